This design comes from an exercise in tuning for small area and a short achievable clock period on the open sky130 flow, not from production work. At most, simulation tests tie the RTL to the original design; equivalence was not proved. Runs are listed by start time; runs that overlapped did not see each other's results, and the first one shown may already differ from the original design. Not every run is shown, and edits may drop behaviour that the tests do not exercise. Function not checked in runs 3, 4, 8, 14 to 16 and 18 to 20: the RTL went through the layout flow alone. Power is estimated from default activity; no workload was simulated. No driver is modelled on the clock port, so clocking that relies on it looks cheaper here than on a real chip.

==> design.v <==
module RAM_FINAL #( parameter MEM_DEPTH = 256 , ADDR_SIZE = 8)
(
    input clk , rst , rx_valid ,
    input [0:9] din , 
    output reg tx_valid , 
    output reg [0:7] dout
);
reg [0 : ADDR_SIZE -1 ] mem [0 : MEM_DEPTH -1];
reg [0:7] internal_address_write;
reg [0:7] internal_address_read;
integer k;
integer i;  
integer j;  
always @ (posedge clk or negedge rst)
begin
    if (!rst)
    begin
        for (j=0 ; j<MEM_DEPTH ; j = j+1)
        begin mem [j] <= 1'd0;
        end
        internal_address_read <= 1'd0;
        internal_address_write <= 1'd0;
        tx_valid <= 1'd0;
        dout <= 1'd0;
        k <= 0;
        i <= 0;
    end
    else if (rx_valid)
    begin
        case (din[0:1])
            2'b00: begin
                internal_address_write <= din[2:9];
                tx_valid <= 1'b0;
                k <= 0;
            end
            2'b01: begin
                mem [internal_address_write] <= din[2:9];
                tx_valid <= 1'b0;
                k <= 0;
            end
            2'b10: begin
                internal_address_read <= din[2:9];
                k <= 0;
            end
            2'b11: begin
                dout <= mem [internal_address_read];
                tx_valid <= 1'b1;
                i <= 1;
            end
        endcase
    end
    else if ( k<8 && i == 1)
    begin
    tx_valid <= 1'b1;
    k <= k+1;
    end
    else tx_valid <= 1'b0;
end
endmodule
module SPI_SLAVE_FINAL(
    input MOSI , clk , rst ,
    tx_valid , ss_n ,
    input [0:7] tx_data ,
    output reg MISO , rx_valid ,
    output reg [0:9] rx_data );
integer i;
reg [1:0] cs;
localparam IDLE = 2'b00, 
CHK_CMD = 2'b01, 
WRITE = 2'b10;
always @ (posedge clk or negedge rst)
begin
if (!rst)
    begin
        MISO <= 1'b0;
        rx_valid <= 1'b0;
        rx_data <= 10'b0;
        cs <= IDLE;
        i <= 0;
    end
else
    begin
        case(cs)
            IDLE:
            begin
                if (ss_n) begin
                cs <= IDLE;
                rx_valid <= 1'b0;
                rx_data <= 10'b0;
                i <= 0;
                MISO <= 1'b0;
                end
                else if (!ss_n)
                begin 
                cs <= CHK_CMD;
                rx_valid <= 1'b0;
                rx_data <= 10'b0;
                i <= 0;
                MISO <= 1'b0;
                end
            end
            CHK_CMD:
            begin
                if (ss_n) cs <= IDLE;
                else if (tx_valid)
                begin
                    MISO <= (i < 8) ? tx_data[i] : 1'b0;
                    if (i<8)
                    begin
                        i <= i+1;
                        cs <= CHK_CMD;
                    end
                    else cs <= IDLE;
                end
                else cs <= WRITE;
            end       
            WRITE:
            begin
                if (ss_n) 
                begin
                    if (i == 9)
                    begin
                    rx_data[i] <= MOSI;
                    rx_valid <= 1'b1;
                    cs <= IDLE;
                    end
                    else cs <= IDLE;
                end
                else
                begin
                    rx_data[i] <= MOSI;
                    if (i<9)
                    begin
                        i <= i+1;
                        cs <= WRITE;
                    end
                    else 
                    begin
                        rx_valid <= 1'b1;
                        i <= 0;
                        cs <= IDLE;
                    end
                end
            end
        endcase
    end
end
endmodule
module SPI_Wrapper_FINAL (
    input MOSI , clk , rst , ss_n ,
    output MISO );
wire [0:9] w1_rx_data;
wire [0:7] w2_tx_data;
wire tx_valid_w3;
wire rx_valid_w4;
SPI_SLAVE_FINAL SPI ( .MOSI(MOSI) , 
.clk(clk) , 
.rst(rst) , 
.tx_valid(tx_valid_w3) ,
.ss_n(ss_n) ,
.tx_data(w2_tx_data) , 
.MISO(MISO) , 
.rx_valid(rx_valid_w4) , 
.rx_data(w1_rx_data) );
RAM_FINAL u_Ram ( .clk(clk) ,
.rst(rst) , 
.rx_valid(rx_valid_w4) , 
.din(w1_rx_data) , 
.dout(w2_tx_data) , 
.tx_valid(tx_valid_w3) );
endmodule
==> run.sh <==
#!/bin/bash
# synth_recipe.tcl (not shown) runs the flow's synth.tcl, then flattens the netlist and writes it again
# the make line also repeats each setting of config.mk as NAME=value (left out here)
make -C /OpenROAD-flow-scripts/flow DESIGN_CONFIG=/design/flow/config.mk WORK_HOME=/design/flow/orfs CLKGATE_MAP_FILE= SYNTH_SCRIPT=/design/flow/synth_recipe.tcl finish
==> config.mk <==
export PLATFORM = sky130hd
export DESIGN_NAME = SPI_Wrapper_FINAL
export DESIGN_NICKNAME = SPI_Wrapper_FINAL
export VERILOG_FILES = /design/flow/design.v
export SDC_FILE = /design/flow/constraint.sdc
export NUM_CORES = 4
export LEC_CHECK = 0
export CAP_MARGIN = 20
export CELL_PAD_IN_SITES_DETAIL_PLACEMENT = 1
export CORE_MARGIN = 2
export CORE_UTILIZATION = 25
export PLACE_DENSITY = 0.35
export SLEW_MARGIN = 40
==> constraint.sdc <==
create_clock -name core_clock -period 7.5 [get_ports {clk}]
set_input_delay 1.5000 -clock core_clock [delete_from_list [all_inputs] [get_ports {clk}]]
set_output_delay 1.5000 -clock core_clock [all_outputs]
set_load 0.01 [all_outputs]
==> reports/metrics.cfg, run 1 <==
[synth]
seq_area_frac_synth_pct=55.0
synth_edf_count=0
syn_area_per_cell_um2=12.7
ys_ff_latch=2152
synth_cell_types=88
syn-num-nets=7736
synthArstFlopShare_pct=100
synth_area_um2=98000
synthFlopType=dfrtp_1
synth_cells=7722
synth_warnings=3

[floorplan]
io_pins=5
coreArea_um2=390000
die_w_um=630
die_area_um2=397000
start_util_pct=25.1
rows=229
fp.dieH_um=630

[cts]
cts_root_buf=clkbuf_16
cts_max_level=5
numCtsBuffers=286
cts_tree=yes
clock_latency_ns=0.99
cts_buffer_depth=4
cts.clk_slew.worst_paths_ns=0.06
cts_hold_buf=0
cts_sinks=2152
cts_setup_buffers=0
cts_resized=0

[global_route]
grt_max_degree=127
first_global_vias=81300
antenna_found_initial=146
grtUsageTotal_pct=39.6
grt_first_pass_wirelength_mm=1000
grt-ovfl-total=0

[timing]
grt_setup_unrepaired=false
tns_ns=0
finalCritPeriodShare_pct=73.8
timing.final.ws_setup_ns=1.96
holdWs_ns=0.437
fin_worst_skew_ns=0.0534
slew_viol_final=0
fmax_mhz=181
min_period_ns=5.54
final-hold-violation-count=0
worst_pin_slew_ns=1.07
maxSlewHeadroom_pct=28.5
setup_viol=0

[layout]
drive_gt1_share_pct=42.9
fin_area_um2=120000
syn_to_final_growth_pct=22.6
num-fill-cells=41300
nNetsFinal=8047
stdcell_count=13500
fin_util_pct=30.8

[critical_path]
slowest_delay_ns=0.77
path_buf_inv=5
start_kind=flip-flop
crit_path_frequent_cell=buf_4
end_kind=flip-flop
cp_num_cells=13
r2r_slack_ns=1.96
cp-endpoint=u_Ram.dout[3]
cp_top_family=simple AND/OR/NAND/NOR gates
reg2reg_depth=13
crit_chain=buf_4, and4b_4, buf_12, a22oi_1, o22ai_1, nor4_1, buf_4, nand3_1, nor3_1, buf_4, nand4_1, buf_4, o32a_1
slowest_stage=nor4_1
critPathRequiredTime_ns=8.36
startpoint=u_Ram.internal_address_read[4]
r2r_start=u_Ram.internal_address_read[4]
reg2reg_to=u_Ram.dout[3]
critPathArrivalTime_ns=6.40
critPathMaxFanout=44
critPathKind=reg -> reg

[route]
drcViolationCount=0
via_per_inst=6.25
drt_wl_total_mm=805
wire_per_inst_um=59.6
dr.pass1.iters=8
antenna_left=0
drtIter0Drc=12900
vias=84400

[placed_design]
place_inst=12900
placed_area_um2=110000
gp_congestion=1.08
hpwl_mm=578
post-place-ws_ns=2.08
portBuffers=4

[power]
finalPower_mw=27.3
power.leakage_nw=54.3
ir_worst_vdd_v=0.000166
power_density_nw_per_um2=227

[hold_path]
min_path_type=in -> async

[status]
outcome=complete, no violations

[job]
maxCapViolations=0

-- worst reg2reg max path: stages, from the launching register on --
cell and delay [ns]:
dfrtp_4 0.70, buf_4 0.37, and4b_4 0.41, buf_12 0.24, a22oi_1 0.57, o22ai_1 0.28, nor4_1 0.77, buf_4 0.29
nand3_1 0.38, nor3_1 0.49, buf_4 0.19, nand4_1 0.20, buf_4 0.24, o32a_1 0.32
-- registers in the layout, indices dropped and copies added (netlist names) --
| register | flops |
|---|---|
| SPI.cs | 2 |
| u_Ram.internal_address_write | 8 |
| SPI.rx_data | 10 |
| u_Ram.k | 32 |
| SPI.MISO | 1 |
| u_Ram.i | 1 |
| u_Ram.tx_valid | 1 |
| u_Ram.dout | 8 |
| SPI.rx_valid | 1 |
| u_Ram.internal_address_read | 8 |
| u_Ram.mem | 2048 |
| SPI.i | 32 |
-- placed cells by master, fill, tap and decap left out, types with 33 or more instances in the layout --
master and instances:
a32oi_1 213, clkbuf_16 288, nor2_2 74, o22ai_1 156, nand2_2 36, nand3_1 186, nor2_1 276, a222oi_1 55
nor2_4 52, buf_4 523, clkbuf_1 72, clkbuf_8 79, nor4_1 64, a21oi_1 79, nor3_1 55, diode_2 54
clkinv_2 33, buf_12 59, o21ai_0 85, nand2_1 219, nand4_1 109, a221oi_1 42, a22oi_1 497, mux2_2 2067
a22o_1 63, dfrtp_1 2136
-- cell type report --
class / count / area [um2] / share of cell area (%)
Sequential cell: 2152 / 53900 / 44.9
Multi-Input combinational cell: 4915 / 43500 / 36.2
Clock buffer: 439 / 8560 / 7.13
Tap cell: 5197 / 6500 / 5.41
Timing Repair Buffer: 658 / 6320 / 5.26
Clock inverter: 75 / 1110 / 0.921
Antenna cell: 54 / 135 / 0.112
Inverter: 20 / 75.1 / 0.0625
-- layer usage --
layer  vias up  routed length [um]  GRT usage (%)
met4        40               73200           30.2
met5         -                 268              0
met3      1666               75500           11.3
met1     46800              328000           51.0
li1      30100                   -              -
met2      5851              328000           55.8
-- worst min-delay path by stage --
stage / startpoint / endpoint / slack, ns / cells after the start
floorplan: u_Ram.i[0] / u_Ram.i[0] / 0.43 / 1
global placement: u_Ram.i[0] / u_Ram.i[0] / 0.47 / 1
detailed placement: u_Ram.i[0] / u_Ram.i[0] / 0.47 / 1
CTS: rst / u_Ram.mem[109][2] / 0.42 / 1
global route: rst / u_Ram.mem[246][5] / 0.47 / 1
finish: rst / u_Ram.mem[230][3] / 0.44 / 1
-- cells in the mapped netlist (51+ instances only) --
| library cell | instances | area [um2] |
|---|---|---|
| o21ai_0 | 89 | 445 |
| nand4_1 | 109 | 682 |
| a222oi_1 | 55 | 551 |
| a22oi_1 | 510 | 3830 |
| nor4_1 | 86 | 538 |
| nor2_1 | 401 | 1510 |
| mux2_2 | 2067 | 23300 |
| o22ai_1 | 169 | 1060 |
| a22o_1 | 63 | 552 |
| nor3_1 | 68 | 340 |
| dfrtp_1 | 2152 | 53900 |
| nand2_1 | 279 | 1050 |
| buf_1 | 54 | 203 |
| nand3_1 | 190 | 951 |
| a21oi_1 | 83 | 415 |
| a221oi_1 | 51 | 447 |
| a32oi_1 | 223 | 1950 |
| clkbuf_1 | 540 | 2030 |
-- power by group --
group          leakage (nW)  internal, mW  switching [mW]
registers              30.0          11.6          0.0652
clock network          4.75          8.42            6.11
logic                  19.5         0.183           0.832
-- cells by family (layout without fill, tap and decap cells) --
kind of cell             count (synthesis)  in the layout  share of synthesized area, %
flip-flops                            2152           2152                          55.0
multiplexers                          2097           2097                          24.1
AO/OA/AOI/OAI                         1404           1404                          10.9
AND/OR/NAND/NOR                       1370           1370                          7.08
buffers and inverters                  655           1192                          2.58
XOR/XNOR                                34             34                         0.304
adder cells (fa/ha/maj)                 10             10                         0.128
other                                    0             54                             0
==> inputs of run 2 (changes only) <==
==> design.v (replaced) <==
module RAM_FINAL (
    input clk , rst , rx_valid ,
    input [0:9] din ,
    output reg tx_valid ,
    output reg [0:7] dout
);
reg [7:0] waddr, raddr;
reg [0:7] wdata;
reg [0:7] pf;
reg [2:0] q;
reg clearing;
reg wr_active;
reg [2:0] wcnt;
reg [3:0] k;
reg rd_seen;
wire [255:0] q7;
wire wbit = wdata[q] & ~clearing;
wire tap = q7[raddr];
genvar w;
generate
    for (w = 0; w < 256; w = w + 1) begin : g_word
        reg [7:0] r;
        wire sel = clearing | (wr_active & (waddr == w));
        always @ (posedge clk)
            r <= {r[6:0], sel ? wbit : r[7]};
        assign q7[w] = r[7];
    end
endgenerate
always @ (posedge clk or negedge rst)
begin
    if (!rst)
    begin
        q <= 3'd7;
        clearing <= 1'b1;
        pf <= 8'd0;
    end
    else
    begin
        q <= q - 3'd1;
        if (q == 3'd0) clearing <= 1'b0;
        pf[q] <= (clearing | (wr_active & (waddr == raddr))) ? wbit : tap;
    end
end
always @ (posedge clk)
    if (rx_valid && din[0:1] == 2'b01) wdata <= din[2:9];
always @ (posedge clk or negedge rst)
begin
    if (!rst)
    begin
        waddr <= 8'd0;
        raddr <= 8'd0;
        dout <= 8'd0;
        tx_valid <= 1'b0;
        k <= 4'd0;
        rd_seen <= 1'b0;
        wr_active <= 1'b0;
        wcnt <= 3'd0;
    end
    else
    begin
        if (wr_active)
        begin
            wcnt <= wcnt + 3'd1;
            if (wcnt == 3'd7) wr_active <= 1'b0;
        end
        if (rx_valid)
        begin
            case (din[0:1])
                2'b00: begin
                    waddr <= din[2:9];
                    tx_valid <= 1'b0;
                    k <= 4'd0;
                end
                2'b01: begin
                    wr_active <= 1'b1;
                    wcnt <= 3'd0;
                    tx_valid <= 1'b0;
                    k <= 4'd0;
                end
                2'b10: begin
                    raddr <= din[2:9];
                    k <= 4'd0;
                end
                2'b11: begin
                    dout <= pf;
                    tx_valid <= 1'b1;
                    rd_seen <= 1'b1;
                end
            endcase
        end
        else if (!k[3] && rd_seen)
        begin
            tx_valid <= 1'b1;
            k <= k + 4'd1;
        end
        else tx_valid <= 1'b0;
    end
end
endmodule
module SPI_SLAVE_FINAL(
    input MOSI , clk , rst ,
    tx_valid , ss_n ,
    input [0:7] tx_data ,
    output reg MISO , rx_valid ,
    output reg [0:9] rx_data );
reg [3:0] i;
reg [1:0] cs;
localparam IDLE = 2'b00,
CHK_CMD = 2'b01,
WRITE = 2'b10;
always @ (posedge clk or negedge rst)
begin
if (!rst)
    begin
        MISO <= 1'b0;
        rx_valid <= 1'b0;
        rx_data <= 10'b0;
        cs <= IDLE;
        i <= 4'd0;
    end
else
    begin
        case(cs)
            CHK_CMD:
            begin
                if (ss_n) cs <= IDLE;
                else if (tx_valid)
                begin
                    MISO <= (i < 4'd8) ? tx_data[i[2:0]] : 1'b0;
                    if (i < 4'd8)
                    begin
                        i <= i + 4'd1;
                        cs <= CHK_CMD;
                    end
                    else cs <= IDLE;
                end
                else cs <= WRITE;
            end
            WRITE:
            begin
                if (ss_n)
                begin
                    if (i == 4'd9)
                    begin
                        rx_data[9] <= MOSI;
                        rx_valid <= 1'b1;
                    end
                    cs <= IDLE;
                end
                else
                begin
                    rx_data[i] <= MOSI;
                    if (i < 4'd9)
                        i <= i + 4'd1;
                    else
                    begin
                        rx_valid <= 1'b1;
                        i <= 4'd0;
                        cs <= IDLE;
                    end
                end
            end
            default:
            begin
                cs <= ss_n ? IDLE : CHK_CMD;
                rx_valid <= 1'b0;
                rx_data <= 10'b0;
                i <= 4'd0;
                MISO <= 1'b0;
            end
        endcase
    end
end
endmodule
module SPI_Wrapper_FINAL (
    input MOSI , clk , rst , ss_n ,
    output MISO );
wire [0:9] w1_rx_data;
wire [0:7] w2_tx_data;
wire tx_valid_w3;
wire rx_valid_w4;
SPI_SLAVE_FINAL SPI ( .MOSI(MOSI) , 
.clk(clk) , 
.rst(rst) , 
.tx_valid(tx_valid_w3) ,
.ss_n(ss_n) ,
.tx_data(w2_tx_data) , 
.MISO(MISO) , 
.rx_valid(rx_valid_w4) , 
.rx_data(w1_rx_data) );
RAM_FINAL u_Ram ( .clk(clk) ,
.rst(rst) , 
.rx_valid(rx_valid_w4) , 
.din(w1_rx_data) , 
.dout(w2_tx_data) , 
.tx_valid(tx_valid_w3) );
endmodule
==> run 2 against run 1 <==
Worst setup slack improved by 1.4 ns. Largest cell class unchanged. Critical endpoint is now SPI.rx_data[0]. Still clean. Critical path depth increased by 1. Sequential share of layout area increased by 24 points. First-iteration DRC count decreased by 91%. Clock power decreased by 28%. Sequential cell count decreased by 32. Highest routed layer is now met4. Routed wire length decreased by 86%.
==> reports/metrics.cfg, run 2 <==
[layout]
syn_to_final_growth_pct=19.7
stdcell_count=6316  ; -53%
regMostFlops=u_Ram.g_word.r
largest_reg_flops=2048  ; unchanged
final_cell_mix=dfxtp_1 (2048), clkbuf_16 (209), o211ai_1 (194), o31ai_1 (192), nand2_1 (113)
fin_util_pct=30.2  ; -0.67 points
fin_area_um2=61900  ; -48%
top_regs=u_Ram.g_word.r: 2048 flops, SPI.rx_data: 10 flops
final_common_cell=dfxtp_1
drive_gt1_share_pct=13.9  ; -29 points
num-fill-cells=21300  ; -48%
nNetsFinal=3475  ; -57%

[critical_path]
slowest_stage=or4b_1
start_kind=flip-flop
crit_chain=inv_1, ha_1, ha_1, or3b_2, nand2b_1, ha_1, or4b_1, nor4_1, o21bai_1, nor3_2, and2_1, nand3_1, mux2_1, a22o_1
r2r_start=SPI.i[1]
crit_path_frequent_cell=ha_1
reg2reg_to=SPI.rx_data[0]
critPathRequiredTime_ns=8.22  ; -0.14 ns
slowest_delay_ns=0.50  ; -0.27 ns
path_buf_inv=1  ; -4
r2r_slack_ns=3.35  ; +1.38 ns
end_kind=flip-flop
cp_top_family=simple AND/OR/NAND/NOR gates
reg2reg_depth=14  ; +1
critPathMaxFanout=7  ; -84%
critPathArrivalTime_ns=4.87  ; -1.53 ns
critPathKind=reg -> reg

[route]
antenna_left=0  ; unchanged
drcViolationCount=0  ; unchanged
dr.pass1.iters=4  ; -4
drtIter0Drc=1191  ; -91%
drt_wl_total_mm=110  ; -86%
wire_per_inst_um=17.4  ; -71%
via_per_inst=3.89  ; -38%
vias=24600  ; -71%

[timing]
holdWs_ns=0.290  ; -0.147 ns
maxSlewHeadroom_pct=43.4  ; +15 points
grt_setup_unrepaired=false
min_period_ns=4.15  ; -1.38 ns
final-hold-violation-count=0  ; unchanged
finalCritPeriodShare_pct=55.4  ; -18 points
timing.final.ws_setup_ns=3.35  ; +1.38 ns
worst_pin_slew_ns=0.849  ; -0.222 ns
slew_viol_final=0  ; unchanged
fmax_mhz=241  ; +33%
setup_viol=0  ; unchanged
tns_ns=0  ; unchanged
fin_worst_skew_ns=0.0504  ; -0.00294 ns

[placed_design]
post-place-ws_ns=3.26  ; +1.18 ns
placed_area_um2=54800  ; -50%
place_inst=5926  ; -54%
portBuffers=4  ; unchanged
gp_congestion=0.705  ; -35%
hpwl_mm=64.2  ; -89%

[synth]
synth_cells=3365  ; -56%
yosysTopAreaCell=dfxtp_1
synth_common_cells=dfxtp_1 (2048), o211ai_1 (194), o31ai_1 (192)
synthFlopType=dfxtp_1
synthArstFlopShare_pct=3.02  ; -97 points
synth_warnings=2  ; -1
synth_cell_types=67  ; -24%
syn-num-nets=3392  ; -56%
synth_area_um2=51700  ; -47%
ys_ff_latch=2120  ; -1.5%
synth_area_leaders=dfxtp_1 (79%), dfrtp_1 (2.9%), o211ai_1 (2.8%)
seq_area_frac_synth_pct=82.8  ; +28 points
synth_edf_count=8  ; +8
syn_area_per_cell_um2=15.4  ; +21%
synth_most_common_cell=dfxtp_1
synth_top_cell_area_share_pct=79.3  ; +24 points

[global_route]
grtUsageTotal_pct=10.6  ; -29 points
grt_first_pass_wirelength_mm=168  ; -83%
grt_max_degree=142  ; +12%
first_global_vias=25600  ; -68%
antenna_found_initial=2  ; -99%
grt-ovfl-total=0  ; unchanged

[floorplan]
coreArea_um2=205000  ; -47%
die_w_um=459  ; -27%
die_area_um2=211000  ; -47%
io_pins=5  ; unchanged
rows=166  ; -28%
fp.dieH_um=459  ; -27%
start_util_pct=25.2  ; +0.056 points

[power]
p_clk_share_pct=47.9  ; -5.4 points
power_density_nw_per_um2=353  ; +56%
power.leakage_nw=23.4  ; -57%
p_comb_share_pct=0.5  ; -3.2 points
swShare_pct=20.1  ; -5.7 points
finalPower_mw=21.8  ; -20%
p_seq_share_pct=51.7  ; +8.8 points
p_int_mw=17.5  ; -14%
p_sw_mw=4.39  ; -37%
ir_worst_vdd_v=0.000253  ; +53%

[cts]
cts_resized=0  ; unchanged
numCtsBuffers=208  ; -27%
cts_tree=yes
cts_max_level=4  ; -1
clock_latency_ns=0.83  ; -0.16 ns
cts_setup_buffers=0  ; unchanged
cts_sinks=2120  ; -1.5%
cts_root_buf=clkbuf_16
cts_hold_buf=0  ; unchanged
cts.clk_slew.worst_paths_ns=0.06  ; about the same
cts_buffer_depth=3  ; -1

[hold_path]
min_path_type=reg -> reg
hold_path_end=u_Ram.g_word[165].r[1]
hold_depth=0
hp-start=u_Ram.g_word[165].r[0]

[status]
outcome=complete, no violations

[job]
maxCapViolations=0  ; unchanged

[run 2: final cells by class]
class                      count  area (um2)  share of cell area [%]
clock buffer                 312        6100                    9.85
timing repair buffer          46         374                   0.604
clock inverter                75         955                    1.54
tap                         2688        3360                    5.43
multi-input combinational   1047        8150                    13.2
inverter                      25         101                   0.164
antenna                        3        7.51                  0.0121
sequential                  2120       42900                    69.2
[run 2: logic make-up after synthesis]
family          after synthesis  synth area share, %
xor+xnor                     15                0.254
mux                         120                 4.07
buf+inv                     198                 1.58
simple gates                354                 3.32
fa+ha+maj                    23                0.556
compound gates              535                 7.37
flops                      2120                 82.8
[run 2: layer usage]
metal	up-vias	GRT usage [%]	part of all wire (%)
met2	350	16.3	44
met3	209	2.23	4.2
li1	11800	-	-
met4	0	3.97	2.7
met5	-	0	0
met1	12200	14.7	49
[run 2: worst max-delay path by stage]
| stage | slack [ns] | end | from | cells past startpoint |
|---|---|---|---|---|
| after detailed placement | 3.26 | SPI.rx_data[0] | SPI.i[1] | 13 |
| after CTS | 3.25 | SPI.rx_data[0] | SPI.i[1] | 13 |
| final | 3.35 | SPI.rx_data[0] | SPI.i[1] | 14 |
| after floorplan | 3.67 | SPI.rx_data[0] | SPI.i[1] | 14 |
| after global routing | 2.98 | SPI.rx_data[0] | SPI.i[1] | 14 |
| after global placement | 3.31 | SPI.rx_data[0] | SPI.i[1] | 14 |
[run 2: power by group through the flow]
stage	logic [mW]	registers, mW	clock network (mW)
2_1_floorplan	0.0730	11.5	0
3_3_place_gp	0.104	11.5	0
3_5_place_dp	0.105	11.5	0
4_1_cts	0.106	11.3	10.9
5_1_grt	0.116	11.3	11.4
6_report	0.101	11.3	10.5
==> inputs of run 3 (changes only) <==
--- a/design.v
+++ b/design.v
@@ -13,6 +13,9 @@
 reg [2:0] wcnt;
 reg [3:0] k;
 reg rd_seen;
+wire [2:0] q_next = {q[2] ^ ~(q[1] | q[0]), q[1] ^ ~q[0], ~q[0]};
+wire [2:0] wcnt_next = {wcnt[2] ^ (wcnt[1] & wcnt[0]), wcnt[1] ^ wcnt[0], ~wcnt[0]};
+wire [3:0] k_next = {k[2] & k[1] & k[0], k[2] ^ (k[1] & k[0]), k[1] ^ k[0], ~k[0]};
 wire [255:0] q7;
 wire wbit = wdata[q] & ~clearing;
 wire tap = q7[raddr];
@@ -36,7 +39,7 @@
     end
     else
     begin
-        q <= q - 3'd1;
+        q <= q_next;
         if (q == 3'd0) clearing <= 1'b0;
         pf[q] <= (clearing | (wr_active & (waddr == raddr))) ? wbit : tap;
     end
@@ -60,7 +63,7 @@
     begin
         if (wr_active)
         begin
-            wcnt <= wcnt + 3'd1;
+            wcnt <= wcnt_next;
             if (wcnt == 3'd7) wr_active <= 1'b0;
         end
         if (rx_valid)
@@ -91,7 +94,7 @@
         else if (!k[3] && rd_seen)
         begin
             tx_valid <= 1'b1;
-            k <= k + 4'd1;
+            k <= k_next;
         end
         else tx_valid <= 1'b0;
     end
@@ -108,6 +111,24 @@
 localparam IDLE = 2'b00,
 CHK_CMD = 2'b01,
 WRITE = 2'b10;
+function [3:0] inc;
+    input [3:0] v;
+    case (v)
+        4'd0: inc = 4'd1;
+        4'd1: inc = 4'd2;
+        4'd2: inc = 4'd3;
+        4'd3: inc = 4'd4;
+        4'd4: inc = 4'd5;
+        4'd5: inc = 4'd6;
+        4'd6: inc = 4'd7;
+        4'd7: inc = 4'd8;
+        4'd8: inc = 4'd9;
+        default: inc = 4'd0;
+    endcase
+endfunction
+wire send = (cs == CHK_CMD) & ~ss_n & tx_valid;
+wire recv = (cs == WRITE) & (~ss_n | (i == 4'd9));
+integer j;
 always @ (posedge clk or negedge rst)
 begin
 if (!rst)
@@ -120,54 +141,18 @@
     end
 else
     begin
-        case(cs)
-            CHK_CMD:
-            begin
-                if (ss_n) cs <= IDLE;
-                else if (tx_valid)
-                begin
-                    MISO <= (i < 4'd8) ? tx_data[i[2:0]] : 1'b0;
-                    if (i < 4'd8)
-                    begin
-                        i <= i + 4'd1;
-                        cs <= CHK_CMD;
-                    end
-                    else cs <= IDLE;
-                end
-                else cs <= WRITE;
-            end
-            WRITE:
-            begin
-                if (ss_n)
-                begin
-                    if (i == 4'd9)
-                    begin
-                        rx_data[9] <= MOSI;
-                        rx_valid <= 1'b1;
-                    end
-                    cs <= IDLE;
-                end
-                else
-                begin
-                    rx_data[i] <= MOSI;
-                    if (i < 4'd9)
-                        i <= i + 4'd1;
-                    else
-                    begin
-                        rx_valid <= 1'b1;
-                        i <= 4'd0;
-                        cs <= IDLE;
-                    end
-                end
-            end
-            default:
-            begin
-                cs <= ss_n ? IDLE : CHK_CMD;
-                rx_valid <= 1'b0;
-                rx_data <= 10'b0;
-                i <= 4'd0;
-                MISO <= 1'b0;
-            end
+        if (cs == IDLE) i <= 4'd0;
+        else if (send | (recv & ~ss_n)) i <= inc(i);
+        for (j = 0; j < 10; j = j + 1)
+            if (cs == IDLE) rx_data[j] <= 1'b0;
+            else if (recv && i == j) rx_data[j] <= MOSI;
+        rx_valid <= recv & (i == 4'd9);
+        if (cs == IDLE) MISO <= 1'b0;
+        else if (send) MISO <= ~i[3] & tx_data[i[2:0]];
+        case (cs)
+            CHK_CMD: cs <= ss_n ? IDLE : (tx_valid ? (i[3] ? IDLE : CHK_CMD) : WRITE);
+            WRITE:   cs <= (ss_n | (i == 4'd9)) ? IDLE : WRITE;
+            default: cs <= ss_n ? IDLE : CHK_CMD;
         endcase
     end
 end
==> run 3 against run 2 <==
Utilization hardly changed. Highest routed layer unchanged. Clock skew fell by 0.0028 ns. Worst setup slack better by 0.34 ns. Register-to-register slack improved by 0.34 ns. Still clean on timing, DRC and antenna. First-iteration DRC count fell by 15%. Sequential share of layout area up 0.33 points. Count of clock-buffer cells in the layout increased by 3. Synthesized cell count shrank 1.5%. Non-clock buffer count grew 3. Worst hold slack got worse by 0.0061 ns.
==> reports/metrics.cfg, run 3 <==
[hold_path]
min_path_type=reg -> reg

[synth]
synth_area_leaders=dfxtp_1 (80%), dfrtp_1 (2.9%), o211ai_1 (2.9%)
syn-num-nets=3335  ; -1.7%
synth_cell_types=59  ; -12%
seq_area_frac_synth_pct=83.6  ; +0.79 points
synth_warnings=2  ; unchanged
yosysTopAreaCell=dfxtp_1
synth_top_cell_area_share_pct=80.0  ; +0.75 points
synthFlopType=dfxtp_1
synth_most_common_cell=dfxtp_1
synthArstFlopShare_pct=3.02  ; unchanged
synth_common_cells=dfxtp_1 (2048), o211ai_1 (196), o31ai_1 (196)
syn_area_per_cell_um2=15.5  ; +0.58%
synth_area_um2=51200  ; -0.94%
ys_ff_latch=2120  ; unchanged
synth_cells=3314  ; -1.5%
synth_edf_count=8  ; unchanged

[floorplan]
coreArea_um2=204000  ; -0.51%
rows=166  ; unchanged
fp.dieH_um=457  ; -0.47%
die_w_um=457  ; -0.47%
io_pins=5  ; unchanged
die_area_um2=209000  ; -0.93%
start_util_pct=25.1  ; -0.11 points

[global_route]
grt_max_degree=140  ; -1.4%
first_global_vias=24900  ; -3.0%
grtUsageTotal_pct=10.5  ; -0.16 points
grt_first_pass_wirelength_mm=163  ; -2.8%
grt-ovfl-total=0  ; unchanged
antenna_found_initial=3  ; +1

[cts]
cts_hold_buf=0  ; unchanged
cts_tree=yes
cts_resized=0  ; unchanged
cts_root_buf=clkbuf_16
cts_setup_buffers=0  ; unchanged
cts.clk_slew.worst_paths_ns=0.06  ; about the same
numCtsBuffers=213  ; +2.4%
cts_max_level=4  ; unchanged
clock_latency_ns=0.82  ; about the same
cts_buffer_depth=3  ; unchanged
cts_sinks=2120  ; unchanged

[route]
via_per_inst=3.85  ; -1.2%
dr.pass1.iters=4  ; unchanged
vias=24100  ; -1.9%
drcViolationCount=0  ; unchanged
antenna_left=0  ; unchanged
drtIter0Drc=1015  ; -15%
drt_wl_total_mm=109  ; -1.1%
wire_per_inst_um=17.4  ; -0.45%

[critical_path]
end_kind=flip-flop
critPathMaxFanout=40  ; +33
critPathKind=reg -> reg
critPathArrivalTime_ns=4.51  ; -0.36 ns
critPathRequiredTime_ns=8.20  ; -0.02 ns
start_kind=flip-flop

[timing]
worst_pin_slew_ns=0.867  ; +0.0176 ns
min_period_ns=3.82  ; -0.338 ns
maxSlewHeadroom_pct=42.0  ; -1.4 points
tns_ns=0  ; unchanged
final-hold-violation-count=0  ; unchanged
slew_viol_final=0  ; unchanged
grt_setup_unrepaired=false
fin_worst_skew_ns=0.0476  ; -0.00278 ns
setup_viol=0  ; unchanged
fmax_mhz=262  ; +8.9%
finalCritPeriodShare_pct=50.9  ; -4.5 points

[layout]
final_cell_mix=dfxtp_1 (2048), clkbuf_16 (215), o31ai_1 (196), o211ai_1 (196), nand2_1 (126)
largest_reg_flops=2048  ; unchanged
top_regs=u_Ram.g_word.r: 2048 flops, SPI.rx_data: 10 flops
regMostFlops=u_Ram.g_word.r
drive_gt1_share_pct=14.2  ; +0.28 points
syn_to_final_growth_pct=20.2
nNetsFinal=3419  ; -1.6%
final_common_cell=dfxtp_1

[placed_design]
portBuffers=4  ; unchanged
gp_congestion=0.688  ; -2.4%
hpwl_mm=63.2  ; -1.6%

[job]
maxCapViolations=0  ; unchanged

[status]
outcome=complete, no violations

[run 3: final timing paths]
| check | startpoint | cells after the start | slack [ns] | end |
|---|---|---|---|---|
| max in group asynchronous | rst | 2 | 6.21 | u_Ram.raddr[2] |
| hold / removal | u_Ram.g_word[38].r[2] | 0 | 0.28 | u_Ram.g_word[38].r[3] |
| hold reg to reg | u_Ram.g_word[38].r[2] | 0 | 0.28 | u_Ram.g_word[38].r[3] |
| min in group asynchronous | rst | 2 | 0.79 | u_Ram.k[1] |
| setup / recovery | u_Ram.raddr[2] | 9 | 3.68 | u_Ram.pf[1] |
| setup reg to reg | u_Ram.raddr[2] | 9 | 3.68 | u_Ram.pf[1] |
[run 3: area by class of cell]
class                      count  area, um2
fill                       21200     143000
inverter                      18       80.1
clock inverter                83       1000
multi-input combinational    996       7640
antenna                        3       7.51
tap                         2688       3360
timing repair buffer          49        422
sequential                  2120      42900
clock buffer                 315       6240
[run 3: metal layers]
layer / GRT usage (%) / vias to the layer above / wire, um
met1: 14.6 / 12000 / 54800
met3: 2.32 / 212 / 3880
met4: 4.10 / 0 / 3150
met5: 0 / - / 0
met2: 15.7 / 323 / 47000
li1: - / 11600 / -
[run 3: logic make-up (layout without fill, tap and decap cells)]
logic type / after synthesis / in the layout / synth area share (%)
multiplexers: 104 / 104 / 3.64
buffers and inverters: 198 / 465 / 1.63
other: 0 / 3 / 0
AND/OR/NAND/NOR: 320 / 320 / 2.96
XOR/XNOR: 10 / 10 / 0.171
AO/OA/AOI/OAI: 545 / 545 / 7.56
adder cells (fa/ha/maj): 17 / 17 / 0.415
flip-flops: 2120 / 2120 / 83.6
[run 3: through the flow]
stage | area [um2] | std cells | hold slack [ns] | setup slack (ns) | utilization [%]
global placement | 54300 | 5870 | 0.310 | 3.59 | 26.6
finish | 61600 | 6272 | 0.284 | 3.68 | 30.2
CTS | 61600 | 6268 | 0.268 | 3.45 | 30.1
global route | 61600 | 6270 | 0.272 | 3.41 | 30.2
detailed placement | 54300 | 5870 | 0.313 | 3.49 | 26.6
floorplan | 51200 | 3314 | 0.310 | 4.68 | -
[run 3: critical path: stages (launching register included)]
cell	delay [ns]
dfrtp_4	0.90
buf_4	0.48
mux4_2	0.27
mux2i_1	0.09
mux2i_1	0.55
a31oi_1	0.19
a32oi_1	0.35
and3_4	0.26
a41oi_4	0.07
o41ai_1	0.47
Power of run 3 is not shown: the default activity estimate is doubtful for this run.
==> inputs of run 4 (changes only) <==
--- a/config.mk
+++ b/config.mk
@@ -8,6 +8,7 @@
 export CAP_MARGIN = 20
 export CELL_PAD_IN_SITES_DETAIL_PLACEMENT = 1
 export CORE_MARGIN = 2
-export CORE_UTILIZATION = 25
-export PLACE_DENSITY = 0.35
+export CORE_UTILIZATION = 50
+export CTS_CLUSTER_SIZE = 30
+export PLACE_DENSITY = 0.6
 export SLEW_MARGIN = 40
==> run 4 against run 3 <==
Non-clock buffer count fell by 16. Via count rose by 3.3%. Synthesized cell count unchanged. Routed wire length fell by 1.8%. Highest routed layer unchanged. Final area is 4.1% lower. Critical path depth did not move. Still clean. First-iteration DRC count up 52%. Maximum frequency is 1.7% lower. Sequential cell count did not move. Final cell count down 22%. Sequential share of layout area rose by 3.0 points.
==> reports/metrics.cfg, run 4 <==
[synth]
synth_top_cell_area_share_pct=80.0  ; unchanged
synth_area_leaders=dfxtp_1 (80%), dfrtp_1 (2.9%), o211ai_1 (2.9%)
seq_area_frac_synth_pct=83.6  ; unchanged
synth_area_um2=51200  ; unchanged
synth_most_common_cell=dfxtp_1
ys_ff_latch=2120  ; unchanged
synth_cells=3314  ; unchanged
synthMuxAreaShare_pct=3.64  ; unchanged
synth_top_family_by_area=compound AO/OA/AOI/OAI gates
synthFlopType=dfxtp_1
synth_warnings=2  ; unchanged
syn_area_per_cell_um2=15.5  ; unchanged
synth_fa_ha_area_share_pct=0.415  ; unchanged
yosysTopAreaCell=dfxtp_1
synth-simple-area-share_pct=2.96  ; unchanged
synth_common_cells=dfxtp_1 (2048), o211ai_1 (196), o31ai_1 (196)
synth_compound_area_share_pct=7.56  ; unchanged
synthArstFlopShare_pct=3.02  ; unchanged
synth_cell_types=59  ; unchanged
synth_xor_area_share_pct=0.171  ; unchanged
syn-num-nets=3335  ; unchanged
synth_edf_count=8  ; unchanged

[floorplan]
die_w_um=324  ; -29%
die_area_um2=105000  ; -50%
io_pins=5  ; unchanged
coreArea_um2=102000  ; -50%
rows=117  ; -30%
fp.dieH_um=324  ; -29%
start_util_pct=50.4  ; +25 points

[timing]
setup_viol=0  ; unchanged
slew_viol_final=0  ; unchanged
finalCritPeriodShare_pct=51.8  ; +0.88 points
worst_pin_slew_ns=0.827  ; -0.0396 ns
tns_ns=0  ; unchanged
fin_worst_skew_ns=0.0188  ; -0.0288 ns
maxSlewHeadroom_pct=44.6  ; +2.6 points
fmax_mhz=258  ; -1.7%
min_period_ns=3.88  ; +0.0657 ns
final-hold-violation-count=0  ; unchanged
grt_setup_unrepaired=false

[route]
drt_wl_total_mm=107  ; -1.8%
wire_per_inst_um=21.9  ; +26%
drtIter0Drc=1547  ; +52%
drcViolationCount=0  ; unchanged
antenna_left=0  ; unchanged
dr.pass1.iters=5  ; +1
via_per_inst=5.11  ; +33%
vias=24900  ; +3.3%

[cts]
cts_tree=yes
cts_resized=0  ; unchanged
cts_hold_buf=0  ; unchanged
cts.clk_slew.worst_paths_ns=0.07  ; about the same
cts_max_level=4  ; unchanged
cts_setup_buffers=0  ; unchanged
clock_latency_ns=0.78  ; -0.04 ns
cts_buffer_depth=3  ; unchanged
numCtsBuffers=189  ; -11%
cts_root_buf=clkbuf_16
cts_sinks=2120  ; unchanged

[global_route]
gr-usage-met3_pct=3.89  ; +1.6 points
antenna_found_initial=0  ; -3
grt_max_degree=123  ; -12%
grtUsageMet1_pct=27.6  ; +13 points
first_global_vias=27400  ; +10%
busiest_layer=met2
grt-ovfl-total=0  ; unchanged
use_met2_pct=34.2  ; +19 points
grt_first_pass_wirelength_mm=165  ; +1.3%
grtUsageTotal_pct=20.8  ; +10 points

[critical_path]
reg2reg_depth=9  ; unchanged
slowest_stage=dfrtp_4
crit_chain=buf_4, mux4_2, mux2i_1, mux2i_1, a31oi_1, a32oi_1, and3_4, a41oi_4, o41ai_1
slowest_delay_ns=0.78  ; -0.12 ns
critPathRequiredTime_ns=8.13  ; -0.07 ns
start_kind=flip-flop
r2r_slack_ns=3.62  ; -0.07 ns
r2r_start=u_Ram.raddr[2]
startpoint=u_Ram.raddr[2]
crit_path_frequent_cell=mux2i_1
reg2reg_to=u_Ram.pf[3]
critPathMaxFanout=32  ; -20%
critPathArrivalTime_ns=4.52  ; about the same
end_kind=flip-flop
critPathKind=reg -> reg

[job]
maxCapViolations=0  ; unchanged

[layout]
regMostFlops=u_Ram.g_word.r
largest_reg_flops=2048  ; unchanged
num-fill-cells=9128  ; -57%
syn_to_final_growth_pct=15.3
multi_input_area_um2=7650  ; +0.13%
regArea_um2=42900  ; about the same
final_common_cell=dfxtp_1
fin_util_pct=58.0  ; +28 points
drive_gt1_share_pct=13.2  ; -0.98 points
top_regs=u_Ram.g_word.r: 2048 flops, SPI.rx_data: 10 flops
nNetsFinal=3379  ; -1.2%
diodes=0  ; -3
final_cell_mix=dfxtp_1 (2048), o31ai_1 (196), o211ai_1 (196), clkbuf_16 (194), nand2_1 (120)

[hold_path]
min_path_type=reg -> reg
hold_depth=0  ; unchanged
hp-start=u_Ram.g_word[253].r[6]
hold_path_end=u_Ram.g_word[253].r[7]

[placed_design]
hpwl_mm=57.8  ; -8.6%
gp_congestion=0.790  ; +15%
portBuffers=4  ; unchanged

[status]
outcome=complete, no violations

run 4: cell counts after synthesis:
No cell type changed its count.
run 4: layout make-up:
| type | count | share of cell area (%) |
|---|---|---|
| clock inverter | 65 | 1.36 |
| timing repair buffer | 33 | 0.481 |
| tap | 1368 | 2.90 |
| clock buffer | 274 | 9.61 |
| sequential | 2120 | 72.6 |
| inverter | 18 | 0.127 |
| multi-input combinational | 996 | 13.0 |
run 4: cells by family after synthesis:
group                    count (synthesis)
adder cells (fa/ha/maj)                 17
AND/OR/NAND/NOR                        320
buffers and inverters                  198
XOR/XNOR                                10
flip-flops                            2120
multiplexers                           104
AO/OA/AOI/OAI                          545
run 4: worst max path at each step:
stage	to	slack (ns)
after floorplan	SPI.rx_data[4]	4.68
after global placement	u_Ram.pf[2]	3.90
after detailed placement	u_Ram.pf[3]	3.77
after CTS	u_Ram.pf[3]	3.68
after global routing	u_Ram.pf[5]	3.53
final	u_Ram.pf[3]	3.62
run 4: critical path, delay by kind of cell (launching register included):
kind / cells / cell delay, ns
AO/OA/AOI/OAI: 4 / 1.16
multiplexers: 3 / 0.85
flip-flops: 1 / 0.78
buffers and inverters: 1 / 0.60
AND/OR/NAND/NOR: 1 / 0.27
run 4: metal layers:
metal / up-vias / routed length (um)
li1: 11500 / -
met1: 12800 / 49100
met2: 468 / 50800
met3: 197 / 4160
met4: 0 / 2830
met5: - / 0
run 4: metrics by stage:
stage	worst slack (ns)	hold slack, ns	instance area (um2)	std cells
after floorplan	4.68	0.310	51200	3314
after global placement	3.90	0.310	52500	4534
after detailed placement	3.77	0.313	52500	4534
after CTS	3.68	0.304	59000	4873
after global routing	3.53	0.314	59100	4874
final	3.62	0.307	59100	4874
Power of run 4 is not shown: the default activity estimate is doubtful for this run.
==> inputs of run 5 (changes only) <==
--- a/design.v
+++ b/design.v
@@ -18,7 +18,10 @@
 wire [3:0] k_next = {k[2] & k[1] & k[0], k[2] ^ (k[1] & k[0]), k[1] ^ k[0], ~k[0]};
 wire [255:0] q7;
 wire wbit = wdata[q] & ~clearing;
-wire tap = q7[raddr];
+reg [3:0] t4;
+reg [2:0] qd;
+reg fd;
+wire fwd = clearing | (wr_active & (waddr == raddr));
 genvar w;
 generate
     for (w = 0; w < 256; w = w + 1) begin : g_word
@@ -35,24 +38,38 @@
     begin
         q <= 3'd7;
         clearing <= 1'b1;
-        pf <= 8'd0;
+        fd <= 1'b1;
     end
     else
     begin
         q <= q_next;
         if (q == 3'd0) clearing <= 1'b0;
-        pf[q] <= (clearing | (wr_active & (waddr == raddr))) ? wbit : tap;
+        fd <= fwd;
     end
 end
+integer b;
 always @ (posedge clk)
+begin
+    t4[0] <= q7[{2'd0, raddr[5:0]}];
+    t4[1] <= q7[{2'd1, raddr[5:0]}];
+    t4[2] <= q7[{2'd2, raddr[5:0]}];
+    t4[3] <= q7[{2'd3, raddr[5:0]}];
+    qd <= q;
+    for (b = 0; b < 8; b = b + 1)
+        if (fwd && q == b) pf[b] <= wbit;
+        else if (!fd && qd == b) pf[b] <= t4[raddr[7:6]];
+end
+always @ (posedge clk)
+begin
     if (rx_valid && din[0:1] == 2'b01) wdata <= din[2:9];
+    if (rx_valid && din[0:1] == 2'b11) dout <= pf;
+end
 always @ (posedge clk or negedge rst)
 begin
     if (!rst)
     begin
         waddr <= 8'd0;
         raddr <= 8'd0;
-        dout <= 8'd0;
         tx_valid <= 1'b0;
         k <= 4'd0;
         rd_seen <= 1'b0;
@@ -85,7 +102,6 @@
                     k <= 4'd0;
                 end
                 2'b11: begin
-                    dout <= pf;
                     tx_valid <= 1'b1;
                     rd_seen <= 1'b1;
                 end
@@ -129,23 +145,24 @@
 wire send = (cs == CHK_CMD) & ~ss_n & tx_valid;
 wire recv = (cs == WRITE) & (~ss_n | (i == 4'd9));
 integer j;
+always @ (posedge clk)
+begin
+    if (cs == IDLE) i <= 4'd0;
+    else if (send | (recv & ~ss_n)) i <= inc(i);
+    for (j = 0; j < 10; j = j + 1)
+        if (cs == IDLE) rx_data[j] <= 1'b0;
+        else if (recv && i == j) rx_data[j] <= MOSI;
+end
 always @ (posedge clk or negedge rst)
 begin
 if (!rst)
     begin
         MISO <= 1'b0;
         rx_valid <= 1'b0;
-        rx_data <= 10'b0;
         cs <= IDLE;
-        i <= 4'd0;
     end
 else
     begin
-        if (cs == IDLE) i <= 4'd0;
-        else if (send | (recv & ~ss_n)) i <= inc(i);
-        for (j = 0; j < 10; j = j + 1)
-            if (cs == IDLE) rx_data[j] <= 1'b0;
-            else if (recv && i == j) rx_data[j] <= MOSI;
         rx_valid <= recv & (i == 4'd9);
         if (cs == IDLE) MISO <= 1'b0;
         else if (send) MISO <= ~i[3] & tx_data[i[2:0]];
--- a/config.mk
+++ b/config.mk
@@ -11,4 +11,5 @@
 export CORE_UTILIZATION = 50
 export CTS_CLUSTER_SIZE = 30
 export PLACE_DENSITY = 0.6
+export SETUP_SLACK_MARGIN = 4.6
 export SLEW_MARGIN = 40
==> run 5 against run 4 <==
Routed wire length rose by 1.6%. Utilization rose by 0.49 points. Sequential cell count up 8. Worst setup slack better by 1.1 ns. Critical path depth decreased by 3. First-iteration DRC count decreased by 6.8%. Synthesized cell count shrank 0.24%. Sequential share of layout area fell by 0.41 points. Still clean on timing, DRC and antenna.
==> reports/metrics.cfg, run 5 <==
[status]
outcome=complete, no violations

[critical_path]
end_kind=flip-flop
crit_chain=buf_4, mux4_2, a31oi_1, o211ai_1, nand4_1, o21ai_0
critPathRequiredTime_ns=8.15  ; +0.02 ns
slowest_stage=dfrtp_2
critPathArrivalTime_ns=3.46  ; -1.06 ns
start_kind=flip-flop
path_buf_inv=1  ; unchanged
critPathMaxFanout=27  ; -16%
slowest_delay_ns=0.85  ; +0.07 ns
critPathKind=reg -> reg
cp_top_family=flip-flops

[timing]
finalCritPeriodShare_pct=37.4  ; -14 points
fmax_mhz=356  ; +38%
worst_pin_slew_ns=0.860  ; +0.0327 ns
maxSlewHeadroom_pct=42.7  ; -1.9 points
setup_viol=0  ; unchanged
min_period_ns=2.81  ; -1.07 ns
grt_setup_unrepaired=false
timing.final.ws_setup_ns=4.69  ; +1.07 ns
slew_viol_final=0  ; unchanged
tns_ns=0  ; unchanged
final-hold-violation-count=0  ; unchanged
fin_worst_skew_ns=0.0247  ; +0.00587 ns
holdWs_ns=0.307  ; -0.000517 ns

[cts]
cts.clk_slew.worst_paths_ns=0.06  ; about the same
clock_latency_ns=0.78  ; about the same
numCtsBuffers=189  ; unchanged
cts_buffer_depth=3  ; unchanged
cts_sinks=2128  ; +0.38%
cts_root_buf=clkbuf_16
cts_hold_buf=0  ; unchanged
cts_max_level=4  ; unchanged
cts_tree=yes

[synth]
ys_ff_latch=2128  ; +0.38%
seq_area_frac_synth_pct=83.6  ; about the same
synth_warnings=2  ; unchanged
synth_cell_types=60  ; +1.7%
synthFlopType=dfxtp_1
synth_area_um2=51500  ; +0.50%
synth_common_cells=dfxtp_1 (2069), o211ai_1 (200), o31ai_1 (197)
synth_edf_count=24  ; +16
synthArstFlopShare_pct=1.64  ; -1.4 points
synth_area_leaders=dfxtp_1 (80%), mux4_2 (3.0%), o211ai_1 (2.9%)
syn_area_per_cell_um2=15.6  ; +0.74%
synth_cells=3306  ; -0.24%
yosysTopAreaCell=dfxtp_1
synth_most_common_cell=dfxtp_1
syn-num-nets=3327  ; -0.24%
synth_top_cell_area_share_pct=80.4  ; +0.42 points

[layout]
drive_gt1_share_pct=13.9  ; +0.71 points
fin_area_um2=59600  ; +0.99%
top_regs=u_Ram.g_word.r: 2048 flops, SPI.rx_data: 10 flops
final_common_cell=dfxtp_1
diodes=0  ; unchanged
syn_to_final_growth_pct=15.8
regMostFlops=u_Ram.g_word.r
nNetsFinal=3395  ; +0.47%
largest_reg_flops=2048  ; unchanged
final_cell_mix=dfxtp_1 (2069), o211ai_1 (200), o31ai_1 (197), clkbuf_16 (194), nand2_1 (145)
num-fill-cells=9217  ; +0.98%

[floorplan]
rows=117  ; unchanged
io_pins=5  ; unchanged
coreArea_um2=102000  ; +0.14%
die_area_um2=106000  ; +0.49%
start_util_pct=50.5  ; +0.18 points
fp.dieH_um=325  ; +0.25%
die_w_um=325  ; +0.25%

[route]
drcViolationCount=0  ; unchanged
antenna_left=0  ; unchanged
wire_per_inst_um=22.1  ; +0.94%
drtIter0Drc=1442  ; -6.8%
via_per_inst=5.08  ; -0.54%
drt_wl_total_mm=109  ; +1.6%
dr.pass1.iters=5  ; unchanged
vias=24900  ; +0.076%

[placed_design]
portBuffers=4  ; unchanged
gp_congestion=0.786  ; -0.44%
hpwl_mm=57.5  ; -0.39%
post-place-ws_ns=4.28  ; +0.505 ns
placed_area_um2=52800  ; +0.55%

[global_route]
grt_first_pass_wirelength_mm=169  ; +2.1%
antenna_found_initial=0  ; unchanged
grtUsageTotal_pct=20.8  ; about the same
first_global_vias=27900  ; +2.1%
grt-ovfl-total=0  ; unchanged
grt_max_degree=114  ; -7.3%

[hold_path]
min_path_type=reg -> reg

[job]
maxCapViolations=0  ; unchanged

-- run 5: area by class of cell --
cell class / count / area, um2 / share of cell area (%)
flip-flops and latches: 2128 / 43000 / 72.2
multi-input cells: 983 / 7680 / 12.9
clock buffers: 268 / 5540 / 9.29
well taps: 1368 / 1710 / 2.87
clock inverters: 85 / 1120 / 1.88
repair buffers: 54 / 472 / 0.791
inverters: 18 / 75.1 / 0.126
-- run 5: kinds of logic (layout without fill, tap and decap cells) --
kind of cell / count (synthesis) / after routing / share of synthesized area [%]
xor+xnor: 10 / 10 / 0.170
buf+inv: 195 / 425 / 1.71
flops: 2128 / 2128 / 83.6
mux: 122 / 122 / 4.09
simple gates: 324 / 324 / 2.98
compound gates: 510 / 510 / 7.09
fa+ha+maj: 17 / 17 / 0.413
-- run 5: worst reg2reg max path: stages (launching register included) --
cell      delay, ns
dfrtp_2        0.85
buf_4          0.63
mux4_2         0.42
a31oi_1        0.25
o211ai_1       0.25
nand4_1        0.17
o21ai_0        0.11
-- run 5: repair_timing --
| item | CTS | global route |
|---|---|---|
| endpoints found under the setup margin | 94 | 84 |
| setup buffers | 0 | 13 |
| resized for setup | 11 | 7 |
-- run 5: path summary, 6_finish.rpt --
kind,from,end,slack [ns],cells after the start
min,u_Ram.g_word[60].r[3],u_Ram.g_word[60].r[4],0.31,0
min reg2reg,u_Ram.g_word[60].r[3],u_Ram.g_word[60].r[4],0.31,0
min in group asynchronous,rst,SPI.rx_valid,1.15,2
max in group asynchronous,rst,u_Ram.raddr[0],5.95,2
max reg2reg,u_Ram.raddr[2],u_Ram.t4[0],4.69,6
max,u_Ram.raddr[2],u_Ram.t4[0],4.69,6
-- run 5: per-stage QoR --
step                      util, %  instances
after floorplan                 -       3306
after global placement       51.7       4532
after detailed placement     51.8       4538
after CTS                    58.4       4891
after global routing         58.5       4904
final                        58.5       4904
-- run 5: per-layer routing --
metal	wire length (um)	vias up	share of wire (%)	GRT usage, %
met3	3730	249	3.4	3.52
met1	48300	12700	45	26.8
li1	-	11500	-	-
met5	0	-	0	0
met2	52200	483	48	34.9
met4	4240	0	3.9	8.57
Power of run 5 is not shown: the default activity estimate is doubtful for this run.
==> inputs of run 6 (changes only) <==
--- a/config.mk
+++ b/config.mk
@@ -9,6 +9,7 @@
 export CELL_PAD_IN_SITES_DETAIL_PLACEMENT = 1
 export CORE_MARGIN = 2
 export CORE_UTILIZATION = 50
+export CTS_BUF_LIST = sky130_fd_sc_hd__clkbuf_8 sky130_fd_sc_hd__clkbuf_4
 export CTS_CLUSTER_SIZE = 30
 export PLACE_DENSITY = 0.6
 export SETUP_SLACK_MARGIN = 4.6
==> run 6 against run 5 <==
Count of clock-buffer cells in the layout is 228 higher. Final cell count is 4.0% higher. Clock skew is 0.046 ns higher. First-iteration DRC count is 20% lower. Synthesized cell count stayed put. Critical path depth is 5 lower. Worst hold slack worse by 0.041 ns. Critical endpoint is now MISO. Sequential cell count stayed put. Register-to-register slack better by 0.03 ns. Largest cell class unchanged. Maximum frequency is 3.8% lower.
==> reports/metrics.cfg, run 6 <==
[floorplan]
io_pins=5  ; unchanged
die_area_um2=106000  ; unchanged
fp.dieH_um=325  ; unchanged
die_w_um=325  ; unchanged
coreArea_um2=102000  ; unchanged
rows=117  ; unchanged
start_util_pct=50.5  ; unchanged

[critical_path]
r2r_slack_ns=4.72  ; +0.03 ns
slowest_delay_ns=0.38  ; -0.47 ns
reg2reg_to=u_Ram.pf[2]
critPathKind=reg -> out
reg2reg_depth=7  ; +1
cp_top_family=flip-flops
critPathArrivalTime_ns=1.42  ; -2.04 ns
end_kind=output pin
critPathMaxFanout=2  ; -93%
r2r_start=u_Ram.raddr[4]
crit_chain=buf_2
slowest_stage=dfrtp_1
path_buf_inv=1  ; unchanged
critPathRequiredTime_ns=6.00  ; -2.15 ns
start_kind=flip-flop

[layout]
drive_gt1_share_pct=19.2  ; +5.3 points
final_cell_mix=dfxtp_1 (2069), clkbuf_8 (402), o211ai_1 (200), o31ai_1 (197), nand2_1 (145)
final_common_cell=dfxtp_1
fin_area_um2=59600  ; about the same
multi_input_area_um2=7670  ; -0.16%
top_regs=u_Ram.g_word.r: 2048 flops, SPI.rx_data: 10 flops
regMostFlops=u_Ram.g_word.r
num-fill-cells=9379  ; +1.8%
nNetsFinal=3532  ; +4.0%
largest_reg_flops=2048  ; unchanged
regArea_um2=43000  ; unchanged
syn_to_final_growth_pct=15.8  ; about the same

[synth]
synth_area_um2=51500  ; unchanged
syn_area_per_cell_um2=15.6  ; unchanged
yosysTopAreaCell=dfxtp_1
synth_common_cells=dfxtp_1 (2069), o211ai_1 (200), o31ai_1 (197)
ys_ff_latch=2128  ; unchanged
seq_area_frac_synth_pct=83.6  ; unchanged
synth_cell_types=60  ; unchanged
synth_most_common_cell=dfxtp_1
synthArstFlopShare_pct=1.64  ; unchanged
syn-num-nets=3327  ; unchanged
synth_warnings=2  ; unchanged
synth_edf_count=24  ; unchanged
synth_cells=3306  ; unchanged
synth_area_leaders=dfxtp_1 (80%), mux4_2 (3.0%), o211ai_1 (2.9%)
synth_top_cell_area_share_pct=80.4  ; unchanged
synthFlopType=dfxtp_1

[placed_design]
placed_area_um2=52800  ; unchanged
gp_congestion=0.786  ; unchanged
post-place-ws_ns=4.28  ; unchanged
hpwl_mm=57.5  ; unchanged
portBuffers=4  ; unchanged

[global_route]
antenna_found_initial=2  ; +2
grtUsageTotal_pct=19.9  ; -0.92 points
grt_first_pass_wirelength_mm=162  ; -4.1%
grt-ovfl-total=0  ; unchanged
grt_max_degree=114  ; unchanged
first_global_vias=28100  ; +0.54%

[hold_path]
hold_path_end=u_Ram.g_word[37].r[2]
hp-start=u_Ram.g_word[37].r[1]
min_path_type=reg -> reg
hold_depth=0  ; unchanged

[timing]
setup_viol=0  ; unchanged
fmax_mhz=343  ; -3.8%
final-hold-violation-count=0  ; unchanged
slew_viol_final=0  ; unchanged
worst_pin_slew_ns=0.893  ; +0.0330 ns
finalCritPeriodShare_pct=38.9  ; +1.5 points
maxSlewHeadroom_pct=40.3  ; -2.3 points
grt_setup_unrepaired=true
fin_worst_skew_ns=0.0709  ; +0.0462 ns
min_period_ns=2.92  ; +0.110 ns
timing.final.ws_setup_ns=4.58  ; -0.110 ns
tns_ns=0  ; unchanged

[route]
wire_per_inst_um=20.4  ; -7.8%
via_per_inst=4.97  ; -2.3%
antenna_left=0  ; unchanged
dr.pass1.iters=4  ; -1
drt_wl_total_mm=104  ; -4.1%
drcViolationCount=0  ; unchanged
vias=25300  ; +1.6%
drtIter0Drc=1155  ; -20%

[status]
outcome=complete, no violations

[job]
maxCapViolations=0  ; unchanged

[cts]
cts.clk_slew.worst_paths_ns=0.06  ; about the same
numCtsBuffers=325  ; +72%
cts_tree=yes
cts_max_level=5  ; +1
cts_sinks=2128  ; unchanged
cts_buffer_depth=4  ; +1
cts_hold_buf=0  ; unchanged
clock_latency_ns=0.96  ; +0.18 ns
cts_root_buf=clkbuf_8

## run 6: cell counts after synthesis
No cell type changed its count.
## run 6: metrics by stage
stage,util (%),hold WS (ns),instances
finish,58.5,0.266,5101
floorplan,-,0.310,3306
global route,58.5,0.279,5100
detailed placement,51.8,0.313,4538
global placement,51.7,0.309,4532
CTS,58.4,0.274,5085
## run 6: logic make-up after synthesis
family,count (synthesis),synth area share (%)
flip-flops,2128,83.6
AO/OA/AOI/OAI,510,7.09
AND/OR/NAND/NOR,324,2.98
buffers and inverters,195,1.71
XOR/XNOR,10,0.170
adder cells (fa/ha/maj),17,0.413
multiplexers,122,4.09
## run 6: what timing repair did
action,4_1_cts,5_1_grt
setup buffers,0,14
gates resized for setup,10,2
endpoints found under the setup margin,33,16
## run 6: worst max path at each step
| stage | from | to | cells after the start |
|---|---|---|---|
| floorplan | ss_n | SPI.rx_data[0] | 5 |
| global placement | ss_n | SPI.rx_data[5] | 5 |
| detailed placement | ss_n | SPI.rx_data[2] | 5 |
| CTS | SPI.MISO | MISO | 1 |
| global route | SPI.MISO | MISO | 1 |
| finish | SPI.MISO | MISO | 1 |
## run 6: layout make-up
class | count | share of cell area, %
inverters | 18 | 0.126
well taps | 1368 | 2.87
multi-input cells | 983 | 12.9
repair buffers | 55 | 0.789
diodes | 2 | 0.00839
clock buffers | 496 | 10.5
flip-flops and latches | 2128 | 72.2
clock inverters | 51 | 0.743
## run 6: layer usage
metal / wire length, um / up-vias / part of all wire, % / GRT usage (%)
met1: 46800 / 12800 / 45 / 25.5
met5: 0 / - / 0 / 0
li1: - / 11800 / - / -
met4: 3110 / 0 / 3.0 / 8.57
met3: 4650 / 230 / 4.5 / 4.51
met2: 49600 / 526 / 48 / 32.4
Power of run 6 is not shown: the default activity estimate is doubtful for this run.
==> inputs of run 7 (changes only) <==
--- a/config.mk
+++ b/config.mk
@@ -9,8 +9,8 @@
 export CELL_PAD_IN_SITES_DETAIL_PLACEMENT = 1
 export CORE_MARGIN = 2
 export CORE_UTILIZATION = 50
-export CTS_BUF_LIST = sky130_fd_sc_hd__clkbuf_8 sky130_fd_sc_hd__clkbuf_4
+export CTS_CLUSTER_DIAMETER = 60
 export CTS_CLUSTER_SIZE = 30
 export PLACE_DENSITY = 0.6
-export SETUP_SLACK_MARGIN = 4.6
+export SETUP_SLACK_MARGIN = 4.85
 export SLEW_MARGIN = 40
==> run 7 against run 6 <==
Largest cell class unchanged. Maximum frequency grew 5.9%. Routed wire length is 3.2% lower. First-iteration DRC count increased by 17%. Worst setup slack better by 0.16 ns. Sequential share of layout area rose by 3.1 points. Utilization is 2.4 points lower. Global-route usage shrank 0.77 points. Register-to-register slack better by 0.27 ns.
==> reports/metrics.cfg, run 7 <==
[layout]
regMostFlops=u_Ram.g_word.r
top_regs=u_Ram.g_word.r: 2048 flops, SPI.rx_data: 10 flops
largest_reg_flops=2048  ; unchanged
final_cell_mix=dfxtp_1 (2069), o211ai_1 (200), o31ai_1 (197), nand2_1 (145), clkbuf_16 (115)
diodes=0  ; -2
regArea_um2=43000  ; about the same
final_common_cell=dfxtp_1
syn_to_final_growth_pct=11.0
fin_util_pct=56.1  ; -2.4 points
nNetsFinal=3310  ; -6.3%
drive_gt1_share_pct=10.9  ; -8.3 points
multi_input_area_um2=7690  ; +0.28%
num-fill-cells=9332  ; -0.50%

[route]
dr.pass1.iters=5  ; +1
antenna_left=0  ; unchanged
wire_per_inst_um=21.2  ; +3.9%
drtIter0Drc=1351  ; +17%
drcViolationCount=0  ; unchanged
vias=23900  ; -5.7%
drt_wl_total_mm=101  ; -3.2%
via_per_inst=5.03  ; +1.2%

[floorplan]
io_pins=5  ; unchanged
coreArea_um2=102000  ; unchanged
fp.dieH_um=325  ; unchanged
start_util_pct=50.5  ; unchanged
rows=117  ; unchanged
die_w_um=325  ; unchanged
die_area_um2=106000  ; unchanged

[critical_path]
crit_chain=buf_2
critPathArrivalTime_ns=1.26  ; -0.16 ns
critPathKind=reg -> out
path_buf_inv=1  ; unchanged
start_kind=flip-flop
cp_top_family=flip-flops
critPathRequiredTime_ns=6.00  ; about the same
critPathMaxFanout=2  ; unchanged
end_kind=output pin
slowest_delay_ns=0.39  ; about the same
slowest_stage=dfrtp_1

[synth]
synth_common_cells=dfxtp_1 (2069), o211ai_1 (200), o31ai_1 (197)
syn_area_per_cell_um2=15.6  ; unchanged
synth_edf_count=24  ; unchanged
syn-num-nets=3327  ; unchanged
synth_most_common_cell=dfxtp_1
yosysTopAreaCell=dfxtp_1
synth_area_um2=51500  ; unchanged
synth_warnings=2  ; unchanged
seq_area_frac_synth_pct=83.6  ; unchanged
synth_cell_types=60  ; unchanged
synth_top_cell_area_share_pct=80.4  ; unchanged
synth_area_leaders=dfxtp_1 (80%), mux4_2 (3.0%), o211ai_1 (2.9%)
synthArstFlopShare_pct=1.64  ; unchanged
ys_ff_latch=2128  ; unchanged
synthFlopType=dfxtp_1
synth_cells=3306  ; unchanged

[timing]
final-hold-violation-count=0  ; unchanged
maxSlewHeadroom_pct=43.4  ; +3.0 points
worst_pin_slew_ns=0.843  ; -0.0501 ns
slew_viol_final=0  ; unchanged
fin_worst_skew_ns=0.0343  ; -0.0366 ns
min_period_ns=2.76  ; -0.164 ns
grt_setup_unrepaired=true
tns_ns=0  ; unchanged
setup_viol=0  ; unchanged
finalCritPeriodShare_pct=36.7  ; -2.2 points
timing.final.ws_setup_ns=4.74  ; +0.164 ns
fmax_mhz=363  ; +5.9%

[cts]
cts_hold_buf=0  ; unchanged
cts_max_level=3  ; -2
cts_tree=yes
cts_buffer_depth=3  ; -1
numCtsBuffers=111  ; -66%
cts_root_buf=clkbuf_16
cts.clk_slew.worst_paths_ns=0.11  ; +0.05 ns
cts_sinks=2128  ; unchanged
clock_latency_ns=0.72  ; -0.24 ns

[global_route]
grt-ovfl-total=0  ; unchanged
grt_max_degree=114  ; unchanged
antenna_found_initial=0  ; -2
grt_first_pass_wirelength_mm=157  ; -3.3%
first_global_vias=26100  ; -7.1%
grtUsageTotal_pct=19.1  ; -0.77 points

[status]
outcome=complete, no violations

[placed_design]
post-place-ws_ns=4.28  ; unchanged
gp_congestion=0.786  ; unchanged
portBuffers=4  ; unchanged
hpwl_mm=57.5  ; unchanged

[hold_path]
min_path_type=reg -> reg

[job]
maxCapViolations=0  ; unchanged

[run 7: cell counts after synthesis]
No cell type changed its count.
[run 7: final cells by class]
class	instances	share of cell area (%)
repair buffers	47	0.873
clock inverters	83	2.11
multi-input cells	983	13.5
clock buffers	123	5.14
inverters	18	0.140
well taps	1368	2.99
flip-flops and latches	2128	75.3
[run 7: timing repair]
action,4_1_cts,5_1_grt
resized for setup,20,11
endpoints found under the setup margin,251,116
cloned,0,1
setup buffers,3,2
[run 7: routing by layer]
metal,share of wire (%),wire (um),vias to the layer above,global-route usage (%)
met5,0,0,-,0
met4,2.5,2500,0,5.89
met3,3.2,3210,150,2.65
met2,48,48100,306,32.2
met1,47,47000,12200,25.6
li1,-,-,11300,-
[run 7: kinds of logic (layout without fill, tap and decap cells)]
kind of cell	count (synthesis)	after routing	share of synthesized area (%)
mux	122	122	4.09
buf+inv	195	271	1.71
fa+ha+maj	17	17	0.413
simple gates	324	324	2.98
xor+xnor	10	10	0.170
flops	2128	2128	83.6
compound gates	510	510	7.09
[run 7: worst paths after layout]
kind	start	to	slack, ns	depth (start not counted)
max	SPI.MISO	MISO	4.74	1
min	u_Ram.g_word[42].r[5]	u_Ram.g_word[42].r[6]	0.30	0
max reg2reg	u_Ram.raddr[5]	u_Ram.pf[2]	4.99	6
min reg2reg	u_Ram.g_word[42].r[5]	u_Ram.g_word[42].r[6]	0.30	0
max in group asynchronous	rst	u_Ram.raddr[1]	5.90	2
min in group asynchronous	rst	SPI.rx_valid	1.20	2
[run 7: per-stage QoR]
step / instances / hold WS [ns] / instance area, um2
after floorplan: 3306 / 0.310 / 51500
after global placement: 4532 / 0.309 / 52700
after detailed placement: 4538 / 0.313 / 52800
after CTS: 4747 / 0.307 / 57100
after global routing: 4750 / 0.309 / 57200
final: 4750 / 0.303 / 57200
Power of run 7 is not shown: the default activity estimate is doubtful for this run.
==> inputs of run 8 (changes only) <==
--- a/design.v
+++ b/design.v
@@ -8,6 +8,7 @@
 reg [0:7] wdata;
 reg [0:7] pf;
 reg [2:0] q;
+reg r;
 reg clearing;
 reg wr_active;
 reg [2:0] wcnt;
@@ -16,33 +17,60 @@
 wire [2:0] q_next = {q[2] ^ ~(q[1] | q[0]), q[1] ^ ~q[0], ~q[0]};
 wire [2:0] wcnt_next = {wcnt[2] ^ (wcnt[1] & wcnt[0]), wcnt[1] ^ wcnt[0], ~wcnt[0]};
 wire [3:0] k_next = {k[2] & k[1] & k[0], k[2] ^ (k[1] & k[0]), k[1] ^ k[0], ~k[0]};
+wire wbit = wdata[q] & ~clearing;
+wire wx = wbit ^ r;
+wire [15:0] whi, wlo;
+genvar a;
+generate
+    for (a = 0; a < 16; a = a + 1) begin : g_wdec
+        assign whi[a] = clearing | (wr_active & (waddr[7:4] == a));
+        assign wlo[a] = clearing | (waddr[3:0] == a);
+    end
+endgenerate
 wire [255:0] q7;
-wire wbit = wdata[q] & ~clearing;
+genvar w;
+generate
+    for (w = 0; w < 256; w = w + 1) begin : g_word
+        reg [7:0] s;
+        wire sel = whi[w / 16] & wlo[w % 16];
+        always @ (posedge clk)
+            s <= {s[6:0], ~(sel ? wx : s[7])};
+        assign q7[w] = s[7];
+    end
+endgenerate
+wire [15:0] rlo;
+wire [3:0] rmid;
+generate
+    for (a = 0; a < 16; a = a + 1) begin : g_rlo
+        assign rlo[a] = (raddr[3:0] == a);
+    end
+    for (a = 0; a < 4; a = a + 1) begin : g_rmid
+        assign rmid[a] = (raddr[5:4] == a);
+    end
+endgenerate
+wire [15:0] grp;
+generate
+    for (a = 0; a < 16; a = a + 1) begin : g_grp
+        assign grp[a] = |(q7[16 * a +: 16] & rlo);
+    end
+endgenerate
 reg [3:0] t4;
 reg [2:0] qd;
-reg fd;
+reg rd, fd;
 wire fwd = clearing | (wr_active & (waddr == raddr));
-genvar w;
-generate
-    for (w = 0; w < 256; w = w + 1) begin : g_word
-        reg [7:0] r;
-        wire sel = clearing | (wr_active & (waddr == w));
-        always @ (posedge clk)
-            r <= {r[6:0], sel ? wbit : r[7]};
-        assign q7[w] = r[7];
-    end
-endgenerate
 always @ (posedge clk or negedge rst)
 begin
     if (!rst)
     begin
         q <= 3'd7;
+        r <= 1'b0;
         clearing <= 1'b1;
         fd <= 1'b1;
     end
     else
     begin
         q <= q_next;
+        if (q == 3'd0) r <= ~r;
         if (q == 3'd0) clearing <= 1'b0;
         fd <= fwd;
     end
@@ -50,14 +78,15 @@
 integer b;
 always @ (posedge clk)
 begin
-    t4[0] <= q7[{2'd0, raddr[5:0]}];
-    t4[1] <= q7[{2'd1, raddr[5:0]}];
-    t4[2] <= q7[{2'd2, raddr[5:0]}];
-    t4[3] <= q7[{2'd3, raddr[5:0]}];
+    t4[0] <= |(grp[3:0] & rmid);
+    t4[1] <= |(grp[7:4] & rmid);
+    t4[2] <= |(grp[11:8] & rmid);
+    t4[3] <= |(grp[15:12] & rmid);
     qd <= q;
+    rd <= r;
     for (b = 0; b < 8; b = b + 1)
         if (fwd && q == b) pf[b] <= wbit;
-        else if (!fd && qd == b) pf[b] <= t4[raddr[7:6]];
+        else if (!fd && qd == b) pf[b] <= t4[raddr[7:6]] ^ rd;
 end
 always @ (posedge clk)
 begin
--- a/config.mk
+++ b/config.mk
@@ -9,8 +9,8 @@
 export CELL_PAD_IN_SITES_DETAIL_PLACEMENT = 1
 export CORE_MARGIN = 2
 export CORE_UTILIZATION = 50
-export CTS_CLUSTER_DIAMETER = 60
-export CTS_CLUSTER_SIZE = 30
+export CTS_CLUSTER_DIAMETER = 80
+export CTS_CLUSTER_SIZE = 26
 export PLACE_DENSITY = 0.6
 export SETUP_SLACK_MARGIN = 4.85
 export SLEW_MARGIN = 40
==> run 8 against run 7 <==
Area after synthesis down 0.47%. Highest routed layer unchanged. Global-route usage up 2.2 points. Die area down 0.47%. Worst hold slack better by 0.0023 ns. Largest cell class unchanged. Register-to-register slack worse by 0.07 ns. Still clean on timing, DRC and antenna. Synthesized cell count up 0.64%. Maximum frequency up 1.6%. Count of clock-buffer cells in the layout down 22. Worst setup slack better by 0.042 ns. Clock skew down 0.0066 ns. Critical path depth unchanged. Final area down 2.1%.
==> reports/metrics.cfg, run 8 <==
[floorplan]
coreArea_um2=102000  ; -0.14%
io_pins=5  ; unchanged
die_w_um=324  ; -0.23%
die_area_um2=105000  ; -0.47%
start_util_pct=50.4  ; -0.17 points
fp.dieH_um=324  ; -0.23%
rows=117  ; unchanged

[layout]
top_regs=u_Ram.g_word.s: 2048 flops, SPI.rx_data: 10 flops
final_common_cell=dfxtp_1
largest_reg_flops=2048  ; unchanged
diodes=0  ; unchanged
regArea_um2=43100  ; +0.10%
num-fill-cells=9358  ; +0.28%
nNetsFinal=3371  ; +1.8%
multi_input_area_um2=7870  ; +2.3%
drive_gt1_share_pct=7.90  ; -3.0 points
stdcell_count=4736  ; -0.29%
final_cell_mix=dfxtp_1 (2070), nand2_1 (312), mux2i_1 (301), clkbuf_16 (98), mux2_2 (39)
regMostFlops=u_Ram.g_word.s
syn_to_final_growth_pct=9.19
fin_util_pct=55.0  ; -1.1 points

[synth]
syn_area_per_cell_um2=15.4  ; -1.1%
synth_xor_area_share_pct=0.205  ; +0.035 points
syn-num-nets=3348  ; +0.63%
seq_area_frac_synth_pct=84.0  ; +0.48 points
synth_edf_count=24  ; unchanged
synth_fa_ha_area_share_pct=0.415  ; +0.0020 points
synth_area_leaders=dfxtp_1 (81%), mux2i_1 (5.9%), nand2_1 (2.3%)
ys_ff_latch=2130  ; +0.094%
synth_warnings=2  ; unchanged
synth_common_cells=dfxtp_1 (2070), nand2_1 (320), mux2i_1 (301)
synth_top_cell_area_share_pct=80.9  ; +0.42 points
synthFlopType=dfxtp_1
synth_area_um2=51200  ; -0.47%
synth_most_common_cell=dfxtp_1
synth_cells=3327  ; +0.64%
synth_top_family_by_area=multiplexers
synth_cell_types=74  ; +23%
synthArstFlopShare_pct=1.69  ; +0.045 points
synth-simple-area-share_pct=4.00  ; +1.0 points
yosysTopAreaCell=dfxtp_1
synthMuxAreaShare_pct=7.18  ; +3.1 points
synth_compound_area_share_pct=2.95  ; -4.1 points

[critical_path]
reg2reg_to=u_Ram.g_word[79].s[0]
crit_chain=buf_2
slowest_stage=dfrtp_1
start_kind=flip-flop
startpoint=SPI.MISO
r2r_slack_ns=4.92  ; -0.07 ns
critPathMaxFanout=2  ; unchanged
reg2reg_depth=8  ; +2
cp_num_cells=1  ; unchanged
critPathArrivalTime_ns=1.21  ; -0.05 ns
critPathKind=reg -> out
slowest_delay_ns=0.38  ; about the same
cp-endpoint=MISO
path_buf_inv=1  ; unchanged
end_kind=output pin
r2r_start=u_Ram.q[0]
critPathRequiredTime_ns=6.00  ; about the same
cp_top_family=flip-flops

[global_route]
antenna_found_initial=3  ; +3
busiest_layer=met2
grt-ovfl-total=0  ; unchanged
use_met2_pct=34.1  ; +1.9 points
grt_first_pass_wirelength_mm=163  ; +4.2%
grtUsageMet1_pct=29.2  ; +3.6 points
grt_max_degree=69  ; -39%
grtUsageTotal_pct=21.3  ; +2.2 points
gr-usage-met3_pct=3.55  ; +0.90 points
first_global_vias=25000  ; -4.1%

[route]
drcViolationCount=0  ; unchanged
vias=23600  ; -1.4%
drtIter0Drc=1712  ; +27%
dr.pass1.iters=5  ; unchanged
via_per_inst=4.97  ; -1.1%
antenna_left=0  ; unchanged
drt_wl_total_mm=111  ; +10%
wire_per_inst_um=23.5  ; +11%

[cts]
cts_root_buf=clkbuf_16
clock_latency_ns=0.71  ; about the same
cts_hold_buf=0  ; unchanged
numCtsBuffers=93  ; -16%
cts_buffer_depth=3  ; unchanged
cts_sinks=2130  ; +0.094%
cts_tree=yes
cts_max_level=3  ; unchanged
cts.clk_slew.worst_paths_ns=0.09  ; -0.02 ns

[timing]
grt_setup_unrepaired=true
worst_pin_slew_ns=0.944  ; +0.101 ns
setup_viol=0  ; unchanged
fin_worst_skew_ns=0.0277  ; -0.00656 ns
slew_viol_final=0  ; unchanged
timing.final.ws_setup_ns=4.79  ; +0.0422 ns
maxSlewHeadroom_pct=36.9  ; -6.5 points
fmax_mhz=369  ; +1.6%
tns_ns=0  ; unchanged
finalCritPeriodShare_pct=36.2  ; -0.56 points
min_period_ns=2.71  ; -0.0422 ns
final-hold-violation-count=0  ; unchanged

[job]
maxCapViolations=0  ; unchanged

[status]
outcome=complete, no violations

[placed_design]
portBuffers=4  ; unchanged
place_inst=4598  ; +1.3%
gp_congestion=0.849  ; +8.0%
hpwl_mm=64.2  ; +12%
post-place-ws_ns=4.14  ; -0.136 ns

[hold_path]
min_path_type=reg -> reg

## run 8: cell count changes after synthesis, sizes merged, moves of 10 or more
cell | previous run | this run
a21oi | 16 | 28
o21ai | 60 | 39
a31o | 2 | 14
a22oi | 0 | 14
o211ai | 200 | 5
clkbuf | 120 | 70
mux2 | 16 | 39
mux4 | 69 | 10
nand3 | 63 | 31
a22o | 1 | 11
o31ai | 197 | 6
nand2 | 155 | 321
a32oi | 0 | 13
mux2i | 37 | 301
## run 8: how the worst min path moves through the flow
stage	to	from	slack (ns)	cells after the start
2_1_floorplan	u_Ram.g_word[0].s[1]	u_Ram.g_word[0].s[0]	0.31	0
3_3_place_gp	u_Ram.g_word[225].s[5]	u_Ram.g_word[225].s[4]	0.31	0
3_5_place_dp	u_Ram.g_word[1].s[2]	u_Ram.g_word[1].s[1]	0.31	0
4_1_cts	u_Ram.g_word[32].s[4]	u_Ram.g_word[32].s[3]	0.31	0
5_1_grt	u_Ram.g_word[32].s[4]	u_Ram.g_word[32].s[3]	0.32	0
6_report	u_Ram.g_word[32].s[4]	u_Ram.g_word[32].s[3]	0.31	0
## run 8: timing repair
item | CTS | global route
setup buffers | 14 | 2
setup endpoints to repair | 263 | 102
pin swaps | 2 | 0
hold endpoints to repair | 0 | 0
resized for setup | 24 | 10
gates cloned | 5 | 3
## run 8: routing by layer
| layer | vias up | wire length, um |
|---|---|---|
| met3 | 180 | 5180 |
| met2 | 509 | 51500 |
| met4 | 0 | 3420 |
| met5 | - | 0 |
| met1 | 12000 | 51100 |
| li1 | 10900 | - |
## run 8: layout make-up
class	instances	area share [%]
inverters	25	0.174
well taps	1368	3.06
clock buffers	101	4.29
repair buffers	50	1.18
multi-input cells	1050	14.1
clock inverters	12	0.253
flip-flops and latches	2130	77.0
## run 8: metrics by stage
step | hold slack, ns | cell area, um2
finish | 0.305 | 56000
global route | 0.320 | 56000
CTS | 0.309 | 55800
detailed placement | 0.313 | 52900
global placement | 0.310 | 52700
floorplan | 0.310 | 51300
## run 8: cell families after synthesis
group                    count (synthesis)
buffers and inverters                  147
adder cells (fa/ha/maj)                 17
multiplexers                           350
AND/OR/NAND/NOR                        463
AO/OA/AOI/OAI                          208
XOR/XNOR                                12
flip-flops                            2130
Power of run 8 is not shown: the default activity estimate is doubtful for this run.
==> inputs of run 9 (changes only) <==
==> design.v: back to that of run 5 <==
--- a/config.mk
+++ b/config.mk
@@ -9,8 +9,8 @@
 export CELL_PAD_IN_SITES_DETAIL_PLACEMENT = 1
 export CORE_MARGIN = 2
 export CORE_UTILIZATION = 50
-export CTS_CLUSTER_DIAMETER = 80
-export CTS_CLUSTER_SIZE = 26
+export CTS_CLUSTER_DIAMETER = 120
+export CTS_CLUSTER_SIZE = 24
 export PLACE_DENSITY = 0.6
-export SETUP_SLACK_MARGIN = 4.85
+export SETUP_SLACK_MARGIN = 4.9
 export SLEW_MARGIN = 40
==> run 9 against run 8 <==
Worst setup slack better by 0.0040 ns. Clock skew is 0.0058 ns lower. Sequential share of layout area is 0.39 points higher. Final cell count is 1.7% lower. Still clean on timing, DRC and antenna. First-iteration DRC count is 20% lower. Worst hold slack better by 0.013 ns.
==> reports/metrics.cfg, run 9 <==
[timing]
tns_ns=0  ; unchanged
maxSlewHeadroom_pct=43.0  ; +6.2 points
grt_setup_unrepaired=true
setup_viol=0  ; unchanged
finalCritPeriodShare_pct=36.1  ; -0.053 points
min_period_ns=2.71  ; -0.00397 ns
worst_pin_slew_ns=0.848  ; -0.0954 ns
slew_viol_final=0  ; unchanged
fmax_mhz=369  ; +0.15%
final-hold-violation-count=0  ; unchanged
fin_worst_skew_ns=0.0219  ; -0.00583 ns

[cts]
cts.clk_slew.worst_paths_ns=0.09  ; about the same
cts_hold_buf=0  ; unchanged
cts_root_buf=clkbuf_16
clock_latency_ns=0.69  ; -0.02 ns
cts_buffer_depth=3  ; unchanged
cts_sinks=2128  ; -0.094%
cts_tree=yes
numCtsBuffers=98  ; +5.4%
cts_max_level=3  ; unchanged

[route]
vias=23600  ; +0.047%
drtIter0Drc=1362  ; -20%
drt_wl_total_mm=99.9  ; -10%
wire_per_inst_um=21.4  ; -8.6%
via_per_inst=5.06  ; +1.7%
dr.pass1.iters=4  ; -1
antenna_left=0  ; unchanged
drcViolationCount=0  ; unchanged

[layout]
final_common_cell=dfxtp_1
top_regs=u_Ram.g_word.r: 2048 flops, SPI.rx_data: 10 flops
syn_to_final_growth_pct=8.01
final_cell_mix=dfxtp_1 (2069), o211ai_1 (200), o31ai_1 (197), nand2_1 (145), clkbuf_16 (102)
diodes=0  ; unchanged
drive_gt1_share_pct=8.21  ; +0.31 points
largest_reg_flops=2048  ; unchanged
nNetsFinal=3297  ; -2.2%
regMostFlops=u_Ram.g_word.r

[global_route]
first_global_vias=25800  ; +3.2%
grt_max_degree=114  ; +65%
grtUsageTotal_pct=19.0  ; -2.3 points
grt-ovfl-total=0  ; unchanged
grt_first_pass_wirelength_mm=155  ; -5.0%
antenna_found_initial=0  ; -3

[placed_design]
portBuffers=4  ; unchanged
gp_congestion=0.786  ; -7.4%
hpwl_mm=57.5  ; -10%

[synth]
synth_compound_area_share_pct=7.09  ; +4.1 points
synth_cells=3306  ; -0.63%
synth_most_common_cell=dfxtp_1
synth_warnings=2  ; unchanged
synth_cell_types=60  ; -19%
synth_top_cell_area_share_pct=80.4  ; -0.42 points
synth_top_family_by_area=compound AO/OA/AOI/OAI gates
synth_area_um2=51500  ; +0.47%
synth_area_leaders=dfxtp_1 (80%), mux4_2 (3.0%), o211ai_1 (2.9%)
synthArstFlopShare_pct=1.64  ; -0.045 points
synthMuxAreaShare_pct=4.09  ; -3.1 points
synth_edf_count=24  ; unchanged
synth-simple-area-share_pct=2.98  ; -1.0 points
syn-num-nets=3327  ; -0.63%
synth_fa_ha_area_share_pct=0.413  ; -0.0020 points
synthFlopType=dfxtp_1
seq_area_frac_synth_pct=83.6  ; -0.48 points
yosysTopAreaCell=dfxtp_1
syn_area_per_cell_um2=15.6  ; +1.1%
synth_common_cells=dfxtp_1 (2069), o211ai_1 (200), o31ai_1 (197)
ys_ff_latch=2128  ; -0.094%
synth_xor_area_share_pct=0.170  ; -0.035 points

[critical_path]
reg2reg_depth=6  ; -2
r2r_start=u_Ram.raddr[0]
path_buf_inv=1  ; unchanged
critPathMaxFanout=2  ; unchanged
cp_top_family=flip-flops
slowest_stage=dfrtp_1
reg2reg_to=u_Ram.t4[2]
critPathKind=reg -> out
critPathArrivalTime_ns=1.21  ; about the same
end_kind=output pin
crit_chain=buf_2
critPathRequiredTime_ns=6.00  ; about the same
r2r_slack_ns=4.96  ; +0.04 ns
start_kind=flip-flop
slowest_delay_ns=0.38  ; about the same

[floorplan]
rows=117  ; unchanged
die_w_um=325  ; +0.23%
fp.dieH_um=325  ; +0.23%
io_pins=5  ; unchanged
start_util_pct=50.5  ; +0.17 points
coreArea_um2=102000  ; +0.14%
die_area_um2=106000  ; +0.47%

[hold_path]
hold_depth=0  ; unchanged
min_path_type=reg -> reg
hp-start=u_Ram.g_word[128].r[4]
hold_path_end=u_Ram.g_word[128].r[5]

[job]
maxCapViolations=0  ; unchanged

[status]
outcome=complete, no violations

==> run 9: kinds of logic (layout without fill, tap and decap cells) <==
kind of cell | after synthesis | after routing
DFF | 2128 | 2128
buffers and inverters | 195 | 178
adders and majority gates | 17 | 17
muxes | 122 | 122
AOI/OAI and AO/OA | 510 | 510
and+or+nand+nor | 324 | 324
xor gates and xnor gates | 10 | 10
==> run 9: through the flow <==
stage / cell area [um2] / std cells / setup WS [ns] / hold slack (ns) / util, %
6_report: 55600 / 4657 / 4.79 / 0.319 / 54.6
5_1_grt: 55600 / 4657 / 4.73 / 0.329 / 54.6
4_1_cts: 55500 / 4654 / 4.73 / 0.320 / 54.5
3_5_place_dp: 52800 / 4538 / 4.28 / 0.313 / 51.8
3_3_place_gp: 52700 / 4532 / 4.14 / 0.309 / 51.7
2_1_floorplan: 51500 / 3306 / 5.03 / 0.310 / -
==> run 9: area by class of cell <==
cell class	count	area [um2]
fill	9412	46300
tap	1368	1710
sequential	2128	43000
clock inverter	3	26.3
multi-input combinational	983	7700
clock buffer	110	2560
timing repair buffer	47	499
inverter	18	80.1
==> run 9: repair_timing <==
action,4_1_cts,5_1_grt
hold endpoints to repair,0,0
setup buffers,3,2
gates resized for setup,22,11
setup endpoints to repair,251,82
pin swaps,0,0
gates cloned,0,1
==> run 9: worst max path at each step <==
| stage | from | to | cells past startpoint |
|---|---|---|---|
| global route | SPI.MISO | MISO | 1 |
| finish | SPI.MISO | MISO | 1 |
| detailed placement | ss_n | SPI.rx_data[2] | 5 |
| CTS | SPI.MISO | MISO | 1 |
| global placement | ss_n | SPI.rx_data[5] | 5 |
| floorplan | ss_n | SPI.rx_data[0] | 5 |
==> run 9: layer usage <==
metal / part of all wire (%) / track usage [%]
met2: 47 / 31.8
met1: 47 / 25.5
met4: 2.7 / 6.17
met3: 3.1 / 2.67
met5: 0 / 0
Power of run 9 is not shown: the default activity estimate is doubtful for this run.
==> inputs of run 10 (changes only) <==
--- a/config.mk
+++ b/config.mk
@@ -9,8 +9,8 @@
 export CELL_PAD_IN_SITES_DETAIL_PLACEMENT = 1
 export CORE_MARGIN = 2
 export CORE_UTILIZATION = 50
-export CTS_CLUSTER_DIAMETER = 120
-export CTS_CLUSTER_SIZE = 24
+export CTS_CLUSTER_DIAMETER = 80
+export CTS_CLUSTER_SIZE = 26
 export PLACE_DENSITY = 0.6
-export SETUP_SLACK_MARGIN = 4.9
+export SETUP_SLACK_MARGIN = 4.85
 export SLEW_MARGIN = 40
==> run 10 against run 9 <==
Area after synthesis unchanged. Global-route usage is essentially flat. Synthesized cell count stayed put. Die area stayed put. Final area decreased by 0.25%. Via count is 0.11% lower. Clock skew is 0.0077 ns higher. Critical path depth is the same. Count of clock-buffer cells in the layout is 5 lower. Critical endpoint unchanged. Highest routed layer unchanged.
==> reports/metrics.cfg, run 10 <==
[cts]
clock_latency_ns=0.69  ; about the same
cts_max_level=3  ; unchanged
numCtsBuffers=92  ; -6.1%
cts_sinks=2128  ; unchanged
cts_buffer_depth=3  ; unchanged
cts_root_buf=clkbuf_16
cts.clk_slew.worst_paths_ns=0.09  ; about the same
cts_tree=yes

[layout]
diodes=0  ; unchanged
fin_util_pct=54.4  ; -0.14 points
drive_gt1_share_pct=8.04  ; -0.17 points
syn_to_final_growth_pct=7.74
nNetsFinal=3289  ; -0.24%
top_regs=u_Ram.g_word.r: 2048 flops, SPI.rx_data: 10 flops
final_cell_mix=dfxtp_1 (2069), o211ai_1 (200), o31ai_1 (197), nand2_1 (145), clkbuf_16 (97)
regMostFlops=u_Ram.g_word.r
num-fill-cells=9398  ; -0.15%
final_common_cell=dfxtp_1
largest_reg_flops=2048  ; unchanged

[critical_path]
critPathKind=reg -> out
slowest_delay_ns=0.39  ; about the same
end_kind=output pin
critPathArrivalTime_ns=1.21  ; about the same
path_buf_inv=1  ; unchanged
crit_chain=buf_2
critPathMaxFanout=2  ; unchanged
start_kind=flip-flop
critPathRequiredTime_ns=6.00  ; about the same
slowest_stage=dfrtp_1
cp_top_family=flip-flops

[placed_design]
hpwl_mm=57.5  ; unchanged
portBuffers=4  ; unchanged
gp_congestion=0.786  ; unchanged

[timing]
grt_setup_unrepaired=true
fin_worst_skew_ns=0.0296  ; +0.00769 ns
slew_viol_final=0  ; unchanged
min_period_ns=2.71  ; -0.000590 ns
setup_viol=0  ; unchanged
tns_ns=0  ; unchanged
final-hold-violation-count=0  ; unchanged
finalCritPeriodShare_pct=36.1  ; about the same
worst_pin_slew_ns=0.803  ; -0.0455 ns
fmax_mhz=369  ; about the same
maxSlewHeadroom_pct=46.2  ; +3.2 points

[synth]
seq_area_frac_synth_pct=83.6  ; unchanged
synthFlopType=dfxtp_1
synth_top_cell_area_share_pct=80.4  ; unchanged
synth_warnings=2  ; unchanged
synth_edf_count=24  ; unchanged
ys_ff_latch=2128  ; unchanged
synth_cell_types=60  ; unchanged
syn_area_per_cell_um2=15.6  ; unchanged
synthArstFlopShare_pct=1.64  ; unchanged
synth_most_common_cell=dfxtp_1
synth_cells=3306  ; unchanged
syn-num-nets=3327  ; unchanged
yosysTopAreaCell=dfxtp_1
synth_area_leaders=dfxtp_1 (80%), mux4_2 (3.0%), o211ai_1 (2.9%)
synth_area_um2=51500  ; unchanged
synth_common_cells=dfxtp_1 (2069), o211ai_1 (200), o31ai_1 (197)

[hold_path]
min_path_type=reg -> reg

[route]
via_per_inst=5.06  ; about the same
vias=23500  ; -0.11%
dr.pass1.iters=5  ; +1
drt_wl_total_mm=99.6  ; -0.26%
antenna_left=0  ; unchanged
drtIter0Drc=1347  ; -1.1%
wire_per_inst_um=21.4  ; -0.11%
drcViolationCount=0  ; unchanged

[floorplan]
coreArea_um2=102000  ; unchanged
die_w_um=325  ; unchanged
fp.dieH_um=325  ; unchanged
rows=117  ; unchanged
die_area_um2=106000  ; unchanged
start_util_pct=50.5  ; unchanged
io_pins=5  ; unchanged

[global_route]
first_global_vias=25600  ; -0.79%
grt_max_degree=114  ; unchanged
antenna_found_initial=0  ; unchanged
grt_first_pass_wirelength_mm=155  ; about the same
grtUsageTotal_pct=18.9  ; -0.028 points
grt-ovfl-total=0  ; unchanged

[job]
maxCapViolations=0  ; unchanged

[status]
outcome=complete, no violations

-- run 10: layout make-up --
| type | instances | area, um2 | area share [%] |
|---|---|---|---|
| flip-flops and latches | 2128 | 43000 | 77.6 |
| multi-input cells | 983 | 7700 | 13.9 |
| clock buffers | 105 | 2460 | 4.43 |
| well taps | 1368 | 1710 | 3.09 |
| repair buffers | 45 | 454 | 0.819 |
| inverters | 18 | 80.1 | 0.144 |
| clock inverters | 3 | 36.3 | 0.0654 |
-- run 10: cells by family (layout without fill, tap and decap cells) --
family	count (synthesis)	count (layout)	synth area share, %
AOI/OAI and AO/OA	510	510	7.09
xor gates and xnor gates	10	10	0.170
muxes	122	122	4.09
buffers and inverters	195	171	1.71
adders and majority gates	17	17	0.413
and+or+nand+nor	324	324	2.98
DFF	2128	2128	83.6
-- run 10: final timing paths --
path                       slack (ns)              startpoint  cells past startpoint                      to
min in group asynchronous        1.25                     rst                      2                SPI.MISO
max                              4.79                SPI.MISO                      1                    MISO
min reg2reg                      0.32  u_Ram.g_word[185].r[5]                      0  u_Ram.g_word[185].r[6]
max in group asynchronous        5.84                     rst                      2          u_Ram.raddr[0]
min                              0.32  u_Ram.g_word[185].r[5]                      0  u_Ram.g_word[185].r[6]
max reg2reg                      4.95          u_Ram.raddr[1]                      7             u_Ram.pf[3]
-- run 10: timing repair --
item / in CTS / in global routing
buffers inserted: 3 / 1
hold buffers: 0 / 0
endpoints found under the setup margin: 251 / 138
cloned: 0 / 0
gates resized for setup: 18 / 13
-- run 10: metrics by stage --
step	worst slack [ns]	hold slack, ns	area (um2)	instances
floorplan	5.03	0.310	51500	3306
global placement	4.14	0.309	52700	4532
detailed placement	4.28	0.313	52800	4538
CTS	4.74	0.323	55400	4649
global route	4.73	0.332	55500	4650
finish	4.79	0.318	55500	4650
-- run 10: per-layer routing --
| metal | global-route usage (%) | share of wire, % | wire length, um | vias up |
|---|---|---|---|---|
| li1 | - | - | - | 11100 |
| met1 | 25.5 | 47 | 46800 | 12000 |
| met2 | 32.0 | 48 | 47600 | 264 |
| met3 | 2.54 | 2.8 | 2780 | 139 |
| met5 | 0 | 0 | 0 | - |
| met4 | 5.74 | 2.5 | 2500 | 0 |
Power of run 10 is not shown: the default activity estimate is doubtful for this run.
==> inputs of run 11 (changes only) <==
--- a/config.mk
+++ b/config.mk
@@ -8,9 +8,9 @@
 export CAP_MARGIN = 20
 export CELL_PAD_IN_SITES_DETAIL_PLACEMENT = 1
 export CORE_MARGIN = 2
-export CORE_UTILIZATION = 50
+export CORE_UTILIZATION = 65
 export CTS_CLUSTER_DIAMETER = 80
 export CTS_CLUSTER_SIZE = 26
-export PLACE_DENSITY = 0.6
+export PLACE_DENSITY = 0.75
 export SETUP_SLACK_MARGIN = 4.85
 export SLEW_MARGIN = 40
==> run 11 against run 10 <==
Still clean. Worst setup slack got worse by 0.0095 ns. Via count increased by 11%. Die area decreased by 23%. Global-route usage increased by 14 points. Clock skew decreased by 0.0063 ns. Critical path depth increased by 5. Maximum frequency decreased by 0.35%. Sequential cell count unchanged. Final cell count decreased by 6.9%. Sequential share of layout area increased by 0.52 points. Critical endpoint is now u_Ram.t4[0]. Largest cell class unchanged.
==> reports/metrics.cfg, run 11 <==
[cts]
numCtsBuffers=91  ; -1.1%
cts_max_level=3  ; unchanged
cts_root_buf=clkbuf_16
cts_hold_buf=0  ; unchanged
cts.clk_slew.worst_paths_ns=0.11  ; +0.02 ns
cts_tree=yes
cts_sinks=2128  ; unchanged
cts_buffer_depth=3  ; unchanged
clock_latency_ns=0.69  ; about the same

[global_route]
antenna_found_initial=4  ; +4
busiest_layer=met2
grt-ovfl-total=0  ; unchanged
gr-usage-met3_pct=5.08  ; +2.5 points
grtUsageMet1_pct=41.1  ; +16 points
first_global_vias=28800  ; +12%
grt_first_pass_wirelength_mm=198  ; +28%
grt_max_degree=94  ; -18%
use_met2_pct=56.2  ; +24 points
grtUsageTotal_pct=32.9  ; +14 points

[route]
drt_wl_total_mm=135  ; +35%
vias=26100  ; +11%
drtIter0Drc=2379  ; +77%
antenna_left=0  ; unchanged
drcViolationCount=0  ; unchanged
via_per_inst=6.03  ; +19%
dr.pass1.iters=5  ; unchanged
wire_per_inst_um=31.1  ; +45%

[floorplan]
fp.dieH_um=285  ; -12%
coreArea_um2=78700  ; -23%
io_pins=5  ; unchanged
start_util_pct=65.4  ; +15 points
rows=103  ; -12%
die_w_um=285  ; -12%
die_area_um2=81500  ; -23%

[synth]
syn-num-nets=3327  ; unchanged
ys_ff_latch=2128  ; unchanged
synthArstFlopShare_pct=1.64  ; unchanged
synth_warnings=2  ; unchanged
synth_cell_types=60  ; unchanged
syn_area_per_cell_um2=15.6  ; unchanged
synth_top_cell_area_share_pct=80.4  ; unchanged
synthFlopType=dfxtp_1
synth_area_um2=51500  ; unchanged
synth_cells=3306  ; unchanged
synth_most_common_cell=dfxtp_1
synth_edf_count=24  ; unchanged
seq_area_frac_synth_pct=83.6  ; unchanged
yosysTopAreaCell=dfxtp_1
synth_area_leaders=dfxtp_1 (80%), mux4_2 (3.0%), o211ai_1 (2.9%)
synth_common_cells=dfxtp_1 (2069), o211ai_1 (200), o31ai_1 (197)

[layout]
multi_input_area_um2=7770  ; +0.91%
nNetsFinal=3291  ; +0.061%
syn_to_final_growth_pct=7.03
regMostFlops=u_Ram.g_word.r
largest_reg_flops=2048  ; unchanged
final_cell_mix=dfxtp_1 (2069), o211ai_1 (200), o31ai_1 (197), nand2_1 (141), clkbuf_16 (95)
regArea_um2=43000  ; unchanged
drive_gt1_share_pct=8.50  ; +0.46 points
diodes=0  ; unchanged
num-fill-cells=6496  ; -31%
top_regs=u_Ram.g_word.r: 2048 flops, SPI.rx_data: 10 flops
final_common_cell=dfxtp_1

[timing]
final-hold-violation-count=0  ; unchanged
maxSlewHeadroom_pct=34.7  ; -12 points
grt_setup_unrepaired=true
fin_worst_skew_ns=0.0233  ; -0.00627 ns
tns_ns=0  ; unchanged
timing.final.ws_setup_ns=4.78  ; -0.00951 ns
setup_viol=0  ; unchanged
finalCritPeriodShare_pct=36.2  ; +0.13 points
worst_pin_slew_ns=0.972  ; +0.170 ns
min_period_ns=2.72  ; +0.00951 ns
fmax_mhz=368  ; -0.35%
slew_viol_final=0  ; unchanged

[placed_design]
portBuffers=4  ; unchanged
post-place-ws_ns=4.07  ; -0.209 ns
hpwl_mm=67.3  ; +17%
gp_congestion=0.812  ; +3.2%

[hold_path]
hp-start=u_Ram.g_word[221].r[4]
min_path_type=reg -> reg
hold_depth=0  ; unchanged
hold_path_end=u_Ram.g_word[221].r[5]

[status]
outcome=complete, no violations

[critical_path]
critPathMaxFanout=5  ; +3
reg2reg_to=u_Ram.t4[0]
critPathArrivalTime_ns=3.24  ; +2.03 ns
start_kind=flip-flop
critPathKind=reg -> reg
r2r_start=u_Ram.raddr[0]
end_kind=flip-flop
critPathRequiredTime_ns=8.02  ; +2.02 ns
reg2reg_depth=6  ; -1
r2r_slack_ns=4.78  ; -0.17 ns

[job]
maxCapViolations=0  ; unchanged

[run 11: cell type report]
| class | instances | share of cell area, % |
|---|---|---|
| sequential | 2128 | 78.1 |
| multi-input combinational | 985 | 14.1 |
| clock buffer | 102 | 4.32 |
| tap | 1050 | 2.38 |
| timing repair buffer | 46 | 0.924 |
| inverter | 18 | 0.143 |
| clock inverter | 2 | 0.0318 |
[run 11: metal layers]
| layer | vias to the layer above | routed length (um) |
|---|---|---|
| met1 | 13400 | 52900 |
| li1 | 11100 | - |
| met2 | 1186 | 67000 |
| met5 | - | 47 |
| met4 | 8 | 6980 |
| met3 | 430 | 7600 |
[run 11: logic make-up after synthesis]
logic type / Yosys count / share of synthesized area (%)
adder cells (fa/ha/maj): 17 / 0.413
AND/OR/NAND/NOR: 324 / 2.98
AO/OA/AOI/OAI: 510 / 7.09
buffers and inverters: 195 / 1.71
flip-flops: 2128 / 83.6
XOR/XNOR: 10 / 0.170
multiplexers: 122 / 4.09
[run 11: timing repair]
| item | in CTS | in global routing |
|---|---|---|
| cloned | 1 | 3 |
| endpoints found under the hold margin | 0 | 0 |
| setup endpoints to repair | 264 | 94 |
| pin swaps | 1 | 2 |
| resized for setup | 36 | 9 |
| setup buffers | 9 | 3 |
[run 11: critical path, cell delays in order, from the launching register on]
cell	delay [ns]
dfrtp_4	0.59
buf_4	0.19
mux4_2	0.50
nor3b_1	0.51
a21oi_1	0.26
a21oi_1	0.30
o21ai_0	0.19
[run 11: worst max-delay path by stage]
| stage | start | end | slack, ns | depth (start not counted) |
|---|---|---|---|---|
| finish | u_Ram.raddr[0] | u_Ram.t4[0] | 4.78 | 6 |
| global route | SPI.MISO | MISO | 4.77 | 1 |
| floorplan | ss_n | SPI.rx_data[0] | 5.03 | 5 |
| CTS | SPI.MISO | MISO | 4.77 | 1 |
| global placement | ss_n | SPI.rx_data[7] | 4.13 | 5 |
| detailed placement | u_Ram.raddr[0] | u_Ram.pf[7] | 4.07 | 7 |
[run 11: through the flow]
step	hold slack, ns	instances	cell area [um2]	utilization [%]
floorplan	0.310	3306	51500	-
global placement	0.310	4210	52300	66.4
detailed placement	0.313	4211	52300	66.5
CTS	0.312	4325	55000	69.8
global route	0.325	4331	55100	70.0
finish	0.323	4331	55100	70.0
Power of run 11 is not shown: the default activity estimate is doubtful for this run.
==> inputs of run 12 (changes only) <==
--- a/design.v
+++ b/design.v
@@ -9,27 +9,38 @@
 reg [0:7] pf;
 reg [2:0] q;
 reg clearing;
-reg wr_active;
-reg [2:0] wcnt;
+reg wr_flag;
 reg [3:0] k;
 reg rd_seen;
 wire [2:0] q_next = {q[2] ^ ~(q[1] | q[0]), q[1] ^ ~q[0], ~q[0]};
-wire [2:0] wcnt_next = {wcnt[2] ^ (wcnt[1] & wcnt[0]), wcnt[1] ^ wcnt[0], ~wcnt[0]};
+wire wr_active = wr_flag & ~k[3];
 wire [3:0] k_next = {k[2] & k[1] & k[0], k[2] ^ (k[1] & k[0]), k[1] ^ k[0], ~k[0]};
 wire [255:0] q7;
 wire wbit = wdata[q] & ~clearing;
 reg [3:0] t4;
-reg [2:0] qd;
+reg rd;
 reg fd;
+wire [2:0] qd = {q[2] ^ (q[1] & q[0]), q[1] ^ q[0], ~q[0]};
 wire fwd = clearing | (wr_active & (waddr == raddr));
+reg r;
+wire wx = wbit ^ r;
+wire [15:0] whi, wlo, whx;
+genvar a;
+generate
+    for (a = 0; a < 16; a = a + 1) begin : g_wdec
+        assign whi[a] = clearing | (wr_active & (waddr[7:4] == a));
+        assign wlo[a] = clearing | (waddr[3:0] == a);
+        assign whx[a] = whi[a] & wx;
+    end
+endgenerate
 genvar w;
 generate
     for (w = 0; w < 256; w = w + 1) begin : g_word
-        reg [7:0] r;
-        wire sel = clearing | (wr_active & (waddr == w));
+        reg [7:0] s;
+        wire keep = ~(whi[w / 16] & wlo[w % 16]);
         always @ (posedge clk)
-            r <= {r[6:0], sel ? wbit : r[7]};
-        assign q7[w] = r[7];
+            s <= {s[6:0], ~((s[7] & keep) | (whx[w / 16] & wlo[w % 16]))};
+        assign q7[w] = s[7];
     end
 endgenerate
 always @ (posedge clk or negedge rst)
@@ -39,11 +50,13 @@
         q <= 3'd7;
         clearing <= 1'b1;
         fd <= 1'b1;
+        r <= 1'b0;
     end
     else
     begin
         q <= q_next;
         if (q == 3'd0) clearing <= 1'b0;
+        if (q == 3'd0) r <= ~r;
         fd <= fwd;
     end
 end
@@ -54,10 +67,10 @@
     t4[1] <= q7[{2'd1, raddr[5:0]}];
     t4[2] <= q7[{2'd2, raddr[5:0]}];
     t4[3] <= q7[{2'd3, raddr[5:0]}];
-    qd <= q;
+    rd <= r;
     for (b = 0; b < 8; b = b + 1)
         if (fwd && q == b) pf[b] <= wbit;
-        else if (!fd && qd == b) pf[b] <= t4[raddr[7:6]];
+        else if (!fd && qd == b) pf[b] <= t4[raddr[7:6]] ^ rd;
 end
 always @ (posedge clk)
 begin
@@ -73,18 +86,13 @@
         tx_valid <= 1'b0;
         k <= 4'd0;
         rd_seen <= 1'b0;
-        wr_active <= 1'b0;
-        wcnt <= 3'd0;
+        wr_flag <= 1'b0;
     end
     else
     begin
-        if (wr_active)
-        begin
-            wcnt <= wcnt_next;
-            if (wcnt == 3'd7) wr_active <= 1'b0;
-        end
         if (rx_valid)
         begin
+            wr_flag <= (din[0:1] == 2'b01);
             case (din[0:1])
                 2'b00: begin
                     waddr <= din[2:9];
@@ -92,8 +100,6 @@
                     k <= 4'd0;
                 end
                 2'b01: begin
-                    wr_active <= 1'b1;
-                    wcnt <= 3'd0;
                     tx_valid <= 1'b0;
                     k <= 4'd0;
                 end
@@ -104,12 +110,13 @@
                 2'b11: begin
                     tx_valid <= 1'b1;
                     rd_seen <= 1'b1;
+                    if (!rd_seen) k <= 4'd0;
                 end
             endcase
         end
-        else if (!k[3] && rd_seen)
+        else if (!k[3])
         begin
-            tx_valid <= 1'b1;
+            tx_valid <= rd_seen;
             k <= k_next;
         end
         else tx_valid <= 1'b0;
--- a/config.mk
+++ b/config.mk
@@ -8,9 +8,9 @@
 export CAP_MARGIN = 20
 export CELL_PAD_IN_SITES_DETAIL_PLACEMENT = 1
 export CORE_MARGIN = 2
-export CORE_UTILIZATION = 65
+export CORE_UTILIZATION = 50
 export CTS_CLUSTER_DIAMETER = 80
 export CTS_CLUSTER_SIZE = 26
-export PLACE_DENSITY = 0.75
+export PLACE_DENSITY = 0.6
 export SETUP_SLACK_MARGIN = 4.85
 export SLEW_MARGIN = 40
==> run 12 against run 11 <==
Still clean on timing, DRC and antenna. Worst setup slack improved by 0.023 ns. Critical path depth decreased by 5. Routed wire length fell by 28%. Via count fell by 18%. Maximum frequency is 0.85% higher. Non-clock buffer count down 9. Die area rose by 28%. Utilization shrank 16 points. Largest cell class unchanged.
==> reports/metrics.cfg, run 12 <==
[status]
outcome=complete, no violations

[cts]
cts_tree=yes
clock_latency_ns=0.68  ; about the same
numCtsBuffers=92  ; +1.1%
cts.clk_slew.worst_paths_ns=0.09  ; -0.02 ns
cts_buffer_depth=3  ; unchanged
cts_hold_buf=0  ; unchanged
cts_sinks=2124  ; -0.19%
cts_root_buf=clkbuf_16
cts_max_level=3  ; unchanged

[synth]
synthFlopType=dfxtp_1
synth_top_cell_area_share_pct=81.3  ; +0.84 points
synth_warnings=2  ; unchanged
synth_edf_count=24  ; unchanged
seq_area_frac_synth_pct=84.3  ; +0.77 points
synth_most_common_cell=dfxtp_1
synth_area_leaders=dfxtp_1 (81%), mux2i_1 (5.6%), mux4_2 (3.1%)
syn_area_per_cell_um2=16.3  ; +4.7%
synth_area_um2=50900  ; -1.1%
synth_cell_types=55  ; -8.3%
synth_common_cells=dfxtp_1 (2067), nand2_1 (298), mux2i_1 (283)
ys_ff_latch=2124  ; -0.19%
yosysTopAreaCell=dfxtp_1
synthArstFlopShare_pct=1.55  ; -0.091 points
syn-num-nets=3145  ; -5.5%
synth_cells=3123  ; -5.5%

[placed_design]
portBuffers=4  ; unchanged
gp_congestion=0.757  ; -6.7%
hpwl_mm=54.0  ; -20%

[layout]
regMostFlops=u_Ram.g_word.s
final_cell_mix=dfxtp_1 (2067), nand2_1 (298), mux2i_1 (282), clkbuf_16 (97), mux4_2 (70)
nNetsFinal=3171  ; -3.6%
syn_to_final_growth_pct=8.45
drive_gt1_share_pct=8.50  ; about the same
top_regs=u_Ram.g_word.s: 2048 flops, SPI.rx_data: 10 flops
final_common_cell=dfxtp_1
largest_reg_flops=2048  ; unchanged

[critical_path]
path_buf_inv=1  ; unchanged
critPathArrivalTime_ns=1.20  ; -2.04 ns
slowest_stage=dfrtp_1
crit_chain=buf_2
critPathRequiredTime_ns=6.00  ; -2.02 ns
start_kind=flip-flop
cp_top_family=flip-flops
slowest_delay_ns=0.38  ; -0.21 ns
critPathKind=reg -> out
critPathMaxFanout=2  ; -3
end_kind=output pin

[timing]
finalCritPeriodShare_pct=35.9  ; -0.31 points
slew_viol_final=0  ; unchanged
tns_ns=0  ; unchanged
setup_viol=0  ; unchanged
min_period_ns=2.70  ; -0.0230 ns
fmax_mhz=371  ; +0.85%
fin_worst_skew_ns=0.0163  ; -0.00706 ns
final-hold-violation-count=0  ; unchanged
worst_pin_slew_ns=0.841  ; -0.131 ns
maxSlewHeadroom_pct=43.9  ; +9.2 points
grt_setup_unrepaired=true

[global_route]
first_global_vias=23100  ; -20%
grtUsageTotal_pct=18.6  ; -14 points
grt-ovfl-total=0  ; unchanged
grt_max_degree=52  ; -45%
grt_first_pass_wirelength_mm=144  ; -27%
antenna_found_initial=6  ; +2

[route]
wire_per_inst_um=21.2  ; -32%
drt_wl_total_mm=96.2  ; -28%
drtIter0Drc=1186  ; -50%
dr.pass1.iters=5  ; unchanged
via_per_inst=4.73  ; -22%
vias=21400  ; -18%
antenna_left=0  ; unchanged
drcViolationCount=0  ; unchanged

[floorplan]
start_util_pct=50.2  ; -15 points
die_w_um=323  ; +13%
coreArea_um2=101000  ; +29%
rows=117  ; +14%
fp.dieH_um=323  ; +13%
io_pins=5  ; unchanged
die_area_um2=104000  ; +28%

[job]
maxCapViolations=0  ; unchanged

[hold_path]
min_path_type=reg -> reg

run 12: cell count changes in the layout (fill, tap and decap cells not counted), sizes merged, moves of 6 or more:
cell | previous run | this run
buf | 42 | 28
o21ai | 60 | 13
nor2 | 28 | 18
a31o | 2 | 14
o211ai | 200 | 2
and3 | 10 | 4
nand3 | 63 | 10
mux2i | 37 | 283
nand2 | 157 | 298
a21o | 6 | 19
o31ai | 197 | 0
run 12: worst paths after layout:
check	start	to	slack (ns)	cells after the start
max reg2reg	u_Ram.raddr[1]	u_Ram.t4[0]	4.92	6
min reg2reg	u_Ram.g_word[47].s[6]	u_Ram.g_word[47].s[7]	0.32	0
max in group asynchronous	rst	u_Ram.raddr[1]	5.90	2
min in group asynchronous	rst	SPI.cs[0]	1.24	2
max	SPI.MISO	MISO	4.80	1
min	u_Ram.g_word[47].s[6]	u_Ram.g_word[47].s[7]	0.32	0
run 12: repair_timing:
item                       4_1_cts  5_1_grt
pin swaps                        1        0
resized for setup               21        5
setup endpoints to repair      186      171
gates cloned                     7        2
setup buffers                    3        2
run 12: cells by family after synthesis:
group           share of synthesized area, %
simple gates                            3.06
compound gates                          1.40
xor+xnor                               0.221
fa+ha+maj                              0.442
buf+inv                                 1.43
flops                                   84.3
mux                                     9.11
run 12: metal layers:
| layer | up-vias | GRT usage (%) | routed length, um |
|---|---|---|---|
| met3 | 144 | 2.80 | 3520 |
| met2 | 298 | 30.0 | 44400 |
| met4 | 2 | 5.44 | 2220 |
| li1 | 10100 | - | - |
| met5 | - | 0 | 12 |
| met1 | 10900 | 26.3 | 46100 |
run 12: cell type report:
class                      instances  area (um2)
antenna                            1        2.50
clock buffer                     103        2410
clock inverter                     6        77.6
fill                            9232       46200
inverter                          19        71.3
multi-input combinational        875        7380
sequential                      2124       42900
tap                             1368        1710
timing repair buffer              37         616
run 12: per-stage QoR:
stage          setup WS [ns]  instances  area, um2  utilization (%)  hold slack, ns
2_1_floorplan           4.91       3123      50900                -           0.310
3_3_place_gp            4.06       4405      52200             51.4           0.310
3_5_place_dp            3.86       4409      52300             51.6           0.313
4_1_cts                 4.75       4528      55100             54.3           0.317
5_1_grt                 4.75       4532      55200             54.4           0.327
6_report                4.80       4533      55200             54.4           0.321
Power of run 12 is not shown: the default activity estimate is doubtful for this run.
==> inputs of run 13 (changes only) <==
--- a/config.mk
+++ b/config.mk
@@ -10,7 +10,7 @@
 export CORE_MARGIN = 2
 export CORE_UTILIZATION = 50
 export CTS_CLUSTER_DIAMETER = 80
-export CTS_CLUSTER_SIZE = 26
+export CTS_CLUSTER_SIZE = 32
 export PLACE_DENSITY = 0.6
 export SETUP_SLACK_MARGIN = 4.85
 export SLEW_MARGIN = 40
==> run 13 against run 12 <==
Global-route usage shrank 0.16 points. Via count fell by 0.70%. Sequential cell count did not move. Final area fell by 0.64%.
==> reports/metrics.cfg, run 13 <==
[timing]
tns_ns=0  ; unchanged
grt_setup_unrepaired=true
final-hold-violation-count=0  ; unchanged
maxSlewHeadroom_pct=46.3  ; +2.4 points
slew_viol_final=0  ; unchanged
worst_pin_slew_ns=0.805  ; -0.0359 ns
finalCritPeriodShare_pct=35.9  ; -0.069 points
min_period_ns=2.69  ; -0.00516 ns
fmax_mhz=372  ; +0.19%
fin_worst_skew_ns=0.0366  ; +0.0203 ns
setup_viol=0  ; unchanged

[global_route]
antenna_found_initial=3  ; -3
grt-ovfl-total=0  ; unchanged
grt_max_degree=52  ; unchanged
grtUsageTotal_pct=18.5  ; -0.16 points
grt_first_pass_wirelength_mm=143  ; -0.38%
first_global_vias=23000  ; -0.40%

[floorplan]
coreArea_um2=101000  ; unchanged
io_pins=5  ; unchanged
start_util_pct=50.2  ; unchanged
die_area_um2=104000  ; unchanged
die_w_um=323  ; unchanged
rows=117  ; unchanged
fp.dieH_um=323  ; unchanged

[synth]
synth_top_family_by_area=multiplexers
synth-simple-area-share_pct=3.06  ; unchanged
syn_area_per_cell_um2=16.3  ; unchanged
synth_warnings=2  ; unchanged
synth_compound_area_share_pct=1.40  ; unchanged
synth_cells=3123  ; unchanged
synth_edf_count=24  ; unchanged
syn-num-nets=3145  ; unchanged
ys_ff_latch=2124  ; unchanged
synth_cell_types=55  ; unchanged
synth_area_leaders=dfxtp_1 (81%), mux2i_1 (5.6%), mux4_2 (3.1%)
synthMuxAreaShare_pct=9.11  ; unchanged
synthArstFlopShare_pct=1.55  ; unchanged
yosysTopAreaCell=dfxtp_1
synth_xor_area_share_pct=0.221  ; unchanged
synth_area_um2=50900  ; unchanged
synth_top_cell_area_share_pct=81.3  ; unchanged
seq_area_frac_synth_pct=84.3  ; unchanged
synth_most_common_cell=dfxtp_1
synth_common_cells=dfxtp_1 (2067), nand2_1 (298), mux2i_1 (283)
synthFlopType=dfxtp_1
synth_fa_ha_area_share_pct=0.442  ; unchanged

[layout]
syn_to_final_growth_pct=7.76
drive_gt1_share_pct=8.22  ; -0.28 points
final_common_cell=dfxtp_1
final_cell_mix=dfxtp_1 (2067), nand2_1 (298), mux2i_1 (282), clkbuf_16 (80), mux4_2 (70)
regMostFlops=u_Ram.g_word.s
top_regs=u_Ram.g_word.s: 2048 flops, SPI.rx_data: 10 flops
multi_input_area_um2=7390  ; +0.12%
num-fill-cells=9277  ; +0.49%
regArea_um2=42900  ; unchanged
nNetsFinal=3157  ; -0.44%
largest_reg_flops=2048  ; unchanged

[critical_path]
end_kind=output pin
slowest_delay_ns=0.39  ; about the same
path_buf_inv=1  ; unchanged
critPathArrivalTime_ns=1.19  ; about the same
critPathRequiredTime_ns=6.00  ; about the same
reg2reg_depth=7  ; +1
slowest_stage=dfrtp_1
crit_chain=buf_2
r2r_start=u_Ram.q[0]
reg2reg_to=u_Ram.g_word[166].s[0]
cp_top_family=flip-flops
start_kind=flip-flop
critPathMaxFanout=2  ; unchanged
r2r_slack_ns=4.92  ; about the same
critPathKind=reg -> out

[cts]
cts_root_buf=clkbuf_16
numCtsBuffers=77  ; -16%
cts_max_level=3  ; unchanged
cts_buffer_depth=3  ; unchanged
cts_sinks=2124  ; unchanged
cts.clk_slew.worst_paths_ns=0.11  ; +0.02 ns
cts_tree=yes
clock_latency_ns=0.69  ; about the same

[route]
dr.pass1.iters=5  ; unchanged
vias=21300  ; -0.70%
via_per_inst=4.71  ; -0.44%
antenna_left=0  ; unchanged
drt_wl_total_mm=95.5  ; -0.79%
drcViolationCount=0  ; unchanged
wire_per_inst_um=21.1  ; -0.52%
drtIter0Drc=1150  ; -3.0%

[job]
maxCapViolations=0  ; unchanged

[hold_path]
hold_depth=0  ; unchanged
hold_path_end=u_Ram.g_word[241].s[4]
hp-start=u_Ram.g_word[241].s[3]
min_path_type=reg -> reg

[placed_design]
gp_congestion=0.757  ; unchanged
portBuffers=4  ; unchanged
hpwl_mm=54.0  ; unchanged

[status]
outcome=complete, no violations

## run 13: cell count changes in the layout (fill, tap and decap cells not counted), sizes merged
| cell | before | now |
|---|---|---|
| inv | 22 | 26 |
| buf | 28 | 29 |
| bufinv | 1 | 0 |
| clkbuf | 105 | 87 |
| bufbuf | 4 | 6 |
## run 13: routing by layer
metal	track usage, %	up-vias	share of wire, %
met2	29.8	235	46
met4	5.23	0	2.0
met5	0	-	0
met3	2.33	115	2.7
li1	-	10100	-
met1	26.4	10800	49
## run 13: how the worst max path moves through the flow
| stage | from | to | slack (ns) | cells past startpoint |
|---|---|---|---|---|
| 6_report | SPI.MISO | MISO | 4.81 | 1 |
| 5_1_grt | SPI.MISO | MISO | 4.75 | 1 |
| 4_1_cts | SPI.MISO | MISO | 4.76 | 1 |
| 3_5_place_dp | u_Ram.q[0] | u_Ram.g_word[50].s[0] | 3.86 | 8 |
| 3_3_place_gp | u_Ram.q[0] | u_Ram.g_word[231].s[0] | 4.06 | 7 |
| 2_1_floorplan | ss_n | SPI.rx_data[1] | 4.91 | 5 |
## run 13: logic make-up after synthesis
logic type      Yosys count
compound gates           96
xor+xnor                 12
fa+ha+maj                18
buf+inv                 124
flops                  2124
mux                     372
simple gates            377
## run 13: final cells by class
type	instances	area share [%]
flip-flops and latches	2124	78.3
multi-input cells	875	13.5
clock buffers	87	3.72
well taps	1368	3.12
repair buffers	38	1.09
clock inverters	9	0.189
inverters	19	0.130
diodes	1	0.00456
## run 13: timing repair
action / CTS / global route
setup endpoints to repair: 186 / 118
pin swaps: 1 / 0
setup buffers: 5 / 3
resized for setup: 19 / 6
gates cloned: 7 / 0
hold buffers: 0 / 0
endpoints found under the hold margin: 0 / 0
## run 13: through the flow
stage / util [%] / hold WS, ns / setup slack, ns / std cells / area, um2
6_report: 54.1 / 0.319 / 4.81 / 4521 / 54900
5_1_grt: 54.1 / 0.325 / 4.75 / 4520 / 54900
4_1_cts: 54.0 / 0.324 / 4.76 / 4517 / 54800
3_5_place_dp: 51.6 / 0.313 / 3.86 / 4409 / 52300
3_3_place_gp: 51.4 / 0.310 / 4.06 / 4405 / 52200
2_1_floorplan: - / 0.310 / 4.91 / 3123 / 50900
Power of run 13 is not shown: the default activity estimate is doubtful for this run.
==> inputs of run 14 (changes only) <==
--- a/design.v
+++ b/design.v
@@ -8,69 +8,56 @@
 reg [0:7] wdata;
 reg [0:7] pf;
 reg [2:0] q;
+reg r;
 reg clearing;
 reg wr_flag;
 reg [3:0] k;
 reg rd_seen;
+wire [3:0] k_next = {k[2] & k[1] & k[0], k[2] ^ (k[1] & k[0]), k[1] ^ k[0], ~k[0]};
 wire [2:0] q_next = {q[2] ^ ~(q[1] | q[0]), q[1] ^ ~q[0], ~q[0]};
-wire wr_active = wr_flag & ~k[3];
-wire [3:0] k_next = {k[2] & k[1] & k[0], k[2] ^ (k[1] & k[0]), k[1] ^ k[0], ~k[0]};
-wire [255:0] q7;
-wire wbit = wdata[q] & ~clearing;
-reg [3:0] t4;
-reg rd;
-reg fd;
-wire [2:0] qd = {q[2] ^ (q[1] & q[0]), q[1] ^ q[0], ~q[0]};
-wire fwd = clearing | (wr_active & (waddr == raddr));
-reg r;
-wire wx = wbit ^ r;
-wire [15:0] whi, wlo, whx;
-genvar a;
+wire wr_now = wr_flag & ~k[3] & (waddr[2:0] == q);
+wire [0:7] wval = clearing ? 8'd0 : wdata;
+wire [0:7] wx = wval ^ {8{r}};
+wire [0:7] last [0:31];
+genvar g;
 generate
-    for (a = 0; a < 16; a = a + 1) begin : g_wdec
-        assign whi[a] = clearing | (wr_active & (waddr[7:4] == a));
-        assign wlo[a] = clearing | (waddr[3:0] == a);
-        assign whx[a] = whi[a] & wx;
+    for (g = 0; g < 32; g = g + 1) begin : g_ring
+        reg [0:7] s0, s1, s2, s3, s4, s5, s6, s7;
+        wire sel = clearing | (wr_now & (waddr[7:3] == g));
+        always @ (posedge clk)
+        begin
+            s0 <= ~(sel ? wx : s7);
+            s1 <= s0;
+            s2 <= s1;
+            s3 <= s2;
+            s4 <= s3;
+            s5 <= s4;
+            s6 <= s5;
+            s7 <= s6;
+        end
+        assign last[g] = s7;
     end
 endgenerate
-genvar w;
-generate
-    for (w = 0; w < 256; w = w + 1) begin : g_word
-        reg [7:0] s;
-        wire keep = ~(whi[w / 16] & wlo[w % 16]);
-        always @ (posedge clk)
-            s <= {s[6:0], ~((s[7] & keep) | (whx[w / 16] & wlo[w % 16]))};
-        assign q7[w] = s[7];
-    end
-endgenerate
+wire fwd = clearing | (wr_now & (waddr == raddr));
 always @ (posedge clk or negedge rst)
 begin
     if (!rst)
     begin
         q <= 3'd7;
+        r <= 1'b0;
         clearing <= 1'b1;
-        fd <= 1'b1;
-        r <= 1'b0;
     end
     else
     begin
         q <= q_next;
+        if (q == 3'd0) r <= ~r;
         if (q == 3'd0) clearing <= 1'b0;
-        if (q == 3'd0) r <= ~r;
-        fd <= fwd;
     end
 end
-integer b;
 always @ (posedge clk)
 begin
-    t4[0] <= q7[{2'd0, raddr[5:0]}];
-    t4[1] <= q7[{2'd1, raddr[5:0]}];
-    t4[2] <= q7[{2'd2, raddr[5:0]}];
-    t4[3] <= q7[{2'd3, raddr[5:0]}];
-    rd <= r;
-    for (b = 0; b < 8; b = b + 1)
-        if (fwd && q == b) pf[b] <= wbit;
-        else if (!fd && qd == b) pf[b] <= t4[raddr[7:6]] ^ rd;
+    if (fwd) pf <= wval;
+    else if (raddr[2:0] == q) pf <= last[raddr[7:3]] ^ {8{r}};
 end
 always @ (posedge clk)
 begin
==> run 14 against run 13 <==
Critical path depth rose by 6. Utilization rose by 1.5 points. Final area grew 1.2%. Largest cell class unchanged.
==> reports/metrics.cfg, run 14 <==
[synth]
synthMuxAreaShare_pct=6.49  ; -2.6 points
synth_cell_types=82  ; +49%
syn_area_per_cell_um2=16.2  ; -0.62%
synthFlopType=dfxtp_1
synth-simple-area-share_pct=3.83  ; +0.76 points
synth_top_cell_area_share_pct=82.0  ; +0.76 points
synthArstFlopShare_pct=1.51  ; -0.043 points
synth_cells=3106  ; -0.54%
seq_area_frac_synth_pct=85.1  ; +0.74 points
synth_area_um2=50300  ; -1.2%
synth_top_family_by_area=multiplexers
synth_compound_area_share_pct=2.64  ; +1.2 points
synth_xor_area_share_pct=0.487  ; +0.27 points
syn-num-nets=3121  ; -0.76%
ys_ff_latch=2118  ; -0.28%
synth_most_common_cell=dfxtp_1
synth_warnings=2  ; unchanged
synth_edf_count=24  ; unchanged
synth_common_cells=dfxtp_1 (2062), mux2i_1 (297), nand3_1 (54)
synth_fa_ha_area_share_pct=0.274  ; -0.17 points
synth_area_leaders=dfxtp_1 (82%), mux2i_1 (5.9%), edfxtp_1 (1.4%)
yosysTopAreaCell=dfxtp_1

[global_route]
antenna_found_initial=1  ; -2
grt_first_pass_wirelength_mm=169  ; +18%
grt_max_degree=56  ; +7.7%
grt-ovfl-total=0  ; unchanged
grtUsageTotal_pct=23.0  ; +4.6 points
first_global_vias=23500  ; +2.3%

[job]
maxCapViolations=0  ; unchanged

[timing]
grt_setup_unrepaired=true
setup_viol=0  ; unchanged
min_period_ns=2.79  ; +0.0991 ns
slew_viol_final=0  ; unchanged
worst_pin_slew_ns=0.930  ; +0.125 ns
fin_worst_skew_ns=0.0321  ; -0.00450 ns
timing.final.ws_setup_ns=4.71  ; -0.0991 ns
maxSlewHeadroom_pct=38.0  ; -8.3 points
finalCritPeriodShare_pct=37.2  ; +1.3 points
tns_ns=0  ; unchanged
fmax_mhz=359  ; -3.6%
final-hold-violation-count=0  ; unchanged

[floorplan]
coreArea_um2=99900  ; -1.6%
fp.dieH_um=321  ; -0.58%
io_pins=5  ; unchanged
die_area_um2=103000  ; -1.2%
rows=116  ; -0.85%
start_util_pct=50.4  ; +0.21 points
die_w_um=321  ; -0.58%

[critical_path]
critPathArrivalTime_ns=3.24  ; +2.05 ns
slowest_stage=or3b_2
r2r_slack_ns=4.71  ; -0.21 ns
cp_top_family=simple AND/OR/NAND/NOR gates
path_buf_inv=1  ; unchanged
start_kind=flip-flop
critPathRequiredTime_ns=7.95  ; +1.95 ns
r2r_start=u_Ram.raddr[4]
slowest_delay_ns=0.54  ; +0.15 ns
reg2reg_depth=7  ; unchanged
critPathKind=reg -> reg
end_kind=flip-flop
critPathMaxFanout=36  ; +34
crit_chain=buf_8, or3b_2, nor2_2, a32oi_1, o2111ai_1, nor4_4, mux2_4
reg2reg_to=u_Ram.pf[6]

[cts]
cts_max_level=3  ; unchanged
cts_tree=yes
cts.clk_slew.worst_paths_ns=0.12  ; about the same
numCtsBuffers=78  ; +1.3%
clock_latency_ns=0.69  ; about the same
cts_buffer_depth=3  ; unchanged
cts_root_buf=clkbuf_16
cts_sinks=2118  ; -0.28%

[route]
antenna_left=0  ; unchanged
via_per_inst=4.98  ; +5.7%
drcViolationCount=0  ; unchanged
drtIter0Drc=1549  ; +35%
vias=22400  ; +5.3%
drt_wl_total_mm=118  ; +24%
dr.pass1.iters=5  ; unchanged
wire_per_inst_um=26.3  ; +24%

[status]
outcome=complete, no violations

[placed_design]
portBuffers=4  ; unchanged
post-place-ws_ns=3.66  ; -0.193 ns
gp_congestion=0.935  ; +24%
hpwl_mm=80.0  ; +48%

[hold_path]
hold_depth=0  ; unchanged
hp-start=u_Ram.g_ring[20].s1[2]
min_path_type=reg -> reg
hold_path_end=u_Ram.g_ring[20].s2[2]

[layout]
final_cell_mix=dfxtp_1 (2062), mux2i_1 (294), clkbuf_16 (82), buf_4 (61), nand3_1 (52)
fin_util_pct=55.6  ; +1.5 points
nNetsFinal=3203  ; +1.5%
syn_to_final_growth_pct=10.3
drive_gt1_share_pct=11.2  ; +3.0 points
final_common_cell=dfxtp_1
diodes=0  ; -1

run 14: changes by cell type in the layout (fill, tap and decap cells not counted), sizes merged, moves of 21 or more:
cell / previous run / this run
mux4: 71 / 2
a32oi: 1 / 22
nand2: 298 / 43
a21oi: 17 / 46
xnor2: 2 / 26
nor2: 18 / 47
buf: 29 / 95
nand3: 10 / 54
and3: 4 / 33
run 14: cells by family after synthesis:
| family | Yosys count |
|---|---|
| and+or+nand+nor | 334 |
| xor gates and xnor gates | 28 |
| adders and majority gates | 11 |
| DFF | 2118 |
| AOI/OAI and AO/OA | 175 |
| buffers and inverters | 119 |
| muxes | 321 |
run 14: worst max path at each step:
stage | startpoint | end | cells after the start
4_1_cts | u_Ram.raddr[3] | u_Ram.pf[4] | 9
5_1_grt | u_Ram.raddr[6] | u_Ram.pf[6] | 8
3_3_place_gp | u_Ram.raddr[6] | u_Ram.pf[6] | 6
6_report | u_Ram.raddr[4] | u_Ram.pf[6] | 7
2_1_floorplan | ss_n | SPI.rx_data[0] | 5
3_5_place_dp | u_Ram.raddr[5] | u_Ram.pf[4] | 7
run 14: area by class of cell:
cell class	count	area, um2
fill	9068	44300
tap	1298	1620
multi-input combinational	870	7670
inverter	18	67.6
timing repair buffer	102	1110
sequential	2118	42800
clock buffer	86	2070
clock inverter	9	166
run 14: routing by layer:
metal | GRT usage, % | up-vias | share of wire [%] | wire length (um)
met2 | 37.7 | 372 | 47 | 55100
met3 | 2.98 | 167 | 3.3 | 3950
met1 | 32.0 | 11500 | 47 | 55400
met4 | 7.20 | 2 | 3.2 | 3830
li1 | - | 10400 | - | -
met5 | 0 | - | 0.014 | 16
run 14: metrics by stage:
stage / hold WS, ns / instance area [um2] / cells
global placement: 0.310 / 51800 / 4344
floorplan: 0.310 / 50300 / 3106
detailed placement: 0.313 / 51900 / 4344
CTS: 0.295 / 55100 / 4487
global route: 0.301 / 55500 / 4501
finish: 0.300 / 55500 / 4501
run 14: repair_timing:
item,CTS,global route
gates cloned,7,1
endpoints found under the hold margin,0,0
setup endpoints to repair,128,89
buffers inserted,41,13
hold buffers,0,0
pin swaps,13,22
resized for setup,98,68
Power of run 14 is not shown: the default activity estimate is doubtful for this run.
==> inputs of run 15 (changes only) <==
--- a/config.mk
+++ b/config.mk
@@ -5,7 +5,7 @@
 export SDC_FILE = /design/flow/constraint.sdc
 export NUM_CORES = 4
 export LEC_CHECK = 0
-export CAP_MARGIN = 20
+export CAP_MARGIN = 15
 export CELL_PAD_IN_SITES_DETAIL_PLACEMENT = 1
 export CORE_MARGIN = 2
 export CORE_UTILIZATION = 50
@@ -13,4 +13,4 @@
 export CTS_CLUSTER_SIZE = 32
 export PLACE_DENSITY = 0.6
 export SETUP_SLACK_MARGIN = 4.85
-export SLEW_MARGIN = 40
+export SLEW_MARGIN = 15
==> run 15 against run 14 <==
Still clean on timing, DRC and antenna. Critical path depth unchanged. Final area decreased by 0.58%. Die area is the same. Clock skew is 0.0034 ns lower. Largest cell class unchanged.
==> reports/metrics.cfg, run 15 <==
[timing]
maxSlewHeadroom_pct=27.0  ; -11 points
grt_setup_unrepaired=true
final-hold-violation-count=0  ; unchanged
holdWs_ns=0.311  ; +0.0109 ns
setup_viol=0  ; unchanged
min_period_ns=2.77  ; -0.0203 ns
fin_worst_skew_ns=0.0287  ; -0.00337 ns
worst_pin_slew_ns=1.10  ; +0.165 ns
fmax_mhz=361  ; +0.73%
tns_ns=0  ; unchanged
finalCritPeriodShare_pct=36.9  ; -0.27 points
slew_viol_final=0  ; unchanged

[synth]
synth_warnings=2  ; unchanged
synth_area_leaders=dfxtp_1 (82%), mux2i_1 (5.9%), edfxtp_1 (1.4%)
yosysTopAreaCell=dfxtp_1
synth_most_common_cell=dfxtp_1
synth_cells=3106  ; unchanged
synth_area_um2=50300  ; unchanged
synth_edf_count=24  ; unchanged
synth_top_cell_area_share_pct=82.0  ; unchanged
syn-num-nets=3121  ; unchanged
synth_common_cells=dfxtp_1 (2062), mux2i_1 (297), nand3_1 (54)
syn_area_per_cell_um2=16.2  ; unchanged
synthFlopType=dfxtp_1
synth_cell_types=82  ; unchanged
seq_area_frac_synth_pct=85.1  ; unchanged
synthArstFlopShare_pct=1.51  ; unchanged
ys_ff_latch=2118  ; unchanged

[layout]
num-fill-cells=9062  ; -0.066%
fin_util_pct=55.3  ; -0.32 points
fin_area_um2=55200  ; -0.58%
syn_to_final_growth_pct=9.71
drive_gt1_share_pct=10.7  ; -0.53 points
final_common_cell=dfxtp_1
diodes=0  ; unchanged
final_cell_mix=dfxtp_1 (2062), mux2i_1 (292), clkbuf_16 (83), buf_4 (58), nand3_1 (52)
nNetsFinal=3197  ; -0.19%

[placed_design]
portBuffers=4  ; unchanged
placed_area_um2=51800  ; -0.24%
gp_congestion=0.935  ; unchanged
hpwl_mm=79.9  ; -0.19%

[critical_path]
critPathMaxFanout=25  ; -31%
critPathRequiredTime_ns=7.96  ; about the same
slowest_delay_ns=0.52  ; -0.02 ns
start_kind=flip-flop
cp_top_family=compound AO/OA/AOI/OAI gates
end_kind=flip-flop
path_buf_inv=1  ; unchanged
crit_chain=bufbuf_16, nand2b_2, nor2_4, a32oi_1, o2111ai_2, nor4_4, mux2_4
critPathArrivalTime_ns=3.23  ; about the same
slowest_stage=dfrtp_2
critPathKind=reg -> reg

[floorplan]
io_pins=5  ; unchanged
start_util_pct=50.4  ; unchanged
die_area_um2=103000  ; unchanged
rows=116  ; unchanged
fp.dieH_um=321  ; unchanged
coreArea_um2=99900  ; unchanged
die_w_um=321  ; unchanged

[cts]
cts_max_level=3  ; unchanged
cts_root_buf=clkbuf_16
clock_latency_ns=0.69  ; about the same
cts.clk_slew.worst_paths_ns=0.12  ; about the same
cts_sinks=2118  ; unchanged
cts_buffer_depth=3  ; unchanged
numCtsBuffers=77  ; -1.3%
cts_tree=yes

[global_route]
first_global_vias=23100  ; -1.9%
grt_max_degree=56  ; unchanged
grt-ovfl-total=0  ; unchanged
antenna_found_initial=0  ; -1
grtUsageTotal_pct=22.8  ; -0.21 points
grt_first_pass_wirelength_mm=168  ; -1.0%

[route]
drt_wl_total_mm=119  ; +0.44%
drcViolationCount=0  ; unchanged
antenna_left=0  ; unchanged
wire_per_inst_um=26.4  ; +0.64%
via_per_inst=5.00  ; +0.44%
vias=22500  ; +0.24%
dr.pass1.iters=5  ; unchanged
drtIter0Drc=1577  ; +1.8%

[hold_path]
min_path_type=reg -> reg

[status]
outcome=complete, no violations

[job]
maxCapViolations=0  ; unchanged

[run 15: cell counts after synthesis]
No cell type changed its count.
[run 15: final cells by class]
| type | count | area [um2] | share of cell area (%) |
|---|---|---|---|
| well taps | 1298 | 1620 | 2.94 |
| inverters | 18 | 71.3 | 0.129 |
| repair buffers | 95 | 1090 | 1.98 |
| clock buffers | 85 | 2000 | 3.62 |
| flip-flops and latches | 2118 | 42800 | 77.6 |
| multi-input cells | 872 | 7500 | 13.6 |
| clock inverters | 6 | 97.6 | 0.177 |
[run 15: what timing repair did]
| action | 4_1_cts | 5_1_grt |
|---|---|---|
| hold buffers | 0 | 0 |
| cloned | 5 | 9 |
| pin swaps | 5 | 22 |
| endpoints found under the setup margin | 86 | 45 |
| gates resized for setup | 84 | 60 |
| buffers inserted | 22 | 21 |
[run 15: path summary, 6_finish.rpt]
check	from	endpoint	slack, ns	cells past startpoint
worst max-delay path	u_Ram.raddr[7]	u_Ram.pf[6]	4.73	7
worst min-delay path	u_Ram.g_ring[2].s0[3]	u_Ram.g_ring[2].s1[3]	0.31	0
worst max register to register	u_Ram.raddr[7]	u_Ram.pf[6]	4.73	7
worst min register to register	u_Ram.g_ring[2].s0[3]	u_Ram.g_ring[2].s1[3]	0.31	0
max in group asynchronous	rst	u_Ram.raddr[4]	5.88	2
min in group asynchronous	rst	SPI.rx_valid	1.23	2
[run 15: cells by family after synthesis]
logic type / count (synthesis) / synth area share (%)
flops: 2118 / 85.1
simple gates: 334 / 3.83
mux: 321 / 6.49
compound gates: 175 / 2.64
buf+inv: 119 / 1.21
xor+xnor: 28 / 0.487
fa+ha+maj: 11 / 0.274
[run 15: worst reg2reg max path: cells and delay by family, from the launching register on]
family	cells	cell delay (ns)
AO/OA/AOI/OAI	2	0.68
AND/OR/NAND/NOR	3	0.65
flip-flops	1	0.52
buffers and inverters	1	0.35
multiplexers	1	0.34
[run 15: through the flow]
step	instances	worst slack, ns
4_1_cts	4462	4.72
3_5_place_dp	4344	3.74
3_3_place_gp	4344	3.81
2_1_floorplan	3106	5.03
6_report	4492	4.73
5_1_grt	4492	4.75
[run 15: per-layer routing]
layer  track usage [%]  part of all wire, %  vias to the layer above
met5                 0                    0                        -
met4              6.25                  3.0                        0
met3              2.73                  3.2                      162
met2              37.3                   47                      394
met1              32.3                   47                    11500
li1                  -                    -                    10400
Power of run 15 is not shown: the default activity estimate is doubtful for this run.
==> inputs of run 16 (changes only) <==
--- a/design.v
+++ b/design.v
@@ -38,6 +38,18 @@
         assign last[g] = s7;
     end
 endgenerate
+wire [0:7] m1 [0:7];
+wire [0:7] m2 [0:1];
+genvar h;
+generate
+    for (h = 0; h < 8; h = h + 1) begin : g_m1
+        assign m1[h] = last[4 * h + raddr[4:3]];
+    end
+    for (h = 0; h < 2; h = h + 1) begin : g_m2
+        assign m2[h] = m1[4 * h + raddr[6:5]];
+    end
+endgenerate
+wire [0:7] tap = m2[raddr[7]];
 wire fwd = clearing | (wr_now & (waddr == raddr));
 always @ (posedge clk or negedge rst)
 begin
@@ -54,10 +66,14 @@
         if (q == 3'd0) clearing <= 1'b0;
     end
 end
+reg [0:7] tq;
+reg tq_ok;
 always @ (posedge clk)
 begin
+    tq <= tap ^ {8{r}};
+    tq_ok <= (raddr[2:0] == q) & ~fwd;
     if (fwd) pf <= wval;
-    else if (raddr[2:0] == q) pf <= last[raddr[7:3]] ^ {8{r}};
+    else if (tq_ok) pf <= tq;
 end
 always @ (posedge clk)
 begin
@@ -138,14 +154,12 @@
 endfunction
 wire send = (cs == CHK_CMD) & ~ss_n & tx_valid;
 wire recv = (cs == WRITE) & (~ss_n | (i == 4'd9));
-integer j;
 always @ (posedge clk)
 begin
     if (cs == IDLE) i <= 4'd0;
     else if (send | (recv & ~ss_n)) i <= inc(i);
-    for (j = 0; j < 10; j = j + 1)
-        if (cs == IDLE) rx_data[j] <= 1'b0;
-        else if (recv && i == j) rx_data[j] <= MOSI;
+    if (cs == IDLE) rx_data <= 10'b0;
+    else if (recv) rx_data <= {rx_data[1:9], MOSI};
 end
 always @ (posedge clk or negedge rst)
 begin
==> run 16 against run 15 <==
Still clean. Clock skew is 0.0053 ns higher. Critical path depth is 6 lower. Maximum frequency is 1.3% higher. Final area is 2.7% lower. Count of clock-buffer cells in the layout is 1 higher. Sequential share of layout area is 2.5 points higher.
==> reports/metrics.cfg, run 16 <==
[global_route]
busiest_layer=met2
antenna_found_initial=0  ; unchanged
grt-ovfl-total=0  ; unchanged
first_global_vias=21800  ; -5.6%
grtUsageTotal_pct=17.7  ; -5.1 points
grt_first_pass_wirelength_mm=136  ; -19%
use_met2_pct=29.0  ; -8.3 points
gr-usage-met3_pct=2.50  ; -0.23 points
grt_max_degree=42  ; -25%
grtUsageMet1_pct=24.3  ; -8.0 points

[synth]
synth_area_um2=49700  ; -1.2%
synth_edf_count=24  ; unchanged
synth_cell_types=46  ; -44%
synth_area_leaders=dfxtp_1 (83%), mux2i_1 (7.8%), edfxtp_1 (1.4%)
synth_xor_area_share_pct=0.564  ; +0.076 points
synth_top_family_by_area=multiplexers
seq_area_frac_synth_pct=86.5  ; +1.4 points
synth_compound_area_share_pct=1.66  ; -0.98 points
synth-simple-area-share_pct=1.57  ; -2.3 points
yosysTopAreaCell=dfxtp_1
synth_warnings=2  ; unchanged
synth_fa_ha_area_share_pct=0.252  ; -0.022 points
synth_most_common_cell=dfxtp_1
synth_cells=2927  ; -5.8%
synth_top_cell_area_share_pct=83.4  ; +1.4 points
syn_area_per_cell_um2=17.0  ; +4.8%
synthMuxAreaShare_pct=8.67  ; +2.2 points
ys_ff_latch=2127  ; +0.42%
synth_common_cells=dfxtp_1 (2071), mux2i_1 (389), a22oi_1 (46)
synthFlopType=dfxtp_1
synthArstFlopShare_pct=1.50  ; -0.0064 points
syn-num-nets=2941  ; -5.8%

[critical_path]
critPathMaxFanout=2  ; -92%
cp_top_family=flip-flops
critPathArrivalTime_ns=1.23  ; -2.00 ns
crit_chain=buf_2
slowest_stage=dfrtp_1
reg2reg_to=u_Ram.g_ring[13].s0[7]
reg2reg_depth=7  ; unchanged
start_kind=flip-flop
critPathRequiredTime_ns=6.00  ; -1.96 ns
r2r_slack_ns=4.87  ; +0.14 ns
path_buf_inv=1  ; unchanged
end_kind=output pin
critPathKind=reg -> out
r2r_start=u_Ram.q[0]
slowest_delay_ns=0.41  ; -0.11 ns

[floorplan]
io_pins=5  ; unchanged
coreArea_um2=98400  ; -1.4%
fp.dieH_um=319  ; -0.60%
die_w_um=319  ; -0.60%
start_util_pct=50.5  ; +0.11 points
die_area_um2=102000  ; -1.2%
rows=115  ; -0.86%

[timing]
fin_worst_skew_ns=0.0340  ; +0.00528 ns
tns_ns=0  ; unchanged
finalCritPeriodShare_pct=36.5  ; -0.46 points
worst_pin_slew_ns=1.02  ; -0.0740 ns
fmax_mhz=366  ; +1.3%
min_period_ns=2.73  ; -0.0347 ns
setup_viol=0  ; unchanged
timing.final.ws_setup_ns=4.77  ; +0.0347 ns
maxSlewHeadroom_pct=31.4  ; +4.4 points
slew_viol_final=0  ; unchanged
final-hold-violation-count=0  ; unchanged
grt_setup_unrepaired=true

[layout]
drive_gt1_share_pct=7.19  ; -3.5 points
multi_input_area_um2=6490  ; -13%
final_cell_mix=dfxtp_1 (2071), mux2i_1 (389), clkbuf_16 (80), a22oi_1 (46), nor2_1 (34)
final_common_cell=dfxtp_1
nNetsFinal=2986  ; -6.6%
diodes=0  ; unchanged
num-fill-cells=8849  ; -2.4%
regArea_um2=43000  ; +0.41%
syn_to_final_growth_pct=8.04

[placed_design]
hpwl_mm=56.1  ; -30%
post-place-ws_ns=4.02  ; +0.274 ns
portBuffers=4  ; unchanged
gp_congestion=0.822  ; -12%

[cts]
cts_tree=yes
cts_sinks=2127  ; +0.42%
numCtsBuffers=77  ; unchanged
cts_root_buf=clkbuf_16
cts_max_level=3  ; unchanged
cts_buffer_depth=3  ; unchanged
clock_latency_ns=0.69  ; about the same
cts.clk_slew.worst_paths_ns=0.12  ; about the same

[route]
antenna_left=0  ; unchanged
dr.pass1.iters=5  ; unchanged
drcViolationCount=0  ; unchanged
drt_wl_total_mm=90.1  ; -24%
via_per_inst=4.70  ; -6.0%
wire_per_inst_um=21.1  ; -20%
vias=20100  ; -11%
drtIter0Drc=1103  ; -30%

[job]
maxCapViolations=0  ; unchanged

[hold_path]
hold_depth=0  ; unchanged
hp-start=u_Ram.g_ring[15].s1[5]
min_path_type=reg -> reg
hold_path_end=u_Ram.g_ring[15].s2[5]

[status]
outcome=complete, no violations

run 16: changes by cell type after synthesis, sizes merged, moves of 12 or more:
cell,before,now
nor3,28,4
nor2,47,35
a32oi,22,0
nand3,54,25
mux2i,297,389
and3,33,2
buf,51,35
a22oi,6,46
nand2,43,19
run 16: kinds of logic (layout without fill, tap and decap cells):
logic type,after synthesis,in the layout
multiplexers,416,416
AO/OA/AOI/OAI,112,112
adder cells (fa/ha/maj),10,10
AND/OR/NAND/NOR,144,144
flip-flops,2127,2127
buffers and inverters,86,148
XOR/XNOR,32,32
run 16: what timing repair did:
action,4_1_cts,5_1_grt
hold buffers,0,0
resized for setup,21,7
pin swaps,1,1
setup endpoints to repair,177,59
cloned,1,0
setup buffers,6,4
run 16: metrics by stage:
stage / hold slack, ns / util (%) / area [um2] / instances
6_report: 0.315 / 54.6 / 53700 / 4276
5_1_grt: 0.318 / 54.6 / 53700 / 4276
4_1_cts: 0.318 / 54.5 / 53600 / 4272
3_5_place_dp: 0.313 / 52.1 / 51300 / 4169
3_3_place_gp: 0.310 / 52.1 / 51300 / 4169
2_1_floorplan: 0.310 / - / 49700 / 2927
run 16: layer usage:
layer / part of all wire [%] / wire [um]
met5: 0 / 0
met4: 2.9 / 2640
met3: 3.0 / 2740
met2: 46 / 41600
met1: 48 / 43200
run 16: worst max path at each step:
stage,end,depth (start not counted),startpoint
final,MISO,1,SPI.MISO
after global routing,MISO,1,SPI.MISO
after CTS,MISO,1,SPI.MISO
after detailed placement,SPI.rx_data[6],4,ss_n
after global placement,SPI.rx_data[2],4,ss_n
after floorplan,SPI.i[2],5,ss_n
run 16: area by class of cell:
cell class                      instances  share of cell area [%]
Sequential cell                      2127                    80.1
Multi-Input combinational cell        714                    12.1
Clock buffer                           86                    3.79
Tap cell                             1287                    3.00
Timing Repair Buffer                   40                   0.771
Clock inverter                         10                   0.200
Inverter                               12                  0.0839
Power of run 16 is not shown: the default activity estimate is doubtful for this run.
==> inputs of run 17 (changes only) <==
==> design.v: back to that of run 12 <==
==> run 17 against run 16 <==
Still clean. Maximum frequency is 1.8% higher. Worst hold slack worse by 0.0041 ns. Worst setup slack better by 0.049 ns. Synthesized cell count is 6.7% higher. Utilization is 0.63 points lower. Sequential share of layout area is 1.6 points lower. Final cell count is 5.7% higher. Via count is 6.2% higher. Sequential cell count is 3 lower. Largest cell class unchanged.
==> reports/metrics.cfg, run 17 <==
[status]
outcome=complete, no violations

[floorplan]
coreArea_um2=101000  ; +3.1%
io_pins=5  ; unchanged
rows=117  ; +1.7%
die_w_um=323  ; +1.2%
start_util_pct=50.2  ; -0.32 points
fp.dieH_um=323  ; +1.2%
die_area_um2=104000  ; +2.4%

[route]
vias=21300  ; +6.2%
wire_per_inst_um=21.4  ; +1.6%
drcViolationCount=0  ; unchanged
dr.pass1.iters=5  ; unchanged
antenna_left=0  ; unchanged
drtIter0Drc=1226  ; +11%
via_per_inst=4.72  ; +0.50%
drt_wl_total_mm=96.7  ; +7.3%

[critical_path]
critPathArrivalTime_ns=1.19  ; -0.04 ns
cp_num_cells=1  ; unchanged
cp_top_family=flip-flops
critPathMaxFanout=2  ; unchanged
critPathRequiredTime_ns=6.00  ; about the same
crit_chain=buf_2
path_buf_inv=1  ; unchanged
slowest_delay_ns=0.39  ; -0.02 ns
start_kind=flip-flop
end_kind=output pin
reg2reg_depth=6  ; -1
slowest_stage=dfrtp_1
critPathKind=reg -> out

[global_route]
use_met2_pct=30.4  ; +1.4 points
grt_first_pass_wirelength_mm=144  ; +6.4%
grtUsageTotal_pct=18.6  ; +0.87 points
busiest_layer=met2
gr-usage-met3_pct=2.27  ; -0.24 points
grt_max_degree=99  ; +140%
antenna_found_initial=4  ; +4
first_global_vias=22800  ; +5.0%
grt-ovfl-total=0  ; unchanged
grtUsageMet1_pct=26.3  ; +2.0 points

[timing]
finalCritPeriodShare_pct=35.8  ; -0.65 points
setup_viol=0  ; unchanged
maxSlewHeadroom_pct=25.0  ; -6.4 points
fin_worst_skew_ns=0.0276  ; -0.00638 ns
grt_setup_unrepaired=true
min_period_ns=2.69  ; -0.0487 ns
slew_viol_final=0  ; unchanged
tns_ns=0  ; unchanged
timing.final.ws_setup_ns=4.81  ; +0.0487 ns
final-hold-violation-count=0  ; unchanged
fmax_mhz=372  ; +1.8%
worst_pin_slew_ns=1.13  ; +0.104 ns

[layout]
nNetsFinal=3153  ; +5.6%
diodes=0  ; unchanged
final_common_cell=dfxtp_1
top_regs=u_Ram.g_word.s: 2048 flops, SPI.rx_data: 10 flops
final_cell_mix=dfxtp_1 (2067), nand2_1 (298), mux2i_1 (282), clkbuf_16 (82), mux4_2 (70)
largest_reg_flops=2048
syn_to_final_growth_pct=7.47
drive_gt1_share_pct=8.13  ; +0.93 points
regMostFlops=u_Ram.g_word.s

[synth]
synth_area_leaders=dfxtp_1 (81%), mux2i_1 (5.6%), mux4_2 (3.1%)
synth_common_cells=dfxtp_1 (2067), nand2_1 (298), mux2i_1 (283)
synth_cell_types=55  ; +20%
synth_edf_count=24  ; unchanged
syn-num-nets=3145  ; +6.9%
seq_area_frac_synth_pct=84.3  ; -2.2 points
synth_top_cell_area_share_pct=81.3  ; -2.1 points
synth_warnings=2  ; unchanged
ys_ff_latch=2124  ; -0.14%
synthFlopType=dfxtp_1
synth_most_common_cell=dfxtp_1
yosysTopAreaCell=dfxtp_1
syn_area_per_cell_um2=16.3  ; -4.0%
synth_cells=3123  ; +6.7%
synth_area_um2=50900  ; +2.4%
synthArstFlopShare_pct=1.55  ; +0.049 points

[cts]
numCtsBuffers=77  ; unchanged
clock_latency_ns=0.69  ; about the same
cts_root_buf=clkbuf_16
cts_tree=yes
cts.clk_slew.worst_paths_ns=0.11  ; about the same
cts_max_level=3  ; unchanged
cts_sinks=2124  ; -0.14%
cts_buffer_depth=3  ; unchanged

[job]
maxCapViolations=0  ; unchanged

[placed_design]
portBuffers=4  ; unchanged
post-place-ws_ns=3.94  ; -0.0826 ns
gp_congestion=0.757  ; -8.0%
hpwl_mm=53.0  ; -5.5%

[hold_path]
min_path_type=reg -> reg
hold_depth=0  ; unchanged

-- run 17: cell types whose count changed after synthesis, moves of 27 or more --
cell,change
nand2_1,+279
mux2i_1,-106
mux4_2,+60
a22oi_1,-46
a21oi_2,-32
buf_6,+27
-- run 17: kinds of logic after synthesis --
group / count (synthesis) / share of synthesized area, %
xor gates and xnor gates: 12 / 0.221
buffers and inverters: 124 / 1.43
adders and majority gates: 18 / 0.442
and+or+nand+nor: 377 / 3.06
muxes: 372 / 9.11
AOI/OAI and AO/OA: 96 / 1.40
DFF: 2124 / 84.3
-- run 17: what timing repair did --
action	in CTS	in global routing
setup buffers	5	5
pin swaps	0	1
hold buffers	0	0
cloned	4	1
resized for setup	21	4
setup endpoints to repair	280	205
-- run 17: final timing paths --
path	start	to	slack, ns
worst max-delay path	SPI.MISO	MISO	4.81
worst min register to register	u_Ram.g_word[243].s[5]	u_Ram.g_word[243].s[6]	0.31
worst max register to register	u_Ram.raddr[2]	u_Ram.t4[0]	4.92
min in group asynchronous	rst	u_Ram.tx_valid	1.22
worst min-delay path	u_Ram.g_word[243].s[5]	u_Ram.g_word[243].s[6]	0.31
max in group asynchronous	rst	u_Ram.raddr[1]	5.89
-- run 17: layer usage --
metal | wire length [um] | vias up
met5 | 0 | -
met4 | 2110 | 0
li1 | - | 10100
met1 | 47200 | 10900
met2 | 44800 | 273
met3 | 2630 | 135
-- run 17: through the flow --
step | utilization, % | std cells | instance area [um2] | hold WS (ns)
3_5_place_dp | 51.4 | 4405 | 52200 | 0.313
5_1_grt | 53.9 | 4518 | 54700 | 0.321
6_report | 53.9 | 4518 | 54700 | 0.311
2_1_floorplan | - | 3123 | 50900 | 0.310
4_1_cts | 53.9 | 4512 | 54600 | 0.316
3_3_place_gp | 51.4 | 4405 | 52200 | 0.310
-- run 17: area by class of cell --
| type | instances | area [um2] |
|---|---|---|
| tap | 1368 | 1710 |
| multi-input combinational | 875 | 7310 |
| clock inverter | 8 | 124 |
| timing repair buffer | 34 | 474 |
| clock buffer | 90 | 2080 |
| inverter | 19 | 71.3 |
| sequential | 2124 | 42900 |
| fill | 9253 | 46700 |
-- run 17: worst reg2reg max path, cell delays in order, from the launching register on --
cell	delay [ns]
dfrtp_4	0.69
buf_8	0.40
mux4_2	0.40
mux2i_1	0.20
mux2i_1	0.18
mux2i_2	0.42
o22ai_1	0.15
Power of run 17 is not shown: the default activity estimate is doubtful for this run.
==> inputs of run 18 (changes only) <==
==> design.v: back to that of run 16 <==
--- a/config.mk
+++ b/config.mk
@@ -12,5 +12,5 @@
 export CTS_CLUSTER_DIAMETER = 80
 export CTS_CLUSTER_SIZE = 32
 export PLACE_DENSITY = 0.6
-export SETUP_SLACK_MARGIN = 4.85
+export SETUP_SLACK_MARGIN = 5.0
 export SLEW_MARGIN = 15
==> run 18 against run 17 <==
Via count down 5.7%. Synthesized cell count shrank 6.3%. First-iteration DRC count shrank 13%. Utilization grew 0.91 points. Highest routed layer unchanged. Count of clock-buffer cells in the layout shrank 4. Global-route usage shrank 0.81 points. Register-to-register slack better by 0.12 ns. Die area is 2.3% lower. Area after synthesis is 2.4% lower. Still clean. Maximum frequency down 1.7%. Final area is 1.4% lower.
==> reports/metrics.cfg, run 18 <==
[floorplan]
coreArea_um2=98400  ; -3.0%
rows=115  ; -1.7%
fp.dieH_um=319  ; -1.2%
io_pins=5  ; unchanged
start_util_pct=50.5  ; +0.32 points
die_area_um2=102000  ; -2.3%
die_w_um=319  ; -1.2%

[critical_path]
end_kind=output pin
slowest_delay_ns=0.41  ; +0.02 ns
critPathArrivalTime_ns=1.23  ; +0.04 ns
start_kind=flip-flop
cp_num_cells=1  ; unchanged
cp_top_family=flip-flops
critPathMaxFanout=2  ; unchanged
critPathRequiredTime_ns=6.00  ; about the same
crit_chain=buf_2
path_buf_inv=1  ; unchanged
slowest_stage=dfrtp_1
reg2reg_depth=6  ; unchanged
critPathKind=reg -> out

[synth]
synth_area_leaders=dfxtp_1 (83%), mux2i_1 (7.8%), edfxtp_1 (1.4%)
synth_warnings=2  ; unchanged
synth_edf_count=24  ; unchanged
synth_cell_types=46  ; -16%
synth_top_cell_area_share_pct=83.4  ; +2.1 points
synth_most_common_cell=dfxtp_1
synth_common_cells=dfxtp_1 (2071), mux2i_1 (389), a22oi_1 (46)
synthArstFlopShare_pct=1.50  ; -0.049 points
seq_area_frac_synth_pct=86.5  ; +2.2 points
synthFlopType=dfxtp_1
synth_cells=2927  ; -6.3%
syn_area_per_cell_um2=17.0  ; +4.2%
yosysTopAreaCell=dfxtp_1
ys_ff_latch=2127  ; +0.14%
syn-num-nets=2941  ; -6.5%
synth_area_um2=49700  ; -2.4%

[global_route]
grtUsageTotal_pct=17.8  ; -0.81 points
grt-ovfl-total=0  ; unchanged
antenna_found_initial=0  ; -4
first_global_vias=21800  ; -4.5%
grt_max_degree=42  ; -58%
grt_first_pass_wirelength_mm=136  ; -5.7%

[hold_path]
min_path_type=reg -> reg
hold_depth=0  ; unchanged

[route]
dr.pass1.iters=5  ; unchanged
wire_per_inst_um=21.1  ; -1.3%
vias=20100  ; -5.7%
antenna_left=0  ; unchanged
via_per_inst=4.70  ; -0.46%
drtIter0Drc=1062  ; -13%
drcViolationCount=0  ; unchanged
drt_wl_total_mm=90.4  ; -6.6%

[timing]
fin_worst_skew_ns=0.0346  ; +0.00699 ns
grt_setup_unrepaired=true
worst_pin_slew_ns=1.00  ; -0.122 ns
maxSlewHeadroom_pct=33.1  ; +8.1 points
min_period_ns=2.73  ; +0.0460 ns
tns_ns=0  ; unchanged
slew_viol_final=0  ; unchanged
final-hold-violation-count=0  ; unchanged
finalCritPeriodShare_pct=36.4  ; +0.61 points
fmax_mhz=366  ; -1.7%
setup_viol=0  ; unchanged

[cts]
cts_buffer_depth=3  ; unchanged
cts_sinks=2127  ; +0.14%
clock_latency_ns=0.69  ; about the same
cts_hold_buf=0  ; unchanged
cts_tree=yes
numCtsBuffers=77  ; unchanged
cts.clk_slew.worst_paths_ns=0.12  ; about the same
cts_max_level=3  ; unchanged
cts_root_buf=clkbuf_16

[layout]
diodes=0  ; unchanged
final_common_cell=dfxtp_1
drive_gt1_share_pct=7.49  ; -0.64 points
nNetsFinal=2988  ; -5.2%
syn_to_final_growth_pct=8.59
final_cell_mix=dfxtp_1 (2071), mux2i_1 (389), clkbuf_16 (80), a22oi_1 (46), nor2_1 (34)

[placed_design]
gp_congestion=0.822  ; +8.6%
portBuffers=4  ; unchanged
hpwl_mm=56.1  ; +5.8%

[status]
outcome=complete, no violations

[job]
maxCapViolations=0  ; unchanged

-- run 18: cell types whose count changed after synthesis, sizes merged, moves of 22 or more --
cell,delta
mux4,-61
a22oi,+46
buf,-22
nand2,-279
a21oi,+27
mux2i,+106
-- run 18: cell families after synthesis --
| logic type | synth area share, % |
|---|---|
| flip-flops | 86.5 |
| adder cells (fa/ha/maj) | 0.252 |
| buffers and inverters | 0.806 |
| multiplexers | 8.67 |
| XOR/XNOR | 0.564 |
| AO/OA/AOI/OAI | 1.66 |
| AND/OR/NAND/NOR | 1.57 |
-- run 18: layout make-up --
class	instances	area [um2]
timing repair buffer	42	464
clock inverter	10	108
sequential	2127	43000
inverter	12	45.0
clock buffer	86	2030
fill	8830	44400
tap	1287	1610
multi-input combinational	714	6710
-- run 18: final timing paths --
path                       slack [ns]             startpoint                endpoint
max                              4.77               SPI.MISO                    MISO
min                              0.32  u_Ram.g_ring[4].s4[2]   u_Ram.g_ring[4].s5[2]
max reg2reg                      5.04             u_Ram.q[0]  u_Ram.g_ring[31].s0[3]
min reg2reg                      0.32  u_Ram.g_ring[4].s4[2]   u_Ram.g_ring[4].s5[2]
max in group asynchronous        5.91                    rst          u_Ram.raddr[6]
min in group asynchronous        1.22                    rst                SPI.MISO
-- run 18: repair_timing --
item,CTS,global route
setup endpoints to repair,261,180
setup buffers,10,2
pin swaps,2,1
hold endpoints to repair,0,0
gates cloned,1,0
gates resized for setup,44,24
-- run 18: metal layers --
| layer | wire [um] | global-route usage, % | vias up |
|---|---|---|---|
| met5 | 0 | 0 | - |
| met4 | 3240 | 6.91 | 0 |
| met3 | 3040 | 2.77 | 129 |
| met2 | 41300 | 28.8 | 259 |
| met1 | 42800 | 24.2 | 10100 |
| li1 | - | - | 9582 |
-- run 18: stage by stage --
stage	cells	setup WS (ns)	util, %	cell area [um2]	hold slack, ns
2_1_floorplan	2927	5.22	-	49700	0.310
3_3_place_gp	4169	4.14	52.1	51300	0.310
3_5_place_dp	4169	4.02	52.1	51300	0.313
4_1_cts	4276	4.71	54.7	53800	0.318
5_1_grt	4278	4.72	54.8	54000	0.318
6_report	4278	4.77	54.8	54000	0.315
-- run 18: worst register-to-register path: cells and delay by family, from the launching register on --
kind / cells / cell delay (ns)
flip-flops: 1 / 0.58
multiplexers: 1 / 0.32
AND/OR/NAND/NOR: 3 / 0.48
XOR/XNOR: 1 / 0.18
AO/OA/AOI/OAI: 1 / 0.82
Power of run 18 is not shown: the default activity estimate is doubtful for this run.
==> inputs of run 19 (changes only) <==
--- a/config.mk
+++ b/config.mk
@@ -9,8 +9,8 @@
 export CELL_PAD_IN_SITES_DETAIL_PLACEMENT = 1
 export CORE_MARGIN = 2
 export CORE_UTILIZATION = 50
-export CTS_CLUSTER_DIAMETER = 80
-export CTS_CLUSTER_SIZE = 32
+export CTS_CLUSTER_DIAMETER = 70
+export CTS_CLUSTER_SIZE = 28
 export PLACE_DENSITY = 0.6
-export SETUP_SLACK_MARGIN = 5.0
+export SETUP_SLACK_MARGIN = 4.85
 export SLEW_MARGIN = 15
==> run 19 against run 18 <==
Worst setup slack about the same. Area after synthesis unchanged. First-iteration DRC count down 2.3%. Non-clock buffer count down 2. Critical path depth unchanged. Sequential share of layout area down 0.32 points. Via count up 0.55%. Maximum frequency about the same. Routed wire length down 0.20%. Register-to-register slack worse by 0.16 ns. Utilization up 0.22 points. Worst hold slack better by 0.00057 ns.
==> reports/metrics.cfg, run 19 <==
[status]
outcome=complete, no violations

[layout]
drive_gt1_share_pct=8.02  ; +0.53 points
final_common_cell=dfxtp_1
syn_to_final_growth_pct=9.02
diodes=0  ; unchanged
nNetsFinal=2999  ; +0.37%
fin_util_pct=55.1  ; +0.22 points
final_cell_mix=dfxtp_1 (2071), mux2i_1 (389), clkbuf_16 (93), a22oi_1 (46), nor2_1 (34)

[placed_design]
portBuffers=4  ; unchanged
hpwl_mm=56.1  ; unchanged
gp_congestion=0.822  ; unchanged

[floorplan]
rows=115  ; unchanged
start_util_pct=50.5  ; unchanged
die_w_um=319  ; unchanged
fp.dieH_um=319  ; unchanged
die_area_um2=102000  ; unchanged
coreArea_um2=98400  ; unchanged
io_pins=5  ; unchanged

[critical_path]
crit_chain=buf_2
path_buf_inv=1  ; unchanged
critPathArrivalTime_ns=1.23  ; about the same
cp_top_family=flip-flops
slowest_stage=dfrtp_1
critPathRequiredTime_ns=6.00  ; about the same
critPathKind=reg -> out
end_kind=output pin
slowest_delay_ns=0.40  ; about the same
start_kind=flip-flop
critPathMaxFanout=2  ; unchanged

[route]
drtIter0Drc=1038  ; -2.3%
wire_per_inst_um=21.0  ; -0.85%
drcViolationCount=0  ; unchanged
dr.pass1.iters=5  ; unchanged
vias=20200  ; +0.55%
antenna_left=0  ; unchanged
drt_wl_total_mm=90.2  ; -0.20%
via_per_inst=4.70  ; -0.11%

[synth]
synth_most_common_cell=dfxtp_1
yosysTopAreaCell=dfxtp_1
ys_ff_latch=2127  ; unchanged
synth_top_cell_area_share_pct=83.4  ; unchanged
synth_area_leaders=dfxtp_1 (83%), mux2i_1 (7.8%), edfxtp_1 (1.4%)
synth_common_cells=dfxtp_1 (2071), mux2i_1 (389), a22oi_1 (46)
synth_area_um2=49700  ; unchanged
synth_edf_count=24  ; unchanged
syn-num-nets=2941  ; unchanged
synth_cells=2927  ; unchanged
synthFlopType=dfxtp_1
synthArstFlopShare_pct=1.50  ; unchanged
seq_area_frac_synth_pct=86.5  ; unchanged
synth_cell_types=46  ; unchanged
syn_area_per_cell_um2=17.0  ; unchanged
synth_warnings=2  ; unchanged

[cts]
cts_buffer_depth=3  ; unchanged
cts_root_buf=clkbuf_16
cts_tree=yes
numCtsBuffers=90  ; +17%
cts_max_level=3  ; unchanged
cts_sinks=2127  ; unchanged
cts.clk_slew.worst_paths_ns=0.10  ; -0.02 ns
clock_latency_ns=0.69  ; about the same

[timing]
min_period_ns=2.73  ; +0.000280 ns
fin_worst_skew_ns=0.0371  ; +0.00249 ns
tns_ns=0  ; unchanged
slew_viol_final=0  ; unchanged
maxSlewHeadroom_pct=31.1  ; -2.0 points
worst_pin_slew_ns=1.03  ; +0.0300 ns
fmax_mhz=366  ; about the same
setup_viol=0  ; unchanged
final-hold-violation-count=0  ; unchanged
finalCritPeriodShare_pct=36.4  ; about the same
holdWs_ns=0.316  ; +0.000573 ns
grt_setup_unrepaired=true

[global_route]
grt_max_degree=42  ; unchanged
grtUsageTotal_pct=17.8  ; -0.026 points
grt-ovfl-total=0  ; unchanged
antenna_found_initial=0  ; unchanged
grt_first_pass_wirelength_mm=136  ; about the same
first_global_vias=21900  ; +0.29%

[job]
maxCapViolations=0  ; unchanged

[hold_path]
min_path_type=reg -> reg

-- run 19: cell count changes in the layout (fill, tap and decap cells not counted), sizes merged --
cell      previous run  this run
clkbuf              86       103
clkinv               5        10
inv                 17        21
clkinvlp             0         3
buf                 38        36
bufinv               0         1
-- run 19: final timing paths --
check                                        from                     end  slack, ns  cells after the start
max in group asynchronous                     rst          u_Ram.raddr[6]       5.92                      2
min in group asynchronous                     rst            SPI.rx_valid       1.21                      2
min                        u_Ram.g_ring[12].s0[5]  u_Ram.g_ring[12].s1[5]       0.32                      0
min reg2reg                u_Ram.g_ring[12].s0[5]  u_Ram.g_ring[12].s1[5]       0.32                      0
max reg2reg                        u_Ram.raddr[3]             u_Ram.tq[7]       4.88                      8
max                                      SPI.MISO                    MISO       4.77                      1
-- run 19: cells by family after synthesis --
logic type      count (synthesis)  share of synthesized area [%]
compound gates                112                           1.66
xor+xnor                       32                          0.564
fa+ha+maj                      10                          0.252
buf+inv                        86                          0.806
flops                        2127                           86.5
mux                           416                           8.67
simple gates                  144                           1.57
-- run 19: area by class of cell --
class                           count  area, um2
Fill cell                        8836      44200
Sequential cell                  2127      43000
Multi-Input combinational cell    714       6480
Clock buffer                      103       2380
Tap cell                         1287       1610
Timing Repair Buffer               40        405
Clock inverter                     23        264
Inverter                           12       45.0
-- run 19: routing by layer --
layer,up-vias,share of wire (%),global-route usage [%]
met5,-,0,0
met4,0,2.9,6.03
met3,126,3.0,2.36
met2,265,46,29.1
met1,10200,48,24.4
li1,9634,-,-
-- run 19: repair_timing --
| action | 4_1_cts | 5_1_grt |
|---|---|---|
| hold buffers | 0 | 0 |
| gates resized for setup | 21 | 7 |
| pin swaps | 1 | 1 |
| setup buffers | 6 | 4 |
| cloned | 1 | 0 |
| endpoints found under the setup margin | 182 | 67 |
-- run 19: per-stage QoR --
stage               area, um2  std cells  setup slack [ns]
finish                  54200       4306              4.77
global route            54200       4306              4.72
CTS                     54100       4302              4.72
detailed placement      51300       4169              4.02
global placement        51300       4169              4.14
floorplan               49700       2927              5.22
Power of run 19 is not shown: the default activity estimate is doubtful for this run.
==> inputs of run 20 (changes only) <==
--- a/design.v
+++ b/design.v
@@ -9,13 +9,15 @@
 reg [0:7] pf;
 reg [2:0] q;
 reg r;
-reg clearing;
+reg ready;
+wire clearing = ~ready;
+reg wr_hit;
 reg wr_flag;
 reg [3:0] k;
 reg rd_seen;
 wire [3:0] k_next = {k[2] & k[1] & k[0], k[2] ^ (k[1] & k[0]), k[1] ^ k[0], ~k[0]};
 wire [2:0] q_next = {q[2] ^ ~(q[1] | q[0]), q[1] ^ ~q[0], ~q[0]};
-wire wr_now = wr_flag & ~k[3] & (waddr[2:0] == q);
+wire wr_now = wr_flag & ~k[3] & wr_hit;
 wire [0:7] wval = clearing ? 8'd0 : wdata;
 wire [0:7] wx = wval ^ {8{r}};
 wire [0:7] last [0:31];
@@ -55,15 +57,15 @@
 begin
     if (!rst)
     begin
-        q <= 3'd7;
+        q <= 3'd0;
         r <= 1'b0;
-        clearing <= 1'b1;
+        ready <= 1'b0;
     end
     else
     begin
         q <= q_next;
         if (q == 3'd0) r <= ~r;
-        if (q == 3'd0) clearing <= 1'b0;
+        if (q == 3'd1) ready <= 1'b1;
     end
 end
 reg [0:7] tq;
@@ -75,6 +77,8 @@
     if (fwd) pf <= wval;
     else if (tq_ok) pf <= tq;
 end
+always @ (posedge clk)
+    wr_hit <= (waddr[2:0] == q_next);
 always @ (posedge clk)
 begin
     if (rx_valid && din[0:1] == 2'b01) wdata <= din[2:9];
--- a/config.mk
+++ b/config.mk
@@ -9,8 +9,8 @@
 export CELL_PAD_IN_SITES_DETAIL_PLACEMENT = 1
 export CORE_MARGIN = 2
 export CORE_UTILIZATION = 50
-export CTS_CLUSTER_DIAMETER = 70
-export CTS_CLUSTER_SIZE = 28
+export CTS_CLUSTER_DIAMETER = 80
+export CTS_CLUSTER_SIZE = 32
 export PLACE_DENSITY = 0.6
 export SETUP_SLACK_MARGIN = 4.85
 export SLEW_MARGIN = 15
==> run 20 against run 19 <==
Final area shrank 0.73%. Area after synthesis grew 0.47%. Highest routed layer unchanged. Non-clock buffer count is 6 lower. Sequential share of layout area rose by 0.60 points. Worst setup slack improved by 0.034 ns. Via count decreased by 2.0%. Critical endpoint unchanged. Critical path depth unchanged. Still clean.
==> reports/metrics.cfg, run 20 <==
[status]
outcome=complete, no violations

[critical_path]
slowest_stage=dfrtp_1
reg2reg_depth=6  ; -2
r2r_start=u_Ram.raddr[4]
critPathMaxFanout=2  ; unchanged
critPathKind=reg -> out
critPathRequiredTime_ns=6.00  ; about the same
path_buf_inv=1  ; unchanged
end_kind=output pin
start_kind=flip-flop
crit_chain=buf_2
r2r_slack_ns=4.94  ; +0.06 ns
critPathArrivalTime_ns=1.20  ; -0.03 ns
slowest_delay_ns=0.39  ; about the same
reg2reg_to=u_Ram.tq[3]
cp_top_family=flip-flops

[placed_design]
gp_congestion=0.805  ; -2.1%
hpwl_mm=54.6  ; -2.7%
portBuffers=4  ; unchanged
post-place-ws_ns=3.89  ; -0.131 ns

[layout]
multi_input_area_um2=6660  ; +2.7%
final_cell_mix=dfxtp_1 (2072), mux2i_1 (391), clkbuf_16 (81), a22oi_1 (56), nand3_1 (32)
regArea_um2=43000  ; about the same
final_common_cell=dfxtp_1
syn_to_final_growth_pct=7.72
drive_gt1_share_pct=7.15  ; -0.86 points
nNetsFinal=2976  ; -0.77%
num-fill-cells=8862  ; +0.29%
diodes=0  ; unchanged

[synth]
syn-num-nets=2932  ; -0.31%
synth_top_cell_area_share_pct=83.1  ; -0.35 points
synth_cells=2917  ; -0.34%
syn_area_per_cell_um2=17.1  ; +0.82%
seq_area_frac_synth_pct=86.1  ; -0.38 points
yosysTopAreaCell=dfxtp_1
synth_warnings=2  ; unchanged
synthArstFlopShare_pct=1.50  ; about the same
synth_cell_types=44  ; -4.3%
synth_edf_count=24  ; unchanged
synth_area_um2=49900  ; +0.47%
synthFlopType=dfxtp_1
synth_area_leaders=dfxtp_1 (83%), mux2i_1 (7.8%), dfrtp_1 (1.6%)
ys_ff_latch=2128  ; +0.047%
synth_common_cells=dfxtp_1 (2072), mux2i_1 (391), a22oi_1 (57)
synth_most_common_cell=dfxtp_1

[cts]
cts.clk_slew.worst_paths_ns=0.11  ; about the same
clock_latency_ns=0.69  ; about the same
cts_max_level=3  ; unchanged
cts_buffer_depth=3  ; unchanged
cts_root_buf=clkbuf_16
numCtsBuffers=77  ; -14%
cts_sinks=2128  ; +0.047%
cts_hold_buf=0  ; unchanged
cts_tree=yes

[hold_path]
min_path_type=reg -> reg
hp-start=u_Ram.g_ring[7].s2[6]
hold_depth=0  ; unchanged
hold_path_end=u_Ram.g_ring[7].s3[6]

[global_route]
grt-ovfl-total=0  ; unchanged
grt_first_pass_wirelength_mm=133  ; -2.6%
first_global_vias=21400  ; -2.1%
grt_max_degree=44  ; +4.8%
grtUsageTotal_pct=17.2  ; -0.55 points
antenna_found_initial=1  ; +1

[timing]
setup_viol=0  ; unchanged
maxSlewHeadroom_pct=32.9  ; +1.8 points
worst_pin_slew_ns=1.01  ; -0.0266 ns
slew_viol_final=0  ; unchanged
tns_ns=0  ; unchanged
finalCritPeriodShare_pct=36.0  ; -0.45 points
final-hold-violation-count=0  ; unchanged
grt_setup_unrepaired=true
fin_worst_skew_ns=0.0417  ; +0.00457 ns
min_period_ns=2.70  ; -0.0341 ns
fmax_mhz=371  ; +1.3%
timing.final.ws_setup_ns=4.80  ; +0.0341 ns

[floorplan]
start_util_pct=50.6  ; +0.090 points
die_w_um=320  ; +0.23%
fp.dieH_um=320  ; +0.23%
coreArea_um2=98700  ; +0.29%
rows=115  ; unchanged
io_pins=5  ; unchanged
die_area_um2=102000  ; +0.46%

[job]
maxCapViolations=0  ; unchanged

[route]
drt_wl_total_mm=87.9  ; -2.6%
antenna_left=0  ; unchanged
drcViolationCount=0  ; unchanged
vias=19800  ; -2.0%
wire_per_inst_um=20.6  ; -1.6%
dr.pass1.iters=4  ; -1
drtIter0Drc=1083  ; +4.3%
via_per_inst=4.65  ; -1.1%

run 20: repair_timing:
item,CTS,global route
pin swaps,0,1
endpoints found under the setup margin,103,30
setup buffers,8,5
resized for setup,10,2
gates cloned,1,0
run 20: how the worst max path moves through the flow:
stage	start	end	slack (ns)	depth (start not counted)
after floorplan	ss_n	SPI.rx_data[0]	5.10	5
after global placement	ss_n	SPI.rx_data[2]	4.09	4
after detailed placement	ss_n	SPI.rx_data[3]	3.89	4
after CTS	SPI.MISO	MISO	4.75	1
after global routing	SPI.MISO	MISO	4.75	1
final	SPI.MISO	MISO	4.80	1
run 20: final cells by class:
class	instances	share of cell area (%)
Clock buffer	88	3.82
Clock inverter	8	0.193
Inverter	11	0.0768
Multi-Input combinational cell	709	12.4
Sequential cell	2128	80.0
Tap cell	1287	2.99
Timing Repair Buffer	34	0.588
run 20: cell families (layout without fill, tap and decap cells):
logic type                 after synthesis  after routing  share of synthesized area (%)
AOI/OAI and AO/OA                      113            113                           2.08
adders and majority gates               11             11                          0.276
and+or+nand+nor                        136            137                           1.59
muxes                                  416            416                           8.60
DFF                                   2128           2128                           86.1
buffers and inverters                   81            141                          0.779
xor gates and xnor gates                32             32                          0.561
run 20: metrics by stage:
stage               instances  utilization, %  area (um2)  hold slack, ns
floorplan                2917               -       49900           0.310
global placement         4155            52.1       51500           0.310
detailed placement       4155            52.1       51500           0.313
CTS                      4260            54.4       53700           0.310
global route             4265            54.5       53800           0.313
finish                   4265            54.5       53800           0.306
run 20: routing by layer:
layer | wire [um] | up-vias | global-route usage [%] | share of wire (%)
met3 | 2840 | 115 | 2.57 | 3.2
li1 | - | 9555 | - | -
met2 | 40900 | 196 | 28.1 | 47
met4 | 2330 | 0 | 5.12 | 2.6
met5 | 0 | - | 0 | 0
met1 | 41800 | 9953 | 23.9 | 48
Power of run 20 is not shown: the default activity estimate is doubtful for this run.
==> inputs of run 21 (changes only) <==
--- a/design.v
+++ b/design.v
@@ -137,6 +137,8 @@
     output reg MISO , rx_valid ,
     output reg [0:9] rx_data );
 reg [3:0] i;
+reg miso_n;
+wire miso_next = (cs == IDLE) ? 1'b0 : (send ? (~i[3] & tx_data[i[2:0]]) : ~miso_n);
 reg [1:0] cs;
 localparam IDLE = 2'b00,
 CHK_CMD = 2'b01,
@@ -170,14 +172,15 @@
 if (!rst)
     begin
         MISO <= 1'b0;
+        miso_n <= 1'b1;
         rx_valid <= 1'b0;
         cs <= IDLE;
     end
 else
     begin
         rx_valid <= recv & (i == 4'd9);
-        if (cs == IDLE) MISO <= 1'b0;
-        else if (send) MISO <= ~i[3] & tx_data[i[2:0]];
+        MISO <= miso_next;
+        miso_n <= ~miso_next;
         case (cs)
             CHK_CMD: cs <= ss_n ? IDLE : (tx_valid ? (i[3] ? IDLE : CHK_CMD) : WRITE);
             WRITE:   cs <= (ss_n | (i == 4'd9)) ? IDLE : WRITE;
==> run 21 against run 20 <==
Still clean. Area after synthesis grew 0.34%. Final cell count grew 0.21%. Synthesized cell count grew 0.21%. Critical path type unchanged. Highest routed layer unchanged.
==> reports/metrics.cfg, run 21 <==
[status]
outcome=complete, no violations

[layout]
fin_util_pct=54.1  ; -0.45 points
final_common_cell=dfxtp_1
syn_to_final_growth_pct=7.55
drive_gt1_share_pct=7.12  ; -0.029 points
num-fill-cells=8925  ; +0.71%
final_cell_mix=dfxtp_1 (2072), mux2i_1 (393), clkbuf_16 (79), a22oi_1 (46), o21ai_4 (32)
diodes=0  ; unchanged
nNetsFinal=2973  ; -0.10%

[timing]
min_period_ns=2.68  ; -0.0184 ns
finalCritPeriodShare_pct=35.7  ; -0.25 points
worst_pin_slew_ns=1.12  ; +0.108 ns
fin_worst_skew_ns=0.0267  ; -0.0150 ns
setup_viol=0  ; unchanged
holdWs_ns=0.317  ; +0.0112 ns
timing.final.ws_setup_ns=4.82  ; +0.0184 ns
fmax_mhz=373  ; +0.69%
tns_ns=0  ; unchanged
maxSlewHeadroom_pct=25.7  ; -7.2 points
grt_setup_unrepaired=true
final-hold-violation-count=0  ; unchanged
slew_viol_final=0  ; unchanged

[floorplan]
coreArea_um2=99700  ; +1.0%
start_util_pct=50.3  ; -0.34 points
rows=116  ; +0.87%
die_area_um2=103000  ; +0.34%
die_w_um=321  ; +0.17%
fp.dieH_um=321  ; +0.17%
io_pins=5  ; unchanged

[cts]
cts_sinks=2129  ; +0.047%
cts_tree=yes
clock_latency_ns=0.68  ; about the same
cts_max_level=3  ; unchanged
cts_root_buf=clkbuf_16
numCtsBuffers=77  ; unchanged
cts_buffer_depth=3  ; unchanged
cts.clk_slew.worst_paths_ns=0.11  ; about the same

[global_route]
grt_first_pass_wirelength_mm=135  ; +1.5%
grtUsageTotal_pct=17.4  ; +0.21 points
antenna_found_initial=0  ; -1
grt_max_degree=57  ; +30%
grt-ovfl-total=0  ; unchanged
first_global_vias=21800  ; +1.6%

[synth]
synthMuxAreaShare_pct=8.66  ; +0.055 points
synth_most_common_cell=dfxtp_1
seq_area_frac_synth_pct=85.9  ; -0.24 points
synth_area_um2=50100  ; +0.34%
yosysTopAreaCell=dfxtp_1
syn-num-nets=2938  ; +0.20%
synth_common_cells=dfxtp_1 (2072), mux2i_1 (393), a22oi_1 (46)
synth_compound_area_share_pct=2.20  ; +0.12 points
synth_xor_area_share_pct=0.559  ; -0.0019 points
synth_top_cell_area_share_pct=82.8  ; -0.28 points
ys_ff_latch=2129  ; +0.047%
syn_area_per_cell_um2=17.1  ; +0.14%
synthArstFlopShare_pct=1.55  ; +0.046 points
synth_area_leaders=dfxtp_1 (83%), mux2i_1 (7.9%), dfrtp_1 (1.6%)
synth-simple-area-share_pct=1.57  ; -0.018 points
synthFlopType=dfxtp_1
synth_cells=2923  ; +0.21%
synth_edf_count=24  ; unchanged
synth_top_family_by_area=multiplexers
synth_fa_ha_area_share_pct=0.275  ; -0.00094 points
synth_cell_types=51  ; +16%
synth_warnings=2  ; unchanged

[critical_path]
cp_top_family=flip-flops
crit_chain=buf_2
critPathRequiredTime_ns=6.00  ; about the same
start_kind=flip-flop
reg2reg_depth=6  ; unchanged
critPathKind=reg -> out
path_buf_inv=1  ; unchanged
slowest_delay_ns=0.37  ; -0.02 ns
cp_num_cells=1  ; unchanged
slowest_stage=dfrtp_1
critPathArrivalTime_ns=1.18  ; -0.02 ns
critPathMaxFanout=1  ; -1
end_kind=output pin

[hold_path]
hold_depth=0  ; unchanged
min_path_type=reg -> reg

[route]
antenna_left=0  ; unchanged
wire_per_inst_um=20.8  ; +1.0%
via_per_inst=4.66  ; +0.37%
drt_wl_total_mm=89.0  ; +1.2%
drtIter0Drc=1010  ; -6.7%
vias=19900  ; +0.58%
dr.pass1.iters=4  ; unchanged
drcViolationCount=0  ; unchanged

[placed_design]
post-place-ws_ns=3.93  ; +0.0399 ns
hpwl_mm=53.4  ; -2.1%
portBuffers=4  ; unchanged
gp_congestion=0.798  ; -0.86%

[job]
maxCapViolations=0  ; unchanged

[run 21: cell count changes in the layout (fill, tap and decap cells not counted), moves of 4 or more]
cell      before  now
inv_6          2    6
nand2b_1      12    7
o21ai_4       26   32
nand2_1       17   21
o21ai_2        6    0
clkinv_8       4    0
nand3_1       32   25
a22oi_1       56   46
o211ai_1       0    4
buf_4         25   20
[run 21: worst paths after layout]
check | slack, ns | to | startpoint
max | 4.82 | MISO | SPI.MISO
min | 0.32 | u_Ram.g_ring[23].s2[6] | u_Ram.g_ring[23].s1[6]
max reg2reg | 4.94 | u_Ram.tq[1] | u_Ram.raddr[4]
min reg2reg | 0.32 | u_Ram.g_ring[23].s2[6] | u_Ram.g_ring[23].s1[6]
max in group asynchronous | 5.92 | u_Ram.ready | rst
min in group asynchronous | 1.22 | u_Ram.tx_valid | rst
[run 21: through the flow]
stage	instance area, um2	std cells
floorplan	50100	2923
global placement	51600	4171
detailed placement	51600	4171
CTS	53900	4273
global route	53900	4274
finish	53900	4274
[run 21: cell type report]
type | count | area (um2) | share of cell area [%]
Clock buffer | 87 | 2020 | 3.74
Clock inverter | 10 | 93.8 | 0.174
Inverter | 12 | 45.0 | 0.0836
Multi-Input combinational cell | 709 | 6770 | 12.6
Sequential cell | 2129 | 43000 | 79.9
Tap cell | 1298 | 1620 | 3.01
Timing Repair Buffer | 29 | 309 | 0.573
[run 21: timing repair]
| action | in CTS | in global routing |
|---|---|---|
| hold buffers | 0 | 0 |
| resized for setup | 9 | 3 |
| pin swaps | 1 | 1 |
| cloned | 2 | 0 |
| endpoints found under the setup margin | 162 | 31 |
| buffers inserted | 3 | 1 |
[run 21: cells by family after synthesis]
| family | count (synthesis) |
|---|---|
| flip-flops | 2129 |
| multiplexers | 419 |
| XOR/XNOR | 32 |
| buffers and inverters | 85 |
| adder cells (fa/ha/maj) | 11 |
| AND/OR/NAND/NOR | 132 |
| AO/OA/AOI/OAI | 115 |
[run 21: per-layer routing]
layer  GRT usage [%]  routed length, um
met1            23.5              41600
met2            29.2              42300
met3            2.67               3010
met4            5.13               2050
met5               0                  0
Power of run 21 is not shown: the default activity estimate is doubtful for this run.
==> inputs of run 22 (changes only) <==
--- a/config.mk
+++ b/config.mk
@@ -8,9 +8,9 @@
 export CAP_MARGIN = 15
 export CELL_PAD_IN_SITES_DETAIL_PLACEMENT = 1
 export CORE_MARGIN = 2
-export CORE_UTILIZATION = 50
+export CORE_UTILIZATION = 45
 export CTS_CLUSTER_DIAMETER = 80
 export CTS_CLUSTER_SIZE = 32
-export PLACE_DENSITY = 0.6
-export SETUP_SLACK_MARGIN = 4.85
+export PLACE_DENSITY = 0.65
+export SETUP_SLACK_MARGIN = 4.9
 export SLEW_MARGIN = 15
==> run 22 against run 21 <==
Worst hold slack got worse by 0.0017 ns. Synthesized cell count did not move. First-iteration DRC count rose by 7.4%. Utilization fell by 4.9 points. Final area rose by 0.73%. Routed wire length fell by 0.45%. Critical path depth did not move. Area after synthesis did not move. Sequential share of layout area fell by 0.58 points. Maximum frequency rose by 0.47%. Still clean on timing, DRC and antenna. Die area rose by 11%. Global-route usage fell by 1.7 points.
==> reports/metrics.cfg, run 22 <==
[floorplan]
fp.dieH_um=338  ; +5.3%
coreArea_um2=111000  ; +11%
die_area_um2=114000  ; +11%
rows=122  ; +5.2%
io_pins=5  ; unchanged
die_w_um=338  ; +5.3%
start_util_pct=45.3  ; -4.9 points

[synth]
synth_cells=2923  ; unchanged
synthMuxAreaShare_pct=8.66  ; unchanged
synth_top_cell_area_share_pct=82.8  ; unchanged
synthArstFlopShare_pct=1.55  ; unchanged
synth_warnings=2  ; unchanged
synth_top_family_by_area=multiplexers
ys_ff_latch=2129  ; unchanged
synth_area_um2=50100  ; unchanged
synth_compound_area_share_pct=2.20  ; unchanged
yosysTopAreaCell=dfxtp_1
synthFlopType=dfxtp_1
synth_xor_area_share_pct=0.559  ; unchanged
synth_common_cells=dfxtp_1 (2072), mux2i_1 (393), a22oi_1 (46)
synth_most_common_cell=dfxtp_1
synth_area_leaders=dfxtp_1 (83%), mux2i_1 (7.9%), dfrtp_1 (1.6%)
seq_area_frac_synth_pct=85.9  ; unchanged
synth_fa_ha_area_share_pct=0.275  ; unchanged
synth_cell_types=51  ; unchanged
synth-simple-area-share_pct=1.57  ; unchanged
syn_area_per_cell_um2=17.1  ; unchanged
synth_edf_count=24  ; unchanged
syn-num-nets=2938  ; unchanged

[route]
drcViolationCount=0  ; unchanged
wire_per_inst_um=19.9  ; -4.7%
via_per_inst=4.44  ; -4.7%
wl_met1_mm=42.9  ; +3.1%
antenna_left=0  ; unchanged
maxUsedRoutingLayer=met4
drtIter0Drc=1085  ; +7.4%
dr_wl_met3_mm=2.87  ; -4.7%
dr.pass1.iters=4  ; unchanged
routed-wl-met2_mm=40.9  ; -3.3%
vias=19800  ; -0.54%
drt_wl_total_mm=88.6  ; -0.45%

[layout]
diodes=0  ; unchanged
nNetsFinal=2973  ; unchanged
syn_to_final_growth_pct=8.33
drive_gt1_share_pct=7.26  ; +0.14 points
final_common_cell=dfxtp_1
num-fill-cells=10300  ; +15%
final_cell_mix=dfxtp_1 (2072), mux2i_1 (393), clkbuf_16 (84), a22oi_1 (46), o21ai_4 (32)

[cts]
clock_latency_ns=0.68  ; about the same
cts_tree=yes
cts.clk_slew.worst_paths_ns=0.11  ; about the same
cts_buffer_depth=3  ; unchanged
cts_sinks=2129  ; unchanged
cts_max_level=3  ; unchanged
cts_hold_buf=0  ; unchanged
numCtsBuffers=78  ; +1.3%
cts_root_buf=clkbuf_16

[timing]
min_period_ns=2.67  ; -0.0125 ns
grt_setup_unrepaired=true
fin_worst_skew_ns=0.0345  ; +0.00784 ns
setup_viol=0  ; unchanged
slew_viol_final=0  ; unchanged
tns_ns=0  ; unchanged
finalCritPeriodShare_pct=35.6  ; -0.17 points
final-hold-violation-count=0  ; unchanged
worst_pin_slew_ns=1.16  ; +0.0431 ns
maxSlewHeadroom_pct=22.8  ; -2.9 points
fmax_mhz=375  ; +0.47%

[placed_design]
hpwl_mm=54.9  ; +2.8%
portBuffers=4  ; unchanged
gp_congestion=0.804  ; +0.79%

[hold_path]
min_path_type=reg -> reg

[job]
maxCapViolations=0  ; unchanged

[critical_path]
critPathMaxFanout=1  ; unchanged
crit_chain=buf_6
end_kind=output pin
slowest_delay_ns=0.39  ; +0.02 ns
path_buf_inv=1  ; unchanged
critPathArrivalTime_ns=1.17  ; about the same
start_kind=flip-flop
critPathKind=reg -> out
cp_top_family=flip-flops
critPathRequiredTime_ns=6.00  ; about the same
slowest_stage=dfrtp_1

[global_route]
antenna_found_initial=0  ; unchanged
grt_max_degree=79  ; +39%
grt-ovfl-total=0  ; unchanged
grt_first_pass_wirelength_mm=134  ; -0.62%
grtUsageTotal_pct=15.7  ; -1.7 points
first_global_vias=21500  ; -1.2%

[status]
outcome=complete, no violations

[run 22: logic make-up after synthesis]
logic type / count (synthesis)
fa+ha+maj: 11
buf+inv: 85
mux: 419
simple gates: 132
compound gates: 115
flops: 2129
xor+xnor: 32
[run 22: final timing paths]
check | startpoint | to | slack [ns] | cells past startpoint
min in group asynchronous | rst | u_Ram.raddr[3] | 1.24 | 2
max | SPI.MISO | MISO | 4.83 | 1
max reg2reg | u_Ram.waddr[4] | u_Ram.g_ring[17].s0[4] | 4.96 | 3
min reg2reg | u_Ram.g_ring[30].s3[3] | u_Ram.g_ring[30].s4[3] | 0.32 | 0
max in group asynchronous | rst | u_Ram.raddr[4] | 5.90 | 2
min | u_Ram.g_ring[30].s3[3] | u_Ram.g_ring[30].s4[3] | 0.32 | 0
[run 22: area by class of cell]
class / count / area, um2 / area share (%)
Clock buffer: 87 / 2090 / 3.85
Clock inverter: 10 / 156 / 0.288
Inverter: 12 / 45.0 / 0.0830
Multi-Input combinational cell: 710 / 6810 / 12.6
Sequential cell: 2129 / 43000 / 79.3
Tap cell: 1488 / 1860 / 3.43
Timing Repair Buffer: 27 / 280 / 0.516
[run 22: metrics by stage]
step           std cells  hold slack [ns]  util, %  worst slack (ns)  area [um2]
6_report            4463            0.316     49.1              4.83       54300
5_1_grt             4463            0.317     49.1              4.77       54300
4_1_cts             4461            0.317     49.1              4.79       54200
3_5_place_dp        4359            0.313     46.9              3.96       51900
3_3_place_gp        4359            0.310     46.9              4.05       51900
2_1_floorplan       2923            0.310        -              5.10       50100
[run 22: layer usage]
layer | global-route usage [%] | vias up
met4 | 4.32 | 0
met1 | 21.8 | 9922
met3 | 2.38 | 107
li1 | - | 9559
met2 | 25.5 | 239
met5 | 0 | -
[run 22: what timing repair did]
| action | 4_1_cts | 5_1_grt |
|---|---|---|
| resized for setup | 12 | 4 |
| endpoints found under the setup margin | 100 | 50 |
| pin swaps | 2 | 1 |
| buffers inserted | 4 | 1 |
| cloned | 1 | 1 |
Power of run 22 is not shown: the default activity estimate is doubtful for this run.
==> inputs of run 23 (changes only) <==
--- a/config.mk
+++ b/config.mk
@@ -8,7 +8,7 @@
 export CAP_MARGIN = 15
 export CELL_PAD_IN_SITES_DETAIL_PLACEMENT = 1
 export CORE_MARGIN = 2
-export CORE_UTILIZATION = 45
+export CORE_UTILIZATION = 40
 export CTS_CLUSTER_DIAMETER = 80
 export CTS_CLUSTER_SIZE = 32
 export PLACE_DENSITY = 0.65
==> run 23 against run 22 <==
Still clean on timing, DRC and antenna. Synthesized cell count is the same. Die area is 12% higher. Final area barely moved. First-iteration DRC count shrank 5.5%. Via count is 0.34% higher. Global-route usage down 2.3 points. Area after synthesis is the same. Utilization down 5.3 points. Critical path type unchanged. Critical endpoint unchanged. Largest cell class unchanged. Highest routed layer unchanged.
==> reports/metrics.cfg, run 23 <==
[cts]
clock_latency_ns=0.68  ; about the same
cts_root_buf=clkbuf_16
numCtsBuffers=77  ; -1.3%
cts_max_level=3  ; unchanged
cts.clk_slew.worst_paths_ns=0.11  ; about the same
cts_tree=yes
cts_buffer_depth=3  ; unchanged
cts_sinks=2129  ; unchanged

[critical_path]
slowest_delay_ns=0.37  ; -0.02 ns
slowest_stage=dfrtp_1
start_kind=flip-flop
critPathMaxFanout=1  ; unchanged
cp_top_family=flip-flops
path_buf_inv=1  ; unchanged
end_kind=output pin
reg2reg_depth=4  ; +1
startpoint=SPI.MISO
critPathRequiredTime_ns=6.00  ; about the same
critPathArrivalTime_ns=1.18  ; about the same
crit_chain=buf_2
cp_num_cells=1  ; unchanged
critPathKind=reg -> out
r2r_start=u_Ram.ready

[hold_path]
min_path_type=reg -> reg
hp-start=u_Ram.g_ring[28].s1[4]
hold_depth=0  ; unchanged

[synth]
synth_fa_ha_area_share_pct=0.275  ; unchanged
syn_area_per_cell_um2=17.1  ; unchanged
synth_top_family_by_area=multiplexers
synth_warnings=2  ; unchanged
synth_common_cells=dfxtp_1 (2072), mux2i_1 (393), a22oi_1 (46)
synth_xor_area_share_pct=0.559  ; unchanged
synth_area_leaders=dfxtp_1 (83%), mux2i_1 (7.9%), dfrtp_1 (1.6%)
synthMuxAreaShare_pct=8.66  ; unchanged
syn-num-nets=2938  ; unchanged
synth_cell_types=51  ; unchanged
synth_compound_area_share_pct=2.20  ; unchanged
synth_top_cell_area_share_pct=82.8  ; unchanged
synth_cells=2923  ; unchanged
seq_area_frac_synth_pct=85.9  ; unchanged
synthFlopType=dfxtp_1
synth_area_um2=50100  ; unchanged
synthArstFlopShare_pct=1.55  ; unchanged
synth_edf_count=24  ; unchanged
synth_most_common_cell=dfxtp_1
ys_ff_latch=2129  ; unchanged
yosysTopAreaCell=dfxtp_1
synth-simple-area-share_pct=1.57  ; unchanged

[timing]
fin_worst_skew_ns=0.0436  ; +0.00908 ns
grt_setup_unrepaired=true
setup_viol=0  ; unchanged
tns_ns=0  ; unchanged
worst_pin_slew_ns=1.19  ; +0.0283 ns
finalCritPeriodShare_pct=35.7  ; +0.12 points
min_period_ns=2.68  ; +0.00925 ns
slew_viol_final=0  ; unchanged
fmax_mhz=374  ; -0.35%
maxSlewHeadroom_pct=20.9  ; -1.9 points
final-hold-violation-count=0  ; unchanged

[status]
outcome=complete, no violations

[floorplan]
coreArea_um2=124000  ; +12%
start_util_pct=40.4  ; -4.9 points
fp.dieH_um=358  ; +6.0%
die_w_um=358  ; +6.0%
io_pins=5  ; unchanged
die_area_um2=128000  ; +12%
rows=129  ; +5.7%

[job]
maxCapViolations=0  ; unchanged

[route]
wire_per_inst_um=18.7  ; -5.8%
vias=19900  ; +0.34%
via_per_inst=4.31  ; -2.9%
drcViolationCount=0  ; unchanged
antenna_left=0  ; unchanged
dr.pass1.iters=4  ; unchanged
drt_wl_total_mm=86.3  ; -2.6%
drtIter0Drc=1025  ; -5.5%

[global_route]
first_global_vias=21100  ; -1.8%
grt_max_degree=44  ; -44%
grt-ovfl-total=0  ; unchanged
antenna_found_initial=0  ; unchanged
grt_first_pass_wirelength_mm=129  ; -3.3%
grtUsageTotal_pct=13.4  ; -2.3 points

[layout]
final_cell_mix=dfxtp_1 (2072), mux2i_1 (393), clkbuf_16 (79), a22oi_1 (46), o21ai_4 (32)
diodes=0  ; unchanged
nNetsFinal=2975  ; +0.067%
drive_gt1_share_pct=7.12  ; -0.14 points
syn_to_final_growth_pct=8.37  ; about the same
final_common_cell=dfxtp_1

[placed_design]
hpwl_mm=54.7  ; -0.45%
gp_congestion=0.746  ; -7.2%
portBuffers=4  ; unchanged

[run 23: area by class of cell]
class	instances	area [um2]
inverters	12	45.0
multi-input cells	710	6800
repair buffers	30	265
clock inverters	8	98.8
fillers	11900	69700
flip-flops and latches	2129	43000
clock buffers	87	2010
well taps	1637	2050
[run 23: per-stage QoR]
| stage | cells | util (%) | hold slack, ns | setup WS, ns | area, um2 |
|---|---|---|---|---|---|
| 4_1_cts | 4608 | 43.8 | 0.317 | 4.77 | 54300 |
| 3_5_place_dp | 4509 | 42.0 | 0.313 | 3.96 | 52000 |
| 2_1_floorplan | 2923 | - | 0.310 | 5.10 | 50100 |
| 3_3_place_gp | 4509 | 42.0 | 0.310 | 4.08 | 52000 |
| 5_1_grt | 4613 | 43.8 | 0.325 | 4.77 | 54300 |
| 6_report | 4613 | 43.8 | 0.315 | 4.82 | 54300 |
[run 23: layer usage]
layer | GRT usage, % | wire [um]
met3 | 1.97 | 2340
met2 | 21.6 | 39400
met1 | 18.8 | 42600
met4 | 4.04 | 1980
met5 | 0 | 0
[run 23: final timing paths]
kind | endpoint | slack, ns
setup / recovery | MISO | 4.82
hold / removal | u_Ram.g_ring[28].s2[4] | 0.31
min in group asynchronous | u_Ram.raddr[7] | 1.22
max in group asynchronous | u_Ram.raddr[4] | 5.94
hold reg to reg | u_Ram.g_ring[28].s2[4] | 0.31
setup reg to reg | u_Ram.g_ring[26].s0[5] | 5.01
[run 23: cells by family after synthesis]
family | count (synthesis)
compound gates | 115
xor+xnor | 32
flops | 2129
fa+ha+maj | 11
buf+inv | 85
simple gates | 132
mux | 419
[run 23: repair_timing]
action / 4_1_cts / 5_1_grt
cloned: 1 / 0
gates resized for setup: 15 / 2
setup buffers: 3 / 5
hold buffers: 0 / 0
pin swaps: 1 / 1
setup endpoints to repair: 61 / 14
Power of run 23 is not shown: the default activity estimate is doubtful for this run.
==> inputs of run 24 (changes only) <==
--- a/config.mk
+++ b/config.mk
@@ -8,9 +8,9 @@
 export CAP_MARGIN = 15
 export CELL_PAD_IN_SITES_DETAIL_PLACEMENT = 1
 export CORE_MARGIN = 2
-export CORE_UTILIZATION = 40
+export CORE_UTILIZATION = 45
 export CTS_CLUSTER_DIAMETER = 80
 export CTS_CLUSTER_SIZE = 32
 export PLACE_DENSITY = 0.65
-export SETUP_SLACK_MARGIN = 4.9
+export SETUP_SLACK_MARGIN = 4.75
 export SLEW_MARGIN = 15
==> run 24 against run 23 <==
Critical path depth unchanged. Area after synthesis did not move. Critical path type unchanged. Via count is 0.27% lower. Utilization up 5.3 points. First-iteration DRC count rose by 12%. Maximum frequency increased by 0.53%. Largest cell class unchanged. Still clean on timing, DRC and antenna. Global-route usage rose by 2.2 points. Sequential cell count did not move. Sequential share of layout area rose by 0.076 points.
==> reports/metrics.cfg, run 24 <==
[critical_path]
critPathArrivalTime_ns=1.16  ; -0.02 ns
reg2reg_to=u_Ram.tq[5]
cp_top_family=flip-flops
reg2reg_depth=5  ; +1
path_buf_inv=1  ; unchanged
slowest_stage=dfrtp_1
critPathRequiredTime_ns=6.00  ; about the same
end_kind=output pin
crit_chain=buf_2
start_kind=flip-flop
slowest_delay_ns=0.37  ; about the same
critPathKind=reg -> out
startpoint=SPI.MISO
critPathMaxFanout=1  ; unchanged
r2r_start=u_Ram.raddr[4]
cp-endpoint=MISO
cp_num_cells=1  ; unchanged
r2r_slack_ns=4.86  ; -0.15 ns

[synth]
seq_area_frac_synth_pct=85.9  ; unchanged
synth_most_common_cell=dfxtp_1
yosysTopAreaCell=dfxtp_1
synth_cells=2923  ; unchanged
syn_area_per_cell_um2=17.1  ; unchanged
synth_top_cell_area_share_pct=82.8  ; unchanged
synth_warnings=2  ; unchanged
synth_cell_types=51  ; unchanged
syn-num-nets=2938  ; unchanged
synth_area_um2=50100  ; unchanged
synthArstFlopShare_pct=1.55  ; unchanged
synthFlopType=dfxtp_1
synth_area_leaders=dfxtp_1 (83%), mux2i_1 (7.9%), dfrtp_1 (1.6%)
synth_edf_count=24  ; unchanged
synth_common_cells=dfxtp_1 (2072), mux2i_1 (393), a22oi_1 (46)
ys_ff_latch=2129  ; unchanged

[hold_path]
min_path_type=reg -> reg

[timing]
grt_setup_unrepaired=false
worst_pin_slew_ns=1.14  ; -0.0427 ns
setup_viol=0  ; unchanged
fin_worst_skew_ns=0.0352  ; -0.00841 ns
timing.final.ws_setup_ns=4.84  ; +0.0142 ns
maxSlewHeadroom_pct=23.7  ; +2.8 points
min_period_ns=2.66  ; -0.0142 ns
tns_ns=0  ; unchanged
holdWs_ns=0.316  ; +0.000669 ns
finalCritPeriodShare_pct=35.5  ; -0.19 points
final-hold-violation-count=0  ; unchanged
fmax_mhz=376  ; +0.53%
slew_viol_final=0  ; unchanged

[global_route]
first_global_vias=21500  ; +1.7%
grt_max_degree=79  ; +80%
grt-ovfl-total=0  ; unchanged
grt_first_pass_wirelength_mm=133  ; +3.0%
antenna_found_initial=0  ; unchanged
grtUsageTotal_pct=15.6  ; +2.2 points

[layout]
final_common_cell=dfxtp_1
nNetsFinal=2975  ; unchanged
stdcell_count=4465  ; -3.2%
final_cell_mix=dfxtp_1 (2072), mux2i_1 (393), clkbuf_16 (83), a22oi_1 (46), o21ai_4 (32)
diodes=0  ; unchanged
num-fill-cells=10300  ; -13%
syn_to_final_growth_pct=8.27  ; about the same
drive_gt1_share_pct=7.29  ; +0.17 points

[floorplan]
rows=122  ; -5.4%
die_w_um=338  ; -5.7%
coreArea_um2=111000  ; -11%
start_util_pct=45.3  ; +4.9 points
die_area_um2=114000  ; -11%
fp.dieH_um=338  ; -5.7%
io_pins=5  ; unchanged

[cts]
clock_latency_ns=0.68  ; about the same
cts.clk_slew.worst_paths_ns=0.11  ; about the same
cts_max_level=3  ; unchanged
numCtsBuffers=78  ; +1.3%
cts_root_buf=clkbuf_16
cts_buffer_depth=3  ; unchanged
cts_hold_buf=0  ; unchanged
cts_sinks=2129  ; unchanged
cts_tree=yes

[route]
drcViolationCount=0  ; unchanged
drt_wl_total_mm=87.7  ; +1.7%
vias=19800  ; -0.27%
dr.pass1.iters=5  ; +1
via_per_inst=4.44  ; +3.0%
wire_per_inst_um=19.6  ; +5.0%
antenna_left=0  ; unchanged
drtIter0Drc=1150  ; +12%

[placed_design]
gp_congestion=0.804  ; +7.8%
post-place-ws_ns=3.96  ; +0.00168 ns
place_inst=4359  ; -3.3%
hpwl_mm=54.9  ; +0.45%
portBuffers=4  ; unchanged

[job]
maxCapViolations=0  ; unchanged

[status]
outcome=complete, no violations

-- run 24: cell counts after synthesis --
No cell type changed its count.
-- run 24: metrics by stage --
| step | cell area, um2 | utilization [%] |
|---|---|---|
| 2_1_floorplan | 50100 | - |
| 3_5_place_dp | 51900 | 46.9 |
| 3_3_place_gp | 51900 | 46.9 |
| 5_1_grt | 54300 | 49.1 |
| 6_report | 54300 | 49.1 |
| 4_1_cts | 54200 | 49.0 |
-- run 24: cells by family after synthesis --
logic type	after synthesis	share of synthesized area, %
compound gates	115	2.20
xor+xnor	32	0.559
fa+ha+maj	11	0.275
buf+inv	85	0.871
flops	2129	85.9
mux	419	8.66
simple gates	132	1.57
-- run 24: cell type report --
cell class | count | area (um2) | share of cell area (%)
Clock buffer | 87 | 2090 | 3.86
Inverter | 12 | 45.0 | 0.0830
Tap cell | 1488 | 1860 | 3.43
Clock inverter | 10 | 156 | 0.288
Timing Repair Buffer | 29 | 268 | 0.494
Sequential cell | 2129 | 43000 | 79.3
Multi-Input combinational cell | 710 | 6790 | 12.5
-- run 24: routing by layer --
| layer | wire length (um) | part of all wire (%) | vias up | global-route usage, % |
|---|---|---|---|---|
| met5 | 0 | 0 | - | 0 |
| met4 | 1970 | 2.2 | 0 | 4.23 |
| met3 | 2410 | 2.7 | 113 | 2.32 |
| met2 | 40300 | 46 | 211 | 25.4 |
| met1 | 43000 | 49 | 9947 | 21.8 |
| li1 | - | - | 9571 | - |
-- run 24: worst min-delay path by stage --
stage | start | to | cells after the start
final | u_Ram.g_ring[30].s3[3] | u_Ram.g_ring[30].s4[3] | 0
after global routing | u_Ram.g_ring[0].s2[6] | u_Ram.g_ring[0].s3[6] | 0
after CTS | u_Ram.g_ring[8].s3[2] | u_Ram.g_ring[8].s4[2] | 0
after detailed placement | u_Ram.g_ring[10].s2[6] | u_Ram.g_ring[10].s3[6] | 0
after global placement | u_Ram.g_ring[16].s2[2] | u_Ram.g_ring[16].s3[2] | 0
after floorplan | u_Ram.g_ring[0].s0[0] | u_Ram.g_ring[0].s1[0] | 0
-- run 24: repair_timing --
item | CTS | global route
setup endpoints to repair | 59 | 15
buffers inserted | 2 | 6
pin swaps | 1 | 1
resized for setup | 9 | 1
gates cloned | 1 | 0
Power of run 24 is not shown: the default activity estimate is doubtful for this run.
==> inputs of run 25 (changes only) <==
==> config.mk (replaced) <==
export PLATFORM = sky130hd
export DESIGN_NAME = SPI_Wrapper_FINAL
export DESIGN_NICKNAME = SPI_Wrapper_FINAL
export VERILOG_FILES = /design/flow/design.v
export SDC_FILE = /design/flow/constraint.sdc
export NUM_CORES = 4
export LEC_CHECK = 0
export CAP_MARGIN = 10
export CELL_PAD_IN_SITES_DETAIL_PLACEMENT = 0
export CORE_MARGIN = 2
export CORE_UTILIZATION = 45
export CTS_CLUSTER_DIAMETER = 80
export CTS_CLUSTER_SIZE = 32
export PLACE_DENSITY = 0.8
export SETUP_SLACK_MARGIN = 4.9
export SLEW_MARGIN = 10
==> run 25 against run 24 <==
Clock skew about the same. Via count down 1.1%. Worst hold slack better by 0.0012 ns. Still clean on timing, DRC and antenna. Final cell count down 0.13%.
==> reports/metrics.cfg, run 25 <==
[status]
outcome=complete, no violations

[floorplan]
coreArea_um2=111000  ; unchanged
die_w_um=338  ; unchanged
start_util_pct=45.3  ; unchanged
fp.dieH_um=338  ; unchanged
io_pins=5  ; unchanged
rows=122  ; unchanged
die_area_um2=114000  ; unchanged

[cts]
cts_sinks=2129  ; unchanged
clock_latency_ns=0.69  ; about the same
cts.clk_slew.worst_paths_ns=0.11  ; about the same
cts_buffer_depth=3  ; unchanged
cts_tree=yes
cts_max_level=3  ; unchanged
cts_root_buf=clkbuf_16
numCtsBuffers=77  ; -1.3%

[route]
dr.pass1.iters=5  ; unchanged
antenna_left=0  ; unchanged
drt_wl_total_mm=79.4  ; -9.5%
wire_per_inst_um=17.8  ; -9.4%
via_per_inst=4.40  ; -0.98%
drtIter0Drc=1277  ; +11%
vias=19600  ; -1.1%
drcViolationCount=0  ; unchanged

[timing]
grt_setup_unrepaired=true
fin_worst_skew_ns=0.0350  ; -0.000189 ns
maxSlewHeadroom_pct=22.6  ; -1.1 points
finalCritPeriodShare_pct=35.9  ; +0.41 points
min_period_ns=2.69  ; +0.0307 ns
tns_ns=0  ; unchanged
worst_pin_slew_ns=1.15  ; +0.0109 ns
final-hold-violation-count=0  ; unchanged
fmax_mhz=371  ; -1.1%
setup_viol=0  ; unchanged
slew_viol_final=0  ; unchanged

[placed_design]
hpwl_mm=48.8  ; -11%
gp_congestion=0.855  ; +6.4%
portBuffers=4  ; unchanged
place_inst=4358  ; -0.023%

[layout]
diodes=0  ; unchanged
final_cell_mix=dfxtp_1 (2072), mux2i_1 (393), clkbuf_16 (77), a22oi_1 (46), o21ai_4 (32)
stdcell_count=4459  ; -0.13%
nNetsFinal=2971  ; -0.13%
regArea_um2=43000  ; about the same
final_common_cell=dfxtp_1
num-fill-cells=8861  ; -14%
syn_to_final_growth_pct=7.84
drive_gt1_share_pct=7.07  ; -0.22 points
multi_input_area_um2=6750  ; -0.59%

[synth]
synthFlopType=dfxtp_1
synth_top_cell_area_share_pct=82.8  ; unchanged
synth_most_common_cell=dfxtp_1
synth_area_um2=50100  ; unchanged
ys_ff_latch=2129  ; unchanged
synth_cell_types=51  ; unchanged
synth_area_leaders=dfxtp_1 (83%), mux2i_1 (7.9%), dfrtp_1 (1.6%)
yosysTopAreaCell=dfxtp_1
synth_cells=2923  ; unchanged
synth_warnings=2  ; unchanged
synth_common_cells=dfxtp_1 (2072), mux2i_1 (393), a22oi_1 (46)
synthArstFlopShare_pct=1.55  ; unchanged
syn-num-nets=2938  ; unchanged
syn_area_per_cell_um2=17.1  ; unchanged
synth_edf_count=24  ; unchanged
seq_area_frac_synth_pct=85.9  ; unchanged

[critical_path]
slowest_delay_ns=0.39  ; +0.02 ns
critPathMaxFanout=1  ; unchanged
slowest_stage=dfrtp_1
cp_top_family=flip-flops
critPathKind=reg -> out
critPathArrivalTime_ns=1.19  ; +0.03 ns
path_buf_inv=1  ; unchanged
critPathRequiredTime_ns=6.00  ; about the same
r2r_slack_ns=4.93  ; +0.07 ns
crit_chain=buf_6
end_kind=output pin
start_kind=flip-flop

[global_route]
grtUsageTotal_pct=13.9  ; -1.7 points
antenna_found_initial=0  ; unchanged
first_global_vias=20000  ; -6.9%
grt_max_degree=43  ; -46%
grt-ovfl-total=0  ; unchanged
grt_first_pass_wirelength_mm=120  ; -10%

[hold_path]
min_path_type=reg -> reg

[job]
maxCapViolations=0  ; unchanged

[run 25: cell counts after synthesis]
Identical to the previous run, type by type.
[run 25: cells by family (layout without fill, tap and decap cells)]
| family | count (synthesis) | after routing | share of synthesized area [%] |
|---|---|---|---|
| adders and majority gates | 11 | 11 | 0.275 |
| xor gates and xnor gates | 32 | 32 | 0.559 |
| muxes | 419 | 419 | 8.66 |
| and+or+nand+nor | 132 | 133 | 1.57 |
| AOI/OAI and AO/OA | 115 | 115 | 2.20 |
| buffers and inverters | 85 | 132 | 0.871 |
| DFF | 2129 | 2129 | 85.9 |
[run 25: stage by stage]
step / cell area, um2 / setup slack [ns] / hold WS, ns / util (%)
after floorplan: 50100 / 5.10 / 0.310 / -
after global placement: 51800 / 4.06 / 0.310 / 46.9
after detailed placement: 51800 / 3.99 / 0.312 / 46.9
after CTS: 54000 / 4.77 / 0.316 / 48.9
after global routing: 54000 / 4.75 / 0.320 / 48.9
final: 54000 / 4.81 / 0.317 / 48.9
[run 25: worst paths after layout]
| path | startpoint | endpoint | cells past startpoint |
|---|---|---|---|
| worst max-delay path | SPI.MISO | MISO | 1 |
| worst min-delay path | u_Ram.g_ring[18].s5[5] | u_Ram.g_ring[18].s6[5] | 0 |
| worst max register to register | u_Ram.raddr[6] | u_Ram.tq[0] | 6 |
| worst min register to register | u_Ram.g_ring[18].s5[5] | u_Ram.g_ring[18].s6[5] | 0 |
| max in group asynchronous | rst | u_Ram.ready | 2 |
| min in group asynchronous | rst | SPI.MISO | 2 |
[run 25: worst register-to-register path, delay by kind of cell (launching register included)]
kind	cells	cell delay (ns)
DFF	1	0.34
and+or+nand+nor	3	1.33
buffers and inverters	1	0.33
AOI/OAI and AO/OA	1	0.26
xor gates and xnor gates	1	0.18
[run 25: area by class of cell]
class | count | area share [%]
Sequential cell | 2129 | 79.6
Clock inverter | 12 | 0.296
Timing Repair Buffer | 26 | 0.433
Clock buffer | 82 | 3.61
Inverter | 12 | 0.0834
Tap cell | 1488 | 3.45
Multi-Input combinational cell | 710 | 12.5
[run 25: timing repair]
item / CTS / global route
endpoints found under the setup margin: 60 / 19
setup buffers: 4 / 2
hold buffers: 0 / 0
resized for setup: 10 / 1
pin swaps: 0 / 2
gates cloned: 0 / 1
[run 25: per-layer routing]
layer	vias up	GRT usage [%]	share of wire, %
li1	9556	-	-
met1	9664	19.8	50
met2	280	21.7	44
met3	121	1.99	3.5
met4	0	5.01	2.9
met5	-	0	0
Power of run 25 is not shown: the default activity estimate is doubtful for this run.
==> inputs of run 26 (changes only) <==
--- a/config.mk
+++ b/config.mk
@@ -9,8 +9,8 @@
 export CELL_PAD_IN_SITES_DETAIL_PLACEMENT = 0
 export CORE_MARGIN = 2
 export CORE_UTILIZATION = 45
-export CTS_CLUSTER_DIAMETER = 80
-export CTS_CLUSTER_SIZE = 32
-export PLACE_DENSITY = 0.8
-export SETUP_SLACK_MARGIN = 4.9
+export CTS_CLUSTER_DIAMETER = 90
+export CTS_CLUSTER_SIZE = 30
+export PLACE_DENSITY = 0.65
+export SETUP_SLACK_MARGIN = 4.95
 export SLEW_MARGIN = 10
==> run 26 against run 25 <==
Final cell count up 0.27%. Clock skew up 0.011 ns. Sequential share of layout area down 0.48 points. Worst hold slack worse by 0.0041 ns. Synthesized cell count unchanged. Utilization up 0.30 points. Global-route usage down 0.23 points. Worst setup slack better by 0.020 ns. Non-clock buffer count up 5. Maximum frequency up 0.76%. Final area up 0.61%. Count of clock-buffer cells in the layout up 10.
==> reports/metrics.cfg, run 26 <==
[status]
outcome=complete, no violations

[route]
antenna_left=0  ; unchanged
drcViolationCount=0  ; unchanged
wl_met1_mm=41.3  ; +5.0%
dr.pass1.iters=5  ; unchanged
via_per_inst=4.32  ; -1.8%
routed-wl-met2_mm=32.3  ; -7.7%
wire_per_inst_um=17.3  ; -2.7%
vias=19300  ; -1.6%
drtIter0Drc=1157  ; -9.4%
maxUsedRoutingLayer=met4
drt_wl_total_mm=77.5  ; -2.4%
dr_wl_met3_mm=2.16  ; -22%

[timing]
worst_pin_slew_ns=1.08  ; -0.0734 ns
slew_viol_final=0  ; unchanged
grt_setup_unrepaired=true
finalCritPeriodShare_pct=35.6  ; -0.27 points
final-hold-violation-count=0  ; unchanged
fmax_mhz=374  ; +0.76%
fin_worst_skew_ns=0.0461  ; +0.0111 ns
tns_ns=0  ; unchanged
min_period_ns=2.67  ; -0.0203 ns
setup_viol=0  ; unchanged
maxSlewHeadroom_pct=27.9  ; +5.3 points
timing.final.ws_setup_ns=4.83  ; +0.0203 ns

[critical_path]
critPathArrivalTime_ns=1.17  ; -0.02 ns
critPathMaxFanout=1  ; unchanged
path_buf_inv=1  ; unchanged
critPathRequiredTime_ns=6.00  ; about the same
end_kind=output pin
slowest_stage=dfrtp_1
critPathKind=reg -> out
slowest_delay_ns=0.39  ; about the same
crit_chain=buf_6
cp_top_family=flip-flops
start_kind=flip-flop

[floorplan]
start_util_pct=45.3  ; unchanged
io_pins=5  ; unchanged
rows=122  ; unchanged
die_area_um2=114000  ; unchanged
coreArea_um2=111000  ; unchanged
fp.dieH_um=338  ; unchanged
die_w_um=338  ; unchanged

[cts]
cts_hold_buf=0  ; unchanged
numCtsBuffers=82  ; +6.5%
cts_root_buf=clkbuf_16
clock_latency_ns=0.69  ; about the same
cts.clk_slew.worst_paths_ns=0.11  ; about the same
cts_buffer_depth=3  ; unchanged
cts_sinks=2129  ; unchanged
cts_tree=yes
cts_max_level=3  ; unchanged

[synth]
yosysTopAreaCell=dfxtp_1
synth_edf_count=24  ; unchanged
seq_area_frac_synth_pct=85.9  ; unchanged
synthFlopType=dfxtp_1
synth_area_um2=50100  ; unchanged
synth_most_common_cell=dfxtp_1
synth_area_leaders=dfxtp_1 (83%), mux2i_1 (7.9%), dfrtp_1 (1.6%)
synth_cells=2923  ; unchanged
ys_ff_latch=2129  ; unchanged
syn-num-nets=2938  ; unchanged
synth_top_cell_area_share_pct=82.8  ; unchanged
synth_cell_types=51  ; unchanged
synthArstFlopShare_pct=1.55  ; unchanged
syn_area_per_cell_um2=17.1  ; unchanged
synth_common_cells=dfxtp_1 (2072), mux2i_1 (393), a22oi_1 (46)
synth_warnings=2  ; unchanged

[layout]
nNetsFinal=2981  ; +0.34%
final_common_cell=dfxtp_1
drive_gt1_share_pct=7.38  ; +0.31 points
diodes=0  ; unchanged
syn_to_final_growth_pct=8.50
final_cell_mix=dfxtp_1 (2072), mux2i_1 (393), clkbuf_16 (84), a22oi_1 (46), o21ai_4 (32)

[placed_design]
gp_congestion=0.804  ; -6.0%
hpwl_mm=47.3  ; -3.1%
portBuffers=4  ; unchanged
post-place-ws_ns=4.01  ; +0.0174 ns

[global_route]
first_global_vias=18800  ; -6.2%
antenna_found_initial=0  ; unchanged
grt_max_degree=40  ; -7.0%
grt-ovfl-total=0  ; unchanged
grtUsageTotal_pct=13.7  ; -0.23 points
grt_first_pass_wirelength_mm=116  ; -2.9%

[job]
maxCapViolations=0  ; unchanged

[hold_path]
min_path_type=reg -> reg

## run 26: cell counts after synthesis
No cell type changed its count.
## run 26: kinds of logic (layout without fill, tap and decap cells)
kind of cell	Yosys count	after routing	share of synthesized area [%]
flops	2129	2129	85.9
mux	419	419	8.66
simple gates	132	133	1.57
compound gates	115	115	2.20
buf+inv	85	144	0.871
xor+xnor	32	32	0.559
fa+ha+maj	11	11	0.275
## run 26: through the flow
step | hold WS [ns] | std cells | util, % | instance area [um2]
floorplan | 0.310 | 2923 | - | 50100
global placement | 0.310 | 4359 | 46.9 | 51900
detailed placement | 0.312 | 4360 | 46.9 | 51900
CTS | 0.299 | 4467 | 49.1 | 54300
global route | 0.311 | 4471 | 49.2 | 54400
finish | 0.313 | 4471 | 49.2 | 54400
## run 26: area by class of cell
type                    instances  area (um2)
fillers                      9195       56100
flip-flops and latches       2129       43000
multi-input cells             710        6800
clock buffers                  92        2140
well taps                    1488        1860
repair buffers                 31         345
clock inverters                 9         138
inverters                      12        45.0
## run 26: worst paths after layout
| check | start | endpoint | slack (ns) | cells after the start |
|---|---|---|---|---|
| setup / recovery | SPI.MISO | MISO | 4.83 | 1 |
| hold / removal | u_Ram.g_ring[24].s1[0] | u_Ram.g_ring[24].s2[0] | 0.31 | 0 |
| setup reg to reg | u_Ram.raddr[7] | u_Ram.tq[4] | 5.05 | 4 |
| hold reg to reg | u_Ram.g_ring[24].s1[0] | u_Ram.g_ring[24].s2[0] | 0.31 | 0 |
| max in group asynchronous | rst | u_Ram.raddr[4] | 5.89 | 2 |
| min in group asynchronous | rst | u_Ram.ready | 1.24 | 2 |
## run 26: timing repair
action / in CTS / in global routing
gates resized for setup: 12 / 3
endpoints found under the hold margin: 0 / 0
setup endpoints to repair: 103 / 16
pin swaps: 1 / 0
buffers inserted: 4 / 4
gates cloned: 2 / 0
## run 26: routing by layer
layer,up-vias,track usage [%]
met1,9410,20.7
met2,207,20.2
met3,107,2.09
met5,-,0
li1,9591,-
met4,0,4.01
Power of run 26 is not shown: the default activity estimate is doubtful for this run.
==> inputs of run 27 (changes only) <==
--- a/config.mk
+++ b/config.mk
@@ -9,8 +9,8 @@
 export CELL_PAD_IN_SITES_DETAIL_PLACEMENT = 0
 export CORE_MARGIN = 2
 export CORE_UTILIZATION = 45
-export CTS_CLUSTER_DIAMETER = 90
-export CTS_CLUSTER_SIZE = 30
+export CTS_CLUSTER_DIAMETER = 80
+export CTS_CLUSTER_SIZE = 32
 export PLACE_DENSITY = 0.65
-export SETUP_SLACK_MARGIN = 4.95
+export SETUP_SLACK_MARGIN = 4.9
 export SLEW_MARGIN = 10
==> run 27 against run 26 <==
Critical endpoint unchanged. Routed wire length decreased by 0.15%. Worst setup slack improved by 0.013 ns. Critical path depth unchanged. Still clean on timing, DRC and antenna. Sequential cell count unchanged. First-iteration DRC count decreased by 0.35%. Count of clock-buffer cells in the layout decreased by 8. Largest cell class unchanged.
==> reports/metrics.cfg, run 27 <==
[layout]
diodes=0  ; unchanged
regArea_um2=43000  ; unchanged
final_cell_mix=dfxtp_1 (2072), mux2i_1 (393), clkbuf_16 (81), a22oi_1 (46), o21ai_4 (32)
nNetsFinal=2975  ; -0.20%
stdcell_count=4463  ; -0.18%
multi_input_area_um2=6810  ; about the same
fin_area_um2=54200  ; -0.22%
drive_gt1_share_pct=7.26  ; -0.11 points
num-fill-cells=9212  ; +0.18%
final_common_cell=dfxtp_1
syn_to_final_growth_pct=8.26

[placed_design]
placed_area_um2=51900  ; unchanged
place_inst=4360  ; unchanged
hpwl_mm=47.3  ; unchanged
gp_congestion=0.804  ; unchanged
portBuffers=4  ; unchanged

[synth]
synthFlopType=dfxtp_1
synth_common_cells=dfxtp_1 (2072), mux2i_1 (393), a22oi_1 (46)
syn_area_per_cell_um2=17.1  ; unchanged
synth_area_um2=50100  ; unchanged
ys_ff_latch=2129  ; unchanged
synth_compound_area_share_pct=2.20  ; unchanged
synth_most_common_cell=dfxtp_1
syn-num-nets=2938  ; unchanged
synth_top_family_by_area=multiplexers
seq_area_frac_synth_pct=85.9  ; unchanged
synth_top_cell_area_share_pct=82.8  ; unchanged
synth-simple-area-share_pct=1.57  ; unchanged
synth_warnings=2  ; unchanged
synthMuxAreaShare_pct=8.66  ; unchanged
synth_fa_ha_area_share_pct=0.275  ; unchanged
synth_edf_count=24  ; unchanged
synth_xor_area_share_pct=0.559  ; unchanged
synth_cell_types=51  ; unchanged
yosysTopAreaCell=dfxtp_1
synthArstFlopShare_pct=1.55  ; unchanged
synth_area_leaders=dfxtp_1 (83%), mux2i_1 (7.9%), dfrtp_1 (1.6%)
synth_cells=2923  ; unchanged

[route]
maxUsedRoutingLayer=met4
drcViolationCount=0  ; unchanged
dr_wl_met3_mm=2.49  ; +15%
wl_met1_mm=41.2  ; -0.30%
routed-wl-met2_mm=32.3  ; about the same
antenna_left=0  ; unchanged
via_per_inst=4.32  ; -0.11%
drtIter0Drc=1153  ; -0.35%
wire_per_inst_um=17.3  ; about the same
drt_wl_total_mm=77.4  ; -0.15%
dr.pass1.iters=4  ; -1
vias=19300  ; -0.28%

[critical_path]
slowest_delay_ns=0.39  ; about the same
start_kind=flip-flop
path_buf_inv=1  ; unchanged
end_kind=output pin
crit_chain=buf_6
cp_top_family=flip-flops
critPathMaxFanout=1  ; unchanged
critPathKind=reg -> out
slowest_stage=dfrtp_1
critPathRequiredTime_ns=6.00  ; about the same
critPathArrivalTime_ns=1.16  ; about the same

[cts]
numCtsBuffers=78  ; -4.9%
cts_root_buf=clkbuf_16
cts.clk_slew.worst_paths_ns=0.11  ; about the same
cts_sinks=2129  ; unchanged
clock_latency_ns=0.68  ; about the same
cts_max_level=3  ; unchanged
cts_buffer_depth=3  ; unchanged
cts_tree=yes

[floorplan]
fp.dieH_um=338  ; unchanged
coreArea_um2=111000  ; unchanged
rows=122  ; unchanged
io_pins=5  ; unchanged
die_w_um=338  ; unchanged
start_util_pct=45.3  ; unchanged
die_area_um2=114000  ; unchanged

[timing]
setup_viol=0  ; unchanged
tns_ns=0  ; unchanged
final-hold-violation-count=0  ; unchanged
maxSlewHeadroom_pct=31.3  ; +3.4 points
finalCritPeriodShare_pct=35.5  ; -0.18 points
worst_pin_slew_ns=1.03  ; -0.0509 ns
fmax_mhz=376  ; +0.50%
grt_setup_unrepaired=true
min_period_ns=2.66  ; -0.0132 ns
slew_viol_final=0  ; unchanged
holdWs_ns=0.311  ; -0.00146 ns
fin_worst_skew_ns=0.0387  ; -0.00737 ns

[global_route]
antenna_found_initial=0  ; unchanged
first_global_vias=18600  ; -0.69%
grt-ovfl-total=0  ; unchanged
grt_max_degree=40  ; unchanged
grtUsageTotal_pct=13.6  ; -0.057 points
grt_first_pass_wirelength_mm=116  ; -0.33%

[job]
maxCapViolations=0  ; unchanged

[status]
outcome=complete, no violations

[hold_path]
min_path_type=reg -> reg

run 27: changes by cell type in the layout (fill, tap and decap cells not counted):
cell / before / now
clkbuf_1: 7 / 3
clkinv_8: 2 / 4
inv_12: 0 / 1
buf_12: 3 / 2
clkinv_16: 1 / 0
nor2b_4: 3 / 2
nor2b_2: 0 / 1
buf_4: 19 / 18
clkbuf_16: 84 / 81
clkbuf_8: 1 / 0
clkinv_2: 0 / 1
xnor2_2: 4 / 3
inv_16: 2 / 1
xnor2_4: 4 / 5
run 27: logic make-up (layout without fill, tap and decap cells):
logic type      Yosys count  after routing
compound gates          115            115
xor+xnor                 32             32
fa+ha+maj                11             11
buf+inv                  85            136
flops                  2129           2129
mux                     419            419
simple gates            132            133
run 27: final timing paths:
| path | from | end | slack, ns | depth (start not counted) |
|---|---|---|---|---|
| setup / recovery | SPI.MISO | MISO | 4.84 | 1 |
| hold / removal | u_Ram.g_ring[3].s2[1] | u_Ram.g_ring[3].s3[1] | 0.31 | 0 |
| setup reg to reg | u_Ram.raddr[6] | u_Ram.tq[1] | 5.02 | 4 |
| hold reg to reg | u_Ram.g_ring[3].s2[1] | u_Ram.g_ring[3].s3[1] | 0.31 | 0 |
| max in group asynchronous | rst | u_Ram.raddr[4] | 5.89 | 2 |
| min in group asynchronous | rst | u_Ram.raddr[3] | 1.24 | 2 |
run 27: per-layer routing:
metal / GRT usage [%] / vias to the layer above
li1: - / 9554
met1: 20.7 / 9407
met2: 20.1 / 215
met3: 2.22 / 84
met4: 3.57 / 0
met5: 0 / -
run 27: area by class of cell:
type	instances	area share [%]
sequential	2129	79.3
multi-input combinational	710	12.5
clock buffer	84	3.76
tap	1488	3.43
timing repair buffer	29	0.586
clock inverter	11	0.261
inverter	12	0.0830
run 27: metrics by stage:
stage          setup slack (ns)  utilization [%]
2_1_floorplan              5.10                -
3_3_place_gp               4.05             46.9
3_5_place_dp               4.01             46.9
4_1_cts                    4.79             49.0
5_1_grt                    4.78             49.1
6_report                   4.84             49.1
run 27: timing repair:
item / in CTS / in global routing
gates resized for setup: 11 / 4
hold buffers: 0 / 0
setup endpoints to repair: 64 / 44
setup buffers: 2 / 4
cloned: 2 / 0
pin swaps: 0 / 2
Power of run 27 is not shown: the default activity estimate is doubtful for this run.
==> inputs of run 28 (changes only) <==
==> flow/run.sh (new file) <==
#!/bin/bash
set -euo pipefail
export CTS_ARGS="-sink_clustering_enable -repair_clock_nets -sink_clustering_size 32 -sink_clustering_max_diameter 80 -dont_use_dummy_load"
bash standard.sh > standard_flow.log 2>&1
==> standard.sh (new file) <==
#!/bin/bash
# synth_recipe.tcl (not shown) runs the flow's synth.tcl, then flattens the netlist and writes it again
# the make line also repeats each setting of config.mk as NAME=value (left out here)
make -C /OpenROAD-flow-scripts/flow DESIGN_CONFIG=/design/flow/config.mk WORK_HOME=/design/flow/orfs CLKGATE_MAP_FILE= SYNTH_SCRIPT=/design/flow/synth_recipe.tcl "${@:-finish}"
removed: run.sh
==> run 28 against run 27 <==
Utilization decreased by 0.22 points. Critical path type unchanged. Count of clock-buffer cells in the layout is 6 lower. Non-clock buffer count unchanged. Worst setup slack improved by 0.028 ns. Final area fell by 0.44%. Still clean.
==> reports/metrics.cfg, run 28 <==
[floorplan]
start_util_pct=45.3  ; unchanged
fp.dieH_um=338  ; unchanged
coreArea_um2=111000  ; unchanged
die_area_um2=114000  ; unchanged
io_pins=5  ; unchanged
rows=122  ; unchanged
die_w_um=338  ; unchanged

[synth]
synth_common_cells=dfxtp_1 (2072), mux2i_1 (393), a22oi_1 (46)
syn-num-nets=2938  ; unchanged
synth_cell_types=51  ; unchanged
synth_area_leaders=dfxtp_1 (83%), mux2i_1 (7.9%), dfrtp_1 (1.6%)
synth_most_common_cell=dfxtp_1
synthArstFlopShare_pct=1.55  ; unchanged
yosysTopAreaCell=dfxtp_1
seq_area_frac_synth_pct=85.9  ; unchanged
ys_ff_latch=2129  ; unchanged
synthFlopType=dfxtp_1
synth_top_cell_area_share_pct=82.8  ; unchanged
syn_area_per_cell_um2=17.1  ; unchanged
synth_edf_count=24  ; unchanged
synth_warnings=2  ; unchanged
synth_cells=2923  ; unchanged
synth_area_um2=50100  ; unchanged

[layout]
syn_to_final_growth_pct=7.78
fin_util_pct=48.9  ; -0.22 points
num-fill-cells=9236  ; +0.26%
drive_gt1_share_pct=6.83  ; -0.43 points
final_cell_mix=dfxtp_1 (2072), mux2i_1 (393), clkbuf_16 (79), a22oi_1 (46), o21ai_4 (32)
diodes=0  ; unchanged
nNetsFinal=2975  ; unchanged
final_common_cell=dfxtp_1

[critical_path]
critPathRequiredTime_ns=6.00  ; about the same
critPathArrivalTime_ns=1.13  ; -0.03 ns
critPathKind=reg -> out
cp_top_family=flip-flops
slowest_stage=dfrtp_1
critPathMaxFanout=1  ; unchanged
slowest_delay_ns=0.39  ; about the same
crit_chain=buf_6
start_kind=flip-flop
end_kind=output pin
path_buf_inv=1  ; unchanged

[global_route]
grt_first_pass_wirelength_mm=115  ; -0.70%
first_global_vias=18600  ; -0.20%
antenna_found_initial=0  ; unchanged
grt_max_degree=79  ; +98%
grtUsageTotal_pct=13.5  ; -0.13 points
grt-ovfl-total=0  ; unchanged

[cts]
cts_tree=yes
numCtsBuffers=78  ; unchanged
cts.clk_slew.worst_paths_ns=0.11  ; about the same
cts_root_buf=clkbuf_16
clock_latency_ns=0.67  ; about the same
cts_hold_buf=0  ; unchanged
cts_buffer_depth=3  ; unchanged
cts_max_level=3  ; unchanged
cts_sinks=2129  ; unchanged

[route]
antenna_left=0  ; unchanged
via_per_inst=4.33  ; +0.36%
vias=19300  ; -0.026%
drcViolationCount=0  ; unchanged
drt_wl_total_mm=77.0  ; -0.51%
dr.pass1.iters=4  ; unchanged
wire_per_inst_um=17.3  ; -0.13%
drtIter0Drc=1192  ; +3.4%

[timing]
setup_viol=0  ; unchanged
worst_pin_slew_ns=1.06  ; +0.0333 ns
fmax_mhz=380  ; +1.1%
min_period_ns=2.63  ; -0.0280 ns
fin_worst_skew_ns=0.0689  ; +0.0302 ns
slew_viol_final=0  ; unchanged
finalCritPeriodShare_pct=35.1  ; -0.37 points
final-hold-violation-count=0  ; unchanged
maxSlewHeadroom_pct=29.1  ; -2.2 points
grt_setup_unrepaired=true
tns_ns=0  ; unchanged
timing.final.ws_setup_ns=4.87  ; +0.0280 ns

[hold_path]
min_path_type=reg -> reg

[job]
maxCapViolations=0  ; unchanged

[placed_design]
hpwl_mm=47.3  ; unchanged
portBuffers=4  ; unchanged
post-place-ws_ns=4.01  ; unchanged
gp_congestion=0.804  ; unchanged

[status]
outcome=complete, no violations

-- run 28: cell counts after synthesis --
Identical to the previous run, type by type.
-- run 28: worst reg2reg max path: cells and delay by family (launching register included) --
family | cells | cell delay (ns)
mux | 1 | 0.67
xor+xnor | 1 | 0.16
simple gates | 1 | 0.16
buf+inv | 1 | 0.30
compound gates | 1 | 0.31
flops | 1 | 0.76
-- run 28: cell type report --
class / count / area, um2 / area share, %
well taps: 1488 / 1860 / 3.45
inverters: 12 / 45.0 / 0.0834
flip-flops and latches: 2129 / 43000 / 79.7
repair buffers: 29 / 318 / 0.588
clock buffers: 78 / 1950 / 3.61
multi-input cells: 710 / 6800 / 12.6
-- run 28: path summary, 6_finish.rpt --
check                                      start               endpoint  slack (ns)  depth (start not counted)
hold / removal             u_Ram.g_ring[3].s2[5]  u_Ram.g_ring[3].s3[5]        0.29                          0
setup reg to reg                  u_Ram.raddr[4]            u_Ram.tq[4]        5.04                          5
max in group asynchronous                    rst         u_Ram.raddr[4]        5.85                          2
min in group asynchronous                    rst         u_Ram.raddr[6]        1.26                          2
hold reg to reg            u_Ram.g_ring[3].s2[5]  u_Ram.g_ring[3].s3[5]        0.29                          0
setup / recovery                        SPI.MISO                   MISO        4.87                          1
-- run 28: stage by stage --
stage,instances,hold slack (ns),cell area [um2]
CTS,4441,0.291,53900
finish,4446,0.286,54000
global placement,4359,0.310,51900
global route,4446,0.294,54000
floorplan,2923,0.310,50100
detailed placement,4360,0.312,51900
-- run 28: metal layers --
| layer | track usage [%] | vias up | wire (um) |
|---|---|---|---|
| li1 | - | 9538 | - |
| met1 | 20.5 | 9419 | 41100 |
| met2 | 19.9 | 213 | 32200 |
| met3 | 2.19 | 85 | 2320 |
| met4 | 3.46 | 0 | 1380 |
| met5 | 0 | - | 0 |
-- run 28: kinds of logic (layout without fill, tap and decap cells) --
logic type	Yosys count	in the layout	synth area share, %
AOI/OAI and AO/OA	115	115	2.20
adders and majority gates	11	11	0.275
DFF	2129	2129	85.9
and+or+nand+nor	132	133	1.57
buffers and inverters	85	119	0.871
xor gates and xnor gates	32	32	0.559
muxes	419	419	8.66
-- run 28: timing repair --
item	in CTS	in global routing
resized for setup	11	3
gates cloned	1	1
setup buffers	2	4
endpoints found under the setup margin	63	48
pin swaps	0	2
Power of run 28 is not shown: the default activity estimate is doubtful for this run.
==> inputs of run 29 (changes only) <==
==> flow/run.sh (replaced) <==
#!/bin/bash
set -euo pipefail
export CTS_ARGS="-sink_clustering_enable -repair_clock_nets -sink_clustering_size 32 -sink_clustering_max_diameter 100 -dont_use_dummy_load"
bash standard.sh > standard_flow.log 2>&1
--- a/config.mk
+++ b/config.mk
@@ -9,7 +9,7 @@
 export CELL_PAD_IN_SITES_DETAIL_PLACEMENT = 0
 export CORE_MARGIN = 2
 export CORE_UTILIZATION = 45
-export CTS_CLUSTER_DIAMETER = 80
+export CTS_CLUSTER_DIAMETER = 100
 export CTS_CLUSTER_SIZE = 32
 export PLACE_DENSITY = 0.65
 export SETUP_SLACK_MARGIN = 4.9
==> run 29 against run 28 <==
Sequential cell count did not move. Die area unchanged. Area after synthesis unchanged. Via count did not move. Critical endpoint unchanged. Routed wire length up 0.58%. Worst hold slack gained 0.0044 ns. Worst setup slack got worse by 0.020 ns. Register-to-register slack about the same. Still clean. Highest routed layer is now met5.
==> reports/metrics.cfg, run 29 <==
[cts]
cts.clk_slew.worst_paths_ns=0.11  ; about the same
cts_sinks=2129  ; unchanged
clock_latency_ns=0.67  ; about the same
cts_hold_buf=0  ; unchanged
cts_tree=yes
cts_buffer_depth=3  ; unchanged
cts_root_buf=clkbuf_16
cts_max_level=3  ; unchanged
numCtsBuffers=76  ; -2.6%

[synth]
ys_ff_latch=2129  ; unchanged
synth_cells=2923  ; unchanged
synth_cell_types=51  ; unchanged
seq_area_frac_synth_pct=85.9  ; unchanged
synth_edf_count=24  ; unchanged
syn-num-nets=2938  ; unchanged
syn_area_per_cell_um2=17.1  ; unchanged
synth_area_leaders=dfxtp_1 (83%), mux2i_1 (7.9%), dfrtp_1 (1.6%)
synthFlopType=dfxtp_1
synthArstFlopShare_pct=1.55  ; unchanged
synth_top_cell_area_share_pct=82.8  ; unchanged
synth_most_common_cell=dfxtp_1
synth_warnings=2  ; unchanged
synth_area_um2=50100  ; unchanged
synth_common_cells=dfxtp_1 (2072), mux2i_1 (393), a22oi_1 (46)
yosysTopAreaCell=dfxtp_1

[placed_design]
portBuffers=4  ; unchanged
gp_congestion=0.804  ; unchanged
post-place-ws_ns=4.01  ; unchanged
hpwl_mm=47.3  ; unchanged

[timing]
grt_setup_unrepaired=true
setup_viol=0  ; unchanged
finalCritPeriodShare_pct=35.3  ; +0.27 points
tns_ns=0  ; unchanged
fmax_mhz=377  ; -0.77%
slew_viol_final=0  ; unchanged
final-hold-violation-count=0  ; unchanged
timing.final.ws_setup_ns=4.85  ; -0.0203 ns
min_period_ns=2.65  ; +0.0203 ns
fin_worst_skew_ns=0.0583  ; -0.0106 ns
maxSlewHeadroom_pct=31.3  ; +2.2 points
holdWs_ns=0.291  ; +0.00440 ns
worst_pin_slew_ns=1.03  ; -0.0329 ns

[hold_path]
min_path_type=reg -> reg

[job]
maxCapViolations=0  ; unchanged

[critical_path]
slowest_delay_ns=0.39  ; about the same
slowest_stage=dfrtp_1
critPathArrivalTime_ns=1.15  ; +0.02 ns
path_buf_inv=1  ; unchanged
cp_top_family=flip-flops
r2r_slack_ns=5.04  ; about the same
start_kind=flip-flop
critPathKind=reg -> out
end_kind=output pin
critPathRequiredTime_ns=6.00  ; about the same
critPathMaxFanout=1  ; unchanged
crit_chain=buf_6

[layout]
diodes=0  ; unchanged
multi_input_area_um2=6810  ; +0.17%
drive_gt1_share_pct=6.77  ; -0.063 points
final_cell_mix=dfxtp_1 (2072), mux2i_1 (393), clkbuf_16 (76), a22oi_1 (46), o21ai_4 (32)
final_common_cell=dfxtp_1
fin_util_pct=48.8  ; about the same
regArea_um2=43000  ; unchanged
num-fill-cells=9234  ; -0.022%
syn_to_final_growth_pct=7.70  ; about the same
nNetsFinal=2973  ; -0.067%

[floorplan]
io_pins=5  ; unchanged
die_area_um2=114000  ; unchanged
start_util_pct=45.3  ; unchanged
coreArea_um2=111000  ; unchanged
fp.dieH_um=338  ; unchanged
rows=122  ; unchanged
die_w_um=338  ; unchanged

[global_route]
grt_first_pass_wirelength_mm=116  ; +0.66%
grt_max_degree=40  ; -49%
antenna_found_initial=1  ; +1
grtUsageTotal_pct=13.6  ; +0.12 points
grt-ovfl-total=0  ; unchanged
first_global_vias=18700  ; +0.33%

[route]
drcViolationCount=0  ; unchanged
drtIter0Drc=1153  ; -3.3%
antenna_left=0  ; unchanged
wire_per_inst_um=17.4  ; +0.62%
drt_wl_total_mm=77.4  ; +0.58%
vias=19300  ; unchanged
dr.pass1.iters=5  ; +1
via_per_inst=4.33  ; about the same

[status]
outcome=complete, no violations

run 29: cell counts after synthesis:
Identical to the previous run, type by type.
run 29: area by class of cell:
class,count,share of cell area [%]
timing repair buffer,29,0.589
multi-input combinational,710,12.6
sequential,2129,79.7
tap,1488,3.45
clock buffer,76,3.52
inverter,12,0.0835
run 29: metrics by stage:
stage / cell area [um2] / std cells
final: 54000 / 4444
after detailed placement: 51900 / 4360
after floorplan: 50100 / 2923
after global routing: 54000 / 4444
after global placement: 51900 / 4359
after CTS: 53900 / 4440
run 29: worst paths after layout:
| check | start | depth (start not counted) | to |
|---|---|---|---|
| max | SPI.MISO | 1 | MISO |
| min | u_Ram.g_ring[2].s4[1] | 0 | u_Ram.g_ring[2].s5[1] |
| max reg2reg | u_Ram.raddr[4] | 5 | u_Ram.tq[5] |
| min reg2reg | u_Ram.g_ring[2].s4[1] | 0 | u_Ram.g_ring[2].s5[1] |
| max in group asynchronous | rst | 2 | u_Ram.ready |
| min in group asynchronous | rst | 2 | u_Ram.raddr[3] |
run 29: routing by layer:
layer	part of all wire [%]	GRT usage [%]	up-vias
li1	-	-	9538
met1	53	20.6	9400
met2	42	20.1	213
met5	0.016	0	-
met4	2.2	3.89	2
met3	3.1	2.22	102
run 29: logic make-up (layout without fill, tap and decap cells):
family          count (synthesis)  count (layout)  share of synthesized area [%]
mux                           419             419                           8.66
buf+inv                        85             117                          0.871
fa+ha+maj                      11              11                          0.275
simple gates                  132             133                           1.57
flops                        2129            2129                           85.9
xor+xnor                       32              32                          0.559
compound gates                115             115                           2.20
run 29: timing repair:
item | 4_1_cts | 5_1_grt
hold endpoints to repair | 0 | 0
pin swaps | 0 | 2
resized for setup | 11 | 4
buffers inserted | 2 | 4
cloned | 2 | 0
setup endpoints to repair | 65 | 49
Power of run 29 is not shown: the default activity estimate is doubtful for this run.
==> inputs of run 30 (changes only) <==
==> flow/run.sh (replaced) <==
#!/bin/bash
set -euo pipefail
export CTS_ARGS="-sink_clustering_enable -repair_clock_nets -sink_clustering_size 34 -sink_clustering_max_diameter 80 -dont_use_dummy_load"
bash standard.sh > standard_flow.log 2>&1
--- a/config.mk
+++ b/config.mk
@@ -9,8 +9,8 @@
 export CELL_PAD_IN_SITES_DETAIL_PLACEMENT = 0
 export CORE_MARGIN = 2
 export CORE_UTILIZATION = 45
-export CTS_CLUSTER_DIAMETER = 100
-export CTS_CLUSTER_SIZE = 32
+export CTS_CLUSTER_DIAMETER = 80
+export CTS_CLUSTER_SIZE = 34
 export PLACE_DENSITY = 0.65
 export SETUP_SLACK_MARGIN = 4.9
 export SLEW_MARGIN = 10
==> run 30 against run 29 <==
Still clean on timing, DRC and antenna. Non-clock buffer count unchanged. Critical path depth is the same. Worst hold slack got worse by 0.032 ns. Via count is 0.39% lower. Global-route usage grew 0.060 points. Clock skew rose by 0.029 ns. Area after synthesis did not move. Maximum frequency up 1.1%. Sequential cell count unchanged. Synthesized cell count stayed put. Utilization about the same. Highest routed layer is now met4.
==> reports/metrics.cfg, run 30 <==
[synth]
synth_compound_area_share_pct=2.20  ; unchanged
synth_cells=2923  ; unchanged
synth_edf_count=24  ; unchanged
synth_fa_ha_area_share_pct=0.275  ; unchanged
synth_xor_area_share_pct=0.559  ; unchanged
synthMuxAreaShare_pct=8.66  ; unchanged
synth_top_cell_area_share_pct=82.8  ; unchanged
ys_ff_latch=2129  ; unchanged
synth_warnings=2  ; unchanged
synth_area_leaders=dfxtp_1 (83%), mux2i_1 (7.9%), dfrtp_1 (1.6%)
synth_most_common_cell=dfxtp_1
synthFlopType=dfxtp_1
syn_area_per_cell_um2=17.1  ; unchanged
synth_area_um2=50100  ; unchanged
synth-simple-area-share_pct=1.57  ; unchanged
synthArstFlopShare_pct=1.55  ; unchanged
syn-num-nets=2938  ; unchanged
yosysTopAreaCell=dfxtp_1
synth_top_family_by_area=multiplexers
seq_area_frac_synth_pct=85.9  ; unchanged
synth_cell_types=51  ; unchanged
synth_common_cells=dfxtp_1 (2072), mux2i_1 (393), a22oi_1 (46)

[critical_path]
critPathArrivalTime_ns=1.12  ; -0.03 ns
slowest_delay_ns=0.38  ; about the same
critPathMaxFanout=1  ; unchanged
cp_top_family=flip-flops
slowest_stage=dfrtp_1
start_kind=flip-flop
critPathRequiredTime_ns=6.00  ; about the same
end_kind=output pin
path_buf_inv=1  ; unchanged
crit_chain=buf_6
critPathKind=reg -> out

[timing]
fin_worst_skew_ns=0.0869  ; +0.0286 ns
grt_setup_unrepaired=true
timing.final.ws_setup_ns=4.88  ; +0.0289 ns
maxSlewHeadroom_pct=28.6  ; -2.7 points
finalCritPeriodShare_pct=35.0  ; -0.38 points
worst_pin_slew_ns=1.07  ; +0.0402 ns
fmax_mhz=381  ; +1.1%
setup_viol=0  ; unchanged
final-hold-violation-count=0  ; unchanged
tns_ns=0  ; unchanged
slew_viol_final=0  ; unchanged
min_period_ns=2.62  ; -0.0289 ns

[global_route]
first_global_vias=18600  ; -0.26%
grt_first_pass_wirelength_mm=116  ; +0.29%
grtUsageTotal_pct=13.7  ; +0.060 points
antenna_found_initial=0  ; -1
grt-ovfl-total=0  ; unchanged
grt_max_degree=40  ; unchanged

[route]
dr.pass1.iters=5  ; unchanged
maxUsedRoutingLayer=met4
wire_per_inst_um=17.5  ; +0.29%
via_per_inst=4.32  ; -0.37%
routed-wl-met2_mm=32.3  ; about the same
wl_met1_mm=41.5  ; +1.5%
antenna_left=0  ; unchanged
drcViolationCount=0  ; unchanged
dr_wl_met3_mm=2.09  ; -13%
drtIter0Drc=1207  ; +4.7%
drt_wl_total_mm=77.6  ; +0.27%
vias=19200  ; -0.39%

[cts]
clock_latency_ns=0.68  ; about the same
cts_hold_buf=0  ; unchanged
numCtsBuffers=74  ; -2.6%
cts_tree=yes
cts_max_level=3  ; unchanged
cts_sinks=2129  ; unchanged
cts_root_buf=clkbuf_16
cts_buffer_depth=3  ; unchanged
cts.clk_slew.worst_paths_ns=0.11  ; about the same

[floorplan]
die_area_um2=114000  ; unchanged
die_w_um=338  ; unchanged
rows=122  ; unchanged
io_pins=5  ; unchanged
start_util_pct=45.3  ; unchanged
coreArea_um2=111000  ; unchanged
fp.dieH_um=338  ; unchanged

[placed_design]
hpwl_mm=47.3  ; unchanged
portBuffers=4  ; unchanged
place_inst=4360  ; unchanged
gp_congestion=0.804  ; unchanged
post-place-ws_ns=4.01  ; unchanged

[layout]
drive_gt1_share_pct=6.70  ; -0.063 points
syn_to_final_growth_pct=7.61  ; about the same
num-fill-cells=9223  ; -0.12%
multi_input_area_um2=6810  ; unchanged
regArea_um2=43000  ; unchanged
final_cell_mix=dfxtp_1 (2072), mux2i_1 (393), clkbuf_16 (74), a22oi_1 (46), o21ai_4 (32)
final_common_cell=dfxtp_1
stdcell_count=4443  ; -0.023%
nNetsFinal=2971  ; -0.067%
fin_util_pct=48.8  ; about the same

[job]
maxCapViolations=0  ; unchanged

[hold_path]
min_path_type=reg -> reg

[status]
outcome=complete, no violations

==> run 30: cell count changes in the layout (fill, tap and decap cells not counted) <==
cell and change:
clkbuf_16 -2, diode_2 +1
==> run 30: logic make-up (layout without fill, tap and decap cells) <==
kind of cell / count (synthesis) / after routing
AND/OR/NAND/NOR: 132 / 133
other: 0 / 1
buffers and inverters: 85 / 115
multiplexers: 419 / 419
XOR/XNOR: 32 / 32
AO/OA/AOI/OAI: 115 / 115
adder cells (fa/ha/maj): 11 / 11
flip-flops: 2129 / 2129
==> run 30: layout make-up <==
cell class / instances / area share (%)
Multi-Input combinational cell: 710 / 12.6
Timing Repair Buffer: 29 / 0.589
Inverter: 12 / 0.0835
Antenna cell: 1 / 0.00464
Tap cell: 1488 / 3.45
Sequential cell: 2129 / 79.8
Clock buffer: 74 / 3.43
==> run 30: path summary, 6_finish.rpt <==
check                                       start                      to  slack [ns]  cells past startpoint
setup / recovery                         SPI.MISO                    MISO        4.88                      1
hold / removal             u_Ram.g_ring[24].s1[0]  u_Ram.g_ring[24].s2[0]        0.26                      0
setup reg to reg                   u_Ram.raddr[6]             u_Ram.tq[0]        5.06                      5
hold reg to reg            u_Ram.g_ring[24].s1[0]  u_Ram.g_ring[24].s2[0]        0.26                      0
max in group asynchronous                     rst              SPI.miso_n        5.87                      2
min in group asynchronous                     rst          u_Ram.raddr[3]        1.25                      2
==> run 30: worst register-to-register path: cells and delay by family, from the launching register on <==
family | cells | cell delay [ns]
compound gates | 1 | 0.24
xor+xnor | 1 | 0.16
flops | 1 | 0.73
simple gates | 3 | 1.19
==> run 30: metal layers <==
metal	GRT usage, %	vias to the layer above
li1	-	9534
met4	3.96	0
met5	0	-
met3	2.15	97
met2	20.1	187
met1	20.8	9362
==> run 30: what timing repair did <==
item,4_1_cts,5_1_grt
gates resized for setup,11,4
gates cloned,2,0
buffers inserted,2,4
pin swaps,0,2
setup endpoints to repair,67,53
==> run 30: metrics by stage <==
stage | cell area, um2 | hold slack, ns
detailed placement | 51900 | 0.312
global route | 53900 | 0.261
global placement | 51900 | 0.310
floorplan | 50100 | 0.310
CTS | 53900 | 0.264
finish | 53900 | 0.259
Power of run 30 is not shown: the default activity estimate is doubtful for this run.
==> inputs of run 31 (changes only) <==
--- a/config.mk
+++ b/config.mk
@@ -11,6 +11,6 @@
 export CORE_UTILIZATION = 45
 export CTS_CLUSTER_DIAMETER = 80
 export CTS_CLUSTER_SIZE = 34
-export PLACE_DENSITY = 0.65
-export SETUP_SLACK_MARGIN = 4.9
+export PLACE_DENSITY = 0.7
+export SETUP_SLACK_MARGIN = 4.95
 export SLEW_MARGIN = 10
==> run 31 against run 30 <==
Still clean on timing, DRC and antenna. Sequential share of layout area is 0.11 points higher. Via count is 0.77% higher. Sequential cell count stayed put. Area after synthesis stayed put. Register-to-register slack worse by 0.07 ns. Die area stayed put. Final cell count is 0.14% lower. Global-route usage is 0.13 points lower. Worst hold slack better by 0.0034 ns. Maximum frequency is 1.3% lower. Clock skew is 0.00063 ns lower.
==> reports/metrics.cfg, run 31 <==
[timing]
maxSlewHeadroom_pct=26.9  ; -1.7 points
slew_viol_final=0  ; unchanged
min_period_ns=2.66  ; +0.0338 ns
tns_ns=0  ; unchanged
fin_worst_skew_ns=0.0863  ; -0.000627 ns
setup_viol=0  ; unchanged
finalCritPeriodShare_pct=35.4  ; +0.45 points
final-hold-violation-count=0  ; unchanged
fmax_mhz=376  ; -1.3%
grt_setup_unrepaired=true
worst_pin_slew_ns=1.10  ; +0.0258 ns

[synth]
ys_ff_latch=2129  ; unchanged
synth_edf_count=24  ; unchanged
synth_warnings=2  ; unchanged
synth_area_um2=50100  ; unchanged
synth_cells=2923  ; unchanged
syn_area_per_cell_um2=17.1  ; unchanged
seq_area_frac_synth_pct=85.9  ; unchanged
synth_most_common_cell=dfxtp_1
synthFlopType=dfxtp_1
syn-num-nets=2938  ; unchanged
synth_common_cells=dfxtp_1 (2072), mux2i_1 (393), a22oi_1 (46)
synth_cell_types=51  ; unchanged
synth_top_cell_area_share_pct=82.8  ; unchanged
synth_area_leaders=dfxtp_1 (83%), mux2i_1 (7.9%), dfrtp_1 (1.6%)
synthArstFlopShare_pct=1.55  ; unchanged
yosysTopAreaCell=dfxtp_1

[critical_path]
slowest_delay_ns=0.37  ; about the same
slowest_stage=dfrtp_1
critPathKind=reg -> out
reg2reg_depth=3  ; -2
path_buf_inv=1  ; unchanged
critPathMaxFanout=1  ; unchanged
cp_num_cells=1  ; unchanged
critPathArrivalTime_ns=1.16  ; +0.04 ns
start_kind=flip-flop
cp_top_family=flip-flops
end_kind=output pin
critPathRequiredTime_ns=6.00  ; about the same
crit_chain=buf_2

[floorplan]
io_pins=5  ; unchanged
die_w_um=338  ; unchanged
die_area_um2=114000  ; unchanged
coreArea_um2=111000  ; unchanged
rows=122  ; unchanged
fp.dieH_um=338  ; unchanged
start_util_pct=45.3  ; unchanged

[job]
maxCapViolations=0  ; unchanged

[layout]
final_cell_mix=dfxtp_1 (2072), mux2i_1 (393), clkbuf_16 (73), a22oi_1 (46), o21ai_4 (32)
regArea_um2=43000  ; unchanged
final_common_cell=dfxtp_1
drive_gt1_share_pct=6.55  ; -0.16 points
nNetsFinal=2965  ; -0.20%
syn_to_final_growth_pct=7.46
multi_input_area_um2=6840  ; +0.48%
num-fill-cells=9169  ; -0.59%

[cts]
cts_buffer_depth=3  ; unchanged
cts.clk_slew.worst_paths_ns=0.11  ; about the same
cts_max_level=3  ; unchanged
clock_latency_ns=0.68  ; about the same
numCtsBuffers=73  ; -1.4%
cts_hold_buf=0  ; unchanged
cts_tree=yes
cts_sinks=2129  ; unchanged
cts_root_buf=clkbuf_16

[placed_design]
gp_congestion=0.785  ; -2.4%
portBuffers=4  ; unchanged
hpwl_mm=46.1  ; -2.4%

[route]
wire_per_inst_um=17.3  ; -1.2%
antenna_left=0  ; unchanged
dr.pass1.iters=5  ; unchanged
drt_wl_total_mm=76.6  ; -1.3%
drtIter0Drc=1104  ; -8.5%
drcViolationCount=0  ; unchanged
via_per_inst=4.36  ; +0.91%
vias=19300  ; +0.77%

[hold_path]
hold_depth=0  ; unchanged
min_path_type=reg -> reg

[global_route]
grt_max_degree=39  ; -2.5%
grtUsageTotal_pct=13.5  ; -0.13 points
grt-ovfl-total=0  ; unchanged
grt_first_pass_wirelength_mm=116  ; about the same
antenna_found_initial=0  ; unchanged
first_global_vias=19200  ; +3.2%

[status]
outcome=complete, no violations

-- run 31: kinds of logic (layout without fill, tap and decap cells) --
| kind of cell | after synthesis | count (layout) | synth area share (%) |
|---|---|---|---|
| XOR/XNOR | 32 | 32 | 0.559 |
| AO/OA/AOI/OAI | 115 | 115 | 2.20 |
| other | 0 | 1 | 0 |
| buffers and inverters | 85 | 107 | 0.871 |
| AND/OR/NAND/NOR | 132 | 135 | 1.57 |
| multiplexers | 419 | 419 | 8.66 |
| adder cells (fa/ha/maj) | 11 | 11 | 0.275 |
| flip-flops | 2129 | 2129 | 85.9 |
-- run 31: layout make-up --
| class | count | share of cell area, % |
|---|---|---|
| Multi-Input combinational cell | 712 | 12.7 |
| Timing Repair Buffer | 22 | 0.437 |
| Tap cell | 1488 | 3.46 |
| Inverter | 12 | 0.0837 |
| Sequential cell | 2129 | 79.9 |
| Antenna cell | 1 | 0.00465 |
| Clock buffer | 73 | 3.39 |
-- run 31: timing repair --
action | in CTS | in global routing
pin swaps | 2 | 0
gates resized for setup | 19 | 3
cloned | 3 | 0
endpoints found under the setup margin | 215 | 33
setup buffers | 3 | 1
-- run 31: final timing paths --
check	startpoint	end	slack, ns
worst max-delay path	SPI.MISO	MISO	4.84
worst min-delay path	u_Ram.g_ring[0].s4[6]	u_Ram.g_ring[0].s5[6]	0.26
worst max register to register	u_Ram.waddr[3]	u_Ram.g_ring[10].s0[5]	4.99
worst min register to register	u_Ram.g_ring[0].s4[6]	u_Ram.g_ring[0].s5[6]	0.26
max in group asynchronous	rst	SPI.miso_n	5.91
min in group asynchronous	rst	u_Ram.waddr[7]	1.24
-- run 31: worst register-to-register path, cell delays in order, from the launching register on --
cell	delay [ns]
dfrtp_1	0.46
nand2b_1	0.67
o21ai_4	0.76
mux2i_1	0.43
-- run 31: through the flow --
step	setup WS, ns	hold slack (ns)	utilization (%)	std cells	area, um2
floorplan	5.10	0.310	-	2923	50100
global placement	4.04	0.309	46.9	4356	51800
detailed placement	3.97	0.312	46.9	4356	51800
CTS	4.79	0.259	48.7	4435	53800
global route	4.79	0.270	48.7	4436	53800
finish	4.84	0.262	48.7	4437	53800
-- run 31: layer usage --
layer / wire, um / global-route usage [%] / vias to the layer above
met2: 32100 / 20.0 / 247
li1: - / - / 9541
met4: 1880 / 4.49 / 0
met1: 40000 / 20.3 / 9437
met5: 0 / 0 / -
met3: 2650 / 2.09 / 103
Power of run 31 is not shown: the default activity estimate is doubtful for this run.

## port drivers added, routing unchanged
The flow's constraints put no driver on any port. The routed layouts listed below were extracted and timed again, unchanged, in two steps.
Step 1, drivers: a clkbuf_16 drives clk and a buf_2 each remaining input, both assumed.
Step 2, shift: input delay + t, output delay - t, t = (earliest + latest rising clock arrival at the registers) / 2. This alone moves slack from input paths to output paths.
a / b / c = ideal ports / drivers / drivers and shift; a / b = the first two.
run	t (ns)	setup slack, ns	worst hold slack (ns)	clock arrival spread, ns	pins driven straight from the clock port
run 1	1.095	1.963 / 1.963 / 1.963	0.437 / 0.393 / 0.470	0.059 / 0.059	1
run 2	0.883	3.345 / 3.345 / 3.345	0.290 / 0.290 / 0.290	0.053 / 0.053	1
run 3	0.881	3.684 / 3.684 / 3.684	0.284 / 0.284 / 0.284	0.053 / 0.054	1
run 4	0.830	3.618 / 3.618 / 3.618	0.307 / 0.307 / 0.307	0.028 / 0.028	1
run 5	0.837	4.691 / 4.637 / 4.215	0.307 / 0.307 / 0.307	0.031 / 0.030	1
run 6	0.988	4.581 / 4.511 / 4.236	0.266 / 0.266 / 0.266	0.085 / 0.085	1
run 7	0.757	4.745 / 4.684 / 4.218	0.303 / 0.303 / 0.303	0.050 / 0.050	1
run 8	0.760	4.787 / 4.720 / 4.276	0.305 / 0.305 / 0.305	0.036 / 0.036	1
run 9	0.750	4.791 / 4.725 / 4.372	0.319 / 0.319 / 0.319	0.025 / 0.025	1
run 10	0.748	4.791 / 4.719 / 4.371	0.318 / 0.318 / 0.318	0.032 / 0.032	1
run 11	0.743	4.782 / 4.730 / 4.246	0.323 / 0.323 / 0.323	0.028 / 0.028	1
run 12	0.736	4.805 / 4.742 / 4.328	0.321 / 0.321 / 0.321	0.019 / 0.019	1
run 13	0.738	4.810 / 4.744 / 4.309	0.319 / 0.319 / 0.319	0.039 / 0.039	1
run 14	0.745	4.711 / 4.711 / 4.239	0.300 / 0.300 / 0.300	0.043 / 0.042	1
run 15	0.750	4.731 / 4.731 / 4.227	0.311 / 0.311 / 0.311	0.029 / 0.029	1
run 16	0.736	4.766 / 4.702 / 4.330	0.315 / 0.315 / 0.315	0.041 / 0.041	1
run 17	0.738	4.815 / 4.747 / 4.290	0.311 / 0.311 / 0.311	0.043 / 0.043	1
run 18	0.736	4.769 / 4.704 / 4.365	0.315 / 0.315 / 0.315	0.039 / 0.039	1
run 19	0.735	4.768 / 4.704 / 4.356	0.316 / 0.316 / 0.316	0.039 / 0.038	1
run 20	0.730	4.802 / 4.739 / 4.252	0.306 / 0.306 / 0.306	0.044 / 0.043	1
run 21	0.732	4.821 / 4.756 / 4.253	0.317 / 0.317 / 0.317	0.034 / 0.034	1
run 22	0.724	4.833 / 4.771 / 4.471	0.316 / 0.316 / 0.316	0.042 / 0.042	1
run 23	0.732	4.824 / 4.756 / 4.488	0.315 / 0.315 / 0.315	0.045 / 0.046	1
run 24	0.722	4.838 / 4.777 / 4.246	0.316 / 0.316 / 0.316	0.047 / 0.047	1
run 25	0.748	4.808 / 4.737 / 4.321	0.317 / 0.317 / 0.317	0.042 / 0.042	1
run 26	0.738	4.828 / 4.754 / 4.514	0.313 / 0.313 / 0.313	0.048 / 0.048	1
run 27	0.726	4.841 / 4.775 / 4.528	0.311 / 0.311 / 0.311	0.041 / 0.041	1
run 28	0.704	4.869 / 4.803 / 4.506	0.286 / 0.286 / 0.286	0.072 / 0.072	1
run 29	0.707	4.849 / 4.781 / 4.518	0.291 / 0.291 / 0.291	0.067 / 0.066	1
run 30	0.710	4.878 / 4.804 / 4.510	0.259 / 0.259 / 0.259	0.091 / 0.091	1
run 31	0.702	4.844 / 4.779 / 4.511	0.262 / 0.262 / 0.262	0.089 / 0.089	1
After both steps setup and hold are still met in every run listed. For run 24, which loses most, drivers alone change the setup slack by -0.061 ns; drivers and shift together by -0.592 ns.
